What follows belongs to an exercise in optimizing a design on an open flow for small area; a production flow would make more cautious choices. At most, simulation tests tie the RTL to the original design; equivalence was not proved. Order is by start time. A run may have started before the one above it ended, and the first run may already hold edits. The series may have gaps, and a smaller design here may also do less where the tests do not look. The RTL of runs 2, 4 to 6 and 16 was laid out without a check of its function. No driver is modelled on the clock port, so clocking that relies on it looks cheaper here than on a real chip. Power figures rest on the tool's default switching activity, not on a simulated workload.

**flow/run.sh**
```bash
#!/bin/bash
# synth_recipe.tcl (not shown) runs the flow's synth.tcl, then flattens the netlist and writes it again
# the make line also repeats each setting of config.mk as NAME=value (left out here)
make -C /OpenROAD-flow-scripts/flow DESIGN_CONFIG=/design/flow/config.mk WORK_HOME=/design/flow/orfs CLKGATE_MAP_FILE= SYNTH_SCRIPT=/design/flow/synth_recipe.tcl finish
```
**flow/config.mk**
```make
export PLATFORM = sky130hd
export DESIGN_NAME = top
export DESIGN_NICKNAME = top
export VERILOG_FILES = /design/flow/design.v
export SDC_FILE = /design/flow/constraint.sdc
export NUM_CORES = 4
export LEC_CHECK = 0
export CAP_MARGIN = 20
export CORE_MARGIN = 2
export CORE_UTILIZATION = 40
export SLEW_MARGIN = 20
```
**flow/constraint.sdc**
```tcl
create_clock -name core_clock -period 10.0 [get_ports {i_clk}]
set_input_delay 2.0000 -clock core_clock [delete_from_list [all_inputs] [get_ports {i_clk}]]
set_output_delay 2.0000 -clock core_clock [all_outputs]
set_load 0.01 [all_outputs]
```
**flow/design.v**
```verilog
`timescale 1ns / 1ps
module button_debouncer(
    input i_clk,
    input i_rst,    
    input i_en,     
    input i_button,
    output o_pressed_pulse
);
reg [3:0] rf_in; 
reg rf_btn;
reg rf_prev_btn;
reg rf_rising_edge;
always @(posedge i_clk) begin  
  if (i_rst) begin
    rf_in <= 4'h0;
    rf_btn <= 1'b0;
    rf_prev_btn <= 1'b0;
    rf_rising_edge <= 1'b0;
  end
  else if (i_en) begin
    rf_in <=  {rf_in[2:0], i_button};
    if (rf_in[3:2] == 2'b11) rf_btn <=  1'b1;
    else if (rf_in[3:2] == 2'b00) rf_btn <=  1'b0;
    else rf_btn <=  rf_btn;
    rf_prev_btn <=  rf_btn;
    if (~rf_prev_btn & rf_btn) rf_rising_edge <=  1'b1;
    else rf_rising_edge <=  1'b0;
  end
end 
assign o_pressed_pulse = rf_rising_edge;
endmodule
`timescale 1ns / 1ps
module clock_divider(
    input i_clk,
    input i_rst,        
    input i_en,         
    input i_reset_l,
    input [19:0] i_max_count,
    output o_clk,
    output o_rise       
);
reg [19:0] rf_count;
reg clk; 
always @ (posedge i_clk) begin
    if (i_rst) begin
        clk <= 1'b0;
        rf_count <= 20'h00000;
    end
    else if (!i_en) begin
        clk <= clk;
        rf_count <= rf_count;
    end
    else if (~i_reset_l) begin
        clk <= 1'b0;
        rf_count <= 20'h00000;
    end    
    else begin 
        if (rf_count == i_max_count) begin
            rf_count <= 20'h00000;
            clk  <= ~clk;
        end
        else begin
            rf_count <= rf_count + 1'b1;
            clk  <= clk;
        end
    end 
end 
assign o_clk = clk;
assign o_rise = i_en & i_reset_l & (rf_count == i_max_count) & ~clk;
endmodule
`timescale 1ns / 1ps
module digit_counter(
    input i_clk,
    input i_rst,    
    input i_en,     
    input i_reset,  
    input i_cnt_up,
    input i_cnt_dwn,
    input [3:0] i_max_count,
    output [3:0] o_digit_val
);
reg [3:0] rf_count;
always @(posedge i_clk) begin 
    if (i_rst) rf_count <= 4'b0000;
    else if (!i_en) rf_count <= rf_count;
    else if (i_reset) rf_count <= 4'b0000;   
    else if (i_cnt_up) begin
         if (rf_count == i_max_count) rf_count <= 4'b0000;
         else rf_count <=  rf_count + 1'b1;
    end
    else if (i_cnt_dwn) begin
         if (rf_count == 4'b000) rf_count <= i_max_count;
         else rf_count <=  rf_count - 1'b1;
    end
    else rf_count <=  rf_count;  
end 
assign o_digit_val = rf_count;
endmodule
`timescale 1ns / 1ps
module digit_shiftreg(
    input i_clk,
    input i_rst,    
    input i_en,     
    input i_shift_left,
    input i_shift_right,
    output [3:0] o_digit_select
);
reg [3:0] rf_shiftreg;
always @(posedge i_clk) begin   
    if (i_rst) rf_shiftreg <= 4'b0001;
    else if (!i_en) rf_shiftreg <= rf_shiftreg;
    else if (i_shift_left) rf_shiftreg <=  {rf_shiftreg[2:0], rf_shiftreg[3]};
    else if (i_shift_right) rf_shiftreg <=  {rf_shiftreg[0], rf_shiftreg[3:1]};
    else rf_shiftreg <=  rf_shiftreg;  
end 
assign o_digit_select = rf_shiftreg;
endmodule
`timescale 1ns/10ps
module get_seg(
  input  [3:0]      i_in,       
  output reg [6:0]  o_out       
);
parameter D0 = 7'b100_0000; 
parameter D1 = 7'b111_1001;
parameter D2 = 7'b010_0100;
parameter D3 = 7'b011_0000;
parameter D4 = 7'b001_1001;
parameter D5 = 7'b001_0010;
parameter D6 = 7'b000_0010;
parameter D7 = 7'b111_1000;
parameter D8 = 7'b000_0000; 
parameter D9 = 7'b001_0000;
parameter DA = 7'b000_1000;
parameter DB = 7'b000_0011;
parameter DC = 7'b100_0110;
parameter DD = 7'b010_0001;
parameter DE = 7'b000_0110;
parameter DF = 7'b000_1110;
always @ (*) begin
  case (i_in)
    4'h0:     o_out = D0;
    4'h1:     o_out = D1;
    4'h2:     o_out = D2;
    4'h3:     o_out = D3;
    4'h4:     o_out = D4;
    4'h5:     o_out = D5;
    4'h6:     o_out = D6;
    4'h7:     o_out = D7;
    4'h8:     o_out = D8;
    4'h9:     o_out = D9; 
    4'hA:     o_out = DA;
    4'hB:     o_out = DB;
    4'hC:     o_out = DC;
    4'hD:     o_out = DD;
    4'hE:     o_out = DE;
    4'hF:     o_out = DF;
    default:  o_out = 7'b0111111;
	endcase
end 
endmodule	
`timescale 1ns/1ps
module seg_driver(
  input             i_clk, 
  input             i_rst,       
  input             i_en,        
  input             i_tick,
  input             i_blink,
  input  [3:0]      i_digit0,
  input  [3:0]      i_digit1,
  input  [3:0]      i_digit2,
  input  [3:0]      i_digit3,
  output [6:0]      o_seg_l,     
  output [3:0]      o_an_l,      
  output reg        o_dp_l       
);
reg [3:0] rf_shifter;
always @ (posedge i_clk) begin
    if (i_rst) begin
       rf_shifter <= 4'b1110;
    end
    else if (i_en && i_tick == 1'b1) begin
       rf_shifter <= {rf_shifter[2:0], rf_shifter[3]};
    end
    else begin
      rf_shifter <= rf_shifter;
    end
end 
assign o_an_l[3:0] = rf_shifter[3:0] | {i_blink, i_blink, i_blink, i_blink}; 
reg [6:0] rc_seg;
wire [6:0] rc_seg0;
wire [6:0] rc_seg1;
wire [6:0] rc_seg2;
wire [6:0] rc_seg3;
get_seg seg0(
  .i_in(i_digit0),
  .o_out(rc_seg0)
);
get_seg seg1(
  .i_in(i_digit1),
  .o_out(rc_seg1)
);
get_seg seg2(
  .i_in(i_digit2),
  .o_out(rc_seg2)
);
get_seg seg3(
  .i_in(i_digit3),
  .o_out(rc_seg3)
);
always @ (*) begin
  case (rf_shifter)
    4'b1101: begin
        rc_seg[6:0] = rc_seg1[6:0] | {i_blink, i_blink, i_blink, i_blink, i_blink, i_blink, i_blink};
        o_dp_l = 1'b1;
    end 
    4'b1011: begin
        rc_seg[6:0] = rc_seg2[6:0] | {i_blink, i_blink, i_blink, i_blink, i_blink, i_blink, i_blink};
        o_dp_l = 1'b0;
    end
    4'b0111: begin
        rc_seg[6:0] = rc_seg3[6:0] | {i_blink, i_blink, i_blink, i_blink, i_blink, i_blink, i_blink}; 
        o_dp_l = 1'b1;
    end
    default: begin
        rc_seg[6:0] = rc_seg0[6:0] | {i_blink, i_blink, i_blink, i_blink, i_blink, i_blink, i_blink};
        o_dp_l = 1'b1;
    end 
  endcase
end 
assign o_seg_l = rc_seg;
endmodule	
`timescale 1ns / 1ps
module tick_generator(
    input i_clk,
    input i_rst,        
    input i_en,         
    input [19:0] i_max_count,
    output o_tick_pulse,
    output o_tick_rise  
);
reg [19:0] rf_count;
reg rf_tick; 
always @ (posedge i_clk) begin
  if (i_rst) begin
      rf_count <=  20'h00000;
      rf_tick  <=  1'b0;
  end
  else if (!i_en) begin
      rf_count <=  rf_count;
      rf_tick  <=  rf_tick;
  end
  else if (rf_count == i_max_count) begin
      rf_count <=  20'h00000;
      rf_tick  <=  1'b1;
  end
  else begin
      rf_count <=  rf_count + 1'b1;
      rf_tick  <=  1'b0;
  end
end 
assign o_tick_pulse = rf_tick;
assign o_tick_rise = i_en & (rf_count == i_max_count) & ~rf_tick;
endmodule
`timescale 1ns/10ps
module top(
  input             i_clk,    
  input             i_rst,    
  input             i_btnC,     
  input             i_btnL,     
  input             i_btnR,     
  input             i_btnU,     
  input             i_btnD,     
  input [15:0]      i_sw,       
  output [15:0]     o_led,       
  output [6:0]      o_seg_l,    
  output [3:0]      o_an_l,   
  output            o_dp_l   
);
parameter TIMER_SET = 3'b000; 
parameter TIMER_RUN = 3'b001;
parameter TIMER_DONE = 3'b010;
parameter STOPWATCH_STOPPED = 3'b011; 
parameter STOPWATCH_RUNNING = 3'b100; 
parameter STOPWATCH_RESET =   3'b101;   
reg [2:0] state;
reg [2:0] next_state;
reg rf_mode;  
assign o_led[9] = rf_mode;  
wire w_clk_1KHz;
wire w_en_1KHz;              
wire w_tick_1s_rise;
reg rf_debug;                
wire w_tick_1s;              
wire w_tick_2ms;             
wire w_blink_500ms;          
reg rc_blink_enable;         
reg rc_reset_digits;         
clock_divider clock_divider0(
    .i_clk(i_clk),
    .i_rst(i_rst),
    .i_en(1'b1),
    .i_reset_l(1'b1),
    .i_max_count(20'h0000F), 
    .o_clk(w_clk_1KHz),
    .o_rise(w_en_1KHz)
);
clock_divider clock_divider1(
    .i_clk(i_clk),
    .i_rst(i_rst),
    .i_en(w_en_1KHz),
    .i_reset_l(rc_blink_enable),
    .i_max_count(20'h001F4), 
    .o_clk(w_blink_500ms),
    .o_rise()
);
tick_generator tick_generator0( 
    .i_clk(i_clk),
    .i_rst(i_rst),
    .i_en(w_en_1KHz),
    .i_max_count(20'h003E8),
    .o_tick_pulse(w_tick_1s),
    .o_tick_rise(w_tick_1s_rise)
);
tick_generator tick_generator1( 
    .i_clk(i_clk),
    .i_rst(i_rst),
    .i_en(w_en_1KHz),
    .i_max_count(20'h00002),
    .o_tick_pulse(w_tick_2ms),
    .o_tick_rise()
);
always @ (posedge i_clk) begin
    if (i_rst) rf_debug <= 1'b0;
    else if (w_tick_1s_rise) rf_debug <= ~rf_debug;
end 
assign o_led[0] = rf_debug; 
wire w_btnC;
button_debouncer button_debouncerC(
    .i_clk(i_clk),
    .i_rst(i_rst),
    .i_en(w_en_1KHz),
    .i_button(i_btnC),
    .o_pressed_pulse(w_btnC)
);
wire w_btnL;
button_debouncer button_debouncerL(
    .i_clk(i_clk),
    .i_rst(i_rst),
    .i_en(w_en_1KHz),
    .i_button(i_btnL),
    .o_pressed_pulse(w_btnL)
);
wire w_btnR;
button_debouncer button_debouncerR(
    .i_clk(i_clk),
    .i_rst(i_rst),
    .i_en(w_en_1KHz),
    .i_button(i_btnR),
    .o_pressed_pulse(w_btnR)
);
wire w_btnU;
button_debouncer button_debouncerU(
    .i_clk(i_clk),
    .i_rst(i_rst),
    .i_en(w_en_1KHz),
    .i_button(i_btnU),
    .o_pressed_pulse(w_btnU)
);
wire w_btnD;
button_debouncer button_debouncerD(
    .i_clk(i_clk),
    .i_rst(i_rst),
    .i_en(w_en_1KHz),
    .i_button(i_btnD),
    .o_pressed_pulse(w_btnD)
);
wire [3:0] w_dsel; 
digit_shiftreg digit_shiftreg0(
    .i_clk(i_clk),
    .i_rst(i_rst),
    .i_en(w_en_1KHz),
    .i_shift_left(w_btnL),
    .i_shift_right(w_btnR),
    .o_digit_select(w_dsel)
);
assign o_led[4:1] = w_dsel;  
reg [3:0] rc_cnt_up;    
reg [3:0] rc_cnt_dwn;
wire [3:0] w_dval0;      
wire [3:0] w_dval1;
wire [3:0] w_dval2;
wire [3:0] w_dval3;      
digit_counter digit_counter0(
    .i_clk(i_clk),
    .i_rst(i_rst),
    .i_en(w_en_1KHz),
    .i_reset(rc_reset_digits),
    .i_cnt_up(rc_cnt_up[0]),
    .i_cnt_dwn(rc_cnt_dwn[0]),
    .i_max_count(4'b1001),       
    .o_digit_val(w_dval0)        
);
digit_counter digit_counter1(
    .i_clk(i_clk),
    .i_rst(i_rst),
    .i_en(w_en_1KHz),
    .i_reset(rc_reset_digits),
    .i_cnt_up(rc_cnt_up[1]),
    .i_cnt_dwn(rc_cnt_dwn[1]),
    .i_max_count(4'b0101),       
    .o_digit_val(w_dval1)        
);
digit_counter digit_counter2(
    .i_clk(i_clk),
    .i_rst(i_rst),
    .i_en(w_en_1KHz),
    .i_reset(rc_reset_digits),
    .i_cnt_up(rc_cnt_up[2]),
    .i_cnt_dwn(rc_cnt_dwn[2]),
    .i_max_count(4'b1001),       
    .o_digit_val(w_dval2)        
);
digit_counter digit_counter3(
    .i_clk(i_clk),
    .i_rst(i_rst),
    .i_en(w_en_1KHz),
    .i_reset(rc_reset_digits),
    .i_cnt_up(rc_cnt_up[3]),
    .i_cnt_dwn(rc_cnt_dwn[3]),
    .i_max_count(4'b1001),       
    .o_digit_val(w_dval3)        
);
reg [3:0] rc_dval;  
always @ (*) begin 
    case (w_dsel)  
        4'b0001:  rc_dval = w_dval0;
        4'b0010:  rc_dval = w_dval1;
        4'b0100:  rc_dval = w_dval2;
        default:  rc_dval = w_dval3;
    endcase 
    rc_blink_enable = 1'b0;
    rc_reset_digits = 1'b0;
    case(state) 
        TIMER_SET: begin  
            rc_cnt_dwn[0] = w_btnD & w_dsel[0];
            rc_cnt_dwn[1] = w_btnD & w_dsel[1];
            rc_cnt_dwn[2] = w_btnD & w_dsel[2];
            rc_cnt_dwn[3] = w_btnD & w_dsel[3];
            rc_cnt_up[0] = w_btnU & w_dsel[0];
            rc_cnt_up[1] = w_btnU & w_dsel[1];
            rc_cnt_up[2] = w_btnU & w_dsel[2];
            rc_cnt_up[3] = w_btnU & w_dsel[3];
        end
        TIMER_RUN: begin  
            rc_cnt_dwn[0] = w_tick_1s;
            rc_cnt_dwn[1] = w_tick_1s && (w_dval0 == 4'h0);
            rc_cnt_dwn[2] = w_tick_1s && (w_dval0 == 4'h0) && (w_dval1 == 4'h0);
            rc_cnt_dwn[3] = w_tick_1s && (w_dval0 == 4'h0) && (w_dval1 == 4'h0) && (w_dval2 == 4'h0);
            rc_cnt_up[3:0] = 4'h0;
        end
        TIMER_DONE: begin  
            rc_cnt_up[3:0] = 4'h0;
            rc_cnt_dwn[3:0] = 4'h0;
            rc_blink_enable = 1'b1;
        end  
        STOPWATCH_STOPPED: begin  
            rc_cnt_up[3:0] = 4'h0;
            rc_cnt_dwn[3:0] = 4'h0; 
        end 
        STOPWATCH_RUNNING: begin  
            rc_cnt_up[0] = w_tick_1s;
            rc_cnt_up[1] = w_tick_1s && (w_dval0 == 4'h9);
            rc_cnt_up[2] = w_tick_1s && (w_dval0 == 4'h9) && (w_dval1 == 4'h5);
            rc_cnt_up[3] = w_tick_1s && (w_dval0 == 4'h9) && (w_dval1 == 4'h5) && (w_dval2 == 4'h9);
            rc_cnt_dwn[3:0] = 4'h0; 
        end 
        STOPWATCH_RESET: begin  
            rc_cnt_up[3:0] = 4'h0;
            rc_cnt_dwn[3:0] = 4'h0; 
            rc_reset_digits = 1'b1;
        end  
        default: begin
            rc_cnt_up[3:0] = 4'h0;
            rc_cnt_dwn[3:0] = 4'h0;
        end 
    endcase
end 
assign o_led[15:12] = rc_dval;  
seg_driver seg_driver0(
  .i_clk(i_clk), 
  .i_rst(i_rst),
  .i_en(w_en_1KHz),
  .i_tick(w_tick_2ms),
  .i_blink(w_blink_500ms),
  .i_digit0(w_dval0),
  .i_digit1(w_dval1),
  .i_digit2(w_dval2),
  .i_digit3(w_dval3),
  .o_seg_l(o_seg_l),     
  .o_an_l(o_an_l),      
  .o_dp_l(o_dp_l)      
);
always @(*) begin 
    case(state) 
        TIMER_SET: begin 
            if (rf_mode) next_state = STOPWATCH_STOPPED;  
            else if (w_btnC) next_state = TIMER_RUN;  
            else next_state = TIMER_SET;
        end
        TIMER_RUN: begin
            if (rf_mode) next_state = STOPWATCH_STOPPED;  
            else if (w_btnC) next_state = TIMER_SET;  
            else if (w_dval0 == 4'h0 && w_dval1 == 4'h0 && w_dval2 == 4'h0 && w_dval3 == 4'h0) next_state = TIMER_DONE;  
            else next_state = TIMER_RUN;
        end
        TIMER_DONE: begin
            if (rf_mode) next_state = STOPWATCH_STOPPED;  
            else if (w_btnC) next_state = TIMER_SET;  
            else next_state = TIMER_DONE;
        end  
        STOPWATCH_STOPPED: begin
            if (~rf_mode) next_state = TIMER_SET;  
            else if (w_btnC) next_state = STOPWATCH_RUNNING;  
            else if (w_btnR) next_state = STOPWATCH_RESET;  
            else next_state = STOPWATCH_STOPPED;
        end 
        STOPWATCH_RUNNING: begin
            if (~rf_mode) next_state = TIMER_SET;  
            else if (w_btnC) next_state = STOPWATCH_STOPPED;  
            else if (w_btnR) next_state = STOPWATCH_RESET;  
            else next_state = STOPWATCH_RUNNING;
        end 
        STOPWATCH_RESET: begin
            if (~rf_mode) next_state = TIMER_SET;  
            else if (w_btnC) next_state = STOPWATCH_RUNNING;  
            else next_state = STOPWATCH_RESET;
        end   
        default: begin
            next_state = TIMER_SET;
        end 
    endcase
end
assign o_led[7:5] = state;  
assign o_led[8] = w_blink_500ms;  
assign o_led[11:10] = 2'b00;  
always @(posedge i_clk) begin 
    if (i_rst) begin
        state <= TIMER_SET;
        rf_mode <= 1'b0;
    end
    else if (w_en_1KHz) begin
        state <= next_state; 
        rf_mode <= i_sw[9];
    end
end
endmodule	
```
==> results_dict.tcl, run 1 <==
set metrics [dict create \
    ff2ff_path_depth 8 \
    max-cap-violations 0 \
    routed_wl_mm 22.03 \
    drc 0 \
    num_rows 57 \
    core_area_um2 24110 \
    cts_hold_buf 0 \
    final_common_cell "dfxtp_1" \
    fin_crit_ps 4618 \
    synth_cell_type_count 94 \
    worstMarginPinSlew_ps 951.9 \
    dp_hpwl_mm 15.17 \
    io_pins 51 \
    startpoint_type "flip-flop" \
    clock.fmax_mhz 216.5 \
    setup_slack_ps 5382 \
    drive_gt1_share_pct 6.505 \
    layout.nets 1253 \
    grt_pass1_vias 7424 \
    finalMaxSlewViolations 0 \
    finalHoldViolCount 0 \
    cpPeakStageDelay_ps 580 \
    regArea_um2 3523 \
    syn_inst 1193 \
    finalClockSkew_ps 11.57 \
    grt_pass1_wl_mm 36.65 \
    multi_input_area_um2 5714 \
    ys.flop_type "dfxtp_1" \
    grt_max_degree 58 \
    synth_seq_cells 176 \
    period_share_pct 46.18 \
    post_drt_wl_per_cell_um 14.47 \
    syn_area_per_cell_um2 8.140 \
    cts_tree "yes" \
    netlist_area_um2 9711 \
    hold_depth 1 \
    chipHeight_um 159.8 \
    cts_buffer_depth 2 \
    clkTransAtPathRegs_ps 70 \
    grt_use_total_pct 17.23 \
    async_flop_share_pct 0 \
    hold_path.class "flip-flop to flip-flop" \
    initial_core_util_pct 40.28 \
    io_buffers 33 \
    layout_common_cells "176 x dfxtp_1, 164 x nand2_1, 118 x nor2_1, 84 x a21oi_1, 48 x nand3_1" \
    cts_max_level 4 \
    ctsResizeCount 0 \
    outcome "timing/DRC/antenna clean" \
    filler_cell_count 2423 \
    synth_edf_count 0 \
    seq_area_frac_synth_pct 36.28 \
    grt_overflow 0 \
    vias 8117 \
    tns_ps 0 \
    clk_latency_ps 440 \
    antenna_found_initial 0 \
    rsz0062_at_grt "false" \
    dieWidth_um 159.8 \
    clkSinkCount 176 \
    cts_setup_buffers 0 \
    n_antenna_cell 0 \
    gp_congestion 0.8526 \
    drt_first_pass_iters 5 \
    worstSetupPathType "flip-flop to output pin" \
    detail-route-antenna-nets 0 \
    drt-initial-drc-count 531 \
    preCtsSetupSlack_ps 5443 \
    crit_fanout 12 \
    critPathArrivalTime_ps 2620 \
    critPathRequiredTime_ps 8000 \
    cp_cell_sequence "inv_1, or3_1, a21oi_1, a31oi_1, o21ai_0, clkdlybuf4s50_1" \
    cts_buffers 17 \
    dieArea_um2 25540 \
    setup_violations 0 \
    slew_headroom_pct 35.70 \
    crit_slowest_cell "dfxtp_1" \
    synth_warnings 8 \
    viasPerCell 5.330 \
    areaGrowthSynthToFinish_pct 11.38 \
    ctsRootBufferMaster "clkbuf_16" \
    cp-end-kind "output pin" \
]
[stage by stage]
step	cell area, um^2	instances	utilization (%)	hold WS [ps]
6_report	10820	1523	44.87	443.1
5_1_grt	10820	1523	44.87	460.1
4_1_cts	10820	1523	44.87	447.5
3_5_place_dp	10210	1491	42.35	436.8
3_3_place_gp	10210	1491	42.35	429.8
2_1_floorplan	9714	1194	-	413.2
[registers in the layout, summed over array words and instances (netlist names), 3 cells and up]
name / count
digit_counter3.rf_count: 4
seg_driver0.rc_seg0: 7
seg_driver0.rc_seg2: 7
clock_divider1.rf_count: 20
digit_counter1.rf_count: 4
button_debouncerU.rf_in: 4
button_debouncerC.rf_in: 4
tick_generator0.rf_count: 20
button_debouncerR.rf_in: 4
clock_divider0.rf_count: 20
digit_shiftreg0.rf_shiftreg: 4
digit_counter2.rf_count: 4
seg_driver0.rc_seg1: 7
seg_driver0.rf_shifter: 4
button_debouncerL.rf_in: 4
digit_counter0.rf_count: 4
state: 3
button_debouncerD.rf_in: 4
tick_generator1.rf_count: 20
seg_driver0.rc_seg3: 7
[worst paths after layout]
path,end,slack [ps],startpoint
hold reg to reg,clock_divider0.rf_count[0]$_SDFF_PP0_,440,clock_divider0.rf_count[0]$_SDFF_PP0_
setup reg to reg,seg_driver0.rc_seg2[0]$_DFF_P_,6080,state[0]$_SDFFE_PP0P_
setup / recovery,o_led[13],5380,digit_shiftreg0.rf_shiftreg[1]$_SDFFE_PP0P_
hold / removal,clock_divider0.rf_count[0]$_SDFF_PP0_,440,clock_divider0.rf_count[0]$_SDFF_PP0_
[Yosys cell counts (26+ instances only)]
| cell type | n | area share, % |
|---|---|---|
| nor3_1 | 26 | 1.3 |
| xnor2_1 | 29 | 2.6 |
| mux2i_1 | 29 | 3.0 |
| a21oi_1 | 84 | 4.3 |
| nor2_1 | 118 | 4.6 |
| inv_1 | 47 | 1.8 |
| ha_1 | 44 | 5.7 |
| xor2_1 | 36 | 3.2 |
| dfxtp_1 | 176 | 36 |
| nand2_1 | 165 | 6.4 |
| nand3_1 | 48 | 2.5 |
| o21ai_0 | 39 | 2.0 |
| clkbuf_1 | 49 | 1.9 |
[area by class of cell]
class | count | area share, %
Clock buffer | 19 | 4.003
Sequential cell | 176 | 32.58
Multi-Input combinational cell | 902 | 52.83
Inverter | 49 | 1.747
Clock inverter | 13 | 1.596
Timing Repair Buffer | 40 | 3.494
Tap cell | 324 | 3.748
[metal layers]
layer | GRT usage, % | routed length (um)
met3 | 3.506 | 803
met4 | 6.183 | 446
met2 | 27.37 | 9899
met1 | 23.25 | 10880
met5 | 0 | 0
[kinds of logic (layout without fill, tap and decap cells)]
| family | count (synthesis) | after routing | synth area share [%] |
|---|---|---|---|
| flip-flops | 176 | 176 | 36.28 |
| multiplexers | 34 | 34 | 3.608 |
| other | 1 | 2 | 0.03862 |
| XOR/XNOR | 65 | 65 | 5.863 |
| buffers and inverters | 116 | 121 | 5.038 |
| adder cells (fa/ha/maj) | 44 | 44 | 5.669 |
| AND/OR/NAND/NOR | 509 | 509 | 25.91 |
| AO/OA/AOI/OAI | 248 | 248 | 17.59 |
[worst max-delay path: cells and delay by family (launching register included)]
| family | cells | cell delay, ps |
|---|---|---|
| AO/OA/AOI/OAI | 3 | 440 |
| buffers and inverters | 2 | 780 |
| flip-flops | 1 | 580 |
| AND/OR/NAND/NOR | 1 | 370 |
Power of run 1 is not shown: the default activity estimate is doubtful for this run.
==> inputs of run 2 (changes only) <==
==> flow/design.v (replaced) <==
`timescale 1ns/10ps
module top(
  input             i_clk,    
  input             i_rst,    
  input             i_btnC,
  input             i_btnL,
  input             i_btnR,
  input             i_btnU,
  input             i_btnD,
  input [15:0]      i_sw,
  output [15:0]     o_led,
  output [6:0]      o_seg_l,
  output [3:0]      o_an_l,
  output            o_dp_l
);
localparam TIMER_SET         = 3'd0;
localparam TIMER_RUN         = 3'd1;
localparam TIMER_DONE        = 3'd2;
localparam STOPWATCH_STOPPED = 3'd3;
localparam STOPWATCH_RUNNING = 3'd4;
localparam STOPWATCH_RESET   = 3'd5;
reg [14:0] g;
wire en = &g[4:0];
wire tick = &g[14:5];
wire tick_rise = en & (g[14:5] == 10'd1022);
always @(posedge i_clk) begin
  if (i_rst) g <= 15'd720;
  else if (&g) g <= 15'd736;
  else g <= g + 1'b1;
end
reg rf_debug;
always @(posedge i_clk) begin
  if (i_rst) rf_debug <= 1'b0;
  else if (tick_rise) rf_debug <= ~rf_debug;
end
wire [4:0] b_in = {i_btnD, i_btnU, i_btnR, i_btnL, i_btnC};
reg [4:0] s0, s1, s2, s3, bt, pv, rs;
always @(posedge i_clk) begin
  if (i_rst) begin
    s0 <= 5'd0; s1 <= 5'd0; s2 <= 5'd0; s3 <= 5'd0;
    bt <= 5'd0; pv <= 5'd0; rs <= 5'd0;
  end else if (en) begin
    s0 <= b_in; s1 <= s0; s2 <= s1; s3 <= s2;
    bt <= (s3 & s2) | (bt & (s3 | s2));
    pv <= bt;
    rs <= bt & ~pv;
  end
end
wire w_btnC = rs[0];
wire w_btnL = rs[1];
wire w_btnR = rs[2];
wire w_btnU = rs[3];
wire w_btnD = rs[4];
reg [2:0] state;
reg rf_mode;
reg [1:0] ds;
always @(posedge i_clk) begin
  if (i_rst) ds <= 2'd0;
  else if (en) begin
    if (w_btnL) ds <= ds + 2'd1;
    else if (w_btnR) ds <= ds - 2'd1;
  end
end
wire [3:0] dsel = 4'b0001 << ds;
reg [3:0] d0;
reg [2:0] d1;
reg [3:0] d2, d3;
wire z0 = (d0 == 4'd0);
wire z1 = (d1 == 3'd0);
wire z2 = (d2 == 4'd0);
wire z3 = (d3 == 4'd0);
wire m0 = d0[3] & d0[0];    
wire m1 = d1[2] & d1[0];    
wire m2 = d2[3] & d2[0];    
wire m3 = d3[3] & d3[0];    
wire st_set = (state == TIMER_SET);
wire st_run = (state == TIMER_RUN);
wire st_swr = (state == STOPWATCH_RUNNING);
wire st_rst = (state == STOPWATCH_RESET);
wire [3:0] up, dn;
assign up[0] = (st_set & w_btnU & dsel[0]) | (st_swr & tick);
assign up[1] = (st_set & w_btnU & dsel[1]) | (st_swr & tick & m0);
assign up[2] = (st_set & w_btnU & dsel[2]) | (st_swr & tick & m0 & m1);
assign up[3] = (st_set & w_btnU & dsel[3]) | (st_swr & tick & m0 & m1 & m2);
assign dn[0] = (st_set & w_btnD & dsel[0]) | (st_run & tick);
assign dn[1] = (st_set & w_btnD & dsel[1]) | (st_run & tick & z0);
assign dn[2] = (st_set & w_btnD & dsel[2]) | (st_run & tick & z0 & z1);
assign dn[3] = (st_set & w_btnD & dsel[3]) | (st_run & tick & z0 & z1 & z2);
always @(posedge i_clk) begin
  if (i_rst) begin
    d0 <= 4'd0; d1 <= 3'd0; d2 <= 4'd0; d3 <= 4'd0;
  end else if (en) begin
    if (st_rst) begin
      d0 <= 4'd0; d1 <= 3'd0; d2 <= 4'd0; d3 <= 4'd0;
    end else begin
      if (up[0]) d0 <= m0 ? 4'd0 : d0 + 4'd1;
      else if (dn[0]) d0 <= z0 ? 4'd9 : d0 - 4'd1;
      if (up[1]) d1 <= m1 ? 3'd0 : d1 + 3'd1;
      else if (dn[1]) d1 <= z1 ? 3'd5 : d1 - 3'd1;
      if (up[2]) d2 <= m2 ? 4'd0 : d2 + 4'd1;
      else if (dn[2]) d2 <= z2 ? 4'd9 : d2 - 4'd1;
      if (up[3]) d3 <= m3 ? 4'd0 : d3 + 4'd1;
      else if (dn[3]) d3 <= z3 ? 4'd9 : d3 - 4'd1;
    end
  end
end
reg [2:0] next_state;
wire zall = z0 & z1 & z2 & z3;
always @(*) begin
  case (state)
    TIMER_SET:         next_state = rf_mode ? STOPWATCH_STOPPED : w_btnC ? TIMER_RUN : TIMER_SET;
    TIMER_RUN:         next_state = rf_mode ? STOPWATCH_STOPPED : w_btnC ? TIMER_SET : zall ? TIMER_DONE : TIMER_RUN;
    TIMER_DONE:        next_state = rf_mode ? STOPWATCH_STOPPED : w_btnC ? TIMER_SET : TIMER_DONE;
    STOPWATCH_STOPPED: next_state = ~rf_mode ? TIMER_SET : w_btnC ? STOPWATCH_RUNNING : w_btnR ? STOPWATCH_RESET : STOPWATCH_STOPPED;
    STOPWATCH_RUNNING: next_state = ~rf_mode ? TIMER_SET : w_btnC ? STOPWATCH_STOPPED : w_btnR ? STOPWATCH_RESET : STOPWATCH_RUNNING;
    STOPWATCH_RESET:   next_state = ~rf_mode ? TIMER_SET : w_btnC ? STOPWATCH_RUNNING : STOPWATCH_RESET;
    default:           next_state = TIMER_SET;
  endcase
end
always @(posedge i_clk) begin
  if (i_rst) begin
    state <= TIMER_SET;
    rf_mode <= 1'b0;
  end else if (en) begin
    state <= next_state;
    rf_mode <= i_sw[9];
  end
end
reg [8:0] bc;
reg blink;
always @(posedge i_clk) begin
  if (i_rst) begin
    bc <= 9'd0; blink <= 1'b0;
  end else if (en) begin
    if (state != TIMER_DONE) begin
      bc <= 9'd0; blink <= 1'b0;
    end else if (bc == 9'd500) begin
      bc <= 9'd0; blink <= ~blink;
    end else bc <= bc + 9'd1;
  end
end
reg [1:0] ph, an;
always @(posedge i_clk) begin
  if (i_rst) begin
    ph <= 2'd0; an <= 2'd0;
  end else if (en) begin
    if (ph == 2'd3) begin
      ph <= 2'd1; an <= an + 2'd1;
    end else ph <= ph + 2'd1;
  end
end
reg [3:0] dshow;
always @(*) begin
  case (an)
    2'd0: dshow = d0;
    2'd1: dshow = {1'b0, d1};
    2'd2: dshow = d2;
    default: dshow = d3;
  endcase
end
wire A = dshow[3], B = dshow[2], C = dshow[1], D = dshow[0];
wire sa = A | C | (B & D) | (~B & ~D);
wire sb = ~B | (~C & ~D) | (C & D);
wire sc = B | ~C | D;
wire sd = A | (~B & ~D) | (~B & C) | (C & ~D) | (B & ~C & D);
wire se = (~B & ~D) | (C & ~D);
wire sf = A | (~C & ~D) | (B & ~C) | (B & ~D);
wire sg = A | (~B & C) | (B & ~C) | (C & ~D);
assign o_seg_l = ~{sg, sf, se, sd, sc, sb, sa} | {7{blink}};
assign o_an_l = ~(4'b0001 << an) | {4{blink}};
assign o_dp_l = ~(an == 2'd2);
reg [3:0] dval;
always @(*) begin
  case (ds)
    2'd0: dval = d0;
    2'd1: dval = {1'b0, d1};
    2'd2: dval = d2;
    default: dval = d3;
  endcase
end
assign o_led[0] = rf_debug;
assign o_led[4:1] = dsel;
assign o_led[7:5] = state;
assign o_led[8] = blink;
assign o_led[9] = rf_mode;
assign o_led[11:10] = 2'b00;
assign o_led[15:12] = dval;
endmodule
==> results_dict.tcl, run 2 <==
set metrics [dict create \
    top_regs "g: 15 flops, bc: 9 flops" \
    synth_edf_count 0 \
    cts_setup_buffers 0 \
    dp_hpwl_mm 7.821 \
    drive_gt1_share_pct 5.057 \
    slew_headroom_pct 39.05 \
    synth_warnings 1 \
    num_rows 40 \
    layout.nets 656 \
    viasPerCell 5.672 \
    cp_cell_sequence "inv_1, ha_1, a222oi_1, mux2i_1, inv_1, maj3_1, a21o_1, clkdlybuf4s50_1" \
    critPathRequiredTime_ps 8000 \
    cts_buffer_depth 2 \
    io_pins 51 \
    rsz0062_at_grt "false" \
    initial_core_util_pct 40.88 \
    top_register "g" \
    finalClockSkew_ps 6.575 \
    power_per_cell_area_nw_per_um2 133.1 \
    cts_buffers 9 \
    grt_pass1_vias 3986 \
    ctsResizeCount 0 \
    gp_congestion 0.9095 \
    clk_latency_ps 340 \
    drt_first_pass_iters 5 \
    clkSinkCount 86 \
    drc 0 \
    post_drt_wl_per_cell_um 15.14 \
    antenna_found_initial 0 \
    critPathTopFamily "buffers and inverters" \
    synth_commonest_cells "86 x dfxtp_1, 83 x nor2_1, 50 x nand2_1, 37 x mux2i_1, 34 x o21ai_0" \
    vias 4311 \
    finalMaxSlewViolations 0 \
    worstSetupPathType "flip-flop to output pin" \
    cts_hold_buf 0 \
    core_area_um2 12010 \
    synth_cell_type_count 68 \
    final_common_cell "dfxtp_1" \
    synth_area_leaders "dfxtp_1 35%, mux2i_1 7.5%, nor2_1 6.3%, ha_1 6.1%, nand2_1 3.8%" \
    crit_fanout 6 \
    cts_tree "yes" \
    setup_violations 0 \
    crit_buf_inv 3 \
    dieWidth_um 114.8 \
    startpoint_type "flip-flop" \
    placed_area_um2 5283 \
    grt_overflow 0 \
    p_leak_nw 2.009 \
    clock.fmax_mhz 209.2 \
    ctsRootBufferMaster "clkbuf_16" \
    cp-end-kind "output pin" \
    detail-route-antenna-nets 0 \
    worstMarginPinSlew_ps 901.6 \
    max-vdd-ir-drop_mv 0.09056 \
    synth_largest_area_cell "dfxtp_1" \
    fin_util_pct 46.85 \
    seq_area_frac_synth_pct 35.07 \
    cpPeakStageDelay_ps 480 \
    critPathArrivalTime_ps 2780 \
    io_buffers 33 \
    yosysMostFrequentCell "dfxtp_1" \
    post-synth-top-area-fraction_pct 35.07 \
    max-cap-violations 0 \
    areaGrowthSynthToFinish_pct 14.63 \
    chipHeight_um 114.8 \
    synth_seq_cells 86 \
    clkTransAtPathRegs_ps 60 \
    fin_crit_ps 4779 \
    finalHoldViolCount 0 \
    period_share_pct 47.79 \
    grt_use_total_pct 18.11 \
    largest_register_ffs 15 \
    dieArea_um2 13180 \
    layout_common_cells "86 x dfxtp_1, 83 x nor2_1, 50 x nand2_1, 37 x mux2i_1, 34 x o21ai_0" \
    ys.flop_type "dfxtp_1" \
    n_antenna_cell 0 \
    cts_max_level 3 \
    crit_slowest_cell "clkdlybuf4s50_1" \
    grt_pass1_wl_mm 19.18 \
    syn_area_per_cell_um2 8.238 \
    tns_ps 0 \
    cpMostUsedCell "inv_1" \
    netlist_area_um2 4910 \
    final_cell_area_um2 5628 \
    syn_inst 596 \
    grt_max_degree 68 \
    hold_path.class "flip-flop to flip-flop" \
    drt-initial-drc-count 370 \
    outcome "timing/DRC/antenna clean" \
    routed_wl_mm 11.51 \
    async_flop_share_pct 0 \
]
==> run 2: logic make-up (layout without fill, tap and decap cells) <==
logic type               after synthesis  after routing  synth area share, %
adder cells (fa/ha/maj)               25             25                6.320
flip-flops                            86             86                35.07
other                                  1              2              0.07638
buffers and inverters                 58             74                5.046
XOR/XNOR                              24             24                4.281
AO/OA/AOI/OAI                        134            134                18.60
multiplexers                          38             38                7.773
AND/OR/NAND/NOR                      230            230                22.83
==> run 2: path summary, 6_finish.rpt <==
kind / startpoint / end / slack, ps / depth (start not counted)
setup reg to reg: state[2]$_SDFFE_PP0P_ / d2[2]$_SDFFE_PP0P_ / 7120 / 6
hold / removal: g[0]$_SDFF_PP0_ / g[0]$_SDFF_PP0_ / 440 / 1
setup / recovery: an[0]$_SDFFE_PP0P_ / o_seg_l[5] / 5220 / 8
hold reg to reg: g[0]$_SDFF_PP0_ / g[0]$_SDFF_PP0_ / 440 / 1
==> run 2: area by class of cell <==
cell class / instances / area [um^2]
clock inverter: 5 / 106.4
clock buffer: 10 / 239.0
tap: 147 / 183.9
inverter: 24 / 90.09
multi-input combinational: 453 / 2947
sequential: 86 / 1722
fill: 1159 / 6384
timing repair buffer: 35 / 340.3
==> run 2: where the power goes <==
part / internal, mW / switching [mW]
registers: 0.344 / 0.00110
logic: 0.00674 / 0.0112
clock network: 0.250 / 0.136
total: 0.601 / 0.148
==> run 2: metal layers <==
layer  track usage [%]  vias to the layer above  wire [um]
met4             8.273                        0        301
met1             23.78                     2026       5236
li1                  -                     2123          -
met2             28.28                      137       5215
met5                 0                        -          0
met3             4.375                       25        753
==> run 2: stage by stage <==
step	setup WS (ps)	hold WS (ps)	power, mW	std cells
after global placement	5644	430.0	0.3702	745
after CTS	5205	443.4	0.7610	760
after detailed placement	5589	434.3	0.3706	745
after global routing	4945	465.9	0.7775	760
final	5221	442.2	0.7491	760
after floorplan	6220	413.0	0.3635	597
==> run 2: worst register-to-register path, cell delays in order, from the launching register on <==
cell	delay [ps]
dfxtp_1	700
or3b_1	460
or4_4	570
o21a_1	310
a31oi_1	280
nor2_1	120
a211o_1	340
==> inputs of run 3 (changes only) <==
--- a/flow/design.v
+++ b/flow/design.v
@@ -35,16 +35,18 @@
 end
 wire [4:0] b_in = {i_btnD, i_btnU, i_btnR, i_btnL, i_btnC};
 reg [4:0] s0, s1, s2, s3, bt, pv, rs;
+wire ld = en & ~i_rst;
+wire hd = ~en & ~i_rst;
+wire [4:0] ld5 = {5{ld}};
+wire [4:0] hd5 = {5{hd}};
 always @(posedge i_clk) begin
-  if (i_rst) begin
-    s0 <= 5'd0; s1 <= 5'd0; s2 <= 5'd0; s3 <= 5'd0;
-    bt <= 5'd0; pv <= 5'd0; rs <= 5'd0;
-  end else if (en) begin
-    s0 <= b_in; s1 <= s0; s2 <= s1; s3 <= s2;
-    bt <= (s3 & s2) | (bt & (s3 | s2));
-    pv <= bt;
-    rs <= bt & ~pv;
-  end
+  s0 <= (ld5 & b_in) | (hd5 & s0);
+  s1 <= (ld5 & s0) | (hd5 & s1);
+  s2 <= (ld5 & s1) | (hd5 & s2);
+  s3 <= (ld5 & s2) | (hd5 & s3);
+  bt <= (ld5 & ((s3 & s2) | (bt & (s3 | s2)))) | (hd5 & bt);
+  pv <= (ld5 & bt) | (hd5 & pv);
+  rs <= (ld5 & bt & ~pv) | (hd5 & rs);
 end
 wire w_btnC = rs[0];
 wire w_btnL = rs[1];
==> results_dict.tcl, run 3 <==
set metrics [dict create \
    synth_edf_count 0 \
    setup_violations 0 \
    post-synth-top-area-fraction_pct 35.35 \
    placed_area_um2 5251 \
    max-cap-violations 0 \
    synth_commonest_cells "86 x dfxtp_1, 81 x nor2_1, 47 x nand2_1, 39 x a21oi_1, 36 x o21ai_0" \
    drt-initial-drc-count 382 \
    cts_max_level 3 \
    grt_max_degree 71 \
    worstMarginPinSlew_ps 833.2 \
    top_register "g" \
    core_area_um2 11960 \
    top_regs "g: 15 flops, bc: 9 flops" \
    cts_buffers 9 \
    drt_first_pass_iters 5 \
    antenna_found_initial 0 \
    drc 0 \
    chipHeight_um 114.4 \
    crit_fanout 6 \
    ctsResizeCount 0 \
    layout_common_cells "86 x dfxtp_1, 81 x nor2_1, 47 x nand2_1, 39 x a21oi_1, 36 x o21ai_0" \
    cts_hold_buf 0 \
    seq_area_frac_synth_pct 35.35 \
    fin_crit_ps 4877 \
    critPathRequiredTime_ps 8000 \
    grt_pass1_wl_mm 19.31 \
    areaGrowthSynthToFinish_pct 14.08 \
    synth_cell_type_count 64 \
    cts_setup_buffers 0 \
    cp-end-kind "output pin" \
    filler_cell_count 1158 \
    layout.nets 659 \
    final_cell_area_um2 5557 \
    clk_latency_ps 350 \
    worstSetupPathType "flip-flop to output pin" \
    syn_area_per_cell_um2 8.118 \
    ctsRootBufferMaster "clkbuf_16" \
    routed_wl_mm 11.40 \
    period_share_pct 48.77 \
    gp_congestion 0.8742 \
    drive_gt1_share_pct 4.862 \
    grt_pass1_vias 4053 \
    final_common_cell "dfxtp_1" \
    finalClockSkew_ps 13.63 \
    dieArea_um2 13080 \
    post_drt_wl_per_cell_um 14.92 \
    grt_use_total_pct 18.32 \
    detail-route-antenna-nets 0 \
    synth_area_leaders "dfxtp_1 35%, mux2i_1 6.4%, nor2_1 6.2%, ha_1 6.2%, a21oi_1 4.0%" \
    dp_hpwl_mm 7.874 \
    cts_tree "yes" \
    hold_path.class "flip-flop to flip-flop" \
    clock.fmax_mhz 205.0 \
    syn_inst 600 \
    num_rows 40 \
    ys.flop_type "dfxtp_1" \
    synth_seq_cells 86 \
    synth_largest_area_cell "dfxtp_1" \
    largest_register_ffs 15 \
    critPathArrivalTime_ps 2880 \
    outcome "timing/DRC/antenna clean" \
    clkSinkCount 86 \
    finalHoldViolCount 0 \
    crit_slowest_cell "clkdlybuf4s50_1" \
    viasPerCell 5.630 \
    io_pins 51 \
    cp_cell_sequence "inv_1, ha_1, a222oi_1, mux2i_1, xnor2_1, o21ai_0, a21o_1, clkdlybuf4s50_1" \
    cts_buffer_depth 2 \
    synth_warnings 1 \
    cpPeakStageDelay_ps 530 \
    io_buffers 33 \
    initial_core_util_pct 40.72 \
    slew_headroom_pct 43.67 \
    async_flop_share_pct 0 \
    n_antenna_cell 0 \
    yosysMostFrequentCell "dfxtp_1" \
    finalMaxSlewViolations 0 \
    rsz0062_at_grt "false" \
    tns_ps 0 \
    vias 4301 \
    dieWidth_um 114.4 \
    grt_overflow 0 \
    startpoint_type "flip-flop" \
    netlist_area_um2 4871 \
    regToRegSetupSlack_ps 6850 \
    clkTransAtPathRegs_ps 70 \
]
-- run 3: worst paths after layout --
check                                        start                    end  cells past startpoint
worst max-delay path            an[0]$_SDFFE_PP0P_             o_seg_l[3]                      8
worst min-delay path               g[0]$_SDFF_PP0_        g[0]$_SDFF_PP0_                      1
worst max register to register     g[0]$_SDFF_PP0_  state[1]$_SDFFE_PP0P_                      8
worst min register to register     g[0]$_SDFF_PP0_        g[0]$_SDFF_PP0_                      1
-- run 3: critical path, delay by kind of cell (launching register included) --
family	cells	cell delay (ps)
muxes	1	270
adders and majority gates	1	290
AOI/OAI and AO/OA	3	730
DFF	1	390
xor gates and xnor gates	1	200
buffers and inverters	2	640
-- run 3: layout make-up --
cell class / instances / area, um^2 / share of cell area (%)
inverter: 25 / 93.84 / 1.689
sequential: 86 / 1722 / 30.98
tap: 147 / 183.9 / 3.310
timing repair buffer: 35 / 340.3 / 6.125
clock inverter: 7 / 80.08 / 1.441
clock buffer: 9 / 225.2 / 4.053
multi-input combinational: 455 / 2912 / 52.40
-- run 3: cell families (layout without fill, tap and decap cells) --
group / Yosys count / in the layout / synth area share [%]
AO/OA/AOI/OAI: 148 / 148 / 19.73
XOR/XNOR: 21 / 21 / 3.776
adder cells (fa/ha/maj): 25 / 25 / 6.370
buffers and inverters: 60 / 76 / 5.009
flip-flops: 86 / 86 / 35.35
multiplexers: 31 / 31 / 6.370
other: 1 / 2 / 0.07699
AND/OR/NAND/NOR: 228 / 228 / 23.32
-- run 3: routing by layer --
layer  track usage (%)  up-vias  share of wire, %
li1                  -     2151                 -
met1             23.25     2026                47
met2             30.12      103                46
met3             3.176       21               4.5
met4             8.943        0               2.3
met5                 0        -                 0
-- run 3: per-stage QoR --
stage,worst slack [ps],utilization (%),hold slack [ps],cells
2_1_floorplan,6220,-,417.6,601
3_3_place_gp,5547,43.90,429.5,748
3_5_place_dp,5504,43.90,451.5,748
4_1_cts,5108,46.45,460.6,764
5_1_grt,4934,46.45,477.5,764
6_report,5123,46.45,459.7,764
Power of run 3 is not shown: the default activity estimate is doubtful for this run.
==> inputs of run 4 (changes only) <==
==> flow/design.v (replaced) <==
`timescale 1ns/10ps
module ts_cnt(
  input i_clk, input i_rst,
  output en,         
  output en_tick,    
  output reg rf_debug
);
  reg [14:0] g;
  assign en = &g[4:0];
  assign en_tick = &g;
  wire tick_rise = en & (g[14:5] == 10'd1022);
  always @(posedge i_clk) begin
    if (i_rst) g <= 15'd720;
    else if (&g) g <= 15'd736;
    else g <= g + 1'b1;
  end
  always @(posedge i_clk) begin
    if (i_rst) rf_debug <= 1'b0;
    else if (tick_rise) rf_debug <= ~rf_debug;
  end
endmodule
module ts_deb(
  input i_clk, input i_rst, input en,
  input [4:0] b_in,
  output [4:0] pulse
);
  reg [4:0] s0, s1, s2, s3, bt, pv, rs;
  wire ld = en & ~i_rst;
  wire hd = ~en & ~i_rst;
  wire [4:0] ld5 = {5{ld}};
  wire [4:0] hd5 = {5{hd}};
  always @(posedge i_clk) begin
    s0 <= (ld5 & b_in) | (hd5 & s0);
    s1 <= (ld5 & s0) | (hd5 & s1);
    s2 <= (ld5 & s1) | (hd5 & s2);
    s3 <= (ld5 & s2) | (hd5 & s3);
    bt <= (ld5 & ((s3 & s2) | (bt & (s3 | s2)))) | (hd5 & bt);
    pv <= (ld5 & bt) | (hd5 & pv);
    rs <= (ld5 & bt & ~pv) | (hd5 & rs);
  end
  assign pulse = rs;
endmodule
module ts_ctl(
  input i_clk, input i_rst, input en,
  input sw9, input btnC, input btnL, input btnR, input zall,
  output reg [2:0] state, output reg rf_mode, output reg [1:0] ds
);
  localparam TIMER_SET         = 3'd0;
  localparam TIMER_RUN         = 3'd1;
  localparam TIMER_DONE        = 3'd2;
  localparam STOPWATCH_STOPPED = 3'd3;
  localparam STOPWATCH_RUNNING = 3'd4;
  localparam STOPWATCH_RESET   = 3'd5;
  reg [2:0] next_state;
  always @(*) begin
    case (state)
      TIMER_SET:         next_state = rf_mode ? STOPWATCH_STOPPED : btnC ? TIMER_RUN : TIMER_SET;
      TIMER_RUN:         next_state = rf_mode ? STOPWATCH_STOPPED : btnC ? TIMER_SET : zall ? TIMER_DONE : TIMER_RUN;
      TIMER_DONE:        next_state = rf_mode ? STOPWATCH_STOPPED : btnC ? TIMER_SET : TIMER_DONE;
      STOPWATCH_STOPPED: next_state = ~rf_mode ? TIMER_SET : btnC ? STOPWATCH_RUNNING : btnR ? STOPWATCH_RESET : STOPWATCH_STOPPED;
      STOPWATCH_RUNNING: next_state = ~rf_mode ? TIMER_SET : btnC ? STOPWATCH_STOPPED : btnR ? STOPWATCH_RESET : STOPWATCH_RUNNING;
      STOPWATCH_RESET:   next_state = ~rf_mode ? TIMER_SET : btnC ? STOPWATCH_RUNNING : STOPWATCH_RESET;
      default:           next_state = TIMER_SET;
    endcase
  end
  always @(posedge i_clk) begin
    if (i_rst) begin
      state <= TIMER_SET;
      rf_mode <= 1'b0;
      ds <= 2'd0;
    end else if (en) begin
      state <= next_state;
      rf_mode <= sw9;
      if (btnL) ds <= ds + 2'd1;
      else if (btnR) ds <= ds - 2'd1;
    end
  end
endmodule
module ts_dig(
  input i_clk, input i_rst, input en, input en_tick,
  input [2:0] state, input [1:0] ds, input btnU, input btnD,
  output reg [3:0] d0, output reg [2:0] d1, output reg [3:0] d2, output reg [3:0] d3,
  output zall
);
  wire z0 = (d0 == 4'd0);
  wire z1 = (d1 == 3'd0);
  wire z2 = (d2 == 4'd0);
  wire z3 = (d3 == 4'd0);
  wire m0 = d0[3] & d0[0];    
  wire m1 = d1[2] & d1[0];    
  wire m2 = d2[3] & d2[0];    
  wire m3 = d3[3] & d3[0];    
  assign zall = z0 & z1 & z2 & z3;
  wire st_set = (state == 3'd0);
  wire st_run = (state == 3'd1);
  wire st_swr = (state == 3'd4);
  wire st_rst = (state == 3'd5);
  wire [3:0] dsel = 4'b0001 << ds;
  wire [3:0] up, dn;
  assign up[0] = (st_set & btnU & dsel[0]) | (st_swr & en_tick);
  assign up[1] = (st_set & btnU & dsel[1]) | (st_swr & en_tick & m0);
  assign up[2] = (st_set & btnU & dsel[2]) | (st_swr & en_tick & m0 & m1);
  assign up[3] = (st_set & btnU & dsel[3]) | (st_swr & en_tick & m0 & m1 & m2);
  assign dn[0] = (st_set & btnD & dsel[0]) | (st_run & en_tick);
  assign dn[1] = (st_set & btnD & dsel[1]) | (st_run & en_tick & z0);
  assign dn[2] = (st_set & btnD & dsel[2]) | (st_run & en_tick & z0 & z1);
  assign dn[3] = (st_set & btnD & dsel[3]) | (st_run & en_tick & z0 & z1 & z2);
  always @(posedge i_clk) begin
    if (i_rst) begin
      d0 <= 4'd0; d1 <= 3'd0; d2 <= 4'd0; d3 <= 4'd0;
    end else if (en) begin
      if (st_rst) begin
        d0 <= 4'd0; d1 <= 3'd0; d2 <= 4'd0; d3 <= 4'd0;
      end else begin
        if (up[0]) d0 <= m0 ? 4'd0 : d0 + 4'd1;
        else if (dn[0]) d0 <= z0 ? 4'd9 : d0 - 4'd1;
        if (up[1]) d1 <= m1 ? 3'd0 : d1 + 3'd1;
        else if (dn[1]) d1 <= z1 ? 3'd5 : d1 - 3'd1;
        if (up[2]) d2 <= m2 ? 4'd0 : d2 + 4'd1;
        else if (dn[2]) d2 <= z2 ? 4'd9 : d2 - 4'd1;
        if (up[3]) d3 <= m3 ? 4'd0 : d3 + 4'd1;
        else if (dn[3]) d3 <= z3 ? 4'd9 : d3 - 4'd1;
      end
    end
  end
endmodule
module ts_blk(
  input i_clk, input i_rst, input en, input done,
  output reg blink
);
  reg [8:0] bc;
  always @(posedge i_clk) begin
    if (i_rst) begin
      bc <= 9'd0; blink <= 1'b0;
    end else if (en) begin
      if (!done) begin
        bc <= 9'd0; blink <= 1'b0;
      end else if (bc == 9'd500) begin
        bc <= 9'd0; blink <= ~blink;
      end else bc <= bc + 9'd1;
    end
  end
endmodule
module ts_disp(
  input i_clk, input i_rst, input en, input blink,
  input [3:0] d0, input [2:0] d1, input [3:0] d2, input [3:0] d3, input [1:0] ds,
  output [6:0] o_seg_l, output [3:0] o_an_l, output o_dp_l, output reg [3:0] dval
);
  reg [1:0] ph, an;
  always @(posedge i_clk) begin
    if (i_rst) begin
      ph <= 2'd0; an <= 2'd0;
    end else if (en) begin
      if (ph == 2'd3) begin
        ph <= 2'd1; an <= an + 2'd1;
      end else ph <= ph + 2'd1;
    end
  end
  reg [3:0] dshow;
  always @(*) begin
    case (an)
      2'd0: dshow = d0;
      2'd1: dshow = {1'b0, d1};
      2'd2: dshow = d2;
      default: dshow = d3;
    endcase
  end
  always @(*) begin
    case (ds)
      2'd0: dval = d0;
      2'd1: dval = {1'b0, d1};
      2'd2: dval = d2;
      default: dval = d3;
    endcase
  end
  wire A = dshow[3], B = dshow[2], C = dshow[1], D = dshow[0];
  wire sa = A | C | (B & D) | (~B & ~D);
  wire sb = ~B | (~C & ~D) | (C & D);
  wire sc = B | ~C | D;
  wire sd = A | (~B & ~D) | (~B & C) | (C & ~D) | (B & ~C & D);
  wire se = (~B & ~D) | (C & ~D);
  wire sf = A | (~C & ~D) | (B & ~C) | (B & ~D);
  wire sg = A | (~B & C) | (B & ~C) | (C & ~D);
  assign o_seg_l = ~{sg, sf, se, sd, sc, sb, sa} | {7{blink}};
  assign o_an_l = ~(4'b0001 << an) | {4{blink}};
  assign o_dp_l = ~(an == 2'd2);
endmodule
module top(
  input             i_clk,    
  input             i_rst,    
  input             i_btnC,
  input             i_btnL,
  input             i_btnR,
  input             i_btnU,
  input             i_btnD,
  input [15:0]      i_sw,
  output [15:0]     o_led,
  output [6:0]      o_seg_l,
  output [3:0]      o_an_l,
  output            o_dp_l
);
  wire en, en_tick, rf_debug;
  ts_cnt u_cnt(.i_clk(i_clk), .i_rst(i_rst), .en(en), .en_tick(en_tick), .rf_debug(rf_debug));
  wire [4:0] p;
  ts_deb u_deb(.i_clk(i_clk), .i_rst(i_rst), .en(en),
    .b_in({i_btnD, i_btnU, i_btnR, i_btnL, i_btnC}), .pulse(p));
  wire [2:0] state;
  wire rf_mode;
  wire [1:0] ds;
  wire zall;
  ts_ctl u_ctl(.i_clk(i_clk), .i_rst(i_rst), .en(en), .sw9(i_sw[9]),
    .btnC(p[0]), .btnL(p[1]), .btnR(p[2]), .zall(zall),
    .state(state), .rf_mode(rf_mode), .ds(ds));
  wire [3:0] d0, d2, d3;
  wire [2:0] d1;
  ts_dig u_dig(.i_clk(i_clk), .i_rst(i_rst), .en(en), .en_tick(en_tick),
    .state(state), .ds(ds), .btnU(p[3]), .btnD(p[4]),
    .d0(d0), .d1(d1), .d2(d2), .d3(d3), .zall(zall));
  wire blink;
  ts_blk u_blk(.i_clk(i_clk), .i_rst(i_rst), .en(en), .done(state == 3'd2), .blink(blink));
  wire [3:0] dval;
  ts_disp u_disp(.i_clk(i_clk), .i_rst(i_rst), .en(en), .blink(blink),
    .d0(d0), .d1(d1), .d2(d2), .d3(d3), .ds(ds),
    .o_seg_l(o_seg_l), .o_an_l(o_an_l), .o_dp_l(o_dp_l), .dval(dval));
  assign o_led[0] = rf_debug;
  assign o_led[4:1] = 4'b0001 << ds;
  assign o_led[7:5] = state;
  assign o_led[8] = blink;
  assign o_led[9] = rf_mode;
  assign o_led[11:10] = 2'b00;
  assign o_led[15:12] = dval;
endmodule
==> flow/flow/run.sh (new file) <==
#!/bin/bash
# Own layout flow: the standard flow, with an area-oriented ABC mapping in
# synthesis, minimum-size port buffers and a lighter clock tree.
set -euo pipefail
W=$PWD
F=$W/flow

# Synthesis: the standard flow's own script, with ABC's mapping script replaced.
{
  echo "proc abc {args} {"
  echo "  set i [lsearch -exact \$args -script]"
  echo "  if {\$i >= 0} { set args [lreplace \$args [expr {\$i + 1}] [expr {\$i + 1}] $F/area.abc] }"
  echo "  yosys abc {*}\$args"
  echo "}"
  cat $W/synth_recipe.tcl
} > $W/own_synth.tcl

bash $W/standard.sh \
  SYNTH_SCRIPT=$W/own_synth.tcl ADDER_MAP_FILE= \
  BUFFER_PORTS_ARGS="-buffer_cell sky130_fd_sc_hd__buf_1" \
  CTS_ARGS="-sink_clustering_enable -repair_clock_nets -dont_use_dummy_load -buf_list sky130_fd_sc_hd__clkbuf_8" \
  finish > $W/flow_make.log 2>&1
==> flow/flow/area.abc (new file) <==
strash; ifraig; &get -n; &st; &dch -f; &nf -R 1000 -p; &put; strash; &get -n; &st; &dch -f; &nf -R 1000 -p; &put; topo
==> flow/standard.sh (new file) <==
#!/bin/bash
# synth_recipe.tcl (not shown) runs the flow's synth.tcl, then flattens the netlist and writes it again
# the make line also repeats each setting of config.mk as NAME=value (left out here)
make -C /OpenROAD-flow-scripts/flow DESIGN_CONFIG=/design/flow/config.mk WORK_HOME=/design/flow/orfs CLKGATE_MAP_FILE= SYNTH_SCRIPT=/design/flow/synth_recipe.tcl "${@:-finish}"
removed: flow/run.sh
==> results_dict.tcl, run 4 <==
set metrics [dict create \
    outcome "timing/DRC/antenna clean" \
    multi_input_area_um2 2092 \
    async_flop_share_pct 0 \
    layout_common_cells "86 x dfxtp_1, 62 x nand2_1, 49 x nor2_1, 41 x a21oi_1, 33 x buf_1" \
    crit_path_end "o_seg_l[1]" \
    max-cap-violations 0 \
    cts_buffer_depth 2 \
    drive_gt1_share_pct 2.953 \
    startpoint "u_disp.an[0]$_SDFFE_PP0P_" \
    grt_max_degree 38 \
    netlist_area_um2 3874 \
    top_regs "u_cnt.g: 15 flops, u_blk.bc: 9 flops" \
    critPathArrivalTime_ps 2630 \
    post-synth-top-area-fraction_pct 44.44 \
    r2r-start "u_cnt.g[0]$_SDFF_PP0_" \
    viasPerCell 5.471 \
    synth_edf_count 0 \
    gp_congestion 0.8038 \
    dieArea_um2 10490 \
    grt_use_total_pct 16.46 \
    drt-initial-drc-count 257 \
    ys.flop_type "dfxtp_1" \
    top_register "u_cnt.g" \
    cts_tree "yes" \
    setup_violations 0 \
    yosysMostFrequentCell "dfxtp_1" \
    io_buffers 33 \
    clkSinkCount 86 \
    num_rows 35 \
    layout.nets 533 \
    cts_buffers 9 \
    filler_cell_count 953 \
    grt_pass1_wl_mm 13.72 \
    critPathRequiredTime_ps 8000 \
    detail-route-antenna-nets 0 \
    worstSetupPathType "flip-flop to output pin" \
    dp_hpwl_mm 5.789 \
    regToRegSetupSlack_ps 6250 \
    hold_path.class "flip-flop to flip-flop" \
    synth_area_leaders "dfxtp_1 44%, nand2_1 6.0%, a21oi_1 5.3%, a22o_1 5.2%, nor2_1 5.0%" \
    ctsRootBufferMaster "clkbuf_8" \
    finalMaxSlewViolations 0 \
    dieWidth_um 102.4 \
    largest_register_ffs 15 \
    vias 3485 \
    grt_overflow 0 \
    syn_area_per_cell_um2 8.295 \
    drt_first_pass_iters 5 \
    core_area_um2 9328 \
    finalClockSkew_ps 20.41 \
    chipHeight_um 102.4 \
    startpoint_type "flip-flop" \
    io_pins 51 \
    finalHoldViolCount 0 \
    cts_max_level 3 \
    antenna_found_initial 0 \
    tns_ps 0 \
    n_antenna_cell 0 \
    synth_seq_cells 86 \
    regArea_um2 1722 \
    cts_setup_buffers 0 \
    period_share_pct 46.30 \
    synth_warnings 6 \
    synth_largest_area_cell "dfxtp_1" \
    worstMarginPinSlew_ps 909.9 \
    synth_cell_type_count 43 \
    rsz0062_at_grt "false" \
    syn_inst 467 \
    routed_wl_mm 8.376 \
    grt_pass1_vias 3009 \
    drc 0 \
    fin_crit_ps 4630 \
    clk_latency_ps 360 \
    crit_fanout 7 \
    cts_hold_buf 0 \
    final_common_cell "dfxtp_1" \
    seq_area_frac_synth_pct 44.44 \
    ctsResizeCount 0 \
    initial_core_util_pct 41.53 \
    clock.fmax_mhz 216.0 \
    post_drt_wl_per_cell_um 13.15 \
    synth_commonest_cells "86 x dfxtp_1, 62 x nand2_1, 52 x nor2_1, 41 x a21oi_1, 30 x nor3_1" \
    ff2ff_path_depth 12 \
    clkTransAtPathRegs_ps 80 \
    areaGrowthSynthToFinish_pct 10.47 \
    cp-end-kind "output pin" \
    r2r_end "u_dig.d2[1]$_SDFFE_PP0P_" \
    slew_headroom_pct 38.55 \
]
-- run 4: cell count changes in the layout (fill, tap and decap cells not counted), moves of 12 or more --
cell,delta
nor2_1,-32
and2_1,-13
a22o_1,+20
mux2i_1,-31
nor3_1,+22
inv_1,-24
clkdlybuf4s50_1,-32
ha_1,-23
buf_1,+33
nand2_1,+15
nand3_1,-12
-- run 4: per-stage QoR --
step / cells / instance area, um^2 / setup slack (ps) / hold slack, ps / util [%]
finish: 637 / 4279 / 5370 / 436.4 / 45.88
global route: 637 / 4279 / 5152 / 459.8 / 45.88
CTS: 637 / 4277 / 5377 / 438.0 / 45.85
detailed placement: 628 / 4153 / 5743 / 424.1 / 44.52
global placement: 628 / 4153 / 5752 / 418.9 / 44.52
floorplan: 468 / 3877 / 6035 / 410.2 / -
-- run 4: area by class of cell --
| cell class | instances | area share (%) |
|---|---|---|
| sequential | 86 | 40.23 |
| timing repair buffer | 36 | 3.421 |
| inverter | 9 | 0.7895 |
| multi-input combinational | 368 | 48.89 |
| clock buffer | 9 | 2.895 |
| tap | 129 | 3.772 |
-- run 4: worst min-delay path by stage --
stage	to	cells after the start	from	slack, ps
6_report	u_deb.pv[3]$_DFF_P_	2	u_deb.pv[3]$_DFF_P_	440
3_5_place_dp	u_deb.pv[0]$_DFF_P_	2	u_deb.pv[0]$_DFF_P_	420
2_1_floorplan	u_deb.pv[0]$_DFF_P_	2	u_deb.pv[0]$_DFF_P_	410
5_1_grt	u_deb.pv[4]$_DFF_P_	2	u_deb.pv[4]$_DFF_P_	460
4_1_cts	u_deb.pv[0]$_DFF_P_	2	u_deb.pv[0]$_DFF_P_	440
3_3_place_gp	u_deb.pv[2]$_DFF_P_	2	u_deb.pv[2]$_DFF_P_	420
-- run 4: logic make-up (layout without fill, tap and decap cells) --
group | Yosys count | in the layout | share of synthesized area [%]
compound gates | 159 | 159 | 27.36
xor+xnor | 15 | 15 | 3.392
flops | 86 | 86 | 44.44
simple gates | 191 | 191 | 22.58
other cells | 1 | 2 | 0.09681
mux | 1 | 1 | 0.2907
buf+inv | 14 | 54 | 1.841
-- run 4: critical path, stage by stage (launching register included) --
cell and delay [ps]:
dfxtp_1 430, nor2b_1 150, a222oi_1 330, a21boi_0 670, o21ai_0 290, a21oi_1 160
or2_0 110, buf_1 150
-- run 4: metal layers --
metal,GRT usage [%],vias up,share of wire [%],routed length (um)
li1,-,1805,-,-
met2,26.47,74,44,3699
met3,4.856,7,5.0,418
met1,21.43,1599,50,4182
met4,5.026,0,0.88,74
met5,0,-,0,0
Power of run 4 is not shown: the default activity estimate is doubtful for this run.
==> inputs of run 5 (changes only) <==
--- a/flow/design.v
+++ b/flow/design.v
@@ -5,14 +5,25 @@
   output en_tick,    
   output reg rf_debug
 );
-  reg [14:0] g;
-  assign en = &g[4:0];
-  assign en_tick = &g;
-  wire tick_rise = en & (g[14:5] == 10'd1022);
-  always @(posedge i_clk) begin
-    if (i_rst) g <= 15'd720;
-    else if (&g) g <= 15'd736;
-    else g <= g + 1'b1;
+  localparam [9:0] S1000 = 10'b0101100100;
+  localparam [9:0] S1001 = 10'b1011001000;
+  reg [4:0] l;
+  reg [9:0] u;
+  assign en = &l;
+  wire ld = en & ~i_rst;
+  wire hd = ~en & ~i_rst;
+  wire tk = (u == S1001);
+  wire ldj = ld & ~tk;
+  wire fb = ~(u[9] ^ u[6]);
+  assign en_tick = en & tk;
+  wire tick_rise = en & (u == S1000);
+  always @(posedge i_clk) begin
+    if (i_rst) l <= 5'd16;
+    else l <= l + 5'd1;
+  end
+  always @(posedge i_clk) begin
+    u[9:1] <= ({9{ldj}} & u[8:0]) | ({9{hd}} & u[9:1]);
+    u[0] <= (ld & (fb | tk)) | (hd & u[0]);
   end
   always @(posedge i_clk) begin
     if (i_rst) rf_debug <= 1'b0;
@@ -79,17 +90,16 @@
 module ts_dig(
   input i_clk, input i_rst, input en, input en_tick,
   input [2:0] state, input [1:0] ds, input btnU, input btnD,
-  output reg [3:0] d0, output reg [2:0] d1, output reg [3:0] d2, output reg [3:0] d3,
+  output reg [4:0] j0, output reg [2:0] j1, output reg [4:0] j2, output reg [4:0] j3,
   output zall
 );
-  wire z0 = (d0 == 4'd0);
-  wire z1 = (d1 == 3'd0);
-  wire z2 = (d2 == 4'd0);
-  wire z3 = (d3 == 4'd0);
-  wire m0 = d0[3] & d0[0];    
-  wire m1 = d1[2] & d1[0];    
-  wire m2 = d2[3] & d2[0];    
-  wire m3 = d3[3] & d3[0];    
+  wire z0 = ~j0[4] & ~j0[0];
+  wire z1 = ~j1[2] & ~j1[0];
+  wire z2 = ~j2[4] & ~j2[0];
+  wire z3 = ~j3[4] & ~j3[0];
+  wire m0 = j0[4] & ~j0[3];    
+  wire m1 = j1[2] & ~j1[1];    
+  wire m2 = j2[4] & ~j2[3];    
   assign zall = z0 & z1 & z2 & z3;
   wire st_set = (state == 3'd0);
   wire st_run = (state == 3'd1);
@@ -105,46 +115,38 @@
   assign dn[1] = (st_set & btnD & dsel[1]) | (st_run & en_tick & z0);
   assign dn[2] = (st_set & btnD & dsel[2]) | (st_run & en_tick & z0 & z1);
   assign dn[3] = (st_set & btnD & dsel[3]) | (st_run & en_tick & z0 & z1 & z2);
-  always @(posedge i_clk) begin
-    if (i_rst) begin
-      d0 <= 4'd0; d1 <= 3'd0; d2 <= 4'd0; d3 <= 4'd0;
-    end else if (en) begin
-      if (st_rst) begin
-        d0 <= 4'd0; d1 <= 3'd0; d2 <= 4'd0; d3 <= 4'd0;
-      end else begin
-        if (up[0]) d0 <= m0 ? 4'd0 : d0 + 4'd1;
-        else if (dn[0]) d0 <= z0 ? 4'd9 : d0 - 4'd1;
-        if (up[1]) d1 <= m1 ? 3'd0 : d1 + 3'd1;
-        else if (dn[1]) d1 <= z1 ? 3'd5 : d1 - 3'd1;
-        if (up[2]) d2 <= m2 ? 4'd0 : d2 + 4'd1;
-        else if (dn[2]) d2 <= z2 ? 4'd9 : d2 - 4'd1;
-        if (up[3]) d3 <= m3 ? 4'd0 : d3 + 4'd1;
-        else if (dn[3]) d3 <= z3 ? 4'd9 : d3 - 4'd1;
-      end
-    end
+  wire nr = ~i_rst;
+  wire clr = en & st_rst;
+  wire [3:0] su = {4{en & nr}} & up;
+  wire [3:0] sd = {4{en & nr}} & dn & ~up;
+  wire [3:0] sh = {4{nr & ~clr}} & ~({4{en}} & (up | dn));
+  always @(posedge i_clk) begin
+    j0 <= ({5{su[0]}} & {j0[3:0], ~j0[4]}) | ({5{sd[0]}} & {~j0[0], j0[4:1]}) | ({5{sh[0]}} & j0);
+    j1 <= ({3{su[1]}} & {j1[1:0], ~j1[2]}) | ({3{sd[1]}} & {~j1[0], j1[2:1]}) | ({3{sh[1]}} & j1);
+    j2 <= ({5{su[2]}} & {j2[3:0], ~j2[4]}) | ({5{sd[2]}} & {~j2[0], j2[4:1]}) | ({5{sh[2]}} & j2);
+    j3 <= ({5{su[3]}} & {j3[3:0], ~j3[4]}) | ({5{sd[3]}} & {~j3[0], j3[4:1]}) | ({5{sh[3]}} & j3);
   end
 endmodule
 module ts_blk(
   input i_clk, input i_rst, input en, input done,
   output reg blink
 );
+  localparam [8:0] B500 = 9'b001000011;
   reg [8:0] bc;
-  always @(posedge i_clk) begin
-    if (i_rst) begin
-      bc <= 9'd0; blink <= 1'b0;
-    end else if (en) begin
-      if (!done) begin
-        bc <= 9'd0; blink <= 1'b0;
-      end else if (bc == 9'd500) begin
-        bc <= 9'd0; blink <= ~blink;
-      end else bc <= bc + 9'd1;
-    end
+  wire ld = en & done & ~i_rst;
+  wire hd = ~en & ~i_rst;
+  wire term = (bc == B500);
+  wire ldn = ld & ~term;
+  wire fb = ~(bc[8] ^ bc[4]);
+  always @(posedge i_clk) begin
+    bc <= ({9{ldn}} & {bc[7:0], fb}) | ({9{hd}} & bc);
+    blink <= (ld & (blink ^ term)) | (hd & blink);
   end
 endmodule
 module ts_disp(
   input i_clk, input i_rst, input en, input blink,
-  input [3:0] d0, input [2:0] d1, input [3:0] d2, input [3:0] d3, input [1:0] ds,
-  output [6:0] o_seg_l, output [3:0] o_an_l, output o_dp_l, output reg [3:0] dval
+  input [4:0] j0, input [2:0] j1, input [4:0] j2, input [4:0] j3, input [1:0] ds,
+  output [6:0] o_seg_l, output [3:0] o_an_l, output o_dp_l, output [3:0] dval
 );
   reg [1:0] ph, an;
   always @(posedge i_clk) begin
@@ -156,32 +158,35 @@
       end else ph <= ph + 2'd1;
     end
   end
-  reg [3:0] dshow;
+  wire [4:0] j1w = {j1[2] & ~j1[1], j1[2] & ~j1[0], j1[2], j1[1] | j1[2], j1[0] | j1[2]};
+  reg [4:0] js, jv;
   always @(*) begin
     case (an)
-      2'd0: dshow = d0;
-      2'd1: dshow = {1'b0, d1};
-      2'd2: dshow = d2;
-      default: dshow = d3;
+      2'd0: js = j0;
+      2'd1: js = j1w;
+      2'd2: js = j2;
+      default: js = j3;
     endcase
-  end
-  always @(*) begin
     case (ds)
-      2'd0: dval = d0;
-      2'd1: dval = {1'b0, d1};
-      2'd2: dval = d2;
-      default: dval = d3;
+      2'd0: jv = j0;
+      2'd1: jv = j1w;
+      2'd2: jv = j2;
+      default: jv = j3;
     endcase
   end
-  wire A = dshow[3], B = dshow[2], C = dshow[1], D = dshow[0];
-  wire sa = A | C | (B & D) | (~B & ~D);
-  wire sb = ~B | (~C & ~D) | (C & D);
-  wire sc = B | ~C | D;
-  wire sd = A | (~B & ~D) | (~B & C) | (C & ~D) | (B & ~C & D);
-  wire se = (~B & ~D) | (C & ~D);
-  wire sf = A | (~C & ~D) | (B & ~C) | (B & ~D);
-  wire sg = A | (~B & C) | (B & ~C) | (C & ~D);
-  assign o_seg_l = ~{sg, sf, se, sd, sc, sb, sa} | {7{blink}};
+  assign dval[0] = (~jv[3] & jv[4]) | (jv[0] & ~jv[1]) | (~jv[1] & jv[2]) | (jv[0] & jv[4]) | (jv[2] & ~jv[3]);
+  assign dval[1] = (~jv[0] & jv[2]) | (jv[1] & ~jv[3]);
+  assign dval[2] = jv[2] & jv[3];
+  assign dval[3] = ~jv[2] & jv[4];
+  wire [6:0] segl;
+  assign segl[0] = (js[0] & ~js[1]) | (js[3] & ~js[4]);
+  assign segl[1] = js[1] & js[4];
+  assign segl[2] = js[1] & ~js[2];
+  assign segl[3] = (js[0] & ~js[1]) | (~js[1] & js[2]) | (js[3] & ~js[4]);
+  assign segl[4] = (~js[3] & js[4]) | (js[0] & ~js[1]) | (~js[1] & js[2]) | (js[0] & js[2]);
+  assign segl[5] = (~js[1] & js[2]) | (js[0] & ~js[3]);
+  assign segl[6] = (~js[1] & js[2]) | (~js[1] & ~js[4]);
+  assign o_seg_l = segl | {7{blink}};
   assign o_an_l = ~(4'b0001 << an) | {4{blink}};
   assign o_dp_l = ~(an == 2'd2);
 endmodule
@@ -211,16 +216,16 @@
   ts_ctl u_ctl(.i_clk(i_clk), .i_rst(i_rst), .en(en), .sw9(i_sw[9]),
     .btnC(p[0]), .btnL(p[1]), .btnR(p[2]), .zall(zall),
     .state(state), .rf_mode(rf_mode), .ds(ds));
-  wire [3:0] d0, d2, d3;
+  wire [4:0] d0, d2, d3;
   wire [2:0] d1;
   ts_dig u_dig(.i_clk(i_clk), .i_rst(i_rst), .en(en), .en_tick(en_tick),
     .state(state), .ds(ds), .btnU(p[3]), .btnD(p[4]),
-    .d0(d0), .d1(d1), .d2(d2), .d3(d3), .zall(zall));
+    .j0(d0), .j1(d1), .j2(d2), .j3(d3), .zall(zall));
   wire blink;
   ts_blk u_blk(.i_clk(i_clk), .i_rst(i_rst), .en(en), .done(state == 3'd2), .blink(blink));
   wire [3:0] dval;
   ts_disp u_disp(.i_clk(i_clk), .i_rst(i_rst), .en(en), .blink(blink),
-    .d0(d0), .d1(d1), .d2(d2), .d3(d3), .ds(ds),
+    .j0(d0), .j1(d1), .j2(d2), .j3(d3), .ds(ds),
     .o_seg_l(o_seg_l), .o_an_l(o_an_l), .o_dp_l(o_dp_l), .dval(dval));
   assign o_led[0] = rf_debug;
   assign o_led[4:1] = 4'b0001 << ds;
--- a/flow/flow/run.sh
+++ b/flow/flow/run.sh
@@ -18,5 +18,5 @@
 bash $W/standard.sh \
   SYNTH_SCRIPT=$W/own_synth.tcl ADDER_MAP_FILE= \
   BUFFER_PORTS_ARGS="-buffer_cell sky130_fd_sc_hd__buf_1" \
-  CTS_ARGS="-sink_clustering_enable -repair_clock_nets -dont_use_dummy_load -buf_list sky130_fd_sc_hd__clkbuf_8" \
+  CTS_ARGS="-sink_clustering_enable -repair_clock_nets -dont_use_dummy_load -sink_clustering_size 100 -sink_clustering_max_diameter 500 -buf_list sky130_fd_sc_hd__clkbuf_16" \
   finish > $W/flow_make.log 2>&1
==> results_dict.tcl, run 5 <==
set metrics [dict create \
    outcome "timing/DRC/antenna clean" \
    synth_area_leaders "dfxtp_1 47%, a22o_1 10%, nand2_1 6.0%, nor2_1 4.1%, o21ai_0 3.2%" \
    dieWidth_um 101.0 \
    crit_fanout 10 \
    preCtsSetupSlack_ps 5974 \
    io_pins 51 \
    clkTransAtPathRegs_ps 60 \
    synth_mux_area_share_pct 0 \
    drt-initial-drc-count 256 \
    drc 0 \
    syn_area_per_cell_um2 8.847 \
    slew_headroom_pct 30.03 \
    cts_tree "yes" \
    setup_violations 0 \
    period_share_pct 43.95 \
    chipHeight_um 101.0 \
    ctsResizeCount 0 \
    seq_area_frac_synth_pct 47.39 \
    fin_crit_ps 4395 \
    startpoint "u_disp.an[1]$_SDFFE_PP0P_" \
    worstSetupPathType "flip-flop to output pin" \
    cts_buffers 9 \
    largest_register_ffs 10 \
    filler_cell_count 927 \
    worstMarginPinSlew_ps 1047 \
    synth_top_family_by_area "compound AO/OA/AOI/OAI gates" \
    hold_depth 2 \
    synth_cell_type_count 43 \
    synth_edf_count 0 \
    post_drt_wl_per_cell_um 14.89 \
    whs_ps 435.6 \
    p_leak_nw 1.630 \
    areaGrowthSynthToFinish_pct 13.41 \
    ctsRootBufferMaster "clkbuf_16" \
    gp_congestion 0.8784 \
    viasPerCell 5.715 \
    setup_slack_ps 5605 \
    pwr-share-comb_pct 1.8 \
    synth_commonest_cells "89 x dfxtp_1, 60 x nand2_1, 43 x a22o_1, 41 x nor2_1, 24 x o21ai_0" \
    synth_largest_area_cell "dfxtp_1" \
    yosysMostFrequentCell "dfxtp_1" \
    antenna_found_initial 0 \
    grt_use_total_pct 17.79 \
    top_register "u_cnt.u" \
    synth_seq_cells 89 \
    grt_max_degree 54 \
    layout.nets 490 \
    dieArea_um2 10190 \
    syn_inst 425 \
    cp-end-kind "output pin" \
    power_frac_seq_pct 55.2 \
    dp_hpwl_mm 5.843 \
    final_common_cell "dfxtp_1" \
    clkSinkCount 89 \
    clk_latency_ps 340 \
    num_rows 35 \
    layout_common_cells "89 x dfxtp_1, 60 x nand2_1, 43 x a22o_1, 39 x nor2_1, 33 x buf_1" \
    tns_ps 0 \
    grt_pass1_wl_mm 14.41 \
    cp_cell_sequence "nor2b_1, a22oi_1, nand3_1, o21a_1, nor2_1, a211o_1, a21o_1, buf_1" \
    placed_area_um2 4011 \
    r2r_end "u_dig.j3[1]$_DFF_P_" \
    final_cell_area_um2 4264 \
    finalHoldViolCount 0 \
    max-cap-violations 0 \
    finalClockSkew_ps 19.83 \
    p_int_mw 0.5174 \
    rsz0062_at_grt "false" \
    netlist_area_um2 3760 \
    vias 3292 \
    ys.flop_type "dfxtp_1" \
    top_regs "u_cnt.u: 10 flops, u_blk.bc: 9 flops" \
    cts_buffer_depth 2 \
    synth_fa_ha_area_share_pct 0 \
    core_area_um2 9196 \
    hold_start "u_deb.pv[3]$_DFF_P_" \
    synth_warnings 6 \
    n_antenna_cell 0 \
    synth_compound_area_share_pct 25.76 \
    regToRegSetupSlack_ps 7250 \
    initial_core_util_pct 40.88 \
    clock.fmax_mhz 227.5 \
    r2r-start "u_cnt.l[0]$_SDFF_PP0_" \
    critPathRequiredTime_ps 8000 \
    max-vdd-ir-drop_mv 0.09521 \
    switching_share_pct 19.94 \
    grt_pass1_vias 2904 \
    cts_setup_buffers 0 \
    critPathArrivalTime_ps 2400 \
    crit_slowest_cell "nor2b_1" \
    hold_path.class "flip-flop to flip-flop" \
    power_per_cell_area_nw_per_um2 151.6 \
    async_flop_share_pct 0 \
    clkPwrFrac_pct 43.0 \
    hold_end "u_deb.pv[3]$_DFF_P_" \
    cts_max_level 3 \
    finalMaxSlewViolations 0 \
    synthXorXnorAreaFrac_pct 1.631 \
    cts_hold_buf 0 \
    drive_gt1_share_pct 2.796 \
    synthSimpleGateAreaFrac_pct 23.23 \
    io_buffers 33 \
    post-synth-top-area-fraction_pct 47.39 \
    startpoint_type "flip-flop" \
    drt_first_pass_iters 5 \
    cpPeakStageDelay_ps 500 \
    ff2ff_path_depth 9 \
    detail-route-antenna-nets 0 \
    grt_overflow 0 \
    routed_wl_mm 8.575 \
    p_sw_mw 0.1288 \
]
## run 5: worst max-delay path, delay by kind of cell (launching register included)
| kind | cells | cell delay, ps |
|---|---|---|
| compound gates | 4 | 780 |
| buf+inv | 1 | 120 |
| flops | 1 | 490 |
| simple gates | 3 | 680 |
## run 5: logic make-up after synthesis
logic type,after synthesis
compound gates,130
xor+xnor,7
buf+inv,14
flops,89
other cells,1
simple gates,184
## run 5: area by class of cell
| type | instances | area (um^2) | share of cell area [%] |
|---|---|---|---|
| Tap cell | 111 | 138.9 | 3.257 |
| Timing Repair Buffer | 35 | 158.9 | 3.727 |
| Inverter | 9 | 33.78 | 0.7923 |
| Clock buffer | 9 | 225.2 | 5.282 |
| Sequential cell | 89 | 1782 | 41.78 |
| Multi-Input combinational cell | 323 | 1926 | 45.16 |
## run 5: stage by stage
stage	std cells	utilization, %	power, mW
6_report	576	46.37	0.6462
5_1_grt	576	46.37	0.6687
4_1_cts	575	46.07	0.6523
3_5_place_dp	566	43.62	0.3746
3_3_place_gp	566	43.62	0.3744
2_1_floorplan	426	-	0.3700
## run 5: worst max path at each step
stage                          endpoint  slack, ps  depth (start not counted)
floorplan           u_blk.blink$_DFF_P_       5920                          3
global placement             o_seg_l[3]       6010                          8
detailed placement           o_seg_l[3]       5970                          8
CTS                          o_seg_l[3]       5620                          8
global route                  o_led[12]       5370                          8
finish                       o_seg_l[3]       5600                          8
## run 5: power by group through the flow
stage          combinational (mW)  clock (mW)  sequential (mW)
3_3_place_gp               0.0102           0            0.364
4_1_cts                    0.0104       0.286            0.356
6_report                   0.0117       0.278            0.356
3_5_place_dp               0.0104           0            0.364
5_1_grt                    0.0130       0.299            0.356
2_1_floorplan             0.00600           0            0.364
## run 5: per-layer routing
metal	vias up	share of wire [%]	global-route usage [%]
met4	0	1.1	4.366
met1	1530	50	25.44
met5	-	0	0
met3	8	5.3	4.646
met2	80	43	26.77
li1	1674	-	-
==> inputs of run 6 (changes only) <==
--- a/flow/flow/run.sh
+++ b/flow/flow/run.sh
@@ -18,5 +18,5 @@
 bash $W/standard.sh \
   SYNTH_SCRIPT=$W/own_synth.tcl ADDER_MAP_FILE= \
   BUFFER_PORTS_ARGS="-buffer_cell sky130_fd_sc_hd__buf_1" \
-  CTS_ARGS="-sink_clustering_enable -repair_clock_nets -dont_use_dummy_load -sink_clustering_size 100 -sink_clustering_max_diameter 500 -buf_list sky130_fd_sc_hd__clkbuf_16" \
+  CTS_ARGS="-sink_clustering_enable -repair_clock_nets -dont_use_dummy_load -sink_clustering_size 30 -sink_clustering_max_diameter 100 -buf_list sky130_fd_sc_hd__clkbuf_8" \
   finish > $W/flow_make.log 2>&1
==> results_dict.tcl, run 6 <==
set metrics [dict create \
    outcome "timing/DRC/antenna clean" \
    ctsResizeCount 0 \
    grt_pass1_wl_mm 14.40 \
    cp-end-kind "output pin" \
    critPathRequiredTime_ps 8000 \
    cts_max_level 3 \
    finalMaxSlewViolations 0 \
    synth_edf_count 0 \
    ys.flop_type "dfxtp_1" \
    worstSetupPathType "flip-flop to output pin" \
    top_regs "u_cnt.u: 10 flops, u_blk.bc: 9 flops" \
    synth_warnings 6 \
    grtUsageMet1_pct 25.44 \
    finalClockSkew_ps 31.99 \
    netlist_area_um2 3760 \
    async_flop_share_pct 0 \
    cts_setup_buffers 0 \
    finalHoldViolCount 0 \
    grt_use_total_pct 17.67 \
    grt_pass1_vias 2923 \
    chipHeight_um 101.0 \
    period_share_pct 43.77 \
    io_buffers 33 \
    use_met2_pct 26.51 \
    drive_gt1_share_pct 2.796 \
    seq_area_frac_synth_pct 47.39 \
    rsz0062_at_grt "false" \
    hold_path.class "flip-flop to flip-flop" \
    vias 3317 \
    clkSinkCount 89 \
    dieArea_um2 10190 \
    startpoint_type "flip-flop" \
    top_register "u_cnt.u" \
    ctsRootBufferMaster "clkbuf_8" \
    synth_commonest_cells "89 x dfxtp_1, 60 x nand2_1, 43 x a22o_1, 41 x nor2_1, 24 x o21ai_0" \
    n_antenna_cell 0 \
    drt_first_pass_iters 5 \
    post_drt_wl_per_cell_um 14.93 \
    cts_hold_buf 0 \
    clock.fmax_mhz 228.5 \
    antenna_found_initial 0 \
    fin_crit_ps 4377 \
    layout.nets 490 \
    clk_latency_ps 360 \
    worstMarginPinSlew_ps 1054 \
    viasPerCell 5.759 \
    cts_tree "yes" \
    clkTransAtPathRegs_ps 90 \
    num_rows 35 \
    tns_ps 0 \
    gp_congestion 0.8784 \
    routed_wl_mm 8.600 \
    drc 0 \
    synth_seq_cells 89 \
    core_area_um2 9196 \
    io_pins 51 \
    top_usage_layer "met2" \
    detail-route-antenna-nets 0 \
    filler_cell_count 946 \
    yosysMostFrequentCell "dfxtp_1" \
    setup_violations 0 \
    power_per_cell_area_nw_per_um2 133.9 \
    syn_area_per_cell_um2 8.847 \
    crit_fanout 10 \
    dp_hpwl_mm 5.843 \
    grt_max_degree 54 \
    max-vdd-ir-drop_mv 0.08032 \
    layout_common_cells "89 x dfxtp_1, 60 x nand2_1, 43 x a22o_1, 39 x nor2_1, 33 x buf_1" \
    largest_register_ffs 10 \
    drt-initial-drc-count 264 \
    finalPower_mw 0.5575 \
    p_leak_nw 1.584 \
    areaGrowthSynthToFinish_pct 10.72 \
    grt_overflow 0 \
    slew_headroom_pct 29.55 \
    cts_buffers 9 \
    synth_cell_type_count 43 \
    met3_usage_pct 3.398 \
    syn_inst 425 \
    final_common_cell "dfxtp_1" \
    initial_core_util_pct 40.88 \
    cts_buffer_depth 2 \
    dieWidth_um 101.0 \
    critPathArrivalTime_ps 2380 \
    synth_area_leaders "dfxtp_1 47%, a22o_1 10%, nand2_1 6.0%, nor2_1 4.1%, o21ai_0 3.2%" \
    post-synth-top-area-fraction_pct 47.39 \
    synth_largest_area_cell "dfxtp_1" \
    max-cap-violations 0 \
]
run 6: cell counts after synthesis:
No cell type changed its count.
run 6: stage by stage:
step                      setup WS [ps]  utilization [%]  hold WS, ps  area, um^2  std cells
final                              5623            45.27        439.2        4163        576
after global routing               5343            45.27        465.4        4163        576
after CTS                          5593            44.97        442.3        4135        575
after detailed placement           5974            43.62        430.0        4011        566
after global placement             6014            43.62        418.6        4011        566
after floorplan                    5917                -        410.2        3764        426
run 6: final cells by class:
class	instances	area [um^2]	share of cell area [%]
sequential	89	1782	42.80
tap	111	138.9	3.336
multi-input combinational	323	1926	46.26
clock buffer	9	123.9	2.976
inverter	9	33.78	0.8115
timing repair buffer	35	158.9	3.817
run 6: power by group:
group | total (mW) | leakage [nW] | switching, mW | internal [mW]
logic | 0.0117 | 0.802 | 0.00815 | 0.00359
clock network | 0.190 | 0.0647 | 0.109 | 0.0808
registers | 0.356 | 0.717 | 0.000828 | 0.355
run 6: worst paths after layout:
kind | from | endpoint | slack (ps) | depth (start not counted)
worst min-delay path | u_deb.pv[3]$_DFF_P_ | u_deb.pv[3]$_DFF_P_ | 440 | 2
worst max-delay path | u_disp.an[1]$_SDFFE_PP0P_ | o_seg_l[3] | 5620 | 8
worst min register to register | u_deb.pv[3]$_DFF_P_ | u_deb.pv[3]$_DFF_P_ | 440 | 2
worst max register to register | u_cnt.l[0]$_SDFF_PP0_ | u_dig.j3[1]$_DFF_P_ | 7210 | 9
run 6: layer usage:
metal | vias up | share of wire, % | routed length (um)
met5 | - | 0 | 0
met4 | 0 | 1.3 | 112
met3 | 9 | 4.5 | 386
met2 | 102 | 43 | 3714
met1 | 1537 | 51 | 4387
li1 | 1669 | - | -
run 6: kinds of logic (layout without fill, tap and decap cells):
kind of cell | count (synthesis) | after routing | synth area share, %
DFF | 89 | 89 | 47.39
AOI/OAI and AO/OA | 130 | 130 | 25.76
other | 1 | 2 | 0.09974
and+or+nand+nor | 184 | 184 | 23.23
xor gates and xnor gates | 7 | 7 | 1.631
buffers and inverters | 14 | 53 | 1.897
run 6: critical path, cell delays in order (launching register included):
cell and delay (ps):
dfxtp_1 490, nor2b_1 480, a22oi_1 170, nand3_1 130, o21a_1 180, nor2_1 50, a211o_1 280, a21o_1 150
buf_1 120
==> inputs of run 7 (changes only) <==
--- a/flow/design.v
+++ b/flow/design.v
@@ -56,32 +56,21 @@
   input sw9, input btnC, input btnL, input btnR, input zall,
   output reg [2:0] state, output reg rf_mode, output reg [1:0] ds
 );
-  localparam TIMER_SET         = 3'd0;
-  localparam TIMER_RUN         = 3'd1;
-  localparam TIMER_DONE        = 3'd2;
-  localparam STOPWATCH_STOPPED = 3'd3;
-  localparam STOPWATCH_RUNNING = 3'd4;
-  localparam STOPWATCH_RESET   = 3'd5;
-  reg [2:0] next_state;
-  always @(*) begin
-    case (state)
-      TIMER_SET:         next_state = rf_mode ? STOPWATCH_STOPPED : btnC ? TIMER_RUN : TIMER_SET;
-      TIMER_RUN:         next_state = rf_mode ? STOPWATCH_STOPPED : btnC ? TIMER_SET : zall ? TIMER_DONE : TIMER_RUN;
-      TIMER_DONE:        next_state = rf_mode ? STOPWATCH_STOPPED : btnC ? TIMER_SET : TIMER_DONE;
-      STOPWATCH_STOPPED: next_state = ~rf_mode ? TIMER_SET : btnC ? STOPWATCH_RUNNING : btnR ? STOPWATCH_RESET : STOPWATCH_STOPPED;
-      STOPWATCH_RUNNING: next_state = ~rf_mode ? TIMER_SET : btnC ? STOPWATCH_STOPPED : btnR ? STOPWATCH_RESET : STOPWATCH_RUNNING;
-      STOPWATCH_RESET:   next_state = ~rf_mode ? TIMER_SET : btnC ? STOPWATCH_RUNNING : STOPWATCH_RESET;
-      default:           next_state = TIMER_SET;
-    endcase
-  end
-  always @(posedge i_clk) begin
-    if (i_rst) begin
-      state <= TIMER_SET;
-      rf_mode <= 1'b0;
-      ds <= 2'd0;
-    end else if (en) begin
-      state <= next_state;
-      rf_mode <= sw9;
+  wire [2:0] st = state;
+  wire mode = rf_mode, C = btnC, R = btnR, Z = zall;
+  wire [2:0] ns;
+  assign ns[0] = (st[0] & ~st[1] & ~st[2] & ~C & ~Z) | (st[0] & mode & ~C) | (~st[0] & ~st[1] & ~st[2] & C) | (~st[1] & ~st[2] & mode) | (~st[0] & mode & C) | (~st[0] & ~st[2] & mode) | (~st[0] & mode & R);
+  assign ns[1] = (~st[0] & st[1] & ~C) | (~st[1] & ~st[2] & mode) | (st[0] & ~st[1] & ~st[2] & ~C & Z) | (~st[0] & mode & C) | (st[1] & mode & ~C & ~R);
+  assign ns[2] = (st[2] & mode & ~C) | (st[0] & st[1] & mode & C) | (st[0] & st[1] & mode & R) | (st[0] & st[2] & mode);
+  wire ld = en & ~i_rst;
+  wire hd = ~en & ~i_rst;
+  always @(posedge i_clk) begin
+    state <= ({3{ld}} & ns) | ({3{hd}} & state);
+    rf_mode <= (ld & sw9) | (hd & rf_mode);
+  end
+  always @(posedge i_clk) begin
+    if (i_rst) ds <= 2'd0;
+    else if (en) begin
       if (btnL) ds <= ds + 2'd1;
       else if (btnR) ds <= ds - 2'd1;
     end
==> results_dict.tcl, run 7 <==
set metrics [dict create \
    tns_ps 0 \
    top_layer_used "met4" \
    layout.nets 488 \
    dieWidth_um 100.3 \
    clkSinkCount 89 \
    layout_common_cells "89 x dfxtp_1, 60 x nand2_1, 40 x a22o_1, 34 x nor2_1, 33 x buf_1" \
    ys.flop_type "dfxtp_1" \
    async_flop_share_pct 0 \
    grt_overflow 0 \
    grt_max_degree 56 \
    viasPerCell 5.646 \
    grt_use_total_pct 17.20 \
    gp_congestion 0.8562 \
    netlist_area_um2 3709 \
    synth_edf_count 0 \
    critPathArrivalTime_ps 2470 \
    post_drt_wl_per_cell_um 14.25 \
    chipHeight_um 100.3 \
    synth_warnings 6 \
    cts_hold_buf 0 \
    synth_cell_type_count 38 \
    worstMarginPinSlew_ps 823.7 \
    top_regs "u_cnt.u: 10 flops, u_blk.bc: 9 flops" \
    synth_seq_cells 89 \
    dp_hpwl_mm 5.630 \
    top_register "u_cnt.u" \
    grt_pass1_wl_mm 13.77 \
    clkTransAtPathRegs_ps 70 \
    ctsResizeCount 0 \
    outcome "timing/DRC/antenna clean" \
    finalHoldViolCount 0 \
    ctsRootBufferMaster "clkbuf_8" \
    yosysMostFrequentCell "dfxtp_1" \
    synth_commonest_cells "89 x dfxtp_1, 60 x nand2_1, 40 x a22o_1, 36 x nor2_1, 27 x o21ai_0" \
    synth_area_leaders "dfxtp_1 48%, a22o_1 9.4%, nand2_1 6.1%, a22oi_1 4.5%, nor2_1 3.6%" \
    cts_buffer_depth 2 \
    cts_setup_buffers 0 \
    io_buffers 33 \
    finalClockSkew_ps 15.04 \
    finalNonFillerCells 574 \
    clock.fmax_mhz 223.5 \
    hold_path.class "flip-flop to flip-flop" \
    cts_tree "yes" \
    dieArea_um2 10060 \
    vias 3241 \
    num_rows 35 \
    routed_wl_mm 8.182 \
    cts_max_level 3 \
    core_area_um2 9109 \
    seq_area_frac_synth_pct 48.04 \
    rsz0062_at_grt "false" \
    grt_pass1_vias 2937 \
    drt_first_pass_iters 5 \
    final_common_cell "dfxtp_1" \
    wl_met2_mm 3.683 \
    syn_area_per_cell_um2 8.788 \
    p_leak_nw 1.530 \
    clk_latency_ps 350 \
    place_inst 564 \
    drive_gt1_share_pct 3.024 \
    drc 0 \
    met1_length_mm 3.996 \
    crit_fanout 10 \
    largest_register_ffs 10 \
    syn_inst 422 \
    drt-initial-drc-count 213 \
    antenna_found_initial 0 \
    slew_headroom_pct 44.66 \
    worstSetupPathType "flip-flop to output pin" \
    areaGrowthSynthToFinish_pct 10.93 \
    startpoint_type "flip-flop" \
    n_antenna_cell 0 \
    post-synth-top-area-fraction_pct 48.04 \
    detail-route-antenna-nets 0 \
    power_per_cell_area_nw_per_um2 135.2 \
    critPathRequiredTime_ps 8000 \
    cp-end-kind "output pin" \
    max-cap-violations 0 \
    cts_buffers 9 \
    initial_core_util_pct 40.71 \
    io_pins 51 \
    finalMaxSlewViolations 0 \
    setup_violations 0 \
    fin_crit_ps 4474 \
    wl_met3_um 303 \
    synth_largest_area_cell "dfxtp_1" \
    period_share_pct 44.74 \
    max-vdd-ir-drop_mv 0.06982 \
]
-- run 7: where the power goes --
group	switching (mW)	internal (mW)
Sequential	0.000813	0.355
Combinational	0.00751	0.00354
Clock	0.109	0.0807
Total	0.117	0.439
-- run 7: path summary, 6_finish.rpt --
check / from / to / slack (ps) / cells after the start
setup / recovery: u_disp.an[1]$_SDFFE_PP0P_ / o_seg_l[3] / 5530 / 8
hold reg to reg: u_deb.pv[1]$_DFF_P_ / u_deb.pv[1]$_DFF_P_ / 430 / 2
hold / removal: u_deb.pv[1]$_DFF_P_ / u_deb.pv[1]$_DFF_P_ / 430 / 2
setup reg to reg: u_cnt.l[0]$_SDFF_PP0_ / u_dig.j3[4]$_DFF_P_ / 7170 / 9
-- run 7: kinds of logic after synthesis --
logic type             Yosys count  share of synthesized area, %
AND/OR/NAND/NOR                166                         20.99
AO/OA/AOI/OAI                  140                         26.59
flip-flops                      89                         48.04
buffers and inverters           18                         2.328
XOR/XNOR                         7                         1.653
multiplexers                     1                        0.3036
other                            1                        0.1011
-- run 7: layout make-up --
| cell class | count | area (um^2) |
|---|---|---|
| Sequential cell | 89 | 1782 |
| Fill cell | 913 | 4995 |
| Tap cell | 111 | 138.9 |
| Clock buffer | 9 | 123.9 |
| Multi-Input combinational cell | 316 | 1854 |
| Timing Repair Buffer | 36 | 166.4 |
| Inverter | 13 | 48.80 |
-- run 7: worst max-delay path: stages, from the launching register on --
cell and delay (ps):
dfxtp_1 520, nor2b_1 460, a22oi_1 180, a21oi_1 230
clkinv_1 150, a21oi_1 170, o21ai_0 130, a21o_1 180
buf_1 120
-- run 7: through the flow --
step / setup slack, ps / utilization [%] / area, um^2 / hold WS, ps / power, mW
detailed placement: 5914 / 43.50 / 3963 / 425.7 / 0.3740
global route: 5349 / 45.16 / 4114 / 455.3 / 0.5790
CTS: 5516 / 44.86 / 4086 / 437.7 / 0.5647
finish: 5526 / 45.16 / 4114 / 432.9 / 0.5564
global placement: 5946 / 43.50 / 3963 / 417.5 / 0.3739
floorplan: 5861 / - / 3712 / 410.2 / 0.3700
-- run 7: routing by layer --
metal	global-route usage (%)	vias to the layer above
met5	0	-
met2	26.64	76
li1	-	1648
met1	22.41	1499
met4	9.484	0
met3	3.552	18
==> inputs of run 8 (changes only) <==
--- a/flow/flow/run.sh
+++ b/flow/flow/run.sh
@@ -18,5 +18,6 @@
 bash $W/standard.sh \
   SYNTH_SCRIPT=$W/own_synth.tcl ADDER_MAP_FILE= \
   BUFFER_PORTS_ARGS="-buffer_cell sky130_fd_sc_hd__buf_1" \
-  CTS_ARGS="-sink_clustering_enable -repair_clock_nets -dont_use_dummy_load -sink_clustering_size 30 -sink_clustering_max_diameter 100 -buf_list sky130_fd_sc_hd__clkbuf_8" \
+  CTS_ARGS="-sink_clustering_enable -repair_clock_nets -dont_use_dummy_load -buf_list sky130_fd_sc_hd__clkbuf_4" \
+  POST_CTS_TCL=$F/post_cts.tcl \
   finish > $W/flow_make.log 2>&1
==> flow/flow/post_cts.tcl (new file) <==
# Runs after clock tree synthesis (POST_CTS_TCL): the tree is built from small
# clock buffers; upsize each clock buffer whose loads see a slew above the
# target, then legalize the placement again.
set clk_slew_target 0.110
proc clk_upsize_pass {target} {
  estimate_parasitics -placement
  set changed 0
  foreach inst [get_cells clkbuf_*] {
    set worst 0
    set onet [get_nets -of_objects [get_pins -of_objects $inst -filter "direction==output"]]
    foreach p [get_pins -of_objects $onet -filter "direction==input"] {
      set s [get_property $p slew_max]
      if {$s > $worst} { set worst $s }
    }
    set m [get_property $inst ref_name]
    if {$worst > $target} {
      set nm [string map {clkbuf_2 clkbuf_4 clkbuf_4 clkbuf_8 clkbuf_8 clkbuf_16} $m]
      if {$nm ne $m} {
        replace_cell $inst $nm
        incr changed
        puts "post_cts: [get_full_name $inst] $m -> $nm (load slew $worst)"
      }
    }
  }
  return $changed
}
while {[clk_upsize_pass $clk_slew_target]} {}
detailed_placement
check_placement -verbose
estimate_parasitics -placement
--- a/flow/config.mk
+++ b/flow/config.mk
@@ -8,4 +8,5 @@
 export CAP_MARGIN = 20
 export CORE_MARGIN = 2
 export CORE_UTILIZATION = 40
+export GPL_TIMING_DRIVEN = 0
 export SLEW_MARGIN = 20
==> results_dict.tcl, run 8 <==
set metrics [dict create \
    pwr-share-comb_pct 2.0 \
    crit_path_end "o_seg_l[3]" \
    grt_use_total_pct 17.27 \
    regToRegSetupSlack_ps 7160 \
    crit_fanout 10 \
    viasPerCell 5.672 \
    critPathArrivalTime_ps 2380 \
    syn_area_per_cell_um2 8.788 \
    use_met2_pct 26.48 \
    num_rows 35 \
    setup_slack_ps 5624 \
    clkTransAtPathRegs_ps 80 \
    critPathRequiredTime_ps 8000 \
    place_inst 568 \
    clock.fmax_mhz 228.5 \
    synth_commonest_cells "89 x dfxtp_1, 60 x nand2_1, 40 x a22o_1, 36 x nor2_1, 27 x o21ai_0" \
    chipHeight_um 100.3 \
    io_pins 51 \
    synth_warnings 6 \
    layout.nets 491 \
    drc 0 \
    finalMaxSlewViolations 0 \
    tns_ps 0 \
    finalHoldViolCount 0 \
    core_area_um2 9109 \
    async_flop_share_pct 0 \
    syn_inst 422 \
    r2r-start "u_cnt.l[0]$_SDFF_PP0_" \
    antenna_found_initial 0 \
    grt_pass1_vias 2882 \
    final_common_cell "dfxtp_1" \
    synth_seq_cells 89 \
    p_int_mw 0.4442 \
    dieArea_um2 10060 \
    yosysMostFrequentCell "dfxtp_1" \
    areaGrowthSynthToFinish_pct 11.61 \
    worstSetupPathType "flip-flop to output pin" \
    synth_area_leaders "dfxtp_1 48%, a22o_1 9.4%, nand2_1 6.1%, a22oi_1 4.5%, nor2_1 3.6%" \
    rsz0062_at_grt "false" \
    ff2ff_path_depth 9 \
    clk_latency_ps 310 \
    period_share_pct 43.76 \
    crit_slowest_cell "dfxtp_1" \
    p_sw_mw 0.1162 \
    finalClockSkew_ps 16.68 \
    ys.flop_type "dfxtp_1" \
    largest_register_ffs 10 \
    synth_largest_area_cell "dfxtp_1" \
    cpPeakStageDelay_ps 510 \
    setup_violations 0 \
    n_antenna_cell 0 \
    gp_congestion 0.8335 \
    post-synth-top-area-fraction_pct 48.04 \
    outcome "timing/DRC/antenna clean" \
    drt_first_pass_iters 5 \
    top_usage_layer "met2" \
    synth_edf_count 0 \
    io_buffers 33 \
    netlist_area_um2 3709 \
    cp-end-kind "output pin" \
    cts_tree "yes" \
    worstMarginPinSlew_ps 1055 \
    met3_usage_pct 3.482 \
    power_frac_seq_pct 63.5 \
    dieWidth_um 100.3 \
    grt_max_degree 37 \
    drive_gt1_share_pct 3.648 \
    dp_hpwl_mm 5.723 \
    max-vdd-ir-drop_mv 0.06962 \
    p_leak_nw 1.546 \
    hold_path.class "flip-flop to flip-flop" \
    clkPwrFrac_pct 34.5 \
    initial_core_util_pct 40.71 \
    startpoint_type "flip-flop" \
    grt_overflow 0 \
    startpoint "u_disp.an[1]$_SDFFE_PP0P_" \
    cp_cell_sequence "nor2b_1, a22oi_1, a21oi_1, clkinv_1, a21oi_1, o21ai_0, a21o_1, buf_1" \
    grt_pass1_wl_mm 13.94 \
    top_register "u_cnt.u" \
    vias 3273 \
    layout_common_cells "89 x dfxtp_1, 60 x nand2_1, 40 x a22o_1, 34 x nor2_1, 33 x buf_1" \
    r2r_end "u_dig.j3[4]$_DFF_P_" \
    cpMostUsedCell "a21oi_1" \
    routed_wl_mm 8.296 \
    grtUsageMet1_pct 23.66 \
    slew_headroom_pct 29.64 \
    finalNonFillerCells 577 \
    detail-route-antenna-nets 0 \
    power_per_cell_area_nw_per_um2 135.4 \
    drt-initial-drc-count 171 \
    max-cap-violations 0 \
    clkSinkCount 89 \
    post_drt_wl_per_cell_um 14.38 \
    switching_share_pct 20.74 \
    preCtsSetupSlack_ps 5578 \
    fin_crit_ps 4376 \
    synth_cell_type_count 38 \
    seq_area_frac_synth_pct 48.04 \
    top_regs "u_cnt.u: 10 flops, u_blk.bc: 9 flops" \
]
## run 8: power by group through the flow
stage | Sequential, mW | Clock (mW) | Combinational [mW]
final | 0.356 | 0.194 | 0.0111
after global routing | 0.356 | 0.214 | 0.0123
after detailed placement | 0.364 | 0 | 0.0112
after global placement | 0.364 | 0 | 0.00973
after floorplan | 0.364 | 0 | 0.00597
## run 8: how the worst min path moves through the flow
stage | startpoint | cells after the start | to | slack (ps)
after floorplan | u_deb.pv[0]$_DFF_P_ | 2 | u_deb.pv[0]$_DFF_P_ | 410
after global placement | u_deb.pv[4]$_DFF_P_ | 2 | u_deb.pv[4]$_DFF_P_ | 420
after detailed placement | u_deb.pv[3]$_DFF_P_ | 2 | u_deb.pv[3]$_DFF_P_ | 420
after global routing | u_deb.pv[4]$_DFF_P_ | 2 | u_deb.pv[4]$_DFF_P_ | 460
final | u_deb.pv[3]$_DFF_P_ | 2 | u_deb.pv[3]$_DFF_P_ | 440
## run 8: critical path, delay by kind of cell (launching register included)
| kind | cells | cell delay, ps |
|---|---|---|
| DFF | 1 | 510 |
| buffers and inverters | 2 | 260 |
| AOI/OAI and AO/OA | 5 | 830 |
| and+or+nand+nor | 1 | 470 |
## run 8: per-layer routing
metal	up-vias	wire length (um)
met3	18	396
met5	-	0
met2	82	3542
met4	0	193
met1	1515	4164
li1	1658	-
## run 8: kinds of logic after synthesis
family | Yosys count | share of synthesized area [%]
buffers and inverters | 18 | 2.328
multiplexers | 1 | 0.3036
AO/OA/AOI/OAI | 140 | 26.59
flip-flops | 89 | 48.04
other | 1 | 0.1011
XOR/XNOR | 7 | 1.653
AND/OR/NAND/NOR | 166 | 20.99
## run 8: layout make-up
class	count	area, um^2
inverters	13	48.80
well taps	111	138.9
repair buffers	34	143.9
flip-flops and latches	89	1782
multi-input cells	316	1859
clock buffers	9	128.9
plain buffers	5	37.54
fillers	928	4970
## run 8: stage by stage
stage / utilization [%] / hold slack, ps / total power [mW] / cell area [um^2]
2_1_floorplan: - / 410.2 / 0.3700 / 3712
3_3_place_gp: 43.64 / 418.0 / 0.3739 / 3975
3_5_place_dp: 44.02 / 424.0 / 0.3754 / 4010
5_1_grt: 45.44 / 456.6 / 0.5822 / 4139
6_report: 45.44 / 435.0 / 0.5605 / 4139
==> inputs of run 9 (changes only) <==
==> flow/flow/post_cts.tcl (replaced) <==
# Runs after clock tree synthesis (POST_CTS_TCL). The tree is built from
# clkbuf_4 cells; the root is set to clkbuf_8, and each leaf buffer whose
# flip-flops see a clock slew above the target is upsized. Then the placement
# is legalized again.
set clk_slew_target 0.120
proc clk_sink_slew {inst} {
  set worst 0
  set onet [get_nets -of_objects [get_pins -of_objects $inst -filter "direction==output"]]
  foreach p [get_pins -of_objects $onet -filter "direction==input"] {
    set s [get_property $p slew_max]
    if {$s > $worst} { set worst $s }
  }
  return $worst
}
set root [get_cells clkbuf_0_*]
if {[get_property $root ref_name] eq "sky130_fd_sc_hd__clkbuf_4"} {
  replace_cell $root sky130_fd_sc_hd__clkbuf_8
}
set changed 1
while {$changed} {
  set changed 0
  estimate_parasitics -placement
  foreach inst [get_cells clkbuf_*] {
    if {$inst == $root} continue
    set worst [clk_sink_slew $inst]
    set m [get_property $inst ref_name]
    if {$worst > $clk_slew_target} {
      set nm [string map {clkbuf_2 clkbuf_4 clkbuf_4 clkbuf_8 clkbuf_8 clkbuf_16} $m]
      if {$nm ne $m} {
        replace_cell $inst $nm
        set changed 1
        puts "post_cts: [get_full_name $inst] $m -> $nm (load slew $worst)"
      }
    }
  }
}
detailed_placement
check_placement -verbose
estimate_parasitics -placement
--- a/flow/config.mk
+++ b/flow/config.mk
@@ -8,5 +8,4 @@
 export CAP_MARGIN = 20
 export CORE_MARGIN = 2
 export CORE_UTILIZATION = 40
-export GPL_TIMING_DRIVEN = 0
 export SLEW_MARGIN = 20
==> results_dict.tcl, run 9 <==
set metrics [dict create \
    outcome "timing/DRC/antenna clean" \
    preCtsSetupSlack_ps 5914 \
    clock.fmax_mhz 222.9 \
    clkPwrFrac_pct 30.9 \
    drt-initial-drc-count 232 \
    pwr-share-comb_pct 2.1 \
    fin_util_pct 44.82 \
    filler_cell_count 918 \
    critPathArrivalTime_ps 2490 \
    period_share_pct 44.85 \
    finalMaxSlewViolations 0 \
    synth_area_leaders "dfxtp_1 48%, a22o_1 9.4%, nand2_1 6.1%, a22oi_1 4.5%, nor2_1 3.6%" \
    grt_max_degree 56 \
    final_common_cell "dfxtp_1" \
    drc 0 \
    max-cap-violations 0 \
    worstSetupPathType "flip-flop to output pin" \
    p_leak_nw 1.517 \
    detail-route-antenna-nets 0 \
    post-synth-top-area-fraction_pct 48.04 \
    hold_start "u_deb.pv[1]$_DFF_P_" \
    finalHoldViolCount 0 \
    yosysMostFrequentCell "dfxtp_1" \
    setup_slack_ps 5515 \
    viasPerCell 5.692 \
    rsz0062_at_grt "false" \
    crit_slowest_cell "dfxtp_1" \
    synth_commonest_cells "89 x dfxtp_1, 60 x nand2_1, 40 x a22o_1, 36 x nor2_1, 27 x o21ai_0" \
    clkTransAtPathRegs_ps 110 \
    post_drt_wl_per_cell_um 14.35 \
    ff2ff_path_depth 9 \
    gp_congestion 0.8562 \
    cpPeakStageDelay_ps 530 \
    cp-end-kind "output pin" \
    grt_pass1_vias 2918 \
    synth_edf_count 0 \
    p_int_mw 0.4183 \
    slew_headroom_pct 43.55 \
    n_antenna_cell 0 \
    grt_use_total_pct 17.01 \
    chipHeight_um 100.3 \
    grt_pass1_wl_mm 13.74 \
    power_per_cell_area_nw_per_um2 130.1 \
    syn_area_per_cell_um2 8.788 \
    synth_seq_cells 89 \
    setup_violations 0 \
    layout_common_cells "89 x dfxtp_1, 60 x nand2_1, 40 x a22o_1, 34 x nor2_1, 33 x buf_1" \
    core_area_um2 9109 \
    finalClockSkew_ps 34.14 \
    synth_cell_type_count 38 \
    cts_tree "yes" \
    dieWidth_um 100.3 \
    layout.nets 488 \
    startpoint "u_disp.an[1]$_SDFFE_PP0P_" \
    fin_crit_ps 4485 \
    crit_fanout 10 \
    async_flop_share_pct 0 \
    hold_path.class "flip-flop to flip-flop" \
    r2r-start "u_cnt.l[0]$_SDFF_PP0_" \
    whs_ps 437.8 \
    drive_gt1_share_pct 3.024 \
    hold_depth 2 \
    clk_latency_ps 360 \
    cpMostUsedCell "a21oi_1" \
    p_sw_mw 0.1127 \
    dp_hpwl_mm 5.630 \
    regToRegSetupSlack_ps 7130 \
    synth_warnings 6 \
    switching_share_pct 21.22 \
    synth_largest_area_cell "dfxtp_1" \
    syn_inst 422 \
    top_register "u_cnt.u" \
    io_buffers 33 \
    power_frac_seq_pct 67.0 \
    areaGrowthSynthToFinish_pct 10.09 \
    initial_core_util_pct 40.71 \
    routed_wl_mm 8.235 \
    drt_first_pass_iters 5 \
    io_pins 51 \
    largest_register_ffs 10 \
    seq_area_frac_synth_pct 48.04 \
    critPathRequiredTime_ps 8000 \
    tns_ps 0 \
    startpoint_type "flip-flop" \
    antenna_found_initial 0 \
    vias 3267 \
    top_regs "u_cnt.u: 10 flops, u_blk.bc: 9 flops" \
    max-vdd-ir-drop_mv 0.06843 \
    grt_overflow 0 \
    num_rows 35 \
    dieArea_um2 10060 \
    ys.flop_type "dfxtp_1" \
    netlist_area_um2 3709 \
    cp_cell_sequence "nor2b_1, a22oi_1, a21oi_1, clkinv_1, a21oi_1, o21ai_0, a21o_1, buf_1" \
    clkSinkCount 89 \
    worstMarginPinSlew_ps 840.3 \
]
==> run 9: final cells by class <==
type | instances | area, um^2 | share of cell area, %
repair buffers | 36 | 166.4 | 4.076
well taps | 111 | 138.9 | 3.402
multi-input cells | 316 | 1854 | 45.42
clock buffers | 9 | 92.59 | 2.268
inverters | 13 | 48.80 | 1.195
flip-flops and latches | 89 | 1782 | 43.64
==> run 9: worst paths after layout <==
| path | to |
|---|---|
| hold reg to reg | u_deb.pv[1]$_DFF_P_ |
| setup reg to reg | u_dig.j3[4]$_DFF_P_ |
| setup / recovery | o_seg_l[3] |
| hold / removal | u_deb.pv[1]$_DFF_P_ |
==> run 9: kinds of logic after synthesis <==
kind of cell,after synthesis,synth area share (%)
AND/OR/NAND/NOR,166,20.99
AO/OA/AOI/OAI,140,26.59
flip-flops,89,48.04
multiplexers,1,0.3036
XOR/XNOR,7,1.653
other,1,0.1011
buffers and inverters,18,2.328
==> run 9: stage by stage <==
stage / instances / power [mW] / instance area (um^2)
global route: 574 / 0.5537 / 4083
detailed placement: 564 / 0.3740 / 3963
floorplan: 423 / 0.3700 / 3712
finish: 574 / 0.5310 / 4083
global placement: 564 / 0.3739 / 3963
==> run 9: power by group through the flow <==
stage	clock network (mW)	registers (mW)	logic (mW)
after global placement	0	0.364	0.00975
after global routing	0.185	0.356	0.0122
after floorplan	0	0.364	0.00597
after detailed placement	0	0.364	0.00980
final	0.164	0.356	0.0111
==> run 9: critical path: cells and delay by family (launching register included) <==
kind	cells	cell delay, ps
compound gates	5	890
buf+inv	2	270
flops	1	530
simple gates	1	450
==> run 9: routing by layer <==
metal / up-vias / share of wire (%) / track usage (%)
met3: 11 / 4.5 / 3.343
li1: 1644 / - / -
met5: - / 0 / 0
met1: 1521 / 48 / 22.32
met2: 91 / 46 / 26.95
met4: 0 / 1.3 / 8.008
==> inputs of run 10 (changes only) <==
--- a/flow/config.mk
+++ b/flow/config.mk
@@ -5,7 +5,7 @@
 export SDC_FILE = /design/flow/constraint.sdc
 export NUM_CORES = 4
 export LEC_CHECK = 0
-export CAP_MARGIN = 20
+export CAP_MARGIN = 0
 export CORE_MARGIN = 2
 export CORE_UTILIZATION = 40
-export SLEW_MARGIN = 20
+export SLEW_MARGIN = 0
==> results_dict.tcl, run 10 <==
set metrics [dict create \
    drive_gt1_share_pct 2.814 \
    slew_headroom_pct 20.97 \
    rsz0062_at_grt "false" \
    critPathRequiredTime_ps 8000 \
    layout.nets 487 \
    num_rows 35 \
    detail-route-antenna-nets 0 \
    cp-end-kind "output pin" \
    chipHeight_um 100.3 \
    clk_latency_ps 360 \
    post-synth-top-area-fraction_pct 48.04 \
    crit_fanout 10 \
    synth_cell_type_count 38 \
    synth_area_leaders "dfxtp_1 48%, a22o_1 9.4%, nand2_1 6.1%, a22oi_1 4.5%, nor2_1 3.6%" \
    io_buffers 33 \
    dieWidth_um 100.3 \
    synth_warnings 6 \
    synth_edf_count 0 \
    filler_cell_count 922 \
    max-vdd-ir-drop_mv 0.06845 \
    synth_largest_area_cell "dfxtp_1" \
    ys.flop_type "dfxtp_1" \
    async_flop_share_pct 0 \
    syn_inst 422 \
    drc 0 \
    largest_register_ffs 10 \
    worstMarginPinSlew_ps 1183 \
    drt-initial-drc-count 218 \
    grt_overflow 0 \
    setup_violations 0 \
    dp_hpwl_mm 5.630 \
    top_register "u_cnt.u" \
    seq_area_frac_synth_pct 48.04 \
    layout_common_cells "89 x dfxtp_1, 60 x nand2_1, 40 x a22o_1, 34 x nor2_1, 33 x buf_1" \
    startpoint_type "flip-flop" \
    grt_use_total_pct 17.01 \
    viasPerCell 5.665 \
    finalClockSkew_ps 31.90 \
    grt_pass1_wl_mm 13.74 \
    clock.fmax_mhz 221.9 \
    critPathArrivalTime_ps 2510 \
    p_leak_nw 1.504 \
    vias 3246 \
    finalPower_mw 0.5298 \
    grt_max_degree 56 \
    io_pins 51 \
    clkTransAtPathRegs_ps 110 \
    syn_area_per_cell_um2 8.788 \
    top_regs "u_cnt.u: 10 flops, u_blk.bc: 9 flops" \
    gp_congestion 0.8562 \
    hold_path.class "flip-flop to flip-flop" \
    outcome "timing/DRC/antenna clean" \
    areaGrowthSynthToFinish_pct 9.345 \
    period_share_pct 45.06 \
    core_area_um2 9109 \
    final_common_cell "dfxtp_1" \
    n_antenna_cell 0 \
    dieArea_um2 10060 \
    fin_crit_ps 4506 \
    max-cap-violations 0 \
    tns_ps 0 \
    synth_seq_cells 89 \
    yosysMostFrequentCell "dfxtp_1" \
    synth_commonest_cells "89 x dfxtp_1, 60 x nand2_1, 40 x a22o_1, 36 x nor2_1, 27 x o21ai_0" \
    cts_tree "yes" \
    antenna_found_initial 0 \
    clkSinkCount 89 \
    initial_core_util_pct 40.71 \
    finalHoldViolCount 0 \
    grt_pass1_vias 2918 \
    power_per_cell_area_nw_per_um2 130.6 \
    drt_first_pass_iters 5 \
    finalMaxSlewViolations 0 \
    worstSetupPathType "flip-flop to output pin" \
    netlist_area_um2 3709 \
    routed_wl_mm 8.273 \
    post_drt_wl_per_cell_um 14.44 \
]
run 10: worst max-delay path, cell delays in order (launching register included):
cell	delay (ps)
dfxtp_1	530
nor2b_1	470
a22oi_1	180
a21oi_1	230
clkinv_1	150
a21oi_1	170
o21ai_0	130
a21o_1	180
buf_1	120
run 10: final timing paths:
check	startpoint	end	slack, ps	cells past startpoint
max	u_disp.an[1]$_SDFFE_PP0P_	o_seg_l[3]	5490	8
min	u_deb.pv[3]$_DFF_P_	u_deb.pv[3]$_DFF_P_	440	2
max reg2reg	u_cnt.l[0]$_SDFF_PP0_	u_dig.j3[4]$_DFF_P_	7140	9
min reg2reg	u_deb.pv[3]$_DFF_P_	u_deb.pv[3]$_DFF_P_	440	2
run 10: cell families (layout without fill, tap and decap cells):
logic type	Yosys count	count (layout)	share of synthesized area [%]
AO/OA/AOI/OAI	140	140	26.59
flip-flops	89	89	48.04
AND/OR/NAND/NOR	166	166	20.99
other	1	2	0.1011
XOR/XNOR	7	7	1.653
buffers and inverters	18	57	2.328
multiplexers	1	1	0.3036
run 10: area by class of cell:
cell class              count  area [um^2]  share of cell area (%)
inverters                  13        48.80                   1.203
multi-input cells         316         1854                   45.73
well taps                 111        138.9                   3.425
flip-flops and latches     89         1782                   43.94
clock buffers               9        92.59                   2.283
repair buffers             35        138.9                   3.425
run 10: metal layers:
metal | share of wire [%] | GRT usage (%) | vias to the layer above
met3 | 4.6 | 3.343 | 13
met4 | 1.6 | 8.008 | 0
met1 | 48 | 22.32 | 1497
li1 | - | - | 1642
met5 | 0 | 0 | -
met2 | 45 | 26.95 | 94
run 10: per-stage QoR:
| stage | utilization [%] | cell area, um^2 | worst slack [ps] | hold WS, ps | cells |
|---|---|---|---|---|---|
| finish | 44.52 | 4055 | 5494 | 438.7 | 573 |
| global placement | 43.50 | 3963 | 5946 | 417.5 | 564 |
| detailed placement | 43.50 | 3963 | 5914 | 425.7 | 564 |
| global route | 44.52 | 4055 | 5315 | 461.7 | 573 |
| floorplan | - | 3712 | 5861 | 410.2 | 423 |
run 10: power breakdown:
group	internal, mW	switching, mW	leakage (nW)	total (mW)
clock network	0.0596	0.104	0.0518	0.164
registers	0.355	0.000813	0.717	0.356
logic	0.00245	0.00733	0.735	0.00978
total	0.417	0.113	1.50	0.530
==> inputs of run 11 (changes only) <==
==> flow/flow/run.sh (replaced) <==
#!/bin/bash
# Own layout flow: the standard flow, with an area-oriented ABC mapping in
# synthesis, minimum-size port buffers and a lighter clock tree. Each tool's
# output is in flow_make.log and in ORFS's own logs under orfs/logs.
set -euo pipefail
W=$PWD
F=$W/flow

# Synthesis: the standard flow's own script, with Yosys's abc command replaced by one that
# maps the logic with each ABC script in flow/abc/ and keeps the smallest.
{
  echo "set abc_scripts {$(cd $F/abc && ls *.abc | tr '\n' ' ')}"
  echo "set abc_dir $F/abc"
  echo "set abc_tmp $W/abc_stat.txt"
  echo "source $F/abc_best.tcl"
  cat $W/synth_recipe.tcl
} > $W/own_synth.tcl

bash $W/standard.sh \
  SYNTH_SCRIPT=$W/own_synth.tcl ADDER_MAP_FILE= \
  BUFFER_PORTS_ARGS="-buffer_cell sky130_fd_sc_hd__buf_1" \
  CTS_ARGS="-sink_clustering_enable -repair_clock_nets -dont_use_dummy_load -buf_list sky130_fd_sc_hd__clkbuf_4" \
  POST_CTS_TCL=$F/post_cts.tcl \
  finish > $W/flow_make.log 2>&1
==> flow/flow/abc/a2.abc (new file) <==
strash; &get -n; &st; &dch -f; &nf -R 1000 -p -F 8 -A 4; &put; topo
==> flow/flow/abc/a3.abc (new file) <==
strash; dc2; &get -n; &st; &dch -f; &nf -R 1000 -p; &put; topo
==> flow/flow/abc/a5.abc (new file) <==
strash; &get -n; &st; &dch -f; &nf -R 1000 -p -E 100; &put; topo
==> flow/flow/abc/a7.abc (new file) <==
strash; ifraig; &get -n; &st; &dch -f; &nf -R 1000 -p; &put; strash; &get -n; &st; &dch -f; &nf -R 1000 -p; &put; topo
==> flow/flow/abc/c01.abc (new file) <==
strash; &get -n; &st; &dch -f; &nf -R 1000 -p -E 100; &put; topo
==> flow/flow/abc/c02.abc (new file) <==
strash; &get -n; &st; &dch -f; &nf -R 1000 -p -E 50; &put; topo
==> flow/flow/abc/c03.abc (new file) <==
strash; &get -n; &st; &dch -f; &nf -R 1000 -p -E 200 -F 8 -A 4; &put; topo
==> flow/flow/abc/c04.abc (new file) <==
strash; ifraig; &get -n; &st; &dch -f; &nf -R 1000 -p -E 100; &put; strash; &get -n; &st; &dch -f; &nf -R 1000 -p -E 100; &put; topo
==> flow/flow/abc/c05.abc (new file) <==
strash; dc2; &get -n; &st; &dch -f; &nf -R 1000 -p -E 100; &put; topo
==> flow/flow/abc/c06.abc (new file) <==
strash; &get -n; &st; &dch; &nf -R 1000 -p -E 100; &put; topo
==> flow/flow/abc/c07.abc (new file) <==
strash; &get -n; &st; &dch -f; &nf -R 1000 -p -E 100 -Q 100; &put; topo
==> flow/flow/abc/c09.abc (new file) <==
strash; &get -n; &st; &dch -f; &nf -R 1000 -p -E 1000; &put; topo
==> flow/flow/abc/c10.abc (new file) <==
strash; dch -f; amap -m; topo
==> flow/flow/abc/s5.abc (new file) <==
strash; dch -f; amap; topo
==> flow/flow/abc/t6.abc (new file) <==
strash; &get -n; &st; &dch -f; &nf -R 1000 -a; &put; topo
==> flow/flow/abc_best.tcl (new file) <==
# Replaces Yosys's abc command inside the standard flow's synthesis script: map the logic
# with each ABC script in abc_scripts and keep the mapping with the smallest
# cell area. Only the combinational logic is remapped; registers are already
# mapped and keep their names and cells.
proc abc {args} {
  global abc_scripts abc_dir abc_tmp
  set i [lsearch -exact $args -script]
  set j [lsearch -exact $args -liberty]
  set lib [lindex $args [expr {$j + 1}]]
  yosys design -save abc_pre
  set best ""
  set best_area 1e30
  foreach s $abc_scripts {
    yosys design -load abc_pre
    set a [lreplace $args [expr {$i + 1}] [expr {$i + 1}] $abc_dir/$s]
    if {[catch {yosys abc {*}$a} err]} { puts "abc_best: $s failed"; continue }
    yosys tee -q -o $abc_tmp stat -liberty $lib
    set f [open $abc_tmp r]
    set txt [read $f]
    close $f
    regexp {Chip area for module[^:]*:\s*([0-9.]+)} $txt -> area
    puts "abc_best: $s area $area"
    if {$area < $best_area} { set best_area $area; set best $s }
  }
  puts "abc_best: using $best ($best_area)"
  yosys design -load abc_pre
  yosys abc {*}[lreplace $args [expr {$i + 1}] [expr {$i + 1}] $abc_dir/$best]
}
--- a/flow/config.mk
+++ b/flow/config.mk
@@ -8,4 +8,5 @@
 export CAP_MARGIN = 0
 export CORE_MARGIN = 2
 export CORE_UTILIZATION = 40
+export GPL_TIMING_DRIVEN = 0
 export SLEW_MARGIN = 0
removed: flow/flow/area.abc
==> results_dict.tcl, run 11 <==
set metrics [dict create \
    outcome "timing/DRC/antenna clean" \
    grt_pass1_vias 2842 \
    antenna_found_initial 0 \
    top_regs "u_cnt.u: 10 flops, u_blk.bc: 9 flops" \
    r2r_end "u_dig.j2[2]$_DFF_P_" \
    cp_cell_sequence "nor2b_1, a222oi_1, nand2_1, o21ai_0, o221ai_1, or2_0, buf_1" \
    async_flop_share_pct 0 \
    drt_first_pass_iters 5 \
    dieWidth_um 99.87 \
    crit_fanout 9 \
    synth_fa_ha_area_share_pct 0 \
    clock.fmax_mhz 233.0 \
    areaGrowthSynthToFinish_pct 11.40 \
    cpPeakStageDelay_ps 490 \
    crit_buf_inv 1 \
    fin_util_pct 46.50 \
    clkPwrFrac_pct 31.5 \
    routed_wl_mm 7.923 \
    grt_use_total_pct 16.88 \
    r2r-start "u_cnt.l[0]$_SDFF_PP0_" \
    synth_compound_area_share_pct 25.87 \
    drt-initial-drc-count 194 \
    gp_congestion 0.8341 \
    hold_start "u_deb.pv[4]$_DFF_P_" \
    dp_hpwl_mm 5.440 \
    detail-route-antenna-nets 0 \
    finalClockSkew_ps 26.44 \
    drive_gt1_share_pct 4.018 \
    period_share_pct 42.92 \
    synthXorXnorAreaFrac_pct 1.430 \
    worstMarginPinSlew_ps 1073 \
    regToRegSetupSlack_ps 6990 \
    io_buffers 33 \
    p_int_mw 0.4224 \
    synth_seq_cells 89 \
    max-vdd-ir-drop_mv 0.07717 \
    synthSimpleGateAreaFrac_pct 21.27 \
    startpoint "u_disp.an[1]$_SDFFE_PP0P_" \
    p_leak_nw 1.506 \
    pwr-share-comb_pct 2.0 \
    ys.flop_type "dfxtp_1" \
    n_antenna_cell 0 \
    dieArea_um2 9973 \
    netlist_area_um2 3676 \
    syn_inst 403 \
    yosysMostFrequentCell "dfxtp_1" \
    synth_area_leaders "dfxtp_1 48%, a22o_1 9.5%, a222oi_1 5.2%, nand2_1 4.9%, nor2_1 3.8%" \
    switching_share_pct 21.13 \
    cp.depth 7 \
    synth_cell_type_count 38 \
    setup_violations 0 \
    viasPerCell 5.674 \
    synth_warnings 6 \
    num_rows 34 \
    largest_register_ffs 10 \
    ff2ff_path_depth 12 \
    finalMaxSlewViolations 0 \
    slew_headroom_pct 28.46 \
    drc 0 \
    initial_core_util_pct 41.74 \
    clkTransAtPathRegs_ps 100 \
    final_common_cell "dfxtp_1" \
    post-synth-top-area-fraction_pct 48.47 \
    setup_slack_ps 5708 \
    power_per_cell_area_nw_per_um2 130.8 \
    vias 3155 \
    rsz0062_at_grt "false" \
    finalHoldViolCount 0 \
    chipHeight_um 99.87 \
    crit_slowest_cell "dfxtp_1" \
    cts_tree "yes" \
    grt_overflow 0 \
    grt_pass1_wl_mm 13.48 \
    max-cap-violations 0 \
    clkSinkCount 89 \
    core_area_um2 8806 \
    seq_area_frac_synth_pct 48.47 \
    synth_top_family_by_area "compound AO/OA/AOI/OAI gates" \
    syn_area_per_cell_um2 9.122 \
    grt_max_degree 43 \
    clk_latency_ps 350 \
    io_pins 51 \
    hold_end "u_deb.pv[4]$_DFF_P_" \
    p_sw_mw 0.1132 \
    synth_largest_area_cell "dfxtp_1" \
    critPathRequiredTime_ps 8000 \
    cp-end-kind "output pin" \
    synth_commonest_cells "89 x dfxtp_1, 48 x nand2_1, 40 x a22o_1, 37 x nor2_1, 24 x nor3_1" \
    layout.nets 473 \
    hold_path.class "flip-flop to flip-flop" \
    power_frac_seq_pct 66.4 \
    fin_crit_ps 4292 \
    tns_ps 0 \
    hold_depth 2 \
    synth_edf_count 0 \
    top_register "u_cnt.u" \
    critPathArrivalTime_ps 2290 \
    worstSetupPathType "flip-flop to output pin" \
    layout_common_cells "89 x dfxtp_1, 48 x nand2_1, 40 x a22o_1, 35 x nor2_1, 33 x buf_1" \
    critPathTopFamily "simple AND/OR/NAND/NOR gates" \
    synth_mux_area_share_pct 0 \
    startpoint_type "flip-flop" \
    post_drt_wl_per_cell_um 14.25 \
    preCtsSetupSlack_ps 5595 \
]
-- run 11: worst reg2reg max path: stages (launching register included) --
cell and delay (ps):
dfxtp_1 390, and3_1 230, and2_0 200, nand2_1 320, nor2_1 210, nand3_1 120
nor3b_1 300, nand2_1 110, a21boi_0 180, a21oi_1 200, nor2_1 120, a222oi_1 400
clkinv_1 110
-- run 11: worst max-delay path by stage --
stage | end | slack [ps]
after detailed placement | u_blk.blink$_DFF_P_ | 5600
final | o_seg_l[3] | 5710
after floorplan | u_blk.blink$_DFF_P_ | 5850
after global placement | u_blk.blink$_DFF_P_ | 4370
after global routing | o_seg_l[3] | 5450
-- run 11: layer usage --
metal | up-vias | global-route usage (%) | wire (um)
li1 | 1616 | - | -
met1 | 1449 | 22.64 | 3892
met2 | 80 | 26.35 | 3531
met3 | 10 | 4.596 | 402
met4 | 0 | 5.796 | 97
met5 | - | 0 | 0
-- run 11: stage by stage --
step | instances | cell area (um^2) | hold slack [ps] | total power, mW
after floorplan | 404 | 3680 | 410.2 | 0.3698
after global placement | 545 | 3939 | 417.9 | 0.3737
after detailed placement | 547 | 3996 | 426.9 | 0.3751
after global routing | 556 | 4095 | 462.8 | 0.5597
final | 556 | 4095 | 439.6 | 0.5356
-- run 11: area by class of cell --
type | instances | area [um^2]
Buffer | 5 | 37.54
Clock buffer | 9 | 98.84
Fill cell | 872 | 4711
Inverter | 18 | 67.56
Multi-Input combinational cell | 292 | 1803
Sequential cell | 89 | 1782
Tap cell | 108 | 135.1
Timing Repair Buffer | 35 | 171.4
-- run 11: power by group through the flow --
stage	clock network [mW]	logic [mW]	registers [mW]
final	0.169	0.0110	0.356
after global routing	0.191	0.0120	0.356
after detailed placement	0	0.0109	0.364
after global placement	0	0.00957	0.364
after floorplan	0	0.00575	0.364
-- run 11: cell families (layout without fill, tap and decap cells) --
logic type | Yosys count | after routing
AO/OA/AOI/OAI | 121 | 121
XOR/XNOR | 6 | 6
buffers and inverters | 23 | 67
flip-flops | 89 | 89
other | 1 | 2
AND/OR/NAND/NOR | 163 | 163
==> inputs of run 12 (changes only) <==
--- a/flow/flow/run.sh
+++ b/flow/flow/run.sh
@@ -20,5 +20,6 @@
   SYNTH_SCRIPT=$W/own_synth.tcl ADDER_MAP_FILE= \
   BUFFER_PORTS_ARGS="-buffer_cell sky130_fd_sc_hd__buf_1" \
   CTS_ARGS="-sink_clustering_enable -repair_clock_nets -dont_use_dummy_load -buf_list sky130_fd_sc_hd__clkbuf_4" \
+  POST_RESIZE_TCL=$F/post_resize.tcl \
   POST_CTS_TCL=$F/post_cts.tcl \
   finish > $W/flow_make.log 2>&1
==> flow/flow/post_resize.tcl (new file) <==
# Runs after the placement repair_design (POST_RESIZE_TCL): downsize each
# buffer that repair inserted to the smallest size that keeps the slew on its
# input and output nets under slew_cap (ns), with no max-slew or max-cap
# violation anywhere.
proc net_worst_slew {net} {
  set w 0
  foreach p [get_pins -of_objects $net] {
    set s [get_property $p slew_max]
    if {$s > $w} { set w $s }
  }
  return $w
}
proc buffer_ok {inst slew_cap} {
  if {[sta::max_slew_violation_count] != 0 || [sta::max_capacitance_violation_count] != 0} { return 0 }
  foreach p [get_pins -of_objects $inst] {
    set n [get_nets -of_objects $p]
    if {$n eq ""} continue
    if {[net_worst_slew $n] > $slew_cap} { return 0 }
  }
  return 1
}
proc shrink_repair_buffers {slew_cap} {
  set sizes {sky130_fd_sc_hd__buf_1 sky130_fd_sc_hd__buf_2 sky130_fd_sc_hd__buf_4 sky130_fd_sc_hd__buf_6 sky130_fd_sc_hd__buf_8 sky130_fd_sc_hd__buf_12 sky130_fd_sc_hd__buf_16}
  estimate_parasitics -placement
  foreach inst [get_cells -quiet {load_slew* place* max_cap* max_length* wire*}] {
    set orig [get_property $inst ref_name]
    if {[lsearch -exact $sizes $orig] < 0} continue
    foreach s $sizes {
      if {$s eq $orig} break
      replace_cell $inst $s
      estimate_parasitics -placement
      if {[buffer_ok $inst $slew_cap]} {
        puts "shrink: [get_full_name $inst] $orig -> $s"
        set orig ""
        break
      }
    }
    if {$orig ne ""} { replace_cell $inst $orig; estimate_parasitics -placement }
  }
}
shrink_repair_buffers 1.0
--- a/flow/config.mk
+++ b/flow/config.mk
@@ -8,5 +8,4 @@
 export CAP_MARGIN = 0
 export CORE_MARGIN = 2
 export CORE_UTILIZATION = 40
-export GPL_TIMING_DRIVEN = 0
 export SLEW_MARGIN = 0
==> results_dict.tcl, run 12 <==
set metrics [dict create \
    yosysMostFrequentCell "dfxtp_1" \
    chipHeight_um 99.87 \
    startpoint_type "flip-flop" \
    vias 3174 \
    critPathTopFamily "simple AND/OR/NAND/NOR gates" \
    synth_cell_type_count 38 \
    setup_violations 0 \
    cts_tree "yes" \
    hold_path.class "flip-flop to flip-flop" \
    synth_warnings 6 \
    max-cap-violations 0 \
    io_buffers 33 \
    clkTransAtPathRegs_ps 110 \
    hold_depth 2 \
    syn_area_per_cell_um2 9.122 \
    routed_wl_mm 7.867 \
    n_antenna_cell 0 \
    critPathRequiredTime_ps 8000 \
    synth_largest_area_cell "dfxtp_1" \
    placed_area_um2 3921 \
    synth_mux_area_share_pct 0 \
    dieArea_um2 9973 \
    crit_slowest_cell "dfxtp_1" \
    detail-route-antenna-nets 0 \
    finalClockSkew_ps 29.25 \
    finalMaxSlewViolations 0 \
    worstMarginPinSlew_ps 1160 \
    grt_max_degree 55 \
    synth_compound_area_share_pct 25.87 \
    rsz0062_at_grt "false" \
    io_pins 51 \
    dp_hpwl_mm 5.327 \
    crit_buf_inv 1 \
    crit_fanout 9 \
    async_flop_share_pct 0 \
    drc 0 \
    top_register "u_cnt.u" \
    outcome "timing/DRC/antenna clean" \
    regArea_um2 1782 \
    synth_seq_cells 89 \
    areaGrowthSynthToFinish_pct 9.360 \
    num_rows 34 \
    grt_use_total_pct 16.35 \
    grtUsageMet1_pct 21.43 \
    period_share_pct 42.86 \
    ff2ff_path_depth 12 \
    top_regs "u_cnt.u: 10 flops, u_blk.bc: 9 flops" \
    viasPerCell 5.760 \
    clkSinkCount 89 \
    synth_area_leaders "dfxtp_1 48%, a22o_1 9.5%, a222oi_1 5.2%, nand2_1 4.9%, nor2_1 3.8%" \
    cp.depth 7 \
    max-vdd-ir-drop_mv 0.06831 \
    fin_crit_ps 4286 \
    power_per_cell_area_nw_per_um2 132.6 \
    core_area_um2 8806 \
    dieWidth_um 99.87 \
    met3_usage_pct 4.178 \
    gp_congestion 0.8379 \
    multi_input_area_um2 1803 \
    synthSimpleGateAreaFrac_pct 21.27 \
    cpPeakStageDelay_ps 490 \
    drive_gt1_share_pct 2.935 \
    filler_cell_count 857 \
    tns_ps 0 \
    post_drt_wl_per_cell_um 14.28 \
    critPathArrivalTime_ps 2290 \
    largest_register_ffs 10 \
    top_usage_layer "met2" \
    grt_overflow 0 \
    synthXorXnorAreaFrac_pct 1.430 \
    initial_core_util_pct 41.74 \
    cp-end-kind "output pin" \
    ys.flop_type "dfxtp_1" \
    drt-initial-drc-count 248 \
    synth_edf_count 0 \
    synth_commonest_cells "89 x dfxtp_1, 48 x nand2_1, 40 x a22o_1, 37 x nor2_1, 24 x nor3_1" \
    p_leak_nw 1.468 \
    finalHoldViolCount 0 \
    drt_first_pass_iters 5 \
    netlist_area_um2 3676 \
    clock.fmax_mhz 233.3 \
    worstSetupPathType "flip-flop to output pin" \
    use_met2_pct 26.56 \
    setup_slack_ps 5714 \
    antenna_found_initial 0 \
    layout_common_cells "89 x dfxtp_1, 48 x nand2_1, 40 x a22o_1, 35 x nor2_1, 33 x buf_1" \
    final_common_cell "dfxtp_1" \
    slew_headroom_pct 22.50 \
    synth_fa_ha_area_share_pct 0 \
    post-synth-top-area-fraction_pct 48.47 \
    grt_pass1_wl_mm 13.22 \
    layout.nets 468 \
    final_cell_area_um2 4020 \
    syn_inst 403 \
    grt_pass1_vias 2827 \
    preCtsSetupSlack_ps 5798 \
    whs_ps 434.9 \
    synth_top_family_by_area "compound AO/OA/AOI/OAI gates" \
    clk_latency_ps 350 \
    seq_area_frac_synth_pct 48.47 \
    cp_cell_sequence "nor2b_1, a222oi_1, nand2_1, o21ai_0, o221ai_1, or2_0, buf_1" \
]
## run 12: final timing paths
kind,start,end,slack [ps]
worst max-delay path,u_disp.an[1]$_SDFFE_PP0P_,o_seg_l[3],5710
worst min-delay path,u_deb.bt[3]$_DFF_P_,u_deb.pv[3]$_DFF_P_,430
worst max register to register,u_cnt.l[0]$_SDFF_PP0_,u_dig.j2[2]$_DFF_P_,7050
worst min register to register,u_deb.bt[3]$_DFF_P_,u_deb.pv[3]$_DFF_P_,430
## run 12: cell type report
| class | count | share of cell area (%) |
|---|---|---|
| Multi-Input combinational cell | 292 | 44.85 |
| Sequential cell | 89 | 44.32 |
| Tap cell | 108 | 3.361 |
| Timing Repair Buffer | 35 | 3.330 |
| Clock buffer | 9 | 2.459 |
| Inverter | 18 | 1.681 |
## run 12: report_power, final
part	leakage (nW)	switching [mW]	internal, mW
sequential	0.717	0.000775	0.355
combinational	0.696	0.00726	0.00224
clock	0.0544	0.104	0.0640
## run 12: kinds of logic (layout without fill, tap and decap cells)
family          count (synthesis)  in the layout
other cells                     1              2
flops                          89             89
xor+xnor                        6              6
simple gates                  163            163
buf+inv                        23             62
compound gates                121            121
## run 12: metrics by stage
step	power [mW]	utilization, %	cells
3_5_place_dp	0.3739	44.53	542
2_1_floorplan	0.3698	-	404
6_report	0.5331	45.65	551
3_3_place_gp	0.3737	44.59	542
5_1_grt	0.5575	45.65	551
## run 12: layer usage
| layer | up-vias | part of all wire, % |
|---|---|---|
| met4 | 0 | 1.1 |
| met5 | - | 0 |
| met1 | 1489 | 49 |
| li1 | 1606 | - |
| met3 | 8 | 4.0 |
| met2 | 71 | 46 |
## run 12: tightest hold or removal path: stages (launching register included)
cell and delay, ps:
dfxtp_1 310, nand2_1 70, nand2_1 50
==> inputs of run 13 (changes only) <==
--- a/flow/design.v
+++ b/flow/design.v
@@ -78,10 +78,12 @@
 endmodule
 module ts_dig(
   input i_clk, input i_rst, input en, input en_tick,
-  input [2:0] state, input [1:0] ds, input btnU, input btnD,
+  input [2:0] state, input [1:0] ds, input btnU, input btnD, input leave,
   output reg [4:0] j0, output reg [2:0] j1, output reg [4:0] j2, output reg [4:0] j3,
+  output reg blink,
   output zall
 );
+  localparam [8:0] B500 = 9'b001000011;
   wire z0 = ~j0[4] & ~j0[0];
   wire z1 = ~j1[2] & ~j1[0];
   wire z2 = ~j2[4] & ~j2[0];
@@ -92,6 +94,7 @@
   assign zall = z0 & z1 & z2 & z3;
   wire st_set = (state == 3'd0);
   wire st_run = (state == 3'd1);
+  wire st_done = (state == 3'd2);
   wire st_swr = (state == 3'd4);
   wire st_rst = (state == 3'd5);
   wire [3:0] dsel = 4'b0001 << ds;
@@ -104,36 +107,37 @@
   assign dn[1] = (st_set & btnD & dsel[1]) | (st_run & en_tick & z0);
   assign dn[2] = (st_set & btnD & dsel[2]) | (st_run & en_tick & z0 & z1);
   assign dn[3] = (st_set & btnD & dsel[3]) | (st_run & en_tick & z0 & z1 & z2);
+  wire [8:0] bc = {j0[0], j3[3:0], j2[3:0]};
+  wire term = (bc == B500);
+  wire fb = ~(bc[8] ^ bc[4]);
   wire nr = ~i_rst;
+  wire ldd = en & st_done & nr;
+  wire sb = ldd & ~term & ~leave;    
+  wire hd = ~en & nr;
+  always @(posedge i_clk) blink <= (ldd & (blink ^ term)) | (hd & blink);
   wire clr = en & st_rst;
   wire [3:0] su = {4{en & nr}} & up;
   wire [3:0] sd = {4{en & nr}} & dn & ~up;
   wire [3:0] sh = {4{nr & ~clr}} & ~({4{en}} & (up | dn));
-  always @(posedge i_clk) begin
-    j0 <= ({5{su[0]}} & {j0[3:0], ~j0[4]}) | ({5{sd[0]}} & {~j0[0], j0[4:1]}) | ({5{sh[0]}} & j0);
+  wire shl0 = sh[0] & ~(en & st_done);
+  wire shl2 = sh[2] & ~(en & st_done);
+  wire shl3 = sh[3] & ~(en & st_done);
+  wire sul2 = su[2] | sb;
+  wire sul3 = su[3] | sb;
+  always @(posedge i_clk) begin
+    j0[4:1] <= ({4{su[0]}} & j0[3:0]) | ({4{sd[0]}} & {~j0[0], j0[4:2]}) | ({4{sh[0]}} & j0[4:1]);
+    j0[0] <= (su[0] & ~j0[4]) | (sb & j3[3]) | (sd[0] & j0[1]) | (shl0 & j0[0]);
     j1 <= ({3{su[1]}} & {j1[1:0], ~j1[2]}) | ({3{sd[1]}} & {~j1[0], j1[2:1]}) | ({3{sh[1]}} & j1);
-    j2 <= ({5{su[2]}} & {j2[3:0], ~j2[4]}) | ({5{sd[2]}} & {~j2[0], j2[4:1]}) | ({5{sh[2]}} & j2);
-    j3 <= ({5{su[3]}} & {j3[3:0], ~j3[4]}) | ({5{sd[3]}} & {~j3[0], j3[4:1]}) | ({5{sh[3]}} & j3);
-  end
-endmodule
-module ts_blk(
-  input i_clk, input i_rst, input en, input done,
-  output reg blink
-);
-  localparam [8:0] B500 = 9'b001000011;
-  reg [8:0] bc;
-  wire ld = en & done & ~i_rst;
-  wire hd = ~en & ~i_rst;
-  wire term = (bc == B500);
-  wire ldn = ld & ~term;
-  wire fb = ~(bc[8] ^ bc[4]);
-  always @(posedge i_clk) begin
-    bc <= ({9{ldn}} & {bc[7:0], fb}) | ({9{hd}} & bc);
-    blink <= (ld & (blink ^ term)) | (hd & blink);
+    j2[4] <= (su[2] & j2[3]) | (sd[2] & ~j2[0]) | (sh[2] & j2[4]);
+    j2[3:1] <= ({3{sul2}} & j2[2:0]) | ({3{sd[2]}} & j2[4:2]) | ({3{shl2}} & j2[3:1]);
+    j2[0] <= (su[2] & ~j2[4]) | (sb & fb) | (sd[2] & j2[1]) | (shl2 & j2[0]);
+    j3[4] <= (su[3] & j3[3]) | (sd[3] & ~j3[0]) | (sh[3] & j3[4]);
+    j3[3:1] <= ({3{sul3}} & j3[2:0]) | ({3{sd[3]}} & j3[4:2]) | ({3{shl3}} & j3[3:1]);
+    j3[0] <= (su[3] & ~j3[4]) | (sb & j2[3]) | (sd[3] & j3[1]) | (shl3 & j3[0]);
   end
 endmodule
 module ts_disp(
-  input i_clk, input i_rst, input en, input blink,
+  input i_clk, input i_rst, input en, input blink, input done,
   input [4:0] j0, input [2:0] j1, input [4:0] j2, input [4:0] j3, input [1:0] ds,
   output [6:0] o_seg_l, output [3:0] o_an_l, output o_dp_l, output [3:0] dval
 );
@@ -147,20 +151,23 @@
       end else ph <= ph + 2'd1;
     end
   end
+  wire [4:0] j0m = {j0[4:1], j0[0] & ~done};
+  wire [4:0] j2m = {j2[4], j2[3:0] & {4{~done}}};
+  wire [4:0] j3m = {j3[4], j3[3:0] & {4{~done}}};
   wire [4:0] j1w = {j1[2] & ~j1[1], j1[2] & ~j1[0], j1[2], j1[1] | j1[2], j1[0] | j1[2]};
   reg [4:0] js, jv;
   always @(*) begin
     case (an)
-      2'd0: js = j0;
+      2'd0: js = j0m;
       2'd1: js = j1w;
-      2'd2: js = j2;
-      default: js = j3;
+      2'd2: js = j2m;
+      default: js = j3m;
     endcase
     case (ds)
-      2'd0: jv = j0;
+      2'd0: jv = j0m;
       2'd1: jv = j1w;
-      2'd2: jv = j2;
-      default: jv = j3;
+      2'd2: jv = j2m;
+      default: jv = j3m;
     endcase
   end
   assign dval[0] = (~jv[3] & jv[4]) | (jv[0] & ~jv[1]) | (~jv[1] & jv[2]) | (jv[0] & jv[4]) | (jv[2] & ~jv[3]);
@@ -205,15 +212,14 @@
   ts_ctl u_ctl(.i_clk(i_clk), .i_rst(i_rst), .en(en), .sw9(i_sw[9]),
     .btnC(p[0]), .btnL(p[1]), .btnR(p[2]), .zall(zall),
     .state(state), .rf_mode(rf_mode), .ds(ds));
+  wire blink;
   wire [4:0] d0, d2, d3;
   wire [2:0] d1;
   ts_dig u_dig(.i_clk(i_clk), .i_rst(i_rst), .en(en), .en_tick(en_tick),
-    .state(state), .ds(ds), .btnU(p[3]), .btnD(p[4]),
-    .j0(d0), .j1(d1), .j2(d2), .j3(d3), .zall(zall));
-  wire blink;
-  ts_blk u_blk(.i_clk(i_clk), .i_rst(i_rst), .en(en), .done(state == 3'd2), .blink(blink));
+    .state(state), .ds(ds), .btnU(p[3]), .btnD(p[4]), .leave(p[0] | rf_mode),
+    .j0(d0), .j1(d1), .j2(d2), .j3(d3), .blink(blink), .zall(zall));
   wire [3:0] dval;
-  ts_disp u_disp(.i_clk(i_clk), .i_rst(i_rst), .en(en), .blink(blink),
+  ts_disp u_disp(.i_clk(i_clk), .i_rst(i_rst), .en(en), .blink(blink), .done(state == 3'd2),
     .j0(d0), .j1(d1), .j2(d2), .j3(d3), .ds(ds),
     .o_seg_l(o_seg_l), .o_an_l(o_an_l), .o_dp_l(o_dp_l), .dval(dval));
   assign o_led[0] = rf_debug;
==> results_dict.tcl, run 13 <==
set metrics [dict create \
    outcome "timing/DRC/antenna clean" \
    slew_headroom_pct 35.88 \
    cts_tree "yes" \
    preCtsSetupSlack_ps 5526 \
    finalPower_mw 0.4841 \
    layout_common_cells "80 x dfxtp_1, 50 x nand2_1, 40 x nor2_1, 33 x buf_1, 31 x a22o_1" \
    finalNonFillerCells 557 \
    synth_top_family_by_area "compound AO/OA/AOI/OAI gates" \
    io_pins 51 \
    cp-end-kind "output pin" \
    finalClockSkew_ps 26.54 \
    pwr-share-comb_pct 2.0 \
    n_antenna_cell 0 \
    dieArea_um2 9581 \
    routed_wl_mm 8.542 \
    viasPerCell 5.786 \
    worstMarginPinSlew_ps 959.5 \
    grt_pass1_vias 2929 \
    top_register "u_cnt.u" \
    fin_crit_ps 4875 \
    synth_area_leaders "dfxtp_1 45%, a22o_1 7.7%, nand2_1 5.3%, a222oi_1 4.5%, nor2_1 4.5%" \
    critPathRequiredTime_ps 8000 \
    finalMaxSlewViolations 0 \
    grt_overflow 0 \
    detail-route-antenna-nets 0 \
    ys.flop_type "dfxtp_1" \
    fin_util_pct 44.74 \
    synth_seq_cells 80 \
    clkPwrFrac_pct 31.9 \
    core_area_um2 8636 \
    synthSimpleGateAreaFrac_pct 22.60 \
    dp_hpwl_mm 5.854 \
    place_inst 548 \
    syn_area_per_cell_um2 8.621 \
    synth_commonest_cells "80 x dfxtp_1, 50 x nand2_1, 42 x nor2_1, 31 x a22o_1, 23 x clkinv_1" \
    gp_congestion 0.8889 \
    final_common_cell "dfxtp_1" \
    power_frac_seq_pct 66.1 \
    synth_largest_area_cell "dfxtp_1" \
    areaGrowthSynthToFinish_pct 9.581 \
    worstSetupPathType "flip-flop to output pin" \
    p_int_mw 0.3813 \
    whs_ps 437.4 \
    crit_fanout 13 \
    post-synth-top-area-fraction_pct 45.42 \
    drt_first_pass_iters 5 \
    synthXorXnorAreaFrac_pct 1.739 \
    chipHeight_um 97.89 \
    critPathArrivalTime_ps 2870 \
    synth_fa_ha_area_share_pct 0 \
    drive_gt1_share_pct 2.895 \
    io_buffers 33 \
    drt-initial-drc-count 242 \
    setup_slack_ps 5125 \
    synth_cell_type_count 47 \
    clkTransAtPathRegs_ps 90 \
    max-cap-violations 0 \
    grt_max_degree 45 \
    synth_warnings 5 \
    synth_compound_area_share_pct 26.61 \
    dieWidth_um 97.89 \
    p_sw_mw 0.1029 \
    yosysMostFrequentCell "dfxtp_1" \
    syn_inst 409 \
    period_share_pct 48.75 \
    max-vdd-ir-drop_mv 0.09199 \
    async_flop_share_pct 0 \
    netlist_area_um2 3526 \
    hold_path.class "flip-flop to flip-flop" \
    num_rows 34 \
    largest_register_ffs 10 \
    final_cell_area_um2 3864 \
    antenna_found_initial 0 \
    placed_area_um2 3771 \
    finalHoldViolCount 0 \
    p_leak_nw 1.409 \
    initial_core_util_pct 40.83 \
    grt_use_total_pct 18.39 \
    switching_share_pct 21.25 \
    synth_edf_count 0 \
    layout.nets 474 \
    drc 0 \
    vias 3223 \
    startpoint_type "flip-flop" \
    post_drt_wl_per_cell_um 15.34 \
    seq_area_frac_synth_pct 45.42 \
    grt_pass1_wl_mm 14.46 \
    power_per_cell_area_nw_per_um2 125.3 \
    clock.fmax_mhz 205.1 \
    tns_ps 0 \
    clkSinkCount 80 \
    setup_violations 0 \
    clk_latency_ps 350 \
    rsz0062_at_grt "false" \
    synth_mux_area_share_pct 0 \
]
[run 13: cell count changes in the layout (fill, tap and decap cells not counted), sizes merged, moves of 4 or more]
cell	previous run	this run
a22o	40	31
dfxtp	89	80
a21oi	10	18
clkinv	18	23
nand2b	6	11
nand3	7	12
nor2	37	42
a221o	8	4
and2	6	2
nor3	24	20
nor3b	5	1
[run 13: metal layers]
metal,up-vias,global-route usage [%],part of all wire (%)
met1,1492,24.50,47
met3,15,4.366,5.5
met4,0,7.051,1.7
met5,-,0,0
li1,1621,-,-
met2,95,28.98,46
[run 13: power by group through the flow]
stage	clock, mW	combinational, mW	sequential (mW)
3_5_place_dp	0	0.00964	0.328
6_report	0.154	0.00954	0.320
5_1_grt	0.176	0.0108	0.320
3_3_place_gp	0	0.00952	0.327
2_1_floorplan	0	0.00575	0.327
[run 13: worst max-delay path, cell delays in order, from the launching register on]
cell	delay [ps]
dfxtp_1	510
clkinv_1	130
or3_1	590
a32o_1	340
a311oi_1	380
nor2_1	90
nor2_1	130
nand2_1	90
a21o_1	150
buf_1	120
[run 13: area by class of cell]
type | instances | area (um^2)
fill | 866 | 4772
tap | 108 | 135.1
clock buffer | 9 | 92.59
timing repair buffer | 35 | 133.9
multi-input combinational | 302 | 1814
inverter | 23 | 86.33
sequential | 80 | 1602
[run 13: cells by family (layout without fill, tap and decap cells)]
logic type	count (synthesis)	count (layout)
AOI/OAI and AO/OA	125	125
xor gates and xnor gates	7	7
buffers and inverters	28	67
DFF	80	80
other	1	2
and+or+nand+nor	168	168
[run 13: worst paths after layout]
path,startpoint,end,slack (ps),cells past startpoint
max,u_ctl.state[1]$_DFF_P_,o_seg_l[3],5130,9
min,u_deb.pv[4]$_DFF_P_,u_deb.pv[4]$_DFF_P_,440,2
max reg2reg,u_cnt.l[0]$_SDFF_PP0_,u_dig.j3[3]$_DFF_P_,6620,11
min reg2reg,u_deb.pv[4]$_DFF_P_,u_deb.pv[4]$_DFF_P_,440,2
==> inputs of run 14 (changes only) <==
--- a/flow/flow/post_cts.tcl
+++ b/flow/flow/post_cts.tcl
@@ -2,7 +2,7 @@
 # clkbuf_4 cells; the root is set to clkbuf_8, and each leaf buffer whose
 # flip-flops see a clock slew above the target is upsized. Then the placement
 # is legalized again.
-set clk_slew_target 0.120
+set clk_slew_target 0.128
 proc clk_sink_slew {inst} {
   set worst 0
   set onet [get_nets -of_objects [get_pins -of_objects $inst -filter "direction==output"]]
--- a/flow/config.mk
+++ b/flow/config.mk
@@ -7,5 +7,5 @@
 export LEC_CHECK = 0
 export CAP_MARGIN = 0
 export CORE_MARGIN = 2
-export CORE_UTILIZATION = 40
+export CORE_UTILIZATION = 60
 export SLEW_MARGIN = 0
==> results_dict.tcl, run 14 <==
set metrics [dict create \
    areaGrowthSynthToFinish_pct 8.126 \
    grt_use_total_pct 27.32 \
    chipHeight_um 80.66 \
    async_flop_share_pct 0 \
    post-synth-top-area-fraction_pct 45.42 \
    finalHoldViolCount 0 \
    largest_register_ffs 10 \
    detail-route-antenna-nets 0 \
    max-cap-violations 0 \
    initial_core_util_pct 62.87 \
    power_frac_seq_pct 66.9 \
    synth_commonest_cells "80 x dfxtp_1, 50 x nand2_1, 42 x nor2_1, 31 x a22o_1, 23 x clkinv_1" \
    critPathArrivalTime_ps 2780 \
    layout.nets 475 \
    synth_edf_count 0 \
    worstSetupPathType "flip-flop to output pin" \
    ys.flop_type "dfxtp_1" \
    drt_first_pass_iters 5 \
    routed_wl_mm 8.257 \
    cp-end-kind "output pin" \
    post_drt_wl_per_cell_um 15.82 \
    switching_share_pct 21.20 \
    yosysMostFrequentCell "dfxtp_1" \
    grt_pass1_vias 3055 \
    dp_hpwl_mm 5.864 \
    whs_ps 445.0 \
    clkTransAtPathRegs_ps 100 \
    finalMaxSlewViolations 0 \
    grt_pass1_wl_mm 13.90 \
    clkPwrFrac_pct 31.2 \
    cpMostUsedCell "nor2_1" \
    synth_warnings 5 \
    worstMarginPinSlew_ps 735.5 \
    dieWidth_um 80.66 \
    period_share_pct 47.79 \
    outcome "timing/DRC/antenna clean" \
    io_pins 51 \
    cts_tree "yes" \
    p_leak_nw 1.409 \
    clock.fmax_mhz 209.3 \
    crit_slowest_cell "or3_1" \
    max-vdd-ir-drop_mv 0.1158 \
    synth_largest_area_cell "dfxtp_1" \
    hold_path.class "flip-flop to flip-flop" \
    core_area_um2 5608 \
    grt_max_degree 44 \
    drc 0 \
    grt_overflow 0 \
    tns_ps 0 \
    crit_fanout 13 \
    syn_inst 409 \
    top_register "u_cnt.u" \
    rsz0062_at_grt "false" \
    gp_congestion 0.9021 \
    critPathTopFamily "simple AND/OR/NAND/NOR gates" \
    final_common_cell "dfxtp_1" \
    startpoint_type "flip-flop" \
    n_antenna_cell 0 \
    syn_area_per_cell_um2 8.621 \
    vias 3254 \
    dieArea_um2 6506 \
    p_int_mw 0.3772 \
    fin_crit_ps 4779 \
    netlist_area_um2 3526 \
    crit_buf_inv 2 \
    antenna_found_initial 0 \
    drt-initial-drc-count 338 \
    synth_area_leaders "dfxtp_1 45%, a22o_1 7.7%, nand2_1 5.3%, a222oi_1 4.5%, nor2_1 4.5%" \
    num_rows 27 \
    cpPeakStageDelay_ps 580 \
    synth_seq_cells 80 \
    viasPerCell 6.234 \
    setup_violations 0 \
    layout_common_cells "80 x dfxtp_1, 50 x nand2_1, 40 x nor2_1, 33 x buf_1, 31 x a22o_1" \
    seq_area_frac_synth_pct 45.42 \
    p_sw_mw 0.1014 \
    filler_cell_count 489 \
    pwr-share-comb_pct 1.9 \
    cp_cell_sequence "clkinv_1, or3_1, a32o_1, a311oi_1, nor2_1, nor2_1, nand2_1, a21o_1, buf_1" \
    clkSinkCount 80 \
    critPathRequiredTime_ps 8000 \
    power_per_cell_area_nw_per_um2 125.5 \
    slew_headroom_pct 50.97 \
    io_buffers 33 \
    clk_latency_ps 360 \
    synth_cell_type_count 47 \
    finalClockSkew_ps 41.54 \
    drive_gt1_share_pct 3.111 \
]
==> run 14: worst paths after layout <==
path                                              from                  end  slack, ps  depth (start not counted)
worst min register to register     u_deb.pv[1]$_DFF_P_  u_deb.pv[1]$_DFF_P_        450                          2
worst max-delay path            u_ctl.state[1]$_DFF_P_           o_seg_l[3]       5220                          9
worst min-delay path               u_deb.pv[1]$_DFF_P_  u_deb.pv[1]$_DFF_P_        450                          2
worst max register to register   u_cnt.l[0]$_SDFF_PP0_  u_dig.j3[1]$_DFF_P_       6680                         11
==> run 14: area by class of cell <==
| type | instances | area, um^2 | share of cell area [%] |
|---|---|---|---|
| multi-input cells | 302 | 1809 | 47.46 |
| flip-flops and latches | 80 | 1602 | 42.01 |
| repair buffers | 36 | 138.9 | 3.643 |
| well taps | 72 | 90.09 | 2.363 |
| clock buffers | 9 | 86.33 | 2.265 |
| inverters | 23 | 86.33 | 2.265 |
==> run 14: logic make-up (layout without fill, tap and decap cells) <==
kind of cell	after synthesis	after routing	synth area share (%)
DFF	80	80	45.42
AOI/OAI and AO/OA	125	125	26.62
buffers and inverters	28	68	3.513
xor gates and xnor gates	7	7	1.739
and+or+nand+nor	168	168	22.60
other	1	2	0.1064
==> run 14: power by group through the flow <==
| stage | Sequential, mW | Combinational [mW] | Clock, mW |
|---|---|---|---|
| 2_1_floorplan | 0.327 | 0.00575 | 0 |
| 3_3_place_gp | 0.328 | 0.00938 | 0 |
| 3_5_place_dp | 0.328 | 0.00925 | 0 |
| 5_1_grt | 0.320 | 0.0105 | 0.166 |
| 6_report | 0.320 | 0.00925 | 0.149 |
==> run 14: metrics by stage <==
| step | util (%) | cells | power (mW) | worst slack, ps | cell area, um^2 |
|---|---|---|---|---|---|
| after floorplan | - | 410 | 0.3331 | 5799 | 3530 |
| after global placement | 66.58 | 513 | 0.3369 | 5607 | 3734 |
| after detailed placement | 66.44 | 513 | 0.3369 | 5583 | 3726 |
| after global routing | 67.98 | 522 | 0.4968 | 4936 | 3812 |
| final | 67.98 | 522 | 0.4786 | 5221 | 3812 |
==> run 14: metal layers <==
metal	wire [um]	track usage, %	vias to the layer above	share of wire, %
li1	-	-	1623	-
met1	3710	34.95	1503	45
met2	3951	45.42	117	48
met3	523	6.404	11	6.3
met4	71	8.814	0	0.86
met5	0	0	-	0
==> run 14: worst register-to-register path: stages (launching register included) <==
cell and delay [ps]:
dfxtp_1 390, and3_1 270, and3_1 530, nand4_1 230
nor3_1 340, nand2_1 140, o32ai_1 470, o21ai_0 170
nand2_1 120, nor2_1 90, a222oi_1 360, clkinv_1 100
==> inputs of run 15 (changes only) <==
--- a/flow/design.v
+++ b/flow/design.v
@@ -35,21 +35,22 @@
   input [4:0] b_in,
   output [4:0] pulse
 );
-  reg [4:0] s0, s1, s2, s3, bt, pv, rs;
+  reg [4:0] s0, s1, s2, q0, q1, q2;
   wire ld = en & ~i_rst;
   wire hd = ~en & ~i_rst;
   wire [4:0] ld5 = {5{ld}};
   wire [4:0] hd5 = {5{hd}};
+  wire [4:0] n0 = (~q1 & q2) | (q0 & s2) | (q0 & q2);
+  wire [4:0] n1 = (q0 & q2) | (~q2 & s2);
   always @(posedge i_clk) begin
     s0 <= (ld5 & b_in) | (hd5 & s0);
     s1 <= (ld5 & s0) | (hd5 & s1);
     s2 <= (ld5 & s1) | (hd5 & s2);
-    s3 <= (ld5 & s2) | (hd5 & s3);
-    bt <= (ld5 & ((s3 & s2) | (bt & (s3 | s2)))) | (hd5 & bt);
-    pv <= (ld5 & bt) | (hd5 & pv);
-    rs <= (ld5 & bt & ~pv) | (hd5 & rs);
-  end
-  assign pulse = rs;
+    q2 <= (ld5 & s2) | (hd5 & q2);
+    q1 <= (ld5 & n1) | (hd5 & q1);
+    q0 <= (ld5 & n0) | (hd5 & q0);
+  end
+  assign pulse = q0 & ~q1;
 endmodule
 module ts_ctl(
   input i_clk, input i_rst, input en,
--- a/flow/flow/post_cts.tcl
+++ b/flow/flow/post_cts.tcl
@@ -2,7 +2,7 @@
 # clkbuf_4 cells; the root is set to clkbuf_8, and each leaf buffer whose
 # flip-flops see a clock slew above the target is upsized. Then the placement
 # is legalized again.
-set clk_slew_target 0.128
+set clk_slew_target 0.120
 proc clk_sink_slew {inst} {
   set worst 0
   set onet [get_nets -of_objects [get_pins -of_objects $inst -filter "direction==output"]]
--- a/flow/config.mk
+++ b/flow/config.mk
@@ -7,5 +7,5 @@
 export LEC_CHECK = 0
 export CAP_MARGIN = 0
 export CORE_MARGIN = 2
-export CORE_UTILIZATION = 60
+export CORE_UTILIZATION = 40
 export SLEW_MARGIN = 0
==> results_dict.tcl, run 15 <==
set metrics [dict create \
    vias 3273 \
    clkSinkCount 75 \
    gp_congestion 0.8837 \
    num_rows 33 \
    viasPerCell 5.834 \
    grt_use_total_pct 18.10 \
    dp_hpwl_mm 5.962 \
    outcome "timing/DRC/antenna clean" \
    areaGrowthSynthToFinish_pct 9.577 \
    async_flop_share_pct 0 \
    synth_largest_area_cell "dfxtp_1" \
    grt_overflow 0 \
    synth_warnings 5 \
    crit_slowest_cell "or3_1" \
    synth_seq_cells 75 \
    finalHoldViolCount 0 \
    finalMaxSlewViolations 0 \
    critPathArrivalTime_ps 2870 \
    cp-end-kind "output pin" \
    finalClockSkew_ps 28.74 \
    drt_first_pass_iters 6 \
    post_drt_wl_per_cell_um 15.18 \
    worstMarginPinSlew_ps 931.1 \
    chipHeight_um 97.04 \
    layout.nets 481 \
    drc 0 \
    ys.flop_type "dfxtp_1" \
    largest_register_ffs 10 \
    filler_cell_count 832 \
    slew_headroom_pct 37.93 \
    synth_cell_type_count 44 \
    drt-initial-drc-count 206 \
    post-synth-top-area-fraction_pct 43.37 \
    n_antenna_cell 0 \
    grt_pass1_vias 2912 \
    rsz0062_at_grt "false" \
    grt_max_degree 38 \
    cpMostUsedCell "a21oi_1" \
    netlist_area_um2 3462 \
    final_common_cell "dfxtp_1" \
    core_area_um2 8299 \
    routed_wl_mm 8.517 \
    setup_violations 0 \
    clock.fmax_mhz 205.4 \
    period_share_pct 48.70 \
    cts_tree "yes" \
    dieArea_um2 9416 \
    yosysMostFrequentCell "dfxtp_1" \
    hold_path.class "flip-flop to flip-flop" \
    top_register "u_cnt.u" \
    syn_area_per_cell_um2 8.342 \
    max-cap-violations 0 \
    preCtsSetupSlack_ps 5510 \
    setup_slack_ps 5130 \
    io_pins 51 \
    initial_core_util_pct 41.72 \
    clkTransAtPathRegs_ps 80 \
    synth_edf_count 0 \
    startpoint_type "flip-flop" \
    synth_commonest_cells "75 x dfxtp_1, 54 x nand2_1, 38 x nor2_1, 32 x clkinv_1" \
    dieWidth_um 97.04 \
    cpPeakStageDelay_ps 660 \
    syn_inst 415 \
    drive_gt1_share_pct 2.851 \
    clk_latency_ps 350 \
    fin_crit_ps 4870 \
    p_leak_nw 1.376 \
    worstSetupPathType "flip-flop to output pin" \
    cp_cell_sequence "clkinv_1, or3_1, a32o_1, a211oi_1, a21oi_1, a21oi_1, nand2_1, or2_0, buf_1" \
    antenna_found_initial 0 \
    crit_fanout 18 \
    grt_pass1_wl_mm 14.05 \
    io_buffers 33 \
    synth_area_leaders "dfxtp_1 43%, a22o_1 6.8%, nand2_1 5.9%, nor2_1 4.1%, a222oi_1 4.0%" \
    critPathRequiredTime_ps 8000 \
    tns_ps 0 \
    layout_common_cells "75 x dfxtp_1, 54 x nand2_1, 36 x nor2_1, 34 x buf_1, 32 x clkinv_1" \
    max-vdd-ir-drop_mv 0.07003 \
    seq_area_frac_synth_pct 43.37 \
    detail-route-antenna-nets 0 \
    power_per_cell_area_nw_per_um2 120.4 \
]
[run 15: logic make-up (layout without fill, tap and decap cells)]
| family | count (synthesis) | in the layout | synth area share (%) |
|---|---|---|---|
| AO/OA/AOI/OAI | 131 | 131 | 27.65 |
| XOR/XNOR | 8 | 8 | 2.024 |
| buffers and inverters | 37 | 77 | 4.554 |
| flip-flops | 75 | 75 | 43.37 |
| other | 1 | 2 | 0.1083 |
| AND/OR/NAND/NOR | 163 | 163 | 22.30 |
[run 15: worst max-delay path: cells and delay by family, from the launching register on]
| kind | cells | cell delay, ps |
|---|---|---|
| buf+inv | 2 | 300 |
| simple gates | 3 | 950 |
| flops | 1 | 460 |
| compound gates | 4 | 830 |
[run 15: power by group]
group	internal [mW]	switching, mW
logic	0.00274	0.00756
clock network	0.0552	0.0910
registers	0.299	0.000791
total	0.357	0.0993
[run 15: worst paths after layout]
path	start	end	slack, ps	depth (start not counted)
hold reg to reg	u_deb.q1[2]$_DFF_P_	u_deb.q0[2]$_DFF_P_	460	1
setup / recovery	u_ctl.state[1]$_DFF_P_	o_seg_l[3]	5130	9
hold / removal	u_deb.q1[2]$_DFF_P_	u_deb.q0[2]$_DFF_P_	460	1
setup reg to reg	u_cnt.l[0]$_SDFF_PP0_	u_dig.j3[1]$_DFF_P_	6740	12
[run 15: layout make-up]
| class | instances | area (um^2) | share of cell area, % |
|---|---|---|---|
| multi-input cells | 304 | 1817 | 47.89 |
| flip-flops and latches | 75 | 1501 | 39.58 |
| inverters | 32 | 120.1 | 3.166 |
| well taps | 105 | 131.4 | 3.463 |
| clock buffers | 9 | 86.33 | 2.276 |
| repair buffers | 36 | 137.6 | 3.628 |
[run 15: through the flow]
stage               total power, mW  instance area (um^2)  hold slack [ps]  instances  util (%)
floorplan                    0.3133                  3466            425.4        416         -
finish                       0.4567                  3794            459.7        561     45.71
detailed placement           0.3174                  3707            448.7        552     44.67
global placement             0.3175                  3716            436.6        552     44.78
global route                 0.4761                  3794            496.3        561     45.71
[run 15: per-layer routing]
metal / vias up / global-route usage (%) / part of all wire, %
li1: 1621 / - / -
met1: 1526 / 25.01 / 50
met2: 110 / 27.46 / 43
met3: 16 / 2.962 / 4.8
met4: 0 / 8.776 / 2.3
met5: - / 0 / 0
==> inputs of run 16 (changes only) <==
--- a/flow/design.v
+++ b/flow/design.v
@@ -35,22 +35,22 @@
   input [4:0] b_in,
   output [4:0] pulse
 );
-  reg [4:0] s0, s1, s2, q0, q1, q2;
+  reg [4:0] s0, lv, a0, a1, a2;
   wire ld = en & ~i_rst;
   wire hd = ~en & ~i_rst;
   wire [4:0] ld5 = {5{ld}};
   wire [4:0] hd5 = {5{hd}};
-  wire [4:0] n0 = (~q1 & q2) | (q0 & s2) | (q0 & q2);
-  wire [4:0] n1 = (q0 & q2) | (~q2 & s2);
+  wire [4:0] lv_n = (s0 & b_in) | (lv & (s0 | b_in));    
+  wire [4:0] rise = ~lv & s0 & b_in;
+  wire [4:0] a0_n = rise | (a0 & ~(a1 & a2));
   always @(posedge i_clk) begin
     s0 <= (ld5 & b_in) | (hd5 & s0);
-    s1 <= (ld5 & s0) | (hd5 & s1);
-    s2 <= (ld5 & s1) | (hd5 & s2);
-    q2 <= (ld5 & s2) | (hd5 & q2);
-    q1 <= (ld5 & n1) | (hd5 & q1);
-    q0 <= (ld5 & n0) | (hd5 & q0);
-  end
-  assign pulse = q0 & ~q1;
+    lv <= (ld5 & lv_n) | (hd5 & lv);
+    a2 <= (ld5 & a1) | (hd5 & a2);
+    a1 <= (ld5 & a0) | (hd5 & a1);
+    a0 <= (ld5 & a0_n) | (hd5 & a0);
+  end
+  assign pulse = a2 & ~a1;
 endmodule
 module ts_ctl(
   input i_clk, input i_rst, input en,
==> results_dict.tcl, run 16 <==
set metrics [dict create \
    critPathArrivalTime_ps 2730 \
    hold_depth 1 \
    syn_inst 381 \
    final_common_cell "dfxtp_1" \
    worstMarginPinSlew_ps 639.0 \
    chipHeight_um 95.01 \
    ys.flop_type "dfxtp_1" \
    io_buffers 33 \
    r2r-start "u_cnt.l[0]$_SDFF_PP0_" \
    grt_use_total_pct 18.87 \
    synth_seq_cells 70 \
    top_register "u_cnt.u" \
    power_per_cell_area_nw_per_um2 116.1 \
    hold_start "u_deb.lv[3]$_DFF_P_" \
    post-synth-top-area-fraction_pct 42.30 \
    areaGrowthSynthToFinish_pct 9.517 \
    gp_congestion 0.9087 \
    period_share_pct 47.33 \
    num_rows 33 \
    clkTransAtPathRegs_ps 100 \
    cpPeakStageDelay_ps 610 \
    finalMaxSlewViolations 0 \
    regToRegSetupSlack_ps 6580 \
    layout_common_cells "70 x dfxtp_1, 33 x nand2_1, 33 x buf_1, 30 x o21ai_0, 28 x nor2_1" \
    grt_overflow 0 \
    vias 3124 \
    p_leak_nw 1.294 \
    crit_fanout 15 \
    async_flop_share_pct 0 \
    crit_buf_inv 2 \
    max-vdd-ir-drop_mv 0.06868 \
    viasPerCell 5.928 \
    initial_core_util_pct 40.73 \
    dp_hpwl_mm 5.549 \
    cp-end-kind "output pin" \
    startpoint_type "flip-flop" \
    setup_slack_ps 5267 \
    fin_crit_ps 4733 \
    cp_cell_sequence "clkinv_1, or3_1, a21oi_1, nor2_1, a31oi_1, a21oi_1, and2_0, nor2_1, o21ai_0, a21o_1, buf_1" \
    dieArea_um2 9027 \
    drc 0 \
    synth_warnings 5 \
    drive_gt1_share_pct 4.028 \
    antenna_found_initial 0 \
    r2r_end "u_dig.j3[2]$_DFF_P_" \
    drt_first_pass_iters 5 \
    setup_violations 0 \
    grt_pass1_vias 2714 \
    largest_register_ffs 10 \
    synth_edf_count 0 \
    grt_max_degree 35 \
    hold_end "u_deb.a0[3]$_DFF_P_" \
    outcome "timing/DRC/antenna clean" \
    drt-initial-drc-count 252 \
    tns_ps 0 \
    seq_area_frac_synth_pct 42.30 \
    ff2ff_path_depth 12 \
    layout.nets 447 \
    hold_path.class "flip-flop to flip-flop" \
    critPathRequiredTime_ps 8000 \
    cts_tree "yes" \
    io_pins 51 \
    worstSetupPathType "flip-flop to output pin" \
    n_antenna_cell 0 \
    netlist_area_um2 3313 \
    clk_latency_ps 340 \
    place_inst 518 \
    yosysMostFrequentCell "dfxtp_1" \
    synth_cell_type_count 48 \
    finalNonFillerCells 527 \
    preCtsSetupSlack_ps 5660 \
    filler_cell_count 809 \
    slew_headroom_pct 57.28 \
    rsz0062_at_grt "false" \
    synth_commonest_cells "70 x dfxtp_1, 33 x nand2_1, 30 x nor2_1, 30 x o21ai_0" \
    synth_largest_area_cell "dfxtp_1" \
    post_drt_wl_per_cell_um 15.30 \
    grt_pass1_wl_mm 13.18 \
    finalHoldViolCount 0 \
    routed_wl_mm 8.061 \
    finalClockSkew_ps 24.05 \
    dieWidth_um 95.01 \
    clock.fmax_mhz 211.3 \
    core_area_um2 8134 \
    synth_area_leaders "dfxtp_1 42%, a22o_1 7.1%, o21ai_0 4.5%, a21oi_1 4.1%, nand2_1 3.7%" \
    max-cap-violations 0 \
    syn_area_per_cell_um2 8.696 \
    critPathTopFamily "simple AND/OR/NAND/NOR gates" \
    detail-route-antenna-nets 0 \
    crit_slowest_cell "or3_1" \
    clkSinkCount 70 \
]
[run 16: changes by cell type in the layout (fill, tap and decap cells not counted), sizes merged, moves of 6 or more]
cell	change
clkinv	-14
a32oi	-6
nand3	-6
nor2	-8
nand2	-21
a21oi	+7
[run 16: power breakdown]
group	internal [mW]	switching [mW]	leakage, nW	total (mW)
Sequential	0.279	0.000728	0.564	0.280
Combinational	0.00263	0.00668	0.685	0.00931
Clock	0.0466	0.0851	0.0440	0.132
[run 16: final cells by class]
cell class	instances	area [um^2]	area share (%)
Multi-Input combinational cell	289	1815	50.03
Sequential cell	70	1401	38.62
Timing Repair Buffer	36	138.9	3.828
Tap cell	105	131.4	3.621
Clock buffer	9	73.82	2.034
Inverter	18	67.56	1.862
[run 16: worst max-delay path by stage]
stage	startpoint	end	slack (ps)	depth (start not counted)
global placement	u_ctl.state[1]$_DFF_P_	o_seg_l[3]	5660	11
detailed placement	u_ctl.state[1]$_DFF_P_	o_seg_l[3]	5660	11
finish	u_ctl.state[1]$_DFF_P_	o_seg_l[3]	5270	11
floorplan	u_ctl.state[1]$_DFF_P_	o_seg_l[3]	5810	10
global route	u_ctl.state[1]$_DFF_P_	o_seg_l[3]	5070	11
[run 16: worst reg2reg max path: stages, from the launching register on]
cell and delay [ps]:
dfxtp_1 390, and3_1 260, and3_1 490, nand2_1 100, nor4b_1 410, and3_1 270, nand2_1 110, o2bb2ai_1 230
nand2b_1 130, a21boi_0 100, and2_0 260, a222oi_1 430, clkinv_1 100
[run 16: cells by family after synthesis]
family | count (synthesis) | synth area share (%)
flops | 70 | 42.30
buf+inv | 23 | 3.172
other cells | 1 | 0.1132
xor+xnor | 4 | 1.058
compound gates | 140 | 30.06
mux | 3 | 2.039
simple gates | 140 | 21.26
[run 16: per-stage QoR]
stage / area, um^2 / hold WS [ps] / power (mW) / util, %
3_3_place_gp: 3562 / 429.7 / 0.2960 / 43.79
5_1_grt: 3628 / 454.2 / 0.4403 / 44.61
2_1_floorplan: 3317 / 422.3 / 0.2917 / -
3_5_place_dp: 3555 / 435.4 / 0.2959 / 43.70
6_report: 3628 / 437.5 / 0.4211 / 44.61
[run 16: metal layers]
layer  vias up  wire, um  global-route usage, %
li1       1542         -                      -
met5         -         0                      0
met2       103      3780                  30.02
met3         6       483                  5.217
met4         0        76                  5.314
met1      1473      3722                  25.21
==> inputs of run 17 (changes only) <==
--- a/flow/design.v
+++ b/flow/design.v
@@ -99,27 +99,23 @@
   wire st_swr = (state == 3'd4);
   wire st_rst = (state == 3'd5);
   wire [3:0] dsel = 4'b0001 << ds;
-  wire [3:0] up, dn;
-  assign up[0] = (st_set & btnU & dsel[0]) | (st_swr & en_tick);
-  assign up[1] = (st_set & btnU & dsel[1]) | (st_swr & en_tick & m0);
-  assign up[2] = (st_set & btnU & dsel[2]) | (st_swr & en_tick & m0 & m1);
-  assign up[3] = (st_set & btnU & dsel[3]) | (st_swr & en_tick & m0 & m1 & m2);
-  assign dn[0] = (st_set & btnD & dsel[0]) | (st_run & en_tick);
-  assign dn[1] = (st_set & btnD & dsel[1]) | (st_run & en_tick & z0);
-  assign dn[2] = (st_set & btnD & dsel[2]) | (st_run & en_tick & z0 & z1);
-  assign dn[3] = (st_set & btnD & dsel[3]) | (st_run & en_tick & z0 & z1 & z2);
+  wire nr = ~i_rst;
+  wire e_set = en & nr & st_set;
+  wire e_u = e_set & btnU;
+  wire e_d = e_set & btnD & ~btnU;    
+  wire t_u = nr & st_swr & en_tick;
+  wire t_d = nr & st_run & en_tick;
+  wire [3:0] su = ({4{e_u}} & dsel) | ({4{t_u}} & {m0 & m1 & m2, m0 & m1, m0, 1'b1});
+  wire [3:0] sd = ({4{e_d}} & dsel) | ({4{t_d}} & {z0 & z1 & z2, z0 & z1, z0, 1'b1});
   wire [8:0] bc = {j0[0], j3[3:0], j2[3:0]};
   wire term = (bc == B500);
   wire fb = ~(bc[8] ^ bc[4]);
-  wire nr = ~i_rst;
   wire ldd = en & st_done & nr;
   wire sb = ldd & ~term & ~leave;    
   wire hd = ~en & nr;
   always @(posedge i_clk) blink <= (ldd & (blink ^ term)) | (hd & blink);
-  wire clr = en & st_rst;
-  wire [3:0] su = {4{en & nr}} & up;
-  wire [3:0] sd = {4{en & nr}} & dn & ~up;
-  wire [3:0] sh = {4{nr & ~clr}} & ~({4{en}} & (up | dn));
+  wire hold = nr & ~(en & st_rst);
+  wire [3:0] sh = {4{hold}} & ~(su | sd);
   wire shl0 = sh[0] & ~(en & st_done);
   wire shl2 = sh[2] & ~(en & st_done);
   wire shl3 = sh[3] & ~(en & st_done);
==> results_dict.tcl, run 17 <==
set metrics [dict create \
    preCtsSetupSlack_ps 5303 \
    syn_area_per_cell_um2 8.415 \
    top_register "u_cnt.u" \
    syn_inst 393 \
    crit_fanout 14 \
    place_inst 531 \
    drive_gt1_share_pct 3.218 \
    setup_slack_ps 5112 \
    areaGrowthSynthToFinish_pct 9.837 \
    grt_pass1_wl_mm 14.20 \
    cp_cell_sequence "clkinv_1, or3_1, nand3_1, o311ai_0, a31oi_1, o21bai_1, a21o_1, or2_0, buf_1" \
    io_buffers 33 \
    outcome "timing/DRC/antenna clean" \
    critPathArrivalTime_ps 2890 \
    yosysMostFrequentCell "dfxtp_1" \
    dp_hpwl_mm 5.907 \
    detail-route-antenna-nets 0 \
    final_common_cell "dfxtp_1" \
    grt_use_total_pct 20.03 \
    ys.flop_type "dfxtp_1" \
    synth_cell_type_count 48 \
    netlist_area_um2 3307 \
    p_leak_nw 1.309 \
    seq_area_frac_synth_pct 42.38 \
    clkSinkCount 70 \
    initial_core_util_pct 40.66 \
    synth_warnings 5 \
    startpoint_type "flip-flop" \
    synth_seq_cells 70 \
    grt_max_degree 36 \
    top_layer_used "met4" \
    max-vdd-ir-drop_mv 0.08620 \
    fin_util_pct 44.65 \
    vias 3173 \
    max-cap-violations 0 \
    finalHoldViolCount 0 \
    slew_headroom_pct 33.54 \
    worstSetupPathType "flip-flop to output pin" \
    met1_length_mm 3.992 \
    rsz0062_at_grt "false" \
    synth_commonest_cells "70 x dfxtp_1, 40 x nand2_1, 32 x clkinv_1, 28 x nor2_1, 25 x a21oi_1" \
    clkTransAtPathRegs_ps 100 \
    post-synth-top-area-fraction_pct 42.38 \
    crit_slowest_cell "or3_1" \
    async_flop_share_pct 0 \
    critPathTopFamily "simple AND/OR/NAND/NOR gates" \
    viasPerCell 5.876 \
    filler_cell_count 831 \
    cpPeakStageDelay_ps 610 \
    grt_overflow 0 \
    dieArea_um2 9011 \
    clock.fmax_mhz 204.6 \
    n_antenna_cell 0 \
    post_drt_wl_per_cell_um 15.37 \
    io_pins 51 \
    synth_area_leaders "dfxtp_1 42%, a22o_1 5.8%, nand2_1 4.5%, a222oi_1 4.2%, a21oi_1 3.8%" \
    cts_tree "yes" \
    drt-initial-drc-count 209 \
    core_area_um2 8134 \
    setup_violations 0 \
    grt_pass1_vias 2847 \
    period_share_pct 48.88 \
    fin_crit_ps 4888 \
    worstMarginPinSlew_ps 971.8 \
    drt_first_pass_iters 7 \
    synth_largest_area_cell "dfxtp_1" \
    whs_ps 446.0 \
    crit_buf_inv 2 \
    tns_ps 0 \
    power_per_cell_area_nw_per_um2 117.4 \
    synth_edf_count 0 \
    cp-end-kind "output pin" \
    largest_register_ffs 10 \
    finalClockSkew_ps 29.88 \
    num_rows 33 \
    gp_congestion 0.9221 \
    dieWidth_um 94.93 \
    drc 0 \
    wl_met2_mm 3.767 \
    wl_met3_um 446 \
    layout.nets 460 \
    hold_path.class "flip-flop to flip-flop" \
    routed_wl_mm 8.298 \
    layout_common_cells "70 x dfxtp_1, 40 x nand2_1, 34 x buf_1, 32 x clkinv_1, 26 x nor2_1" \
    clk_latency_ps 350 \
    chipHeight_um 94.93 \
    finalMaxSlewViolations 0 \
    critPathRequiredTime_ps 8000 \
    antenna_found_initial 0 \
    finalNonFillerCells 540 \
]
## run 17: cell types whose count changed after synthesis, moves of 5 or more
cell / change
clkinv_1: +14
o21ai_0: -9
nand2_1: +7
nand3_1: +6
a222oi_1: +5
a22o_1: -5
nor4_1: +5
## run 17: logic make-up after synthesis
group	after synthesis	share of synthesized area, %
simple gates	149	22.29
flops	70	42.38
buf+inv	37	4.768
compound gates	129	28.60
other cells	1	0.1134
xor+xnor	7	1.854
## run 17: final timing paths
| kind | from | end | slack (ps) | depth (start not counted) |
|---|---|---|---|---|
| worst min-delay path | u_deb.lv[0]$_DFF_P_ | u_deb.a0[0]$_DFF_P_ | 450 | 1 |
| worst min register to register | u_deb.lv[0]$_DFF_P_ | u_deb.a0[0]$_DFF_P_ | 450 | 1 |
| worst max register to register | u_cnt.l[0]$_SDFF_PP0_ | u_dig.j0[2]$_DFF_P_ | 6540 | 9 |
| worst max-delay path | u_ctl.state[1]$_DFF_P_ | o_seg_l[3] | 5110 | 9 |
## run 17: layout make-up
type	instances	area (um^2)	share of cell area, %
multi-input cells	287	1757	48.36
flip-flops and latches	70	1401	38.58
repair buffers	37	142.6	3.927
well taps	105	131.4	3.617
inverters	32	120.1	3.307
clock buffers	9	80.08	2.205
## run 17: report_power, final
group / switching, mW / internal, mW / total, mW
clock: 0.0856 / 0.0509 / 0.136
combinational: 0.00698 / 0.00265 / 0.00963
sequential: 0.000786 / 0.280 / 0.280
total: 0.0934 / 0.333 / 0.426
## run 17: worst reg2reg max path, stage by stage (launching register included)
cell,delay [ps]
dfxtp_1,400
and3_1,250
and3_1,580
nand2b_1,280
nor4_1,310
nand3_1,240
o31ai_1,590
nor3_1,240
a222oi_1,350
clkinv_1,110
## run 17: stage by stage
stage | power [mW] | cell area, um^2
6_report | 0.4264 | 3632
3_5_place_dp | 0.2965 | 3552
2_1_floorplan | 0.2921 | 3311
3_3_place_gp | 0.2964 | 3563
5_1_grt | 0.4481 | 3632
## run 17: metal layers
layer  global-route usage, %  up-vias
li1                        -     1575
met1                   27.13     1505
met2                   31.62       83
met3                   4.709       10
met4                   6.159        0
met5                       0        -
==> inputs of run 18 (changes only) <==
--- a/flow/design.v
+++ b/flow/design.v
@@ -5,8 +5,8 @@
   output en_tick,    
   output reg rf_debug
 );
-  localparam [9:0] S1000 = 10'b0101100100;
-  localparam [9:0] S1001 = 10'b1011001000;
+  localparam [9:0] S1000 = 10'b0010000001;
+  localparam [9:0] S1001 = 10'b0100000011;
   reg [4:0] l;
   reg [9:0] u;
   assign en = &l;
@@ -14,7 +14,7 @@
   wire hd = ~en & ~i_rst;
   wire tk = (u == S1001);
   wire ldj = ld & ~tk;
-  wire fb = ~(u[9] ^ u[6]);
+  wire fb = ~(u[9] ^ u[2]);
   assign en_tick = en & tk;
   wire tick_rise = en & (u == S1000);
   always @(posedge i_clk) begin
==> results_dict.tcl, run 18 <==
set metrics [dict create \
    synthXorXnorAreaFrac_pct 1.340 \
    ff2ff_path_depth 10 \
    clkTransAtPathRegs_ps 100 \
    pwr-share-comb_pct 2.3 \
    routed_wl_mm 7.802 \
    switching_share_pct 21.64 \
    syn_area_per_cell_um2 8.806 \
    synth_commonest_cells "70 x dfxtp_1, 30 x a22o_1, 29 x nand2_1, 28 x nor2_1, 23 x o21ai_0" \
    finalNonFillerCells 514 \
    core_area_um2 7807 \
    critPathArrivalTime_ps 2930 \
    top_register "u_cnt.u" \
    placed_area_um2 3505 \
    hold_path.class "flip-flop to flip-flop" \
    clk_latency_ps 340 \
    fin_crit_ps 4927 \
    io_buffers 33 \
    setup_slack_ps 5073 \
    startpoint "u_ctl.state[0]$_DFF_P_" \
    finalHoldViolCount 0 \
    crit_path_end "o_seg_l[3]" \
    yosysMostFrequentCell "dfxtp_1" \
    synth_edf_count 0 \
    cpPeakStageDelay_ps 600 \
    dp_hpwl_mm 5.318 \
    async_flop_share_pct 0 \
    synthSimpleGateAreaFrac_pct 20.99 \
    synth_largest_area_cell "dfxtp_1" \
    worstSetupPathType "flip-flop to output pin" \
    worstMarginPinSlew_ps 891.2 \
    netlist_area_um2 3267 \
    drc 0 \
    preCtsSetupSlack_ps 5219 \
    clock.fmax_mhz 203.0 \
    largest_register_ffs 10 \
    finalMaxSlewViolations 0 \
    grt_pass1_wl_mm 13.10 \
    vias 3013 \
    clkPwrFrac_pct 31.8 \
    synth_mux_area_share_pct 1.379 \
    antenna_found_initial 0 \
    cts_tree "yes" \
    crit_fanout 18 \
    synth_top_family_by_area "compound AO/OA/AOI/OAI gates" \
    grt_overflow 0 \
    p_sw_mw 0.09198 \
    grt_max_degree 31 \
    max-vdd-ir-drop_mv 0.07130 \
    grt_pass1_vias 2702 \
    viasPerCell 5.862 \
    setup_violations 0 \
    max-cap-violations 0 \
    synth_seq_cells 70 \
    seq_area_frac_synth_pct 42.90 \
    clkSinkCount 70 \
    finalClockSkew_ps 30.54 \
    post_drt_wl_per_cell_um 15.18 \
    rsz0062_at_grt "false" \
    r2r-start "u_cnt.l[0]$_SDFF_PP0_" \
    dieWidth_um 94.37 \
    r2r_end "u_dig.j3[3]$_DFF_P_" \
    place_inst 505 \
    synth_warnings 5 \
    p_leak_nw 1.280 \
    synth_compound_area_share_pct 29.61 \
    post-synth-top-area-fraction_pct 42.90 \
    detail-route-antenna-nets 0 \
    dieArea_um2 8906 \
    final_cell_area_um2 3585 \
    cp-end-kind "output pin" \
    layout_common_cells "70 x dfxtp_1, 33 x buf_1, 30 x a22o_1, 29 x nand2_1, 26 x nor2_1" \
    syn_inst 371 \
    startpoint_type "flip-flop" \
    chipHeight_um 94.37 \
    crit_slowest_cell "dfxtp_1" \
    initial_core_util_pct 41.84 \
    critPathRequiredTime_ps 8000 \
    drt_first_pass_iters 5 \
    tns_ps 0 \
    ys.flop_type "dfxtp_1" \
    drt-initial-drc-count 197 \
    cp_cell_sequence "or3_1, nand2_1, mux4_2, nor2b_1, a211o_1, a21o_1, buf_1" \
    p_int_mw 0.3332 \
    regToRegSetupSlack_ps 6430 \
    final_common_cell "dfxtp_1" \
    slew_headroom_pct 40.13 \
    synth_area_leaders "dfxtp_1 43%, a22o_1 8.0%, o21ai_0 3.5%, a222oi_1 3.4%, nand2_1 3.3%" \
    period_share_pct 49.27 \
    synth_cell_type_count 46 \
    power_frac_seq_pct 65.9 \
    num_rows 32 \
    drive_gt1_share_pct 3.883 \
    power_per_cell_area_nw_per_um2 118.6 \
    areaGrowthSynthToFinish_pct 9.728 \
    synth_fa_ha_area_share_pct 0 \
    layout.nets 437 \
    outcome "timing/DRC/antenna clean" \
    n_antenna_cell 0 \
    gp_congestion 0.8907 \
    grt_use_total_pct 18.50 \
    io_pins 51 \
]
run 18: power groups by stage:
stage	combinational [mW]	clock [mW]	sequential (mW)
floorplan	0.00565	0	0.286
global placement	0.0101	0	0.287
finish	0.00996	0.135	0.280
global route	0.0113	0.149	0.280
detailed placement	0.00996	0	0.287
run 18: cells by family after synthesis:
family | count (synthesis)
AND/OR/NAND/NOR | 136
AO/OA/AOI/OAI | 130
flip-flops | 70
buffers and inverters | 27
XOR/XNOR | 5
multiplexers | 2
other | 1
run 18: final cells by class:
type	instances	area, um^2
sequential	70	1401
tap	102	127.6
clock buffer	9	80.08
inverter	22	82.58
fill	795	4223
multi-input combinational	275	1754
timing repair buffer	36	138.9
run 18: worst max-delay path, delay by kind of cell, from the launching register on:
family | cells | cell delay, ps
AOI/OAI and AO/OA | 2 | 440
buffers and inverters | 1 | 120
DFF | 1 | 600
muxes | 1 | 560
and+or+nand+nor | 3 | 860
run 18: per-stage QoR:
step / total power [mW] / hold WS [ps] / utilization [%]
global placement: 0.2967 / 426.8 / 44.98
finish: 0.4251 / 452.1 / 45.91
floorplan: 0.2921 / 422.3 / -
global route: 0.4412 / 467.0 / 45.91
detailed placement: 0.2966 / 441.5 / 44.89
run 18: routing by layer:
metal	vias to the layer above	share of wire, %	wire [um]	GRT usage (%)
li1	1508	-	-	-
met1	1434	49	3796	24.70
met2	63	47	3635	29.82
met3	8	3.7	292	4.230
met4	0	0.99	77	5.797
met5	-	0	0	0
run 18: worst min-delay path by stage:
| stage | from | to | slack, ps | depth (start not counted) |
|---|---|---|---|---|
| global placement | u_deb.lv[0]$_DFF_P_ | u_deb.a0[0]$_DFF_P_ | 430 | 1 |
| detailed placement | u_deb.lv[1]$_DFF_P_ | u_deb.a0[1]$_DFF_P_ | 440 | 1 |
| global route | u_deb.lv[0]$_DFF_P_ | u_deb.a0[0]$_DFF_P_ | 470 | 1 |
| floorplan | u_deb.lv[0]$_DFF_P_ | u_deb.a0[0]$_DFF_P_ | 420 | 1 |
| finish | u_deb.lv[0]$_DFF_P_ | u_deb.a0[0]$_DFF_P_ | 450 | 1 |
==> inputs of run 19 (changes only) <==
--- a/flow/design.v
+++ b/flow/design.v
@@ -80,19 +80,25 @@
 module ts_dig(
   input i_clk, input i_rst, input en, input en_tick,
   input [2:0] state, input [1:0] ds, input btnU, input btnD, input leave,
-  output reg [4:0] j0, output reg [2:0] j1, output reg [4:0] j2, output reg [4:0] j3,
+  output reg [3:0] j0, output reg [2:0] j1, output reg [3:0] j2, output reg [3:0] j3,
   output reg blink,
   output zall
 );
   localparam [8:0] B500 = 9'b001000011;
-  wire z0 = ~j0[4] & ~j0[0];
+  wire z0 = ~j0[0] & ~j0[1] & ~j0[3];
   wire z1 = ~j1[2] & ~j1[0];
-  wire z2 = ~j2[4] & ~j2[0];
-  wire z3 = ~j3[4] & ~j3[0];
-  wire m0 = j0[4] & ~j0[3];    
-  wire m1 = j1[2] & ~j1[1];    
-  wire m2 = j2[4] & ~j2[3];    
+  wire z2 = ~j2[0] & ~j2[1] & ~j2[3];
+  wire z3 = ~j3[0] & ~j3[1] & ~j3[3];
+  wire m0 = ~j0[1] & ~j0[2] & j0[3];    
+  wire m1 = j1[2] & ~j1[1];             
+  wire m2 = ~j2[1] & ~j2[2] & j2[3];    
   assign zall = z0 & z1 & z2 & z3;
+  wire f0 = (~j0[2] & ~j0[3]) | (j0[0] & ~j0[1]) | (~j0[0] & j0[1] & j0[3]);
+  wire f2 = (~j2[2] & ~j2[3]) | (j2[0] & ~j2[1]) | (~j2[0] & j2[1] & j2[3]);
+  wire f3 = (~j3[2] & ~j3[3]) | (j3[0] & ~j3[1]) | (~j3[0] & j3[1] & j3[3]);
+  wire g0 = (~j0[0] & ~j0[3]) | (~j0[2] & j0[3]) | (j0[0] & j0[3]);
+  wire g2 = (~j2[0] & ~j2[3]) | (~j2[2] & j2[3]) | (j2[0] & j2[3]);
+  wire g3 = (~j3[0] & ~j3[3]) | (~j3[2] & j3[3]) | (j3[0] & j3[3]);
   wire st_set = (state == 3'd0);
   wire st_run = (state == 3'd1);
   wire st_done = (state == 3'd2);
@@ -107,7 +113,7 @@
   wire t_d = nr & st_run & en_tick;
   wire [3:0] su = ({4{e_u}} & dsel) | ({4{t_u}} & {m0 & m1 & m2, m0 & m1, m0, 1'b1});
   wire [3:0] sd = ({4{e_d}} & dsel) | ({4{t_d}} & {z0 & z1 & z2, z0 & z1, z0, 1'b1});
-  wire [8:0] bc = {j0[0], j3[3:0], j2[3:0]};
+  wire [8:0] bc = {j0[2:0], j3[2:0], j2[2:0]};
   wire term = (bc == B500);
   wire fb = ~(bc[8] ^ bc[4]);
   wire ldd = en & st_done & nr;
@@ -119,23 +125,25 @@
   wire shl0 = sh[0] & ~(en & st_done);
   wire shl2 = sh[2] & ~(en & st_done);
   wire shl3 = sh[3] & ~(en & st_done);
+  wire sul0 = su[0] | sb;
   wire sul2 = su[2] | sb;
   wire sul3 = su[3] | sb;
   always @(posedge i_clk) begin
-    j0[4:1] <= ({4{su[0]}} & j0[3:0]) | ({4{sd[0]}} & {~j0[0], j0[4:2]}) | ({4{sh[0]}} & j0[4:1]);
-    j0[0] <= (su[0] & ~j0[4]) | (sb & j3[3]) | (sd[0] & j0[1]) | (shl0 & j0[0]);
+    j0[3] <= (su[0] & j0[2]) | (sd[0] & g0) | (sh[0] & j0[3]);
+    j0[2:1] <= ({2{sul0}} & j0[1:0]) | ({2{sd[0]}} & j0[3:2]) | ({2{shl0}} & j0[2:1]);
+    j0[0] <= (su[0] & f0) | (sb & j3[2]) | (sd[0] & j0[1]) | (shl0 & j0[0]);
     j1 <= ({3{su[1]}} & {j1[1:0], ~j1[2]}) | ({3{sd[1]}} & {~j1[0], j1[2:1]}) | ({3{sh[1]}} & j1);
-    j2[4] <= (su[2] & j2[3]) | (sd[2] & ~j2[0]) | (sh[2] & j2[4]);
-    j2[3:1] <= ({3{sul2}} & j2[2:0]) | ({3{sd[2]}} & j2[4:2]) | ({3{shl2}} & j2[3:1]);
-    j2[0] <= (su[2] & ~j2[4]) | (sb & fb) | (sd[2] & j2[1]) | (shl2 & j2[0]);
-    j3[4] <= (su[3] & j3[3]) | (sd[3] & ~j3[0]) | (sh[3] & j3[4]);
-    j3[3:1] <= ({3{sul3}} & j3[2:0]) | ({3{sd[3]}} & j3[4:2]) | ({3{shl3}} & j3[3:1]);
-    j3[0] <= (su[3] & ~j3[4]) | (sb & j2[3]) | (sd[3] & j3[1]) | (shl3 & j3[0]);
+    j2[3] <= (su[2] & j2[2]) | (sd[2] & g2) | (sh[2] & j2[3]);
+    j2[2:1] <= ({2{sul2}} & j2[1:0]) | ({2{sd[2]}} & j2[3:2]) | ({2{shl2}} & j2[2:1]);
+    j2[0] <= (su[2] & f2) | (sb & fb) | (sd[2] & j2[1]) | (shl2 & j2[0]);
+    j3[3] <= (su[3] & j3[2]) | (sd[3] & g3) | (sh[3] & j3[3]);
+    j3[2:1] <= ({2{sul3}} & j3[1:0]) | ({2{sd[3]}} & j3[3:2]) | ({2{shl3}} & j3[2:1]);
+    j3[0] <= (su[3] & f3) | (sb & j2[2]) | (sd[3] & j3[1]) | (shl3 & j3[0]);
   end
 endmodule
 module ts_disp(
   input i_clk, input i_rst, input en, input blink, input done,
-  input [4:0] j0, input [2:0] j1, input [4:0] j2, input [4:0] j3, input [1:0] ds,
+  input [3:0] j0, input [2:0] j1, input [3:0] j2, input [3:0] j3, input [1:0] ds,
   output [6:0] o_seg_l, output [3:0] o_an_l, output o_dp_l, output [3:0] dval
 );
   reg [1:0] ph, an;
@@ -148,11 +156,11 @@
       end else ph <= ph + 2'd1;
     end
   end
-  wire [4:0] j0m = {j0[4:1], j0[0] & ~done};
-  wire [4:0] j2m = {j2[4], j2[3:0] & {4{~done}}};
-  wire [4:0] j3m = {j3[4], j3[3:0] & {4{~done}}};
-  wire [4:0] j1w = {j1[2] & ~j1[1], j1[2] & ~j1[0], j1[2], j1[1] | j1[2], j1[0] | j1[2]};
-  reg [4:0] js, jv;
+  wire [3:0] j0m = {j0[3], j0[2:0] & {3{~done}}};
+  wire [3:0] j2m = {j2[3], j2[2:0] & {3{~done}}};
+  wire [3:0] j3m = {j3[3], j3[2:0] & {3{~done}}};
+  wire [3:0] j1w = {j1[2] & ~j1[0], j1[2], j1[1], j1[0] | (j1[2] & ~j1[1])};
+  reg [3:0] js, jv;
   always @(*) begin
     case (an)
       2'd0: js = j0m;
@@ -167,18 +175,18 @@
       default: jv = j3m;
     endcase
   end
-  assign dval[0] = (~jv[3] & jv[4]) | (jv[0] & ~jv[1]) | (~jv[1] & jv[2]) | (jv[0] & jv[4]) | (jv[2] & ~jv[3]);
-  assign dval[1] = (~jv[0] & jv[2]) | (jv[1] & ~jv[3]);
-  assign dval[2] = jv[2] & jv[3];
-  assign dval[3] = ~jv[2] & jv[4];
+  assign dval[0] = (jv[0] & ~jv[1]) | (jv[2] & ~jv[3]) | (~jv[1] & ~jv[2] & jv[3]);
+  assign dval[1] = (jv[0] & jv[1]) | (jv[2] & ~jv[3]);
+  assign dval[2] = (jv[1] & jv[3]) | (~jv[0] & jv[1]) | (jv[0] & jv[3]);
+  assign dval[3] = ~jv[0] & ~jv[1] & jv[3];
   wire [6:0] segl;
-  assign segl[0] = (js[0] & ~js[1]) | (js[3] & ~js[4]);
-  assign segl[1] = js[1] & js[4];
-  assign segl[2] = js[1] & ~js[2];
-  assign segl[3] = (js[0] & ~js[1]) | (~js[1] & js[2]) | (js[3] & ~js[4]);
-  assign segl[4] = (~js[3] & js[4]) | (js[0] & ~js[1]) | (~js[1] & js[2]) | (js[0] & js[2]);
-  assign segl[5] = (~js[1] & js[2]) | (js[0] & ~js[3]);
-  assign segl[6] = (~js[1] & js[2]) | (~js[1] & ~js[4]);
+  assign segl[0] = (~js[0] & js[1] & js[3]) | (js[0] & ~js[1] & ~js[3]);
+  assign segl[1] = js[0] & js[3];
+  assign segl[2] = js[1] & ~js[2] & ~js[3];
+  assign segl[3] = (~js[0] & js[1]) | (js[0] & ~js[1] & ~js[3]);
+  assign segl[4] = (js[0] & ~js[1]) | (js[1] & js[2]) | (~js[1] & ~js[2] & js[3]);
+  assign segl[5] = (js[0] & ~js[3]) | (js[2] & ~js[3]);
+  assign segl[6] = (~js[0] & ~js[3]) | (~js[1] & ~js[3]);
   assign o_seg_l = segl | {7{blink}};
   assign o_an_l = ~(4'b0001 << an) | {4{blink}};
   assign o_dp_l = ~(an == 2'd2);
@@ -210,7 +218,7 @@
     .btnC(p[0]), .btnL(p[1]), .btnR(p[2]), .zall(zall),
     .state(state), .rf_mode(rf_mode), .ds(ds));
   wire blink;
-  wire [4:0] d0, d2, d3;
+  wire [3:0] d0, d2, d3;
   wire [2:0] d1;
   ts_dig u_dig(.i_clk(i_clk), .i_rst(i_rst), .en(en), .en_tick(en_tick),
     .state(state), .ds(ds), .btnU(p[3]), .btnD(p[4]), .leave(p[0] | rf_mode),
==> results_dict.tcl, run 19 <==
set metrics [dict create \
    clock.fmax_mhz 216.4 \
    crit_buf_inv 1 \
    ys.flop_type "dfxtp_1" \
    slew_headroom_pct 46.36 \
    netlist_area_um2 3183 \
    critPathArrivalTime_ps 2620 \
    drt-initial-drc-count 144 \
    yosysMostFrequentCell "dfxtp_1" \
    dp_hpwl_mm 5.249 \
    cp_cell_sequence "or3b_1, a32o_1, a21oi_1, o21ai_0, o21ai_0, nor2_1, o21ai_0, buf_1" \
    synth_area_leaders "dfxtp_1 42%, a22o_1 8.0%, nand2_1 6.0%, o21ai_0 4.9%, nor2_1 4.0%" \
    regArea_um2 1341 \
    hold_path.class "flip-flop to flip-flop" \
    io_pins 51 \
    filler_cell_count 785 \
    rsz0062_at_grt "false" \
    cpMostUsedCell "o21ai_0" \
    critPathRequiredTime_ps 8000 \
    crit_fanout 16 \
    gp_congestion 0.8501 \
    power_per_cell_area_nw_per_um2 119.6 \
    viasPerCell 5.769 \
    worstSetupPathType "flip-flop to output pin" \
    core_area_um2 7727 \
    p_leak_nw 1.279 \
    drive_gt1_share_pct 3.248 \
    synth_commonest_cells "67 x dfxtp_1, 51 x nand2_1, 34 x nor2_1, 31 x o21ai_0, 29 x a22o_1" \
    fin_crit_ps 4621 \
    fin_util_pct 45.35 \
    synth_largest_area_cell "dfxtp_1" \
    placed_area_um2 3425 \
    synth_seq_cells 67 \
    layout_common_cells "67 x dfxtp_1, 51 x nand2_1, 34 x buf_1, 32 x nor2_1, 31 x o21ai_0" \
    finalClockSkew_ps 34.50 \
    grt_pass1_wl_mm 13.16 \
    areaGrowthSynthToFinish_pct 10.10 \
    syn_inst 389 \
    clkSinkCount 67 \
    top_register "u_cnt.u" \
    clkTransAtPathRegs_ps 90 \
    synth_edf_count 0 \
    max-vdd-ir-drop_mv 0.08008 \
    grt_pass1_vias 2751 \
    dieArea_um2 8687 \
    tns_ps 0 \
    cts_tree "yes" \
    antenna_found_initial 0 \
    largest_register_ffs 10 \
    ff2ff_path_depth 8 \
    routed_wl_mm 7.662 \
    synth_warnings 5 \
    grt_max_degree 31 \
    finalHoldViolCount 0 \
    dieWidth_um 93.21 \
    cpPeakStageDelay_ps 660 \
    synth_cell_type_count 44 \
    num_rows 32 \
    io_buffers 33 \
    chipHeight_um 93.21 \
    setup_slack_ps 5379 \
    preCtsSetupSlack_ps 5775 \
    cp-end-kind "output pin" \
    drt_first_pass_iters 4 \
    setup_violations 0 \
    layout.nets 456 \
    seq_area_frac_synth_pct 42.14 \
    syn_area_per_cell_um2 8.183 \
    grt_overflow 0 \
    async_flop_share_pct 0 \
    period_share_pct 46.21 \
    finalMaxSlewViolations 0 \
    post-synth-top-area-fraction_pct 42.14 \
    hold_depth 2 \
    crit_slowest_cell "or3b_1" \
    outcome "timing/DRC/antenna clean" \
    clk_latency_ps 350 \
    final_cell_area_um2 3505 \
    cp.depth 8 \
    final_common_cell "dfxtp_1" \
    vias 3075 \
    max-cap-violations 0 \
    multi_input_area_um2 1775 \
    initial_core_util_pct 41.19 \
    grt_use_total_pct 19.03 \
    worstMarginPinSlew_ps 804.6 \
    detail-route-antenna-nets 0 \
    drc 0 \
    startpoint_type "flip-flop" \
    whs_ps 454.6 \
    critPathTopFamily "compound AO/OA/AOI/OAI gates" \
    n_antenna_cell 0 \
    post_drt_wl_per_cell_um 14.38 \
]
run 19: cell count changes in the layout (fill, tap and decap cells not counted), sizes merged, moves of 5 or more:
cell,previous run,this run
a21oi,17,22
a221o,7,2
a222oi,11,3
a31oi,9,3
clkinv,22,10
nand2,29,51
nand3,16,25
nor2,28,34
o21ai,23,31
o22ai,2,11
run 19: report_power, final:
| part | total, mW | internal, mW | switching [mW] |
|---|---|---|---|
| Clock | 0.134 | 0.0508 | 0.0832 |
| Combinational | 0.0155 | 0.00487 | 0.0106 |
| Sequential | 0.270 | 0.268 | 0.00175 |
run 19: cells by family (layout without fill, tap and decap cells):
family / count (synthesis) / count (layout) / share of synthesized area [%]
AO/OA/AOI/OAI: 126 / 126 / 27.04
XOR/XNOR: 6 / 6 / 1.651
buffers and inverters: 15 / 56 / 2.359
flip-flops: 67 / 67 / 42.14
other: 1 / 2 / 0.1178
AND/OR/NAND/NOR: 174 / 174 / 26.69
run 19: worst paths after layout:
path              slack (ps)              startpoint               endpoint
setup reg to reg        7040   u_cnt.l[0]$_SDFF_PP0_    u_dig.j0[3]$_DFF_P_
hold reg to reg          450   u_cnt.l[4]$_SDFF_PP1_  u_cnt.l[4]$_SDFF_PP1_
setup / recovery        5380  u_ctl.state[0]$_DFF_P_             o_seg_l[4]
hold / removal           450   u_cnt.l[4]$_SDFF_PP1_  u_cnt.l[4]$_SDFF_PP1_
run 19: stage by stage:
| stage | cells | power (mW) |
|---|---|---|
| floorplan | 390 | 0.2853 |
| global placement | 524 | 0.2916 |
| detailed placement | 524 | 0.2914 |
| global route | 533 | 0.4387 |
| finish | 533 | 0.4193 |
run 19: per-layer routing:
metal | routed length, um | track usage [%]
met1 | 3662 | 25.13
met2 | 3453 | 28.74
met3 | 403 | 6.366
met4 | 143 | 7.353
met5 | 0 | 0
run 19: cell type report:
type | count | area share (%)
clock buffer | 9 | 2.285
inverter | 10 | 1.071
multi-input combinational | 308 | 50.66
sequential | 67 | 38.27
tap | 102 | 3.642
timing repair buffer | 37 | 4.070
run 19: worst reg2reg max path: stages (launching register included):
cell	delay, ps
dfxtp_1	390
and3_1	260
nand3_1	90
buf_1	350
nor4b_1	440
nand3_1	270
o31ai_1	640
nor4b_1	130
a221o_1	280
==> inputs of run 20 (changes only) <==
==> flow/flow/post_cts.tcl (replaced) <==
# Runs after clock tree synthesis (POST_CTS_TCL). Each leaf clock buffer is
# sized to the smallest clkbuf whose flip-flops see a clock slew at most the
# target (the root keeps the size CTS gave it, unless a leaf cannot meet the
# target); then the placement is legalized again.
set clk_slew_target 0.120
set clk_sizes {sky130_fd_sc_hd__clkbuf_2 sky130_fd_sc_hd__clkbuf_4 sky130_fd_sc_hd__clkbuf_8 sky130_fd_sc_hd__clkbuf_16}
proc clk_sink_slew {inst} {
  set worst 0
  set onet [get_nets -of_objects [get_pins -of_objects $inst -filter "direction==output"]]
  foreach p [get_pins -of_objects $onet -filter "direction==input"] {
    set s [get_property $p slew_max]
    if {$s > $worst} { set worst $s }
  }
  return $worst
}
proc clk_size_leaves {} {
  global clk_slew_target clk_sizes
  set root [get_cells clkbuf_0_*]
  set ok 1
  foreach inst [get_cells clkbuf_*] {
    if {$inst == $root} continue
    set done 0
    foreach s $clk_sizes {
      replace_cell $inst $s
      estimate_parasitics -placement
      set w [clk_sink_slew $inst]
      if {$w <= $clk_slew_target} { set done 1; break }
    }
    puts "post_cts: [get_full_name $inst] -> $s (clock slew $w)"
    if {!$done} { set ok 0 }
  }
  return $ok
}
if {![clk_size_leaves]} {
  replace_cell [get_cells clkbuf_0_*] sky130_fd_sc_hd__clkbuf_16
  puts "post_cts: root -> clkbuf_16"
  clk_size_leaves
}
detailed_placement
check_placement -verbose
estimate_parasitics -placement
==> results_dict.tcl, run 20 <==
set metrics [dict create \
    clkSinkCount 67 \
    ys.flop_type "dfxtp_1" \
    async_flop_share_pct 0 \
    seq_area_frac_synth_pct 42.14 \
    synth_edf_count 0 \
    post-synth-top-area-fraction_pct 42.14 \
    synth_seq_cells 67 \
    io_buffers 33 \
    synth_commonest_cells "67 x dfxtp_1, 51 x nand2_1, 34 x nor2_1, 31 x o21ai_0, 29 x a22o_1" \
    synth_area_leaders "dfxtp_1 42%, a22o_1 8.0%, nand2_1 6.0%, o21ai_0 4.9%, nor2_1 4.0%" \
    syn_inst 389 \
    outcome "stopped before the end" \
    syn_area_per_cell_um2 8.183 \
    dieWidth_um 93.21 \
    preCtsSetupSlack_ps 5775 \
    placed_area_um2 3425 \
    stop_stage "4_1_cts" \
    stop_error "Error: cts.tcl, 90 can't read \"clk_sizes\": no such variable" \
    synth_warnings 5 \
    synth_cell_type_count 44 \
    io_pins 51 \
    place_inst 524 \
    dp_hpwl_mm 5.249 \
    initial_core_util_pct 41.19 \
    gp_congestion 0.8501 \
    netlist_area_um2 3183 \
    yosysMostFrequentCell "dfxtp_1" \
    chipHeight_um 93.21 \
    num_rows 32 \
    synth_largest_area_cell "dfxtp_1" \
]
## run 20: cell counts after synthesis
Identical to the previous run, type by type.
## run 20: power groups by stage
| stage | registers, mW | clock network [mW] | logic [mW] |
|---|---|---|---|
| 3_3_place_gp | 0.276 | 0 | 0.0158 |
| 2_1_floorplan | 0.276 | 0 | 0.00977 |
| 3_5_place_dp | 0.276 | 0 | 0.0155 |
## run 20: cells by family after synthesis
group | share of synthesized area, %
buffers and inverters | 2.359
other | 0.1178
AND/OR/NAND/NOR | 26.69
flip-flops | 42.14
AO/OA/AOI/OAI | 27.04
XOR/XNOR | 1.651
## run 20: how the worst min path moves through the flow
stage	startpoint	end	slack [ps]	cells past startpoint
after detailed placement	u_cnt.l[0]$_SDFF_PP0_	u_cnt.l[0]$_SDFF_PP0_	440	1
after global placement	u_cnt.l[0]$_SDFF_PP0_	u_cnt.l[0]$_SDFF_PP0_	430	1
after floorplan	u_cnt.l[0]$_SDFF_PP0_	u_cnt.l[0]$_SDFF_PP0_	420	1
==> inputs of run 21 (changes only) <==
--- a/flow/flow/post_cts.tcl
+++ b/flow/flow/post_cts.tcl
@@ -2,8 +2,6 @@
 # sized to the smallest clkbuf whose flip-flops see a clock slew at most the
 # target (the root keeps the size CTS gave it, unless a leaf cannot meet the
 # target); then the placement is legalized again.
-set clk_slew_target 0.120
-set clk_sizes {sky130_fd_sc_hd__clkbuf_2 sky130_fd_sc_hd__clkbuf_4 sky130_fd_sc_hd__clkbuf_8 sky130_fd_sc_hd__clkbuf_16}
 proc clk_sink_slew {inst} {
   set worst 0
   set onet [get_nets -of_objects [get_pins -of_objects $inst -filter "direction==output"]]
@@ -13,8 +11,8 @@
   }
   return $worst
 }
-proc clk_size_leaves {} {
-  global clk_slew_target clk_sizes
+# (This file is sourced inside a procedure, so the settings are arguments.)
+proc clk_size_leaves {clk_slew_target clk_sizes} {
   set root [get_cells clkbuf_0_*]
   set ok 1
   foreach inst [get_cells clkbuf_*] {
@@ -31,10 +29,11 @@
   }
   return $ok
 }
-if {![clk_size_leaves]} {
+set sizes {sky130_fd_sc_hd__clkbuf_2 sky130_fd_sc_hd__clkbuf_4 sky130_fd_sc_hd__clkbuf_8 sky130_fd_sc_hd__clkbuf_16}
+if {![clk_size_leaves 0.120 $sizes]} {
   replace_cell [get_cells clkbuf_0_*] sky130_fd_sc_hd__clkbuf_16
   puts "post_cts: root -> clkbuf_16"
-  clk_size_leaves
+  clk_size_leaves 0.120 $sizes
 }
 detailed_placement
 check_placement -verbose
--- a/flow/config.mk
+++ b/flow/config.mk
@@ -7,5 +7,5 @@
 export LEC_CHECK = 0
 export CAP_MARGIN = 0
 export CORE_MARGIN = 2
-export CORE_UTILIZATION = 40
+export CORE_UTILIZATION = 55
 export SLEW_MARGIN = 0
==> results_dict.tcl, run 21 <==
set metrics [dict create \
    cpPeakStageDelay_ps 670 \
    cp-end-kind "flip-flop" \
    dieWidth_um 80.08 \
    setup_violations 0 \
    layout.nets 456 \
    max-cap-violations 0 \
    synth_commonest_cells "67 x dfxtp_1, 51 x nand2_1, 34 x nor2_1, 31 x o21ai_0, 29 x a22o_1" \
    yosysMostFrequentCell "dfxtp_1" \
    critPathRequiredTime_ps 10250 \
    n_antenna_cell 0 \
    period_share_pct 46.39 \
    tns_ps 0 \
    final_cell_area_um2 3452 \
    clkSinkCount 67 \
    io_pins 51 \
    cpMostUsedCell "buf_1" \
    crit_slowest_cell "buf_1" \
    rsz0062_at_grt "false" \
    netlist_area_um2 3183 \
    synth_seq_cells 67 \
    io_buffers 33 \
    outcome "timing/DRC/antenna clean" \
    dp_hpwl_mm 5.166 \
    grt_pass1_vias 2715 \
    max-vdd-ir-drop_mv 0.08543 \
    crit_buf_inv 3 \
    whs_ps 456.2 \
    synth_edf_count 0 \
    p_leak_nw 1.271 \
    syn_area_per_cell_um2 8.183 \
    cp_cell_sequence "buf_1, buf_2, nor2_2, buf_1, and4b_1, nand3_1, o22ai_1, nor3_1, a221o_1" \
    initial_core_util_pct 57.45 \
    grt_max_degree 28 \
    synth_area_leaders "dfxtp_1 42%, a22o_1 8.0%, nand2_1 6.0%, o21ai_0 4.9%, nor2_1 4.0%" \
    post_drt_wl_per_cell_um 14.84 \
    drt_first_pass_iters 4 \
    hold_path.class "flip-flop to flip-flop" \
    synth_cell_type_count 44 \
    crit_fanout 27 \
    cts_tree "yes" \
    worstSetupPathType "input pin to flip-flop" \
    synth_warnings 5 \
    seq_area_frac_synth_pct 42.14 \
    dieArea_um2 6412 \
    power_per_cell_area_nw_per_um2 117.1 \
    vias 3044 \
    startpoint_type "input pin" \
    gp_congestion 0.9174 \
    finalPower_mw 0.4044 \
    final_common_cell "dfxtp_1" \
    syn_inst 389 \
    drc 0 \
    grt_pass1_wl_mm 12.69 \
    clk_latency_ps 390 \
    placed_area_um2 3386 \
    finalClockSkew_ps 37.40 \
    async_flop_share_pct 0 \
    core_area_um2 5540 \
    finalHoldViolCount 0 \
    layout_common_cells "67 x dfxtp_1, 51 x nand2_1, 35 x buf_1, 32 x nor2_1, 31 x o21ai_0" \
    clock.fmax_mhz 215.6 \
    post-synth-top-area-fraction_pct 42.14 \
    ys.flop_type "dfxtp_1" \
    clkTransAtPathRegs_ps 100 \
    detail-route-antenna-nets 0 \
    drive_gt1_share_pct 3.016 \
    fin_crit_ps 4639 \
    chipHeight_um 80.08 \
    grt_overflow 0 \
    routed_wl_mm 7.466 \
    fin_util_pct 62.31 \
    synth_largest_area_cell "dfxtp_1" \
    top_register "u_cnt.u" \
    drt-initial-drc-count 280 \
    critPathArrivalTime_ps 4890 \
    largest_register_ffs 10 \
    areaGrowthSynthToFinish_pct 8.451 \
    slew_headroom_pct 33.96 \
    num_rows 27 \
    critPathTopFamily "simple AND/OR/NAND/NOR gates" \
    viasPerCell 6.052 \
    worstMarginPinSlew_ps 983.1 \
    antenna_found_initial 0 \
    finalMaxSlewViolations 0 \
    grt_use_total_pct 24.75 \
]
[run 21: report_power, final]
part | leakage, nW | internal [mW] | total [mW] | switching (mW)
clock network | 0.0427 | 0.0402 | 0.119 | 0.0791
registers | 0.540 | 0.268 | 0.270 | 0.00174
logic | 0.688 | 0.00487 | 0.0153 | 0.0104
total | 1.27 | 0.313 | 0.404 | 0.0913
[run 21: path summary, 6_finish.rpt]
check                                                 start                     endpoint  slack [ps]  depth (start not counted)
worst max-delay path                                  i_rst          u_dig.j2[3]$_DFF_P_        5360                          9
worst max register to register        u_cnt.l[0]$_SDFF_PP0_          u_dig.j2[3]$_DFF_P_        6170                         10
worst min register to register  u_cnt.rf_debug$_SDFFE_PP0P_  u_cnt.rf_debug$_SDFFE_PP0P_         460                          1
worst min-delay path            u_cnt.rf_debug$_SDFFE_PP0P_  u_cnt.rf_debug$_SDFFE_PP0P_         460                          1
[run 21: per-layer routing]
| metal | wire (um) | track usage [%] |
|---|---|---|
| met4 | 80 | 9.661 |
| met3 | 409 | 3.708 |
| met5 | 0 | 0 |
| met1 | 3484 | 35.28 |
| met2 | 3492 | 37.58 |
[run 21: layout make-up]
cell class	count	area (um^2)
timing repair buffer	37	141.4
clock buffer	9	66.31
tap	72	90.09
inverter	10	37.54
sequential	67	1341
multi-input combinational	308	1775
fill	541	2088
[run 21: worst reg2reg max path: cells and delay by family (launching register included)]
kind                   cells  cell delay, ps
AO/OA/AOI/OAI              2             710
flip-flops                 1             390
AND/OR/NAND/NOR            6            1580
buffers and inverters      2            1030
[run 21: cell families (layout without fill, tap and decap cells)]
family          Yosys count  count (layout)  synth area share (%)
simple gates            174             174                 26.69
compound gates          126             126                 27.04
other cells               1               2                0.1178
xor+xnor                  6               6                 1.651
buf+inv                  15              56                 2.359
flops                    67              67                 42.14
[run 21: metrics by stage]
step           setup WS [ps]  cells
5_1_grt                 5097    503
2_1_floorplan           5744    390
6_report                5361    503
3_5_place_dp            5015    494
3_3_place_gp            5501    494
==> inputs of run 22 (changes only) <==
==> flow/flow/abc/d01.abc (new file) <==
strash; ifraig; &get -n; &st; &dch -f; &nf -R 1000 -p -E 100; &put; strash; &get -n; &st; &dch -f; &nf -R 1000 -p -E 100; &put; strash; &get -n; &st; &dch -f; &nf -R 1000 -p -E 100; &put; topo
==> flow/flow/abc/d02.abc (new file) <==
strash; ifraig; &get -n; &st; &dch -f; &nf -R 1000 -p; &put; strash; &get -n; &st; &dch -f; &nf -R 1000 -p -E 100; &put; topo
==> flow/flow/abc/d03.abc (new file) <==
strash; ifraig; &get -n; &st; &dch -f; &nf -R 1000 -p -E 100 -F 8 -A 4; &put; strash; &get -n; &st; &dch -f; &nf -R 1000 -p -E 100 -F 8 -A 4; &put; topo
==> flow/flow/abc/d04.abc (new file) <==
strash; ifraig; dc2; &get -n; &st; &dch -f; &nf -R 1000 -p -E 100; &put; strash; &get -n; &st; &dch -f; &nf -R 1000 -p -E 100; &put; topo
==> flow/flow/abc/d05.abc (new file) <==
strash; ifraig; &get -n; &st; &dch -f; &nf -R 1000 -p -E 30; &put; strash; &get -n; &st; &dch -f; &nf -R 1000 -p -E 30; &put; topo
==> flow/flow/abc/d06.abc (new file) <==
strash; &get -n; &st; &dch -f; &nf -R 1000 -p -E 100; &put; strash; &get -n; &st; &dch -f; &nf -R 1000 -p -E 100; &put; topo
--- a/flow/config.mk
+++ b/flow/config.mk
@@ -7,5 +7,5 @@
 export LEC_CHECK = 0
 export CAP_MARGIN = 0
 export CORE_MARGIN = 2
-export CORE_UTILIZATION = 55
+export CORE_UTILIZATION = 40
 export SLEW_MARGIN = 0
==> results_dict.tcl, run 22 <==
set metrics [dict create \
    clock.fmax_mhz 204.1 \
    routed_wl_mm 7.984 \
    setup_violations 0 \
    grt_max_degree 28 \
    setup_slack_ps 5101 \
    clk_latency_ps 400 \
    synth_commonest_cells "67 x dfxtp_1, 34 x o21ai_0, 33 x nand2_1, 31 x nor2_1, 26 x a22o_1" \
    drt_first_pass_iters 5 \
    final_common_cell "dfxtp_1" \
    rsz0062_at_grt "false" \
    post_drt_wl_per_cell_um 15.32 \
    critPathRequiredTime_ps 8000 \
    hold_path.class "flip-flop to flip-flop" \
    vias 3068 \
    worstSetupPathType "flip-flop to output pin" \
    layout_common_cells "67 x dfxtp_1, 34 x o21ai_0, 33 x nand2_1, 33 x buf_1, 29 x nor2_1" \
    largest_register_ffs 10 \
    gp_congestion 0.8649 \
    clkSinkCount 67 \
    drt-initial-drc-count 315 \
    synth_edf_count 0 \
    synth_area_leaders "dfxtp_1 42%, a22o_1 7.2%, o21ai_0 5.4%, nand3_1 4.0%, nand2_1 3.9%" \
    drive_gt1_share_pct 3.341 \
    placed_area_um2 3398 \
    viasPerCell 5.889 \
    final_cell_area_um2 3472 \
    cp-end-kind "output pin" \
    core_area_um2 7687 \
    drc 0 \
    finalHoldViolCount 0 \
    ys.flop_type "dfxtp_1" \
    tns_ps 0 \
    dp_hpwl_mm 5.405 \
    outcome "timing/DRC/antenna clean" \
    syn_inst 378 \
    fin_crit_ps 4899 \
    detail-route-antenna-nets 0 \
    grt_pass1_vias 2701 \
    antenna_found_initial 0 \
    finalMaxSlewViolations 0 \
    io_pins 51 \
    num_rows 32 \
    finalClockSkew_ps 22.29 \
    slew_headroom_pct 48.60 \
    max-vdd-ir-drop_mv 0.08412 \
    grt_overflow 0 \
    synth_cell_type_count 45 \
    seq_area_frac_synth_pct 42.44 \
    yosysMostFrequentCell "dfxtp_1" \
    synth_seq_cells 67 \
    whs_ps 462.9 \
    max-cap-violations 0 \
    grt_use_total_pct 19.01 \
    synth_warnings 5 \
    post-synth-top-area-fraction_pct 42.44 \
    io_buffers 33 \
    synth_largest_area_cell "dfxtp_1" \
    chipHeight_um 92.89 \
    startpoint_type "flip-flop" \
    preCtsSetupSlack_ps 5049 \
    netlist_area_um2 3161 \
    syn_area_per_cell_um2 8.361 \
    fin_util_pct 45.17 \
    dieWidth_um 92.89 \
    p_leak_nw 1.225 \
    dieArea_um2 8629 \
    period_share_pct 48.99 \
    cts_tree "yes" \
    layout.nets 444 \
    initial_core_util_pct 41.11 \
    clkTransAtPathRegs_ps 90 \
    areaGrowthSynthToFinish_pct 9.857 \
    grt_pass1_wl_mm 13.05 \
    crit_fanout 21 \
    worstMarginPinSlew_ps 764.0 \
    power_per_cell_area_nw_per_um2 117.5 \
    async_flop_share_pct 0 \
    critPathArrivalTime_ps 2900 \
    top_register "u_cnt.u" \
    n_antenna_cell 0 \
]
-- run 22: cell count changes in the layout (fill, tap and decap cells not counted), moves of 4 or more --
| cell | previous run | this run |
|---|---|---|
| a222oi_1 | 3 | 8 |
| a21oi_1 | 22 | 18 |
| nand2_1 | 51 | 33 |
| nor2b_1 | 15 | 7 |
| nand2b_1 | 5 | 9 |
| clkinv_1 | 10 | 22 |
-- run 22: metrics by stage --
step | std cells | power (mW)
6_report | 521 | 0.4078
5_1_grt | 521 | 0.4273
3_5_place_dp | 512 | 0.2842
3_3_place_gp | 512 | 0.2843
2_1_floorplan | 379 | 0.2800
-- run 22: final cells by class --
cell class | count | area, um^2
Clock buffer | 9 | 73.82
Fill cell | 823 | 4215
Inverter | 22 | 82.58
Multi-Input combinational cell | 285 | 1708
Sequential cell | 67 | 1341
Tap cell | 102 | 127.6
Timing Repair Buffer | 36 | 138.9
-- run 22: cell families (layout without fill, tap and decap cells) --
| kind of cell | count (synthesis) | count (layout) | synth area share (%) |
|---|---|---|---|
| other | 1 | 2 | 0.1187 |
| XOR/XNOR | 6 | 6 | 1.663 |
| AO/OA/AOI/OAI | 136 | 136 | 30.13 |
| flip-flops | 67 | 67 | 42.44 |
| buffers and inverters | 27 | 67 | 3.801 |
| AND/OR/NAND/NOR | 141 | 141 | 21.85 |
-- run 22: path summary, 6_finish.rpt --
kind / cells after the start / endpoint / from / slack, ps
worst max-delay path: 9 / o_seg_l[4] / u_ctl.state[1]$_DFF_P_ / 5100
worst min-delay path: 2 / u_cnt.l[4]$_SDFF_PP1_ / u_cnt.l[4]$_SDFF_PP1_ / 460
worst max register to register: 9 / u_dig.j0[3]$_DFF_P_ / u_cnt.l[0]$_SDFF_PP0_ / 6280
worst min register to register: 2 / u_cnt.l[4]$_SDFF_PP1_ / u_cnt.l[4]$_SDFF_PP1_ / 460
-- run 22: worst max-delay path: stages (launching register included) --
cell and delay (ps):
dfxtp_1 450, clkinv_1 180, or3_1 670, a32oi_1 300
nand2_1 70, a41oi_1 360, o21ai_0 150, nor2_1 110
o21ai_0 80, buf_1 130
-- run 22: metal layers --
| layer | vias to the layer above | global-route usage (%) | routed length, um |
|---|---|---|---|
| met4 | 0 | 7.353 | 103 |
| met5 | - | 0 | 0 |
| met3 | 13 | 6.428 | 534 |
| li1 | 1527 | - | - |
| met2 | 93 | 28.99 | 3620 |
| met1 | 1435 | 24.76 | 3726 |
-- run 22: where the power goes --
part	total, mW	leakage (nW)	internal, mW	switching (mW)
Sequential	0.268	0.540	0.268	0.000838
Clock	0.130	0.0440	0.0461	0.0838
Combinational	0.00958	0.641	0.00297	0.00661
Total	0.408	1.22	0.317	0.0912
==> inputs of run 23 (changes only) <==
removed: flow/flow/abc/d01.abc
removed: flow/flow/abc/d02.abc
removed: flow/flow/abc/d03.abc
removed: flow/flow/abc/d04.abc
removed: flow/flow/abc/d05.abc
removed: flow/flow/abc/d06.abc
==> results_dict.tcl, run 23 <==
set metrics [dict create \
    outcome "timing/DRC/antenna clean" \
    antenna_found_initial 0 \
    clkTransAtPathRegs_ps 90 \
    preCtsSetupSlack_ps 5775 \
    post_drt_wl_per_cell_um 14.34 \
    setup_slack_ps 5330 \
    routed_wl_mm 7.641 \
    detail-route-antenna-nets 0 \
    crit_buf_inv 1 \
    layout_common_cells "67 x dfxtp_1, 51 x nand2_1, 34 x buf_1, 32 x nor2_1, 31 x o21ai_0" \
    worstMarginPinSlew_ps 790.7 \
    synth_top_family_by_area "compound AO/OA/AOI/OAI gates" \
    largest_register_ffs 10 \
    synthXorXnorAreaFrac_pct 1.651 \
    synth_edf_count 0 \
    hold_path.class "flip-flop to flip-flop" \
    cts_tree "yes" \
    chipHeight_um 93.21 \
    max-vdd-ir-drop_mv 0.07992 \
    gp_congestion 0.8501 \
    top_register "u_cnt.u" \
    io_pins 51 \
    critPathTopFamily "compound AO/OA/AOI/OAI gates" \
    synth_area_leaders "dfxtp_1 42%, a22o_1 8.0%, nand2_1 6.0%, o21ai_0 4.9%, nor2_1 4.0%" \
    synth_fa_ha_area_share_pct 0 \
    layout.nets 456 \
    synth_cell_type_count 44 \
    core_area_um2 7727 \
    regToRegSetupSlack_ps 7060 \
    clk_latency_ps 410 \
    dp_hpwl_mm 5.249 \
    finalClockSkew_ps 39.26 \
    dieWidth_um 93.21 \
    rsz0062_at_grt "false" \
    ys.flop_type "dfxtp_1" \
    post-synth-top-area-fraction_pct 42.14 \
    areaGrowthSynthToFinish_pct 9.827 \
    cp_cell_sequence "or3b_1, a32o_1, a21oi_1, o21ai_0, o21ai_0, nor2_1, o21ai_0, buf_1" \
    synthSimpleGateAreaFrac_pct 26.69 \
    crit_fanout 16 \
    final_common_cell "dfxtp_1" \
    p_leak_nw 1.276 \
    drt_first_pass_iters 4 \
    drc 0 \
    fin_crit_ps 4670 \
    dieArea_um2 8687 \
    drive_gt1_share_pct 3.248 \
    grt_pass1_vias 2751 \
    cpMostUsedCell "o21ai_0" \
    critPathRequiredTime_ps 8000 \
    n_antenna_cell 0 \
    grt_max_degree 31 \
    vias 3058 \
    synth_commonest_cells "67 x dfxtp_1, 51 x nand2_1, 34 x nor2_1, 31 x o21ai_0, 29 x a22o_1" \
    startpoint_type "flip-flop" \
    num_rows 32 \
    period_share_pct 46.70 \
    worstSetupPathType "flip-flop to output pin" \
    filler_cell_count 785 \
    tns_ps 0 \
    viasPerCell 5.737 \
    synth_seq_cells 67 \
    synth_mux_area_share_pct 0 \
    setup_violations 0 \
    clkSinkCount 67 \
    slew_headroom_pct 47.28 \
    grt_use_total_pct 19.03 \
    grt_overflow 0 \
    synth_compound_area_share_pct 27.04 \
    cpPeakStageDelay_ps 640 \
    initial_core_util_pct 41.19 \
    syn_area_per_cell_um2 8.183 \
    clock.fmax_mhz 214.1 \
    max-cap-violations 0 \
    netlist_area_um2 3183 \
    place_inst 524 \
    grt_pass1_wl_mm 13.16 \
    synth_largest_area_cell "dfxtp_1" \
    yosysMostFrequentCell "dfxtp_1" \
    syn_inst 389 \
    critPathArrivalTime_ps 2670 \
    synth_warnings 5 \
    drt-initial-drc-count 146 \
    io_buffers 33 \
    power_per_cell_area_nw_per_um2 117.8 \
    finalMaxSlewViolations 0 \
    cp-end-kind "output pin" \
    seq_area_frac_synth_pct 42.14 \
    finalHoldViolCount 0 \
    async_flop_share_pct 0 \
    finalNonFillerCells 533 \
    crit_slowest_cell "or3b_1" \
]
==> run 23: cell count changes after synthesis, sizes merged, moves of 4 or more <==
cell,change
a222oi,-5
nand2b,-4
clkinv,-12
nand2,+18
nor2b,+8
a21oi,+4
==> run 23: where the power goes <==
group	internal, mW	leakage, nW	total [mW]	switching [mW]
Clock	0.0441	0.0435	0.127	0.0827
Combinational	0.00487	0.693	0.0154	0.0105
Sequential	0.268	0.540	0.270	0.00177
==> run 23: path summary, 6_finish.rpt <==
check | depth (start not counted) | startpoint | to
max reg2reg | 8 | u_cnt.l[0]$_SDFF_PP0_ | u_dig.j0[3]$_DFF_P_
min | 2 | u_cnt.l[4]$_SDFF_PP1_ | u_cnt.l[4]$_SDFF_PP1_
max | 8 | u_ctl.state[0]$_DFF_P_ | o_seg_l[4]
min reg2reg | 2 | u_cnt.l[4]$_SDFF_PP1_ | u_cnt.l[4]$_SDFF_PP1_
==> run 23: per-layer routing <==
layer  GRT usage [%]  vias to the layer above  share of wire [%]
met3           6.366                       13                5.3
met1           25.13                     1428                 48
met5               0                        -                  0
li1                -                     1548                  -
met4           7.353                        0                1.5
met2           28.74                       69                 45
==> run 23: logic make-up after synthesis <==
kind of cell	count (synthesis)
AND/OR/NAND/NOR	174
AO/OA/AOI/OAI	126
flip-flops	67
buffers and inverters	15
XOR/XNOR	6
other	1
==> run 23: tightest hold or removal path: stages (launching register included) <==
cell and delay [ps]:
dfxtp_1 330, clkinv_1 40, a21oi_1 40
==> run 23: layout make-up <==
| type | instances | area [um^2] | area share [%] |
|---|---|---|---|
| clock buffers | 9 | 71.32 | 2.040 |
| multi-input cells | 308 | 1775 | 50.79 |
| well taps | 102 | 127.6 | 3.651 |
| repair buffers | 37 | 142.6 | 4.080 |
| inverters | 10 | 37.54 | 1.074 |
| flip-flops and latches | 67 | 1341 | 38.37 |
==> run 23: stage by stage <==
step | util (%) | hold slack [ps] | power (mW) | instance area, um^2
2_1_floorplan | - | 417.7 | 0.2853 | 3187
3_3_place_gp | 44.46 | 433.9 | 0.2916 | 3436
3_5_place_dp | 44.32 | 442.6 | 0.2914 | 3425
5_1_grt | 45.24 | 488.0 | 0.4317 | 3496
6_report | 45.24 | 454.6 | 0.4119 | 3496

==> re-timing with driven ports <==
The flow's constraints put no driver on any port. The routed layouts listed below were extracted and timed again, unchanged, in two steps.
Step 1, drivers: a clkbuf_16 drives i_clk and a buf_2 each remaining input, both assumed.
Step 2 also shifts input and output timing later by t, the mid clock arrival at the registers, as if the neighbouring blocks saw the same clock.
Three values: ideal, step 1, step 2; two values: the first two.
run	shift t [ns]	setup WS [ns]	worst setup path at the end
run 1	0.480	5.382 / 5.333 / 5.432	input to register
run 2	0.373	5.221 / 5.184 / 5.557	register to output
run 3	0.386	5.123 / 5.083 / 5.469	register to output
run 4	0.377	5.370 / 5.338 / 5.715	register to output
run 5	0.368	5.605 / 5.566 / 5.934	register to output
run 6	0.376	5.623 / 5.588 / 5.964	register to output
run 7	0.374	5.526 / 5.494 / 5.869	register to output
run 8	0.345	5.624 / 5.585 / 5.639	input to register
run 9	0.370	5.515 / 5.484 / 5.854	register to output
run 10	0.370	5.494 / 5.463 / 5.833	register to output
run 11	0.374	5.708 / 5.674 / 5.575	input to register
run 12	0.371	5.714 / 5.682 / 5.814	input to register
run 13	0.368	5.125 / 5.093 / 5.462	register to output
run 14	0.367	5.221 / 5.190 / 5.557	register to output
run 15	0.363	5.130 / 5.099 / 5.462	register to output
run 16	0.361	5.267 / 5.235 / 5.596	register to output
run 17	0.360	5.112 / 5.083 / 5.267	input to register
run 18	0.356	5.073 / 5.045 / 5.189	input to register
run 19	0.362	5.379 / 5.349 / 5.711	register to output
run 21	0.398	5.361 / 5.336 / 4.972	input to register
run 22	0.417	5.101 / 5.073 / 5.001	input to register
run 23	0.419	5.330 / 5.302 / 5.722	register to output
After both steps every run listed still meets setup and hold. The setup slack of run 21, which loses most, moves by -0.025 ns with the drivers and by -0.389 ns with both steps.
